Source: an optimization exercise on an open RTL-to-GDS flow (aim: small area). Production flows keep margins and buffers that such runs may drop.
Where RTL was checked, it was by simulation tests only, not by an equivalence proof against the original.
Runs are listed by start time; runs that overlapped did not see each other's results, and the first one shown may already differ from the original design.
The series may have gaps, and a smaller design here may also do less where the tests do not look.
Only the layout flow was run in run 1; the RTL was not checked for function there.
No activity file was given, so power comes from the tool's default toggle rates.

**flow/run.sh**
```bash
#!/bin/bash
# synth_recipe.tcl (not shown) runs the flow's synth.tcl, then flattens the netlist and writes it again
# the make line also repeats each setting of config.mk as NAME=value (left out here)
make -C /OpenROAD-flow-scripts/flow DESIGN_CONFIG=/design/flow/config.mk WORK_HOME=/design/flow/orfs CLKGATE_MAP_FILE= SYNTH_SCRIPT=/design/flow/synth_recipe.tcl finish
```
**flow/config.mk**
```make
export PLATFORM = sky130hd
export DESIGN_NAME = combine
export DESIGN_NICKNAME = combine
export VERILOG_FILES = /design/flow/design.v
export SDC_FILE = /design/flow/constraint.sdc
export NUM_CORES = 4
export LEC_CHECK = 0
export CAP_MARGIN = 20
export CORE_MARGIN = 2
export CORE_UTILIZATION = 40
export SLEW_MARGIN = 20
```
**flow/constraint.sdc**
```tcl
create_clock -name core_clock -period 8.0 [get_ports {clk}]
set_input_delay 1.6000 -clock core_clock [delete_from_list [all_inputs] [get_ports {clk}]]
set_output_delay 1.6000 -clock core_clock [all_outputs]
set_load 0.01 [all_outputs]
```
**flow/design.v**
```verilog
`timescale 1ns / 1ps
    module display(led, led_in);
        output reg [6:0]led ;
        input [3:0]led_in;
        always @(led_in) begin
            case (led_in)
                4'd0: led = 7'b0000001;
                4'd1: led = 7'b1001111;
                4'd2: led = 7'b0010010;
                4'd3: led = 7'b0000110;
                4'd4: led = 7'b1001100;
                4'd5: led = 7'b0100100;
                4'd6: led = 7'b0100000;
                4'd7: led = 7'b0001111;
                4'd8: led = 7'b0000000;
                4'd9: led = 7'b0000100;
                default: led = 7'b0000000;
            endcase
        end
    endmodule
`timescale 1ns / 1ps
module edgeDetector(input sig, input clk, output p, input rst);
    reg [1:0] sig_ly;
    always @(posedge clk) begin
      if (rst) sig_ly <= 2'b00;
      else begin
        sig_ly[0] <= sig;
        sig_ly[1] <= sig_ly[0];
      end
    end
    assign p = sig_ly[0] & ~sig_ly[1];
endmodule
`timescale 1ns / 1ps
module get1hz(clk, enb, rst);
    input clk;
    input rst;
    output reg enb;
    parameter div = 20;
    reg [4:0] cnt;
    always @(posedge clk) begin
      if (rst) begin
        cnt <= 5'd0;
        enb <= 1'b0;
      end
      else begin
        if (cnt >= (div-1)) cnt <= 0;
        else cnt <= cnt+1;
        enb <= (cnt == 0) ? 1:0;
      end
    end
endmodule
`timescale 1ns / 1ps
module clock(clk, enb, btn, mode, hour, min, sec, h1, h2, m1, m2, s1, s2, rst);
    input clk;
    input rst;
    input enb;
    input [3:0] btn;
    input [3:0] mode;
    output reg [5:0] hour, min, sec;
    output [3:0] h1, h2, m1, m2, s1, s2;
    wire p0, p1, p2, p3;
    wire [3:0] p;
    edgeDetector e0(btn[0], clk, p0, rst);
    edgeDetector e1(btn[1], clk, p1, rst);
    edgeDetector e2(btn[2], clk, p2, rst);
    edgeDetector e3(btn[3], clk, p3, rst);
    assign p = {p3, p2, p1, p0};
    always @ (posedge clk) begin
        if (rst) begin
            hour <= 6'd0;
            min <= 6'd0;
            sec <= 6'd0;
        end
        else if(|p) begin
            if (mode == 0) begin
                case (p)
                    4'b1000:begin
                        if (hour >= 6'd23) hour <= 6'd0;
                        else hour <= hour + 6'd1;
                    end
                    4'b0100:begin
                        if (hour <= 6'd0) hour <= 6'd23;
                        else hour <= hour - 6'd1;
                    end                    
                    4'b0010: begin
                        if (min >= 6'd59) begin
                            min <= 0;
                            if (hour >= 6'd23) hour <= 6'd0;
                            else hour <= hour + 6'd1;
                        end
                        else min <= min + 6'd1;
                    end
                    4'b0001: begin
                        if (min <= 6'd0) begin
                            min <= 59;
                            if (hour <= 6'd0) hour <= 6'd23;
                            else hour <= hour - 6'd1;
                        end
                        else min <= min - 6'd1;
                    end
                endcase
            end
        end 
        else if(enb) begin
            if(sec >= 6'd59) begin   
                sec <= 0;
                if( min >= 6'd59) begin   
                    min <= 0;
                    if( hour >= 6'd23) hour <= 0;
                    else hour <= hour + 6'd1;
                end
                else min <= min + 6'd1;
            end
            else sec <= sec + 6'd1;
        end
    end
    assign h1 = hour / 6'd10;
    assign h2 = hour % 6'd10;
    assign m1 = min / 6'd10;
    assign m2 = min % 6'd10;
    assign s1 = sec / 6'd10;
    assign s2 = sec % 6'd10;
endmodule
`timescale 1ns / 1ps
module alarmClk(
    input clk,
    input [3:0] btn,
    input sw0,
    input [5:0] c_hour, c_min,
    input [3:0] mode,
    output reg [5:0] a_hr, a_min,
    output reg alarm,
    input rst
);
    wire p0, p1, p2, p3;
    wire [3:0] p;
    edgeDetector e0(btn[0], clk, p0, rst);
    edgeDetector e1(btn[1], clk, p1, rst);
    edgeDetector e2(btn[2], clk, p2, rst);
    edgeDetector e3(btn[3], clk, p3, rst);
    assign p = {p3, p2, p1, p0};
    always @ (posedge clk) begin
    if (rst) begin
        alarm <= 1'b0;
        a_hr <= 6'd0;
        a_min <= 6'd0;
    end
    else begin
    if (sw0 == 1'b1) begin
        if ({c_hour, c_min} == {a_hr, a_min}) alarm <= 1'b1;
        else alarm <= 1'b0;
    end
    else alarm <= 1'b0;
        if(mode == 2) begin
            if (|p) begin
                case (p)
                    4'b1000: begin
                        if(a_hr >= 6'd23) a_hr <= 6'd0; 
                        else a_hr <= a_hr + 6'd1;          
                    end
                    4'b0100: begin
                        if(a_hr <= 6'd0) a_hr <= 6'd23; 
                        else a_hr <= a_hr - 6'd1;          
                    end                                    
                    4'b0010: begin
                        if(a_min >= 6'd59) a_min <= 6'd0;
                        else a_min <= a_min + 6'd1;          
                    end
                    4'b0001: begin
                        if(a_min <= 6'd0) a_min <= 6'd59;
                        else a_min <= a_min - 6'd1;
                    end
                endcase
            end
        end
    end
    end
endmodule
`timescale 1ns / 1ps
module mmdd(
    input clk,
    input [3:0] mode,
    input [3:0] btn,
    input [5:0] hr, min, sec,
    output [3:0] mm1, mm2, dd1, dd2,
    input rst
);
    reg [5:0] mm, dd;
    wire p0, p1, p2, p3;
    wire [3:0] p;
    edgeDetector e0(btn[0], clk, p0, rst);
    edgeDetector e1(btn[1], clk, p1, rst);
    edgeDetector e2(btn[2], clk, p2, rst);
    edgeDetector e3(btn[3], clk, p3, rst);
    assign p = {p3, p2, p1, p0};
    always @ (posedge clk)
    begin
        if (rst) begin
            mm <= 6'd0;
            dd <= 6'd0;
        end
        else if(mode == 1) begin
            if (mm == 0) begin
                mm <= 1;
                dd <= 1;
            end
            if (|p) begin
                case (p)
                    4'b1000: begin
                        if (mm >= 6'd12) mm <= 1;
                        else mm <= mm + 6'd1;
                    end
                    4'b0100: begin
                        if (mm <= 6'd1) mm <= 12;
                        else mm <= mm - 6'd1;
                    end
                    4'b0010: begin
                        dd <= dd + 1; 
                        if (mm == 6'd1 || mm==6'd3 || mm==6'd5 || mm==6'd7 || mm == 6'd8 || mm == 6'd10) begin  
                            if (dd >= 6'd31) begin
                                dd <= 1;
                                mm <= mm + 1;
                            end
                        end
                        else if (mm == 6'd2) begin  
                            if (dd >= 6'd28) begin
                                dd <= 1;
                                mm <= mm + 1;
                            end
                        end
                        else if (mm == 6'd4 || mm == 6'd6 || mm == 6'd9 || mm == 6'd11) begin  
                            if (dd >= 6'd30) begin
                                dd <= 1;
                                mm <= mm + 1;
                            end
                        end
                        else if (mm == 6'd12) begin  
                            if (dd >= 6'd31) begin
                                dd <= 1;
                                mm <= 1;
                            end
                        end
                    end
                    4'b0001: begin
                        dd <= dd - 1; 
                        if (mm==6'd3 || mm==6'd5 || mm==6'd7 || mm == 6'd8 || mm == 6'd10 || mm == 6'd12 ) begin  
                            if (dd <= 6'd1) begin
                                dd <= 31;
                                mm <= mm - 1;
                            end
                        end
                        else if (mm == 6'd2) begin  
                            if (dd <= 6'd1) begin
                                dd <= 28;
                                mm <= mm - 1;
                            end
                        end
                        else if (mm == 6'd4 || mm == 6'd6 || mm == 6'd9 || mm == 6'd11) begin  
                            if (dd >= 6'd1) begin
                                dd <= 30;
                                mm <= mm - 1;
                            end
                        end
                        else if (mm == 6'd1) begin  
                            if (dd <= 6'd1) begin
                                dd <= 31;
                                mm <= 12;
                            end
                        end
                    end
                endcase
            end
            else if (hr == 23 && min == 59 && sec == 59) begin
                dd <= dd + 1;
                if (mm == 6'd1 || mm==6'd3 || mm==6'd5 || mm==6'd7 || mm == 6'd8 || mm == 6'd10) begin  
                    if (dd >= 6'd31) begin
                        dd <= 1;
                        mm <= mm + 1;
                    end
                end
                else if (mm == 6'd2) begin  
                    if (dd >= 6'd28) begin
                        dd <= 1;
                        mm <= mm + 1;
                    end
                end
                else if (mm == 6'd4 || mm == 6'd6 || mm == 6'd9 || mm == 6'd11) begin  
                    if (dd >= 6'd30) begin
                        dd <= 1;
                        mm <= mm + 1;
                    end
                end
                else if (mm == 6'd12) begin  
                    if (dd >= 6'd31) begin
                        dd <= 1;
                        mm <= 1;
                    end
                end
            end
        end
    end
    assign mm1 = mm / 6'd10;
    assign mm2 = mm % 6'd10;
    assign dd1 = dd / 6'd10;
    assign dd2 = dd % 6'd10;
endmodule
`timescale 1ns / 1ps
module countClock(
    input clk,
    input enb,
    input [3:0] mode,
    input [3:0] btn,
    output reg [5:0] counthr, countmin, countsec,
    output reg countflag,
    output reg timeout,
    input rst
    );
    wire p0, p1, p2, p3;
    wire [3:0] p;
    edgeDetector e0(btn[0], clk, p0, rst);
    edgeDetector e1(btn[1], clk, p1, rst);
    edgeDetector e2(btn[2], clk, p2, rst);
    edgeDetector e3(btn[3], clk, p3, rst);
    assign p = {p3, p2, p1, p0};
    always @ (posedge clk) begin
      if (rst) begin
        counthr <= 6'd0;
        countmin <= 6'd0;
        countsec <= 6'd0;
        countflag <= 1'b0;
        timeout <= 1'b0;
      end
      else begin
        if (mode == 3) begin
            if(|p) begin
                case (p)
                    4'b1000: begin
                        if (counthr >= 23) counthr <= 6'd0; 
                        else counthr <= counthr + 1;
                    end 
                    4'b0100: begin
                        if (countmin >= 59) countmin <= 6'd0;
                        else countmin <= countmin + 1;
                    end 
                    4'b0010: begin
                        if (countsec >= 59) countsec <= 6'd0;
                        else countsec <= countsec + 1;
                    end 
                    4'b0001: begin
                        countflag <= ~countflag;
                    end 
                endcase
            end
        end
        if (enb) begin
        if (countflag) begin
            if (counthr == 6'd0 && countmin == 6'd0 && countsec == 6'd0) begin
                timeout <= 1;  
            end
            else if (countsec == 6'd0) begin
                if (countmin == 6'd0) begin
                    if (counthr > 6'd0) begin
                        counthr <= counthr - 1;
                        countmin <= 59;
                        countsec <= 59;
                    end
                end
                else begin
                    countmin <= countmin - 1;
                    countsec <= 59;
                end
            end 
            else begin
                countsec <= countsec - 1;
            end
        end
        else timeout <= 0;
        end
      end
    end
endmodule
`timescale 1ns / 1ps
module policeSiren(enb_alarm, enb_count, clk_in, clk_out_red, clk_out_blue, rst);
    input enb_alarm, enb_count;
    input clk_in;
    input rst;
    output reg clk_out_red, clk_out_blue;
    reg [3:0] counter_red;
    reg [3:0] counter_blue;
    parameter Div = 12;
    always @ (posedge clk_in) begin
      if (rst) begin
        counter_red <= 4'd0;
        counter_blue <= 4'd0;
        clk_out_red <= 1'b0;
        clk_out_blue <= 1'b0;
      end
      else begin
        if (enb_alarm) begin
            counter_red <= counter_red + 4'd1;
            if (counter_red >= (Div-1)) counter_red <= 4'd0;
            clk_out_red <= (counter_red < Div/2)? 1'b1 : 1'b0;
        end
        if (enb_count) begin
            counter_blue <= counter_blue + 4'd1;
            if (counter_blue >= (Div-1)) counter_blue <= 4'd0;
            clk_out_blue <= (counter_blue < Div/2)? 1'b1 : 1'b0;
        end
      end
    end
endmodule
`timescale 1ns / 1ps
module combine(led1, led2, led3, led4, led5, led6, l_red, l_blue, sw0, sw1, btn, clk, rst);
    input sw0, sw1;
    input rst;
    input [3:0] btn;
    input clk;
    output [6:0] led1, led2;
    output [6:0] led3, led4;
    output [6:0] led5, led6;
    output l_red, l_blue;
    wire enb;
    wire al_on, count_flag, timeout_on;
    wire [3:0] h1, h2, m1, m2, s1, s2;
    wire [3:0] dd1, dd2, mm1, mm2;
    wire [3:0] a_hr1, a_hr2, a_min1, a_min2;
    wire [3:0] counth1, counth2, countm1, countm2, counts1, counts2;
    reg [3:0] led1_reg, led2_reg, led3_reg, led4_reg, led5_reg, led6_reg;
    wire [5:0] a_hr, a_min;
    wire [5:0] hr, min, sec;
    wire [5:0] dd, mm;
    wire [5:0] counthr, countmin, countsec;
    reg [3:0] mode_controller;
    reg [3:0] sw1_prev;
    get1hz get(clk, enb, rst);
    clock dc(clk, enb, btn, mode_controller, hr, min, sec, h1, h2, m1, m2, s1, s2, rst);
    alarmClk alarm(clk, btn, sw0, hr, min, mode_controller, a_hr, a_min, al_on, rst);
    mmdd monthDate(clk, mode_controller, btn, hr, min, sec, mm1, mm2, dd1, dd2, rst);
    countClock counting(clk, enb, mode_controller, btn, counthr, countmin, countsec, count_flag, timeout_on, rst);
    policeSiren alert(al_on, timeout_on, clk, l_red, l_blue, rst);
    assign a_hr1 = a_hr / 6'd10;
    assign a_hr2 = a_hr % 6'd10;
    assign a_min1 = a_min / 6'd10;
    assign a_min2 = a_min % 6'd10;
    assign counth1 = counthr / 6'd10;
    assign counth2 = counthr % 6'd10;
    assign countm1 = countmin / 6'd10;
    assign countm2 = countmin % 6'd10;
    assign counts1 = countsec / 6'd10;
    assign counts2 = countsec % 6'd10;
    display dis1(led1, led1_reg);
    display dis2(led2, led2_reg);
    display dis3(led3, led3_reg);
    display dis4(led4, led4_reg);
    display dis5(led5, led5_reg);
    display dis6(led6, led6_reg);
    always @(posedge clk) begin
      if (rst) begin
        mode_controller <= 4'd0;
        sw1_prev <= 4'd0;
        led1_reg <= 4'd0;
        led2_reg <= 4'd0;
        led3_reg <= 4'd0;
        led4_reg <= 4'd0;
        led5_reg <= 4'd0;
        led6_reg <= 4'd0;
      end
      else begin
        if(sw1 != sw1_prev)begin
            if(mode_controller >= 5) mode_controller <= 0;
            else mode_controller <= mode_controller + 1'b1;    
        end
        sw1_prev <= sw1;        
        if(mode_controller == 0) begin
            led1_reg <= h1;
            led2_reg <= h2;
            led3_reg <= m1;
            led4_reg <= m2;
            led5_reg <= s1;
            led6_reg <= s2;
        end
        else if(mode_controller == 1) begin
            led1_reg <= mm1;
            led2_reg <= mm2;
            led3_reg <= dd1;
            led4_reg <= dd2;
            led5_reg <= 2;
            led6_reg <= 4;            
        end
        else if(mode_controller == 2) begin
            led1_reg <= a_hr1;
            led2_reg <= a_hr2;
            led3_reg <= a_min1;
            led4_reg <= a_min2;
            led5_reg <= 2;
            led6_reg <= 2;
        end
        else if(mode_controller == 3) begin
            led1_reg <= counth1;
            led2_reg <= counth2;
            led3_reg <= countm1;
            led4_reg <= countm2;
            led5_reg <= counts1;
            led6_reg <= counts2;        
        end
        else if(mode_controller == 4) begin
            led1_reg <= 4;
            led2_reg <= 4;
            led3_reg <= 4;
            led4_reg <= 4;
            led5_reg <= 4;
            led6_reg <= 4;        
        end
        else if(mode_controller == 5) begin
            led1_reg <= 8;
            led2_reg <= 8;
            led3_reg <= 8;
            led4_reg <= 8;
            led5_reg <= 8;
            led6_reg <= 8;        
        end
      end
    end
endmodule
```
==> results of run 1 <==
[Yosys cell counts (8+ instances only)]
| cell | instances | area, µm² |
|---|---|---|
| nor2_1 | 167 | 627 |
| dfxtp_1 | 156 | 3120 |
| nand2_1 | 137 | 514 |
| a21oi_1 | 131 | 656 |
| o21ai_0 | 116 | 581 |
| ha_1 | 97 | 1210 |
| inv_1 | 79 | 297 |
| clkbuf_1 | 66 | 248 |
| nand3_1 | 62 | 310 |
| nor3_1 | 45 | 225 |
| nor2b_1 | 43 | 269 |
| nand2b_1 | 41 | 257 |
| xnor2_1 | 37 | 324 |
| buf_2 | 27 | 135 |
| a211oi_1 | 25 | 188 |
| a31oi_1 | 22 | 138 |
| mux2i_1 | 21 | 210 |
| a221oi_1 | 20 | 175 |
| and3_1 | 20 | 125 |
| xor2_1 | 17 | 149 |
| and2_1 | 16 | 100 |
| or3_1 | 15 | 93.8 |
| a22oi_1 | 14 | 105 |
| o211ai_1 | 13 | 97.6 |
| o22ai_1 | 13 | 81.3 |
| nor3b_1 | 12 | 90.1 |
| o21ai_1 | 12 | 60.1 |
| nor4_1 | 11 | 68.8 |
| nand3b_1 | 10 | 75.1 |
| or2_2 | 10 | 62.6 |
| a21o_1 | 9 | 67.6 |
| a311oi_1 | 9 | 78.8 |
| nand4_1 | 9 | 56.3 |
| a32oi_1 | 8 | 70.1 |
| o221ai_1 | 8 | 70.1 |
[path summary, 6_finish.rpt]
check / startpoint / end / cells past startpoint
setup / recovery: dc.min[3] / led3[3] / 14
hold / removal: led6_reg[0] / led6_reg[0] / 2
hold reg to reg: led6_reg[0] / led6_reg[0] / 2
setup reg to reg: dc.min[3] / led3[3] / 14
[cells by family (layout without fill, tap and decap cells)]
logic type / count (synthesis) / count (layout) / share of synthesized area, %
XOR/XNOR: 54 / 54 / 3.85
AO/OA/AOI/OAI: 483 / 483 / 25.9
buffers and inverters: 184 / 175 / 6.08
flip-flops: 156 / 156 / 25.4
adder cells (fa/ha/maj): 98 / 98 / 9.95
multiplexers: 25 / 25 / 2.08
AND/OR/NAND/NOR: 640 / 640 / 26.7
[area by class of cell]
cell class                 instances  area (µm²)
sequential                       156        3120
inverter                          80         300
clock inverter                    15         191
multi-input combinational       1300        8420
clock buffer                      17         425
fill                            3104       16900
timing repair buffer              63         598
tap                              396         495
[metal layers]
metal	routed length, µm	track usage [%]
met4	1030	8.97
met5	0	0
met2	16600	36.5
met1	16500	30.5
met3	1950	3.71
[per-stage QoR]
| step | setup slack (ns) | hold WS, ns | util, % | std cells | total power (W) |
|---|---|---|---|---|---|
| 6_report | 3.91 | 0.468 | 44.6 | 2027 | 0.00273 |
| 2_1_floorplan | 4.49 | 0.439 | - | 1640 | 0.00157 |
| 3_5_place_dp | 3.84 | 0.458 | 42.5 | 1995 | 0.00187 |
| 5_1_grt | 3.62 | 0.507 | 44.6 | 2027 | 0.00289 |
| 3_3_place_gp | 3.94 | 0.449 | 42.5 | 1995 | 0.00187 |
| 4_1_cts | 4.00 | 0.467 | 44.6 | 2027 | 0.00274 |
[where the power goes]
group,internal (W),total [W],switching (W)
logic,0.000375,0.000910,0.000535
registers,0.000872,0.000962,0.0000902
clock network,0.000451,0.000860,0.000409
[worst register-to-register path, delay by kind of cell (launching register included)]
family / cells / cell delay, ns
AND/OR/NAND/NOR: 3 / 0.75
AO/OA/AOI/OAI: 7 / 1.47
adder cells (fa/ha/maj): 2 / 0.72
flip-flops: 1 / 0.75
buffers and inverters: 2 / 0.32
==> results.json, run 1 <==
{
  "cp_slowest_cell": "dfxtp_1",
  "end_kind": "register",
  "yosys_warnings": 9,
  "finalHoldViolations": 0,
  "post_drt_wl_per_cell_um": 17.8,
  "grt_usage_pct": 22.7,
  "die_y_um": 179,
  "reg2reg_slack_ns": 3.91,
  "arrival_ns": 4.47,
  "p_per_area_nw_per_um2": 202,
  "design_area_um2": 13600,
  "rows": 64,
  "pin_count": 52,
  "critPathKind": "register to register",
  "synth_flop_cell": "dfxtp_1",
  "final.setup.tns_ns": 0,
  "root_buffer": "clkbuf_16",
  "insertion_delay_ns": 0.45,
  "antenna_left": 0,
  "cap_viol_max_count": 0,
  "cp_max_fo": 19,
  "wl_um": 36100,
  "diodes": 0,
  "fin_worst_skew_ns": 0.0111,
  "syn_nets": 1745,
  "synth_enable_flop_cells": 0,
  "syn_inst": 1640,
  "coreArea_um2": 30400,
  "final_cell_mix": "nor2_1, dfxtp_1, nand2_1",
  "grt_antenna_before_repair": 0,
  "relSlewSlack_pct": 31.0,
  "cp_num_buf_inv": 2,
  "peakVddDrop_uv": 174,
  "grt_pass1_vias": 11100,
  "worst_pin_slew_ns": 1.03,
  "async_reset_ff_share_pct": 0,
  "post_cts_resized": 0,
  "rsz0062_at_grt": "no",
  "cp_data_required_time_ns": 8.38,
  "avgSynthCellArea_um2": 7.50,
  "cpMostUsedCell": "a21oi_1",
  "synth.distinct_cells": 110,
  "port_buffers": 51,
  "p_leak_nw": 5.17,
  "synthesis.area_um2": 12300,
  "drt_iter0_markers": 822,
  "firstDrtPassIters": 6,
  "crit_path_start_kind": "register",
  "via_per_inst": 5.87,
  "htree_levels": 4,
  "cts_tree": "built",
  "cp_top_family": "compound AO/OA/AOI/OAI gates",
  "slowest_delay_ns": 0.75,
  "drc": 0,
  "clockBufferDepth": 2,
  "layout.nets": 1723,
  "cts_buffers": 17,
  "cts.sinks": 156,
  "hpwlAfterDp_um": 26300,
  "layout_commonest_cell": "nor2_1",
  "die_area_um2": 32200,
  "synth-seq-cells": 156,
  "setup_viol": 0,
  "grt_pass1_wl_um": 58200,
  "worst_hold_path_type": "register to register",
  "gp_congestion": 0.903,
  "holdBufCountCts": 0,
  "vias": 11900,
  "area_growth_pct": 10.3,
  "ys_seq_area_share_pct": 25.4,
  "grt-ovfl-total": 0,
  "die_w_um": 179,
  "post-route-period-util_pct": 51.1,
  "placed_area_um2": 12900,
  "post_cts_buffers": 0,
  "path_cells": "inv_1 > ha_1 > a21oi_1 > o21ai_0 > o221ai_1 > o21ai_0 > nor2b_1 > a211oi_1 > a21oi_1 > nor2_1 > inv_1 > ha_1 > or3_1 > a21oi_1",
  "final_layout_size_suffix_gt1_share_pct": 6.13,
  "clk_transition_reported_paths_ns": 0.07,
  "grt_max_degree": 56,
  "initial_core_util_pct": 40.4,
  "slew_violations": 0,
  "status": "no timing/DRC/antenna violations",
  "fin_crit_ns": 4.09,
  "timing.fmax_ghz": 0.245
}
==> run 2, diff against run 1 <==
==> flow/design.v (replaced) <==
module combine(led1, led2, led3, led4, led5, led6, l_red, l_blue, sw0, sw1, btn, clk, rst);
    input sw0, sw1;
    input rst;
    input [3:0] btn;
    input clk;
    output [6:0] led1, led2;
    output [6:0] led3, led4;
    output [6:0] led5, led6;
    output l_red, l_blue;
    reg [3:0] e0, e1;       
    reg [3:0] pq;           
    reg sw0_l, sw1_l;       
    reg [4:0] cnt;          
    reg [3:0] cr, cb;       
    reg [2:0] mode;
    reg sw1p;
    reg [4:0] hr;
    reg [5:0] mn, sc;
    reg [3:0] mm;
    reg [5:0] dd;
    reg [4:0] ahr;
    reg [5:0] amin;
    reg [4:0] ch;
    reg [5:0] cm, cs;
    reg cflag, tout;
    wire enb = (cnt == 5'd2);      
    wire any = |pq;
    wire b3 = (pq == 4'b1000);
    wire b2 = (pq == 4'b0100);
    wire b1 = (pq == 4'b0010);
    wire b0 = (pq == 4'b0001);
    wire al = sw0_l & (hr == ahr) & (mn == amin);
    reg [2:0] n_mode;
    reg [4:0] n_hr, n_ahr, n_ch;
    reg [5:0] n_mn, n_sc, n_dd, n_amin, n_cm, n_cs;
    reg [3:0] n_mm;
    reg n_cflag, n_tout;
    wire m31u = (mm == 4'd1) || (mm == 4'd3) || (mm == 4'd5) || (mm == 4'd7) || (mm == 4'd8) || (mm == 4'd10);
    wire m31d = (mm == 4'd3) || (mm == 4'd5) || (mm == 4'd7) || (mm == 4'd8) || (mm == 4'd10) || (mm == 4'd12);
    wire m30  = (mm == 4'd4) || (mm == 4'd6) || (mm == 4'd9) || (mm == 4'd11);
    always @* begin
        n_mode = mode;
        if (sw1_l != sw1p) n_mode = (mode >= 3'd5) ? 3'd0 : mode + 3'd1;
        n_hr = hr; n_mn = mn; n_sc = sc;
        if (any) begin
            if (mode == 3'd0) begin
                if (b3) n_hr = (hr >= 5'd23) ? 5'd0 : hr + 5'd1;
                if (b2) n_hr = (hr == 5'd0) ? 5'd23 : hr - 5'd1;
                if (b1) begin
                    if (mn >= 6'd59) begin
                        n_mn = 6'd0;
                        n_hr = (hr >= 5'd23) ? 5'd0 : hr + 5'd1;
                    end else n_mn = mn + 6'd1;
                end
                if (b0) begin
                    if (mn == 6'd0) begin
                        n_mn = 6'd59;
                        n_hr = (hr == 5'd0) ? 5'd23 : hr - 5'd1;
                    end else n_mn = mn - 6'd1;
                end
            end
        end else if (enb) begin
            if (sc >= 6'd59) begin
                n_sc = 6'd0;
                if (mn >= 6'd59) begin
                    n_mn = 6'd0;
                    n_hr = (hr >= 5'd23) ? 5'd0 : hr + 5'd1;
                end else n_mn = mn + 6'd1;
            end else n_sc = sc + 6'd1;
        end
        n_mm = mm; n_dd = dd;
        if (mode == 3'd1) begin
            if (mm == 4'd0) begin
                n_mm = 4'd1;
                n_dd = 6'd1;
            end
            if (any) begin
                if (b3) n_mm = (mm >= 4'd12) ? 4'd1 : mm + 4'd1;
                if (b2) n_mm = (mm <= 4'd1) ? 4'd12 : mm - 4'd1;
                if (b1) begin
                    n_dd = dd + 6'd1;
                    if (m31u) begin
                        if (dd >= 6'd31) begin n_dd = 6'd1; n_mm = mm + 4'd1; end
                    end else if (mm == 4'd2) begin
                        if (dd >= 6'd28) begin n_dd = 6'd1; n_mm = mm + 4'd1; end
                    end else if (m30) begin
                        if (dd >= 6'd30) begin n_dd = 6'd1; n_mm = mm + 4'd1; end
                    end else if (mm == 4'd12) begin
                        if (dd >= 6'd31) begin n_dd = 6'd1; n_mm = 4'd1; end
                    end
                end
                if (b0) begin
                    n_dd = dd - 6'd1;
                    if (m31d) begin
                        if (dd <= 6'd1) begin n_dd = 6'd31; n_mm = mm - 4'd1; end
                    end else if (mm == 4'd2) begin
                        if (dd <= 6'd1) begin n_dd = 6'd28; n_mm = mm - 4'd1; end
                    end else if (m30) begin
                        if (dd >= 6'd1) begin n_dd = 6'd30; n_mm = mm - 4'd1; end
                    end else if (mm == 4'd1) begin
                        if (dd <= 6'd1) begin n_dd = 6'd31; n_mm = 4'd12; end
                    end
                end
            end else if (hr == 5'd23 && mn == 6'd59 && sc == 6'd59) begin
                n_dd = dd + 6'd1;
                if (m31u) begin
                    if (dd >= 6'd31) begin n_dd = 6'd1; n_mm = mm + 4'd1; end
                end else if (mm == 4'd2) begin
                    if (dd >= 6'd28) begin n_dd = 6'd1; n_mm = mm + 4'd1; end
                end else if (m30) begin
                    if (dd >= 6'd30) begin n_dd = 6'd1; n_mm = mm + 4'd1; end
                end else if (mm == 4'd12) begin
                    if (dd >= 6'd31) begin n_dd = 6'd1; n_mm = 4'd1; end
                end
            end
        end
        n_ahr = ahr; n_amin = amin;
        if (mode == 3'd2) begin
            if (b3) n_ahr = (ahr >= 5'd23) ? 5'd0 : ahr + 5'd1;
            if (b2) n_ahr = (ahr == 5'd0) ? 5'd23 : ahr - 5'd1;
            if (b1) n_amin = (amin >= 6'd59) ? 6'd0 : amin + 6'd1;
            if (b0) n_amin = (amin == 6'd0) ? 6'd59 : amin - 6'd1;
        end
        n_ch = ch; n_cm = cm; n_cs = cs; n_cflag = cflag; n_tout = tout;
        if (mode == 3'd3) begin
            if (b3) n_ch = (ch >= 5'd23) ? 5'd0 : ch + 5'd1;
            if (b2) n_cm = (cm >= 6'd59) ? 6'd0 : cm + 6'd1;
            if (b1) n_cs = (cs >= 6'd59) ? 6'd0 : cs + 6'd1;
            if (b0) n_cflag = ~cflag;
        end
        if (enb) begin
            if (cflag) begin
                if (ch == 5'd0 && cm == 6'd0 && cs == 6'd0) n_tout = 1'b1;
                else if (cs == 6'd0) begin
                    if (cm == 6'd0) begin
                        n_ch = ch - 5'd1;
                        n_cm = 6'd59;
                        n_cs = 6'd59;
                    end else begin
                        n_cm = cm - 6'd1;
                        n_cs = 6'd59;
                    end
                end else n_cs = cs - 6'd1;
            end else n_tout = 1'b0;
        end
    end
    always @(posedge clk) begin
        if (rst) begin
            e0 <= 4'd0; e1 <= 4'd0; pq <= 4'd0;
            sw0_l <= 1'b0; sw1_l <= 1'b0;
            cnt <= 5'd0;
            cr <= 4'd0; cb <= 4'd0;
            mode <= 3'd0; sw1p <= 1'b0;
            hr <= 5'd0; mn <= 6'd0; sc <= 6'd0;
            mm <= 4'd0; dd <= 6'd0;
            ahr <= 5'd0; amin <= 6'd0;
            ch <= 5'd0; cm <= 6'd0; cs <= 6'd0; cflag <= 1'b0; tout <= 1'b0;
        end else begin
            e0 <= btn; e1 <= e0; pq <= e0 & ~e1;
            sw0_l <= sw0; sw1_l <= sw1;
            cnt <= (cnt >= 5'd19) ? 5'd0 : cnt + 5'd1;
            if (al) cr <= (cr >= 4'd11) ? 4'd0 : cr + 4'd1;
            if (n_tout) cb <= (cb >= 4'd11) ? 4'd0 : cb + 4'd1;
            mode <= n_mode; sw1p <= sw1_l;
            hr <= n_hr; mn <= n_mn; sc <= n_sc;
            mm <= n_mm; dd <= n_dd;
            ahr <= n_ahr; amin <= n_amin;
            ch <= n_ch; cm <= n_cm; cs <= n_cs; cflag <= n_cflag; tout <= n_tout;
        end
    end
    assign l_red  = (cr != 4'd0) && (cr <= 4'd6);
    assign l_blue = (cb != 4'd0) && (cb <= 4'd6);
    reg [5:0] v1, v2, v3;
    always @* begin
        case (mode)
            3'd0: begin v1 = {1'b0, hr}; v2 = mn; v3 = sc; end
            3'd1: begin v1 = {2'b0, mm}; v2 = dd; v3 = cs; end
            3'd2: begin v1 = {1'b0, ahr}; v2 = amin; v3 = cs; end
            default: begin v1 = {1'b0, ch}; v2 = cm; v3 = cs; end
        endcase
    end
    wire [3:0] t1 = v1 / 6'd10, u1 = v1 % 6'd10;
    wire [3:0] t2 = v2 / 6'd10, u2 = v2 % 6'd10;
    wire [3:0] t3 = v3 / 6'd10, u3 = v3 % 6'd10;
    reg [3:0] d1, d2, d3, d4, d5, d6;
    always @* begin
        d1 = t1; d2 = u1; d3 = t2; d4 = u2; d5 = t3; d6 = u3;
        case (mode)
            3'd1: begin d5 = 4'd2; d6 = 4'd4; end
            3'd2: begin d5 = 4'd2; d6 = 4'd2; end
            3'd4: begin d1 = 4'd4; d2 = 4'd4; d3 = 4'd4; d4 = 4'd4; d5 = 4'd4; d6 = 4'd4; end
            3'd5: begin d1 = 4'd8; d2 = 4'd8; d3 = 4'd8; d4 = 4'd8; d5 = 4'd8; d6 = 4'd8; end
            default: ;
        endcase
    end
    function [6:0] seg;
        input [3:0] d;
        case (d)
            4'd0: seg = 7'b0000001;
            4'd1: seg = 7'b1001111;
            4'd2: seg = 7'b0010010;
            4'd3: seg = 7'b0000110;
            4'd4: seg = 7'b1001100;
            4'd5: seg = 7'b0100100;
            4'd6: seg = 7'b0100000;
            4'd7: seg = 7'b0001111;
            4'd8: seg = 7'b0000000;
            4'd9: seg = 7'b0000100;
            default: seg = 7'b0000000;
        endcase
    endfunction
    assign led1 = seg(d1);
    assign led2 = seg(d2);
    assign led3 = seg(d3);
    assign led4 = seg(d4);
    assign led5 = seg(d5);
    assign led6 = seg(d6);
endmodule
==> results.json, run 2 <==
{
  "synth-seq-cells": 88,
  "synth_top_area_share_pct": 19.8,
  "clk_transition_reported_paths_ns": 0.07,
  "drt_iter0_markers": 736,
  "relSlewSlack_pct": 34.5,
  "initial_core_util_pct": 40.8,
  "via_per_inst": 5.90,
  "rows": 54,
  "pin_count": 52,
  "peakVddDrop_uv": 104,
  "critPathKind": "register to primary output",
  "end_kind": "primary output",
  "grt_pass1_vias": 8263,
  "layout_commonest_cell": "nor2_1",
  "synthTopCellsByArea": "dfxtp_1, ha_1, nor2_1",
  "r2r_end": "dd[2]",
  "post_drt_wl_per_cell_um": 16.4,
  "insertion_delay_ns": 0.35,
  "syn_nets": 1344,
  "cp_slowest_cell": "or3_1",
  "diodes": 0,
  "cts_tree": "built",
  "holdBufCountCts": 0,
  "grt_antenna_before_repair": 0,
  "hold_depth": 1,
  "cts_buffers": 9,
  "area_growth_pct": 9.82,
  "timing.fmax_ghz": 0.139,
  "root_buffer": "clkbuf_16",
  "p_leak_nw": 3.75,
  "cp_data_required_time_ns": 6.40,
  "fillers": 2284,
  "synth_enable_flop_cells": 0,
  "antenna_left": 0,
  "ys_seq_area_share_pct": 19.8,
  "synth.most_common_cell": "nor2_1",
  "avgSynthCellArea_um2": 7.08,
  "crit_start": "mode[0]",
  "final.setup.tns_ns": 0,
  "grt_usage_pct": 21.3,
  "reg2reg_slack_ns": 4.56,
  "synth_top_area_cell": "dfxtp_1",
  "final_cell_mix": "nor2_1, nand2_1, a21oi_1",
  "coreArea_um2": 21800,
  "vias": 9055,
  "setup_viol": 0,
  "synth_flop_cell": "dfxtp_1",
  "cts.sinks": 88,
  "fin_worst_skew_ns": 0.00739,
  "final_layout_size_suffix_gt1_share_pct": 4.86,
  "async_reset_ff_share_pct": 0,
  "crit_end": "led4[3]",
  "gp_congestion": 0.939,
  "path_cells": "inv_1 > ha_1 > buf_4 > or3_1 > and3_1 > nor4_1 > nor2_1 > ha_1 > o21a_1 > o21ai_1 > o21ai_1 > a221o_1 > inv_2 > a21oi_1 > nor2_1 > xnor2_1 > nand2_1 > ha_1 > or2_1 > a21oi_1 > clkdlybuf4s50_1",
  "slew_violations": 0,
  "worst_hold_path_type": "register to register",
  "wl_um": 25100,
  "synth.distinct_cells": 89,
  "worst_pin_slew_ns": 0.979,
  "htree_levels": 3,
  "hpwlAfterDp_um": 18600,
  "reg2reg_from": "mm[0]",
  "clockBufferDepth": 2,
  "die_area_um2": 23500,
  "holdCritStartpoint": "e1[3]",
  "post_cts_resized": 0,
  "firstDrtPassIters": 8,
  "port_buffers": 51,
  "cap_viol_max_count": 0,
  "grt_max_degree": 78,
  "rr_worst_depth": 11,
  "crit_path_start_kind": "register",
  "drc": 0,
  "p_per_area_nw_per_um2": 152,
  "slowest_delay_ns": 0.56,
  "status": "no timing/DRC/antenna violations",
  "post-route-period-util_pct": 90.1,
  "stdcell_count": 1534,
  "synthesis.area_um2": 8910,
  "die_w_um": 153,
  "grt_pass1_wl_um": 42100,
  "cp_max_fo": 21,
  "arrival_ns": 5.61,
  "yosys_warnings": 1,
  "die_y_um": 153,
  "post_cts_buffers": 0,
  "rsz0062_at_grt": "no",
  "cpMostUsedCell": "ha_1",
  "finalHoldViolations": 0,
  "fin_crit_ns": 7.21,
  "place_inst": 1518,
  "syn_inst": 1259,
  "layout.nets": 1334,
  "ys_top_cells_by_count": "nor2_1, nand2_1, a21oi_1, dfxtp_1, ha_1",
  "grt-ovfl-total": 0
}
==> run 2: cells by family after synthesis <==
logic type / after synthesis / share of synthesized area [%]
AND/OR/NAND/NOR: 493 / 26.6
AO/OA/AOI/OAI: 391 / 29.3
multiplexers: 24 / 2.84
flip-flops: 88 / 19.8
buffers and inverters: 145 / 6.64
adder cells (fa/ha/maj): 77 / 10.8
XOR/XNOR: 41 / 4.03
==> run 2: final cells by class <==
cell class | instances | area (µm²) | share of cell area (%)
tap | 280 | 350 | 3.58
inverter | 64 | 240 | 2.46
multi-input combinational | 1026 | 6570 | 67.1
timing repair buffer | 60 | 573 | 5.86
clock inverter | 5 | 57.6 | 0.588
clock buffer | 11 | 233 | 2.38
sequential | 88 | 1760 | 18.0
==> run 2: layer usage <==
layer	vias up	global-route usage (%)	routed length (µm)
li1	4548	-	-
met1	4207	29.3	11800
met2	261	34.9	11500
met3	39	2.32	1290
met4	0	6.53	551
met5	-	0	0
==> run 2: per-stage QoR <==
step	util, %	cell area, µm²	power, W	hold WS, ns	setup slack [ns]
5_1_grt	44.8	9780	0.00158	0.404	0.377
2_1_floorplan	-	8910	0.000882	0.367	2.49
3_5_place_dp	43.5	9490	0.00106	0.375	1.25
4_1_cts	44.8	9780	0.00149	0.387	0.837
3_3_place_gp	43.5	9490	0.00105	0.372	1.27
6_report	44.8	9780	0.00148	0.384	0.794
==> run 2: where the power goes <==
group	internal [W]	switching (W)	total, W
clock network	0.000243	0.000189	0.000432
registers	0.000455	0.0000354	0.000490
logic	0.000245	0.000316	0.000561
==> run 2: worst min-delay path by stage <==
stage	end
after global routing	pq[3]
final	pq[3]
after CTS	pq[1]
after global placement	pq[2]
after floorplan	pq[0]
after detailed placement	pq[3]
==> run 2: worst max-delay path, delay by kind of cell, from the launching register on <==
kind	cells	cell delay (ns)
AO/OA/AOI/OAI	6	0.92
XOR/XNOR	1	0.17
flip-flops	1	0.37
adder cells (fa/ha/maj)	3	0.75
AND/OR/NAND/NOR	7	2.10
buffers and inverters	4	0.96
==> run 3, diff against run 2 <==
==> flow/flow/run.sh (new file) <==
#!/bin/bash
# Own layout flow: the standard layout (standard.sh), except that synthesis
# maps the logic with an area-oriented ABC script (area.abc) and without the
# platform's half/full adder cells. Synthesis is otherwise the standard flow's own script
# (synth_recipe.tcl: synth -nofsm -noshare, flatten, renames), so the registers
# keep the standard synthesis's names and cells.
set -euo pipefail
W=$PWD
F=$W/flow
export AREA_ABC_SCRIPT=$F/area.abc
make -C "$FLOW_HOME" DESIGN_CONFIG="$W/config.mk" WORK_HOME="$W/orfs" CLKGATE_MAP_FILE= \
  SYNTH_SCRIPT="$F/synth.tcl" ADDER_MAP_FILE= synth > "$W/synth.log" 2>&1
bash "$W/standard.sh" ADDER_MAP_FILE= > "$W/layout.log" 2>&1
==> flow/flow/area.abc (new file) <==
strash
&get -n
&fraig -x
&put
dc2
strash
&get -n
&dch -f
&nf -R 1000
&put
topo
==> flow/flow/synth.tcl (new file) <==
# synth_recipe.tcl with the final ABC mapping run on the script in $AREA_ABC_SCRIPT
proc synth {args} { yosys synth -nofsm -noshare {*}$args }
proc abc {args} {
  set i [lsearch -exact $args -script]
  if { $i >= 0 && [info exists ::env(AREA_ABC_SCRIPT)] } {
    set f [open $::env(AREA_ABC_SCRIPT) r]
    set s [string trim [read $f]]
    close $f
    lset args [expr { $i + 1 }] "+[join [split $s "\n"] ";"]"
  }
  yosys abc {*}$args
}
source $::env(SCRIPTS_DIR)/synth.tcl
# left out here: clear keep_hierarchy, flatten, clean up, hide names made inside functions, write 1_2_yosys.v
==> flow/standard.sh (new file) <==
#!/bin/bash
# synth_recipe.tcl (not shown) runs the flow's synth.tcl, then flattens the netlist and writes it again
# the make line also repeats each setting of config.mk as NAME=value (left out here)
make -C /OpenROAD-flow-scripts/flow DESIGN_CONFIG=/design/flow/config.mk WORK_HOME=/design/flow/orfs CLKGATE_MAP_FILE= SYNTH_SCRIPT=/design/flow/synth_recipe.tcl "${@:-finish}"
removed: flow/run.sh
==> results.json, run 3 <==
{
  "fillers": 1636,
  "via_per_inst": 5.94,
  "synth-seq-cells": 88,
  "rows": 46,
  "rsz0062_at_grt": "no",
  "design_area_um2": 7560,
  "final_layout_size_suffix_gt1_share_pct": 2.57,
  "cp_slowest_cell": "and2_0",
  "post_cts_buffers": 0,
  "place_inst": 1210,
  "synthTopCellsByArea": "dfxtp_1, nor2_1, a21oi_1",
  "power_frac_seq_pct": 36.7,
  "setup_ws_ns": 1.56,
  "synth.distinct_cells": 57,
  "cts.sinks": 88,
  "cp_num_cells": 19,
  "layout_commonest_cell": "nor2_1",
  "cp_top_family": "simple AND/OR/NAND/NOR gates",
  "ys_top_cells_by_count": "nor2_1, nand2_1, a21oi_1, dfxtp_1, o21ai_0",
  "cap_viol_max_count": 0,
  "status": "no timing/DRC/antenna violations",
  "fin_worst_skew_ns": 0.00944,
  "diodes": 0,
  "grt_usage_pct": 23.2,
  "r2r_end": "mm[1]",
  "multi_input_area_um2": 4610,
  "slew_violations": 0,
  "ys_seq_area_share_pct": 27.4,
  "wl_um": 20000,
  "arrival_ns": 4.84,
  "firstDrtPassIters": 6,
  "cp_num_buf_inv": 1,
  "netSwitchingFraction_pct": 35.2,
  "synth_enable_flop_cells": 0,
  "pre_cts_ws_ns": 1.97,
  "path_cells": "nor2_1 > and2_0 > a221oi_1 > nand2_1 > o31ai_1 > nand3_1 > o21a_1 > nand2_1 > a31o_1 > xnor2_1 > o21ai_0 > nand2_1 > nand3_1 > nand2_1 > o311ai_0 > nand2_1 > a21oi_1 > nor2b_1 > clkdlybuf4s50_1",
  "antenna_left": 0,
  "reg2reg_slack_ns": 4.41,
  "synth_flop_cell": "dfxtp_1",
  "avgSynthCellArea_um2": 6.87,
  "hpwlAfterDp_um": 14600,
  "coreArea_um2": 15800,
  "insertion_delay_ns": 0.36,
  "cts_buffers": 9,
  "cts_tree": "built",
  "initial_core_util_pct": 40.7,
  "combPwrFrac_pct": 31.5,
  "critPathKind": "register to primary output",
  "die_area_um2": 17100,
  "power_w": 0.00137,
  "grt_max_degree": 72,
  "fin_crit_ns": 6.44,
  "die_y_um": 131,
  "worst_hold_path_type": "register to register",
  "placed_area_um2": 7270,
  "timing.fmax_ghz": 0.155,
  "grt_pass1_vias": 6207,
  "cpMostUsedCell": "nand2_1",
  "post_drt_wl_per_cell_um": 16.3,
  "post_cts_resized": 0,
  "synth.most_common_cell": "nor2_1",
  "reg2reg_from": "mm[2]",
  "gp_congestion": 0.945,
  "async_reset_ff_share_pct": 0,
  "synth_top_area_cell": "dfxtp_1",
  "p_int_w": 0.000886,
  "area_growth_pct": 17.4,
  "yosys_warnings": 1,
  "die_w_um": 131,
  "drt_iter0_markers": 536,
  "cp_data_required_time_ns": 6.40,
  "holdBufCountCts": 0,
  "relSlewSlack_pct": 36.3,
  "seq_area_um2": 1760,
  "post-route-period-util_pct": 80.5,
  "grt-ovfl-total": 0,
  "power_frac_clock_pct": 31.8,
  "slowest_delay_ns": 0.63,
  "peakVddDrop_uv": 118,
  "rr_worst_depth": 11,
  "grt_antenna_before_repair": 0,
  "clk_transition_reported_paths_ns": 0.07,
  "final.setup.tns_ns": 0,
  "htree_levels": 3,
  "syn_nets": 945,
  "pin_count": 52,
  "crit_start": "mode[2]",
  "crit_path_start_kind": "register",
  "port_buffers": 50,
  "vias": 7287,
  "synthesis.area_um2": 6440,
  "setup_viol": 0,
  "end_kind": "primary output",
  "p_per_area_nw_per_um2": 181,
  "syn_inst": 937,
  "clockBufferDepth": 2,
  "worst_pin_slew_ns": 0.947,
  "finalHoldViolations": 0,
  "p_switching_w": 0.000481,
  "p_leak_nw": 2.73,
  "grt_pass1_wl_um": 31300,
  "cp_max_fo": 13,
  "final_cell_mix": "nor2_1, nand2_1, a21oi_1",
  "synth_top_area_share_pct": 27.4,
  "crit_end": "led4[5]",
  "drc": 0,
  "layout.nets": 1013,
  "stdcell_count": 1226,
  "root_buffer": "clkbuf_16"
}
-- run 3: cell families (layout without fill, tap and decap cells) --
family | after synthesis | after routing | synth area share [%]
AND/OR/NAND/NOR | 468 | 468 | 33.8
AO/OA/AOI/OAI | 308 | 308 | 30.4
flip-flops | 88 | 88 | 27.4
XOR/XNOR | 45 | 45 | 6.12
buffers and inverters | 21 | 94 | 1.28
multiplexers | 6 | 6 | 0.952
other | 1 | 1 | 0.0582
-- run 3: layout make-up --
type,instances,share of cell area [%]
Clock buffer,10,3.03
Clock inverter,6,0.877
Inverter,20,0.993
Multi-Input combinational cell,828,60.9
Sequential cell,88,23.3
Tap cell,216,3.57
Timing Repair Buffer,58,7.34
-- run 3: how the worst min path moves through the flow --
stage,startpoint,end,slack [ns],cells after the start
2_1_floorplan,e1[0],pq[0],0.37,1
4_1_cts,e1[2],pq[2],0.38,1
3_3_place_gp,e1[2],pq[2],0.37,1
6_report,e1[2],pq[2],0.38,1
3_5_place_dp,e1[3],pq[3],0.37,1
5_1_grt,e1[1],pq[1],0.40,1
-- run 3: layer usage --
layer,vias up,GRT usage [%],wire (µm)
li1,3622,-,-
met1,3425,32.0,9120
met2,210,37.3,9330
met3,30,3.38,1150
met4,0,7.57,390
met5,-,0,0
-- run 3: stage by stage --
stage | util, % | hold slack [ns]
after floorplan | - | 0.367
after global placement | 45.9 | 0.371
after detailed placement | 45.9 | 0.373
after CTS | 47.8 | 0.385
after global routing | 47.8 | 0.405
final | 47.8 | 0.382
-- run 3: power by group through the flow --
| stage | logic (W) | clock network [W] | registers, W |
|---|---|---|---|
| after floorplan | 0.000272 | 0 | 0.000495 |
| after global placement | 0.000427 | 0 | 0.000511 |
| after detailed placement | 0.000426 | 0 | 0.000510 |
| after CTS | 0.000428 | 0.000446 | 0.000500 |
| after global routing | 0.000477 | 0.000459 | 0.000505 |
| final | 0.000431 | 0.000434 | 0.000501 |
==> run 4, diff against run 3 <==
==> flow/design.v (replaced) <==
module combine(led1, led2, led3, led4, led5, led6, l_red, l_blue, sw0, sw1, btn, clk, rst);
    input sw0, sw1;
    input rst;
    input [3:0] btn;
    input clk;
    output [6:0] led1, led2;
    output [6:0] led3, led4;
    output [6:0] led5, led6;
    output l_red, l_blue;
    reg [3:0] e0, e1;       
    reg [3:0] pq;           
    reg sw0_l, sw1_l;       
    reg [4:0] cnt;          
    reg [3:0] cr, cb;       
    reg [2:0] mode;
    reg sw1p;
    reg [4:0] hr;
    reg [5:0] mn, sc;
    reg [3:0] mm;
    reg [5:0] dd;
    reg [4:0] ahr;
    reg [5:0] amin;
    reg [4:0] ch;
    reg [5:0] cm, cs;
    reg cflag, tout;
    wire enb = (cnt == 5'd2);      
    wire any = |pq;
    wire b3 = (pq == 4'b1000);
    wire b2 = (pq == 4'b0100);
    wire b1 = (pq == 4'b0010);
    wire b0 = (pq == 4'b0001);
    wire md0 = (mode == 3'd0), md1 = (mode == 3'd1), md2 = (mode == 3'd2), md3 = (mode == 3'd3);
    wire al = sw0_l & (hr == ahr) & (mn == amin);
    function h23;  input [4:0] h; h23 = h[4] & h[2] & h[1] & h[0]; endfunction
    function m59;  input [5:0] m; m59 = m[5] & m[4] & m[3] & m[1] & m[0]; endfunction
    function [4:0] hinc; input [4:0] h; hinc = h23(h) ? 5'd0 : h + 5'd1; endfunction
    function [4:0] hdec; input [4:0] h; hdec = (h == 5'd0) ? 5'd23 : h - 5'd1; endfunction
    function [5:0] minc; input [5:0] m; minc = m59(m) ? 6'd0 : m + 6'd1; endfunction
    function [5:0] mdec; input [5:0] m; mdec = (m == 6'd0) ? 6'd59 : m - 6'd1; endfunction
    wire tick = enb & ~any;
    wire sc59 = m59(sc), mn59 = m59(mn), mn0 = (mn == 6'd0);
    wire mn_up = (md0 & b1) | (tick & sc59);
    wire mn_dn = md0 & b0;
    wire hr_up = (md0 & (b3 | (b1 & mn59))) | (tick & sc59 & mn59);
    wire hr_dn = md0 & (b2 | (b0 & mn0));
    wire [5:0] n_sc = tick ? minc(sc) : sc;
    wire [5:0] n_mn = mn_up ? minc(mn) : mn_dn ? mdec(mn) : mn;
    wire [4:0] n_hr = hr_up ? hinc(hr) : hr_dn ? hdec(hr) : hr;
    wire mm0    = (mm == 4'd0);
    wire mm2    = ~mm[3] & ~mm[2] & mm[1] & ~mm[0];
    wire mm12   = mm[3] & mm[2];
    wire mm_le1 = ~mm[3] & ~mm[2] & ~mm[1];
    wire is31   = mm[3] ^ mm[0];                           
    wire is30   = ~(mm[3] ^ mm[0]) & (mm[3] | mm[2]);      
    wire dd_le1 = (dd <= 6'd1);
    wire eom = (is31 & (dd >= 6'd31)) | (mm2 & (dd >= 6'd28)) | (is30 & (dd >= 6'd30));
    wire som = is30 | (dd_le1 & ~mm0);                     
    wire midnight = h23(hr) & mn59 & sc59;
    wire day_up = md1 & (b1 | (~any & midnight));
    wire day_dn = md1 & b0;
    wire mm_up = (md1 & b3) | (day_up & eom);
    wire mm_dn = (md1 & b2) | (day_dn & som);
    wire [3:0] mm_inc = mm12 ? 4'd1 : mm + 4'd1;
    wire [3:0] mm_dec = mm_le1 ? 4'd12 : mm - 4'd1;
    wire [3:0] n_mm = mm_up ? mm_inc : mm_dn ? mm_dec : (md1 & mm0) ? 4'd1 : mm;
    reg [5:0] n_dd;
    always @* begin
        n_dd = dd;
        if (day_up) n_dd = eom ? 6'd1 : dd + 6'd1;
        else if (day_dn) begin
            if (is30) n_dd = 6'd30;
            else if (dd_le1 & mm2) n_dd = 6'd28;
            else if (dd_le1 & ~mm0) n_dd = 6'd31;
            else n_dd = dd - 6'd1;
        end else if (md1 & mm0) n_dd = 6'd1;
    end
    wire [4:0] n_ahr = (md2 & b3) ? hinc(ahr) : (md2 & b2) ? hdec(ahr) : ahr;
    wire [5:0] n_amin = (md2 & b1) ? minc(amin) : (md2 & b0) ? mdec(amin) : amin;
    wire cz_s = (cs == 6'd0), cz_m = (cm == 6'd0), cz_h = (ch == 5'd0);
    wire dn = enb & cflag & ~(cz_s & cz_m & cz_h);
    wire [5:0] n_cs = dn ? (cz_s ? 6'd59 : cs - 6'd1) : (md3 & b1) ? minc(cs) : cs;
    wire [5:0] n_cm = (dn & cz_s) ? (cz_m ? 6'd59 : cm - 6'd1) : (md3 & b2) ? minc(cm) : cm;
    wire [4:0] n_ch = (dn & cz_s & cz_m) ? ch - 5'd1 : (md3 & b3) ? hinc(ch) : ch;
    wire n_cflag = cflag ^ (md3 & b0);
    wire n_tout = enb ? (cflag & (tout | (cz_s & cz_m & cz_h))) : tout;
    wire [2:0] n_mode = (sw1_l != sw1p) ? ((mode >= 3'd5) ? 3'd0 : mode + 3'd1) : mode;
    always @(posedge clk) begin
        if (rst) begin
            e0 <= 4'd0; e1 <= 4'd0; pq <= 4'd0;
            sw0_l <= 1'b0; sw1_l <= 1'b0;
            cnt <= 5'd0;
            cr <= 4'd0; cb <= 4'd0;
            mode <= 3'd0; sw1p <= 1'b0;
            hr <= 5'd0; mn <= 6'd0; sc <= 6'd0;
            mm <= 4'd0; dd <= 6'd0;
            ahr <= 5'd0; amin <= 6'd0;
            ch <= 5'd0; cm <= 6'd0; cs <= 6'd0; cflag <= 1'b0; tout <= 1'b0;
        end else begin
            e0 <= btn; e1 <= e0; pq <= e0 & ~e1;
            sw0_l <= sw0; sw1_l <= sw1;
            cnt <= (cnt >= 5'd19) ? 5'd0 : cnt + 5'd1;
            if (al) cr <= (cr >= 4'd11) ? 4'd0 : cr + 4'd1;
            if (n_tout) cb <= (cb >= 4'd11) ? 4'd0 : cb + 4'd1;
            mode <= n_mode; sw1p <= sw1_l;
            hr <= n_hr; mn <= n_mn; sc <= n_sc;
            mm <= n_mm; dd <= n_dd;
            ahr <= n_ahr; amin <= n_amin;
            ch <= n_ch; cm <= n_cm; cs <= n_cs; cflag <= n_cflag; tout <= n_tout;
        end
    end
    assign l_red  = (cr != 4'd0) && (cr <= 4'd6);
    assign l_blue = (cb != 4'd0) && (cb <= 4'd6);
    reg [5:0] v1, v2, v3;
    always @* begin
        case (mode)
            3'd0: begin v1 = {1'b0, hr}; v2 = mn; v3 = sc; end
            3'd1: begin v1 = {2'b0, mm}; v2 = dd; v3 = cs; end
            3'd2: begin v1 = {1'b0, ahr}; v2 = amin; v3 = cs; end
            default: begin v1 = {1'b0, ch}; v2 = cm; v3 = cs; end
        endcase
    end
    wire [3:0] t1 = v1 / 6'd10, u1 = v1 % 6'd10;
    wire [3:0] t2 = v2 / 6'd10, u2 = v2 % 6'd10;
    wire [3:0] t3 = v3 / 6'd10, u3 = v3 % 6'd10;
    reg [3:0] d1, d2, d3, d4, d5, d6;
    always @* begin
        d1 = t1; d2 = u1; d3 = t2; d4 = u2; d5 = t3; d6 = u3;
        case (mode)
            3'd1: begin d5 = 4'd2; d6 = 4'd4; end
            3'd2: begin d5 = 4'd2; d6 = 4'd2; end
            3'd4: begin d1 = 4'd4; d2 = 4'd4; d3 = 4'd4; d4 = 4'd4; d5 = 4'd4; d6 = 4'd4; end
            3'd5: begin d1 = 4'd8; d2 = 4'd8; d3 = 4'd8; d4 = 4'd8; d5 = 4'd8; d6 = 4'd8; end
            default: ;
        endcase
    end
    function [6:0] seg;
        input [3:0] d;
        case (d)
            4'd0: seg = 7'b0000001;
            4'd1: seg = 7'b1001111;
            4'd2: seg = 7'b0010010;
            4'd3: seg = 7'b0000110;
            4'd4: seg = 7'b1001100;
            4'd5: seg = 7'b0100100;
            4'd6: seg = 7'b0100000;
            4'd7: seg = 7'b0001111;
            4'd8: seg = 7'b0000000;
            4'd9: seg = 7'b0000100;
            default: seg = 7'b0000000;
        endcase
    endfunction
    assign led1 = seg(d1);
    assign led2 = seg(d2);
    assign led3 = seg(d3);
    assign led4 = seg(d4);
    assign led5 = seg(d5);
    assign led6 = seg(d6);
endmodule
==> results.json, run 4 <==
{
  "yosys_warnings": 1,
  "synth.most_common_cell": "nor2_1",
  "worst_hold_path_type": "register to register",
  "async_reset_ff_share_pct": 0,
  "pin_count": 52,
  "grt_max_degree": 78,
  "finalHoldViolations": 0,
  "status": "no timing/DRC/antenna violations",
  "syn_inst": 800,
  "synth_top_area_share_pct": 31.0,
  "vias": 6133,
  "grt_usage_pct": 21.8,
  "layout_commonest_cell": "nor2_1",
  "whs_ns": 0.382,
  "cp_slowest_cell": "nor2b_1",
  "synthAdderAreaFrac_pct": 0,
  "grt-ovfl-total": 0,
  "ys_top_cells_by_count": "nor2_1, nand2_1, a21oi_1, dfxtp_1, o21ai_0",
  "synth_enable_flop_cells": 0,
  "wl_um": 16300,
  "cap_viol_max_count": 0,
  "drt_iter0_markers": 687,
  "synth-xor-area-share_pct": 5.71,
  "layout.nets": 871,
  "slowest_delay_ns": 0.69,
  "htree_levels": 3,
  "firstDrtPassIters": 8,
  "rows": 43,
  "path_cells": "nor2b_1 > nor2b_1 > a222oi_1 > a21boi_0 > o21bai_1 > or2_0 > nand2_1 > nor2_1 > clkinv_1 > a31oi_1 > xor2_1 > and2_0 > o21ai_0 > a21oi_1 > o21ai_0 > a21oi_1 > or2_0 > a21oi_1 > clkdlybuf4s50_1",
  "die_y_um": 123,
  "antenna_left": 0,
  "fillers": 1368,
  "synth_compound_area_share_pct": 27.7,
  "cts.sinks": 88,
  "grt_pass1_wl_um": 26500,
  "grt_antenna_before_repair": 0,
  "clk_transition_reported_paths_ns": 0.07,
  "area_growth_pct": 18.4,
  "cts_buffers": 9,
  "post_cts_buffers": 0,
  "post_drt_wl_per_cell_um": 15.5,
  "slew_violations": 0,
  "final_cell_mix": "nor2_1, nand2_1, a21oi_1",
  "relSlewSlack_pct": 35.4,
  "synth-seq-cells": 88,
  "insertion_delay_ns": 0.35,
  "hpwlAfterDp_um": 12000,
  "setup_viol": 0,
  "critPathKind": "register to primary output",
  "arrival_ns": 5.82,
  "synth.distinct_cells": 49,
  "cp_top_family": "simple AND/OR/NAND/NOR gates",
  "clockBufferDepth": 2,
  "syn_nets": 808,
  "cp_num_buf_inv": 2,
  "cp_max_fo": 9,
  "die_area_um2": 15200,
  "root_buffer": "clkbuf_16",
  "port_buffers": 50,
  "via_per_inst": 5.85,
  "timing.fmax_ghz": 0.135,
  "die_w_um": 123,
  "coreArea_um2": 13900,
  "fin_crit_ns": 7.42,
  "holdBufCountCts": 0,
  "synth_flop_cell": "dfxtp_1",
  "synthesis.area_um2": 5680,
  "ys_seq_area_share_pct": 31.0,
  "p_per_area_nw_per_um2": 184,
  "cp_data_required_time_ns": 6.40,
  "rsz0062_at_grt": "no",
  "cts_tree": "built",
  "post_cts_resized": 0,
  "reg2reg_slack_ns": 4.79,
  "end_kind": "primary output",
  "diodes": 0,
  "worst_pin_slew_ns": 0.960,
  "grt_pass1_vias": 5433,
  "synth_top_area_cell": "dfxtp_1",
  "crit_path_start_kind": "register",
  "synthMuxAreaShare_pct": 1.59,
  "p_leak_nw": 2.47,
  "gp_congestion": 0.911,
  "drc": 0,
  "fin_worst_skew_ns": 0.00914,
  "final_layout_size_suffix_gt1_share_pct": 2.42,
  "initial_core_util_pct": 40.9,
  "cpMostUsedCell": "a21oi_1",
  "peakVddDrop_uv": 170,
  "synthTopCellsByArea": "dfxtp_1, nor2_1, a21oi_1",
  "synth-simple-area-share_pct": 32.6,
  "avgSynthCellArea_um2": 7.10,
  "final.setup.tns_ns": 0,
  "post-route-period-util_pct": 92.7,
  "synth_top_family_by_area": "simple AND/OR/NAND/NOR gates"
}
==> run 4: cell count changes after synthesis, moves of 6 or more <==
| cell | delta |
|---|---|
| nor2_1 | -45 |
| nor3_1 | -14 |
| a211oi_1 | -13 |
| o21ai_0 | -10 |
| nand2_1 | -9 |
| xnor2_1 | -9 |
| a2111oi_0 | -6 |
| a21o_1 | -6 |
| a21oi_1 | -6 |
| and3_1 | -6 |
| o31ai_1 | -6 |
==> run 4: metrics by stage <==
step	instance area, µm²	total power [W]	util, %	setup WS (ns)	instances
floorplan	5680	0.000681	-	2.18	800
global placement	6420	0.000811	46.2	1.40	1032
detailed placement	6420	0.000819	46.2	1.12	1032
CTS	6720	0.00125	48.4	0.679	1048
global route	6720	0.00130	48.4	0.0490	1048
finish	6720	0.00124	48.4	0.585	1048
==> run 4: cell type report <==
| type | count | area, µm² | share of cell area (%) |
|---|---|---|---|
| clock buffers | 9 | 225 | 3.35 |
| inverters | 17 | 63.8 | 0.950 |
| flip-flops and latches | 88 | 1760 | 26.2 |
| multi-input cells | 694 | 3850 | 57.3 |
| repair buffers | 53 | 518 | 7.71 |
| clock inverters | 7 | 75.1 | 1.12 |
| well taps | 180 | 225 | 3.35 |
==> run 4: per-layer routing <==
metal	vias up	GRT usage, %	routed length (µm)
met5	-	0	0
met4	0	6.39	332
met3	24	4.75	1080
met2	210	35.0	7100
met1	2815	29.5	7730
li1	3084	-	-
==> run 4: cell families after synthesis <==
family                 Yosys count
buffers and inverters           18
XOR/XNOR                        37
AND/OR/NAND/NOR                391
flip-flops                      88
multiplexers                     9
other                            1
AO/OA/AOI/OAI                  256
==> run 4: worst paths after layout <==
kind	to	from	cells after the start
worst max register to register	mm[0]	pq[1]	10
worst min-delay path	pq[2]	e1[2]	1
worst max-delay path	led4[0]	mode[0]	19
worst min register to register	pq[2]	e1[2]	1
==> run 4: where the power goes <==
group	switching [W]	internal, W	leakage, nW	total [W]
clock network	0.000203	0.000221	0.144	0.000424
registers	0.0000321	0.000456	0.716	0.000489
logic	0.000173	0.000150	1.61	0.000323
total	0.000408	0.000828	2.47	0.00124
==> run 5, diff against run 4 <==
==> flow/flow/run.sh (replaced) <==
#!/bin/bash
# Own layout flow: the standard layout (standard.sh), except that
# * synthesis maps the logic with an area-oriented ABC script (area.abc) and
#   without the platform's half/full adder cells. Synthesis is otherwise
#   the standard flow's own script (synth_recipe.tcl: synth -nofsm -noshare, flatten,
#   renames), so the registers keep the standard synthesis's names and cells;
# * every port still gets its buffer, but a small one (buf_1);
# * clock tree synthesis builds the tree from clkbuf_8 cells, without dummy loads.
set -euo pipefail
W=$PWD
F=$W/flow
export AREA_ABC_SCRIPT=$F/area.abc
make -C "$FLOW_HOME" DESIGN_CONFIG="$W/config.mk" WORK_HOME="$W/orfs" CLKGATE_MAP_FILE= \
  SYNTH_SCRIPT="$F/synth.tcl" ADDER_MAP_FILE= synth > "$W/synth.log" 2>&1
bash "$W/standard.sh" ADDER_MAP_FILE= \
  "BUFFER_PORTS_ARGS=-buffer_cell sky130_fd_sc_hd__buf_1" \
  "CTS_ARGS=-sink_clustering_enable -repair_clock_nets -dont_use_dummy_load -buf_list sky130_fd_sc_hd__clkbuf_8" \
  > "$W/layout.log" 2>&1
==> results.json, run 5 <==
{
  "peakVddDrop_uv": 94.2,
  "clk_transition_reported_paths_ns": 0.10,
  "hpwlAfterDp_um": 11200,
  "fin_worst_skew_ns": 0.0413,
  "pin_count": 52,
  "end_kind": "primary output",
  "cp_max_fo": 9,
  "htree_levels": 3,
  "cp_data_required_time_ns": 6.40,
  "initial_core_util_pct": 40.9,
  "post-route-period-util_pct": 86.6,
  "fillers": 1456,
  "post_cts_buffers": 0,
  "critPathKind": "register to primary output",
  "yosys_warnings": 1,
  "synthTopCellsByArea": "dfxtp_1, nor2_1, a21oi_1",
  "relSlewSlack_pct": 38.2,
  "syn_inst": 800,
  "die_area_um2": 15200,
  "grt_pass1_wl_um": 24900,
  "cap_viol_max_count": 0,
  "ys_top_cells_by_count": "nor2_1, nand2_1, a21oi_1, dfxtp_1, o21ai_0",
  "layout.nets": 872,
  "holdBufCountCts": 0,
  "cp_top_family": "simple AND/OR/NAND/NOR gates",
  "finalHoldViolations": 0,
  "via_per_inst": 5.70,
  "synth_top_area_cell": "dfxtp_1",
  "avgSynthCellArea_um2": 7.10,
  "cp_slowest_cell": "nor2b_1",
  "status": "no timing/DRC/antenna violations",
  "synth_enable_flop_cells": 0,
  "slew_violations": 0,
  "coreArea_um2": 13900,
  "gp_congestion": 0.904,
  "p_leak_nw": 2.27,
  "cpMostUsedCell": "a21oi_1",
  "firstDrtPassIters": 5,
  "clockBufferDepth": 2,
  "slowest_delay_ns": 0.63,
  "synthesis.area_um2": 5680,
  "rows": 43,
  "worst_hold_path_type": "register to register",
  "multi_input_area_um2": 3840,
  "p_per_area_nw_per_um2": 161,
  "synth-seq-cells": 88,
  "grt_antenna_before_repair": 0,
  "drc": 0,
  "cts.sinks": 88,
  "ys_seq_area_share_pct": 31.0,
  "crit_path_start_kind": "register",
  "worst_pin_slew_ns": 0.917,
  "synth.distinct_cells": 49,
  "root_buffer": "clkbuf_8",
  "grt-ovfl-total": 0,
  "layout_commonest_cell": "nor2_1",
  "stdcell_count": 1042,
  "post_drt_wl_per_cell_um": 14.8,
  "cts_tree": "built",
  "grt_pass1_vias": 5074,
  "die_w_um": 123,
  "synth_top_area_share_pct": 31.0,
  "insertion_delay_ns": 0.39,
  "async_reset_ff_share_pct": 0,
  "arrival_ns": 5.33,
  "path_cells": "nor2b_1 > nor2b_1 > nand2_1 > a21oi_1 > or2_0 > nand2_1 > nor2_1 > clkinv_1 > a31oi_1 > xor2_1 > and2_0 > o21ai_0 > a21oi_1 > o21ai_0 > a21oi_1 > or2_0 > a21oi_1 > buf_1",
  "cts_buffers": 9,
  "diodes": 0,
  "vias": 5936,
  "setup_viol": 0,
  "timing.fmax_ghz": 0.144,
  "cp_num_buf_inv": 2,
  "drt_iter0_markers": 526,
  "die_y_um": 123,
  "syn_nets": 808,
  "final_cell_mix": "nor2_1, nand2_1, a21oi_1",
  "seq_area_um2": 1760,
  "grt_usage_pct": 20.7,
  "post_cts_resized": 0,
  "grt_max_degree": 78,
  "rsz0062_at_grt": "no",
  "wl_um": 15500,
  "final_layout_size_suffix_gt1_share_pct": 1.62,
  "port_buffers": 50,
  "area_growth_pct": 9.87,
  "power_w": 0.00100,
  "antenna_left": 0,
  "final.setup.tns_ns": 0,
  "place_inst": 1033,
  "fin_crit_ns": 6.93,
  "synth.most_common_cell": "nor2_1",
  "synth_flop_cell": "dfxtp_1"
}
run 5: final cells by class:
type / count / area share (%)
clock buffers: 9 / 1.99
inverters: 17 / 1.02
multi-input cells: 694 / 61.6
flip-flops and latches: 88 / 28.2
well taps: 180 / 3.61
repair buffers: 54 / 3.51
run 5: final timing paths:
kind                               from       to  slack (ns)  cells past startpoint
worst max register to register    pq[1]    mm[0]        4.81                     10
worst min register to register    e1[0]    pq[0]        0.39                      1
worst min-delay path              e1[0]    pq[0]        0.39                      1
worst max-delay path            mode[0]  led4[0]        1.07                     18
run 5: kinds of logic (layout without fill, tap and decap cells):
group / count (synthesis) / count (layout) / share of synthesized area, %
mux: 9 / 9 / 1.59
xor+xnor: 37 / 37 / 5.71
flops: 88 / 88 / 31.0
other cells: 1 / 1 / 0.0661
buf+inv: 18 / 80 / 1.26
compound gates: 256 / 256 / 27.7
simple gates: 391 / 391 / 32.6
run 5: per-stage QoR:
step	util, %	hold slack, ns	area, µm²	setup WS (ns)
detailed placement	44.0	0.371	6110	1.54
global placement	44.0	0.370	6110	1.75
CTS	44.9	0.387	6240	1.13
finish	44.9	0.387	6240	1.07
floorplan	-	0.367	5680	2.18
global route	44.9	0.403	6240	0.361
run 5: report_power, final:
part | total, W | switching, W | internal [W] | leakage (nW)
registers | 0.000488 | 0.0000313 | 0.000457 | 0.716
logic | 0.000267 | 0.000168 | 0.0000987 | 1.49
clock network | 0.000248 | 0.000147 | 0.000101 | 0.0647
run 5: routing by layer:
layer  global-route usage [%]  up-vias  share of wire [%]
li1                         -     3055                  -
met1                     29.1     2697                 50
met2                     31.8      165                 43
met3                     3.09       19                5.5
met4                     8.03        0                1.9
met5                        0        -                  0
==> run 6, diff against run 5 <==
--- a/flow/design.v
+++ b/flow/design.v
@@ -44,8 +44,12 @@
     wire hr_up = (md0 & (b3 | (b1 & mn59))) | (tick & sc59 & mn59);
     wire hr_dn = md0 & (b2 | (b0 & mn0));
     wire [5:0] n_sc = tick ? minc(sc) : sc;
-    wire [5:0] n_mn = mn_up ? minc(mn) : mn_dn ? mdec(mn) : mn;
-    wire [4:0] n_hr = hr_up ? hinc(hr) : hr_dn ? hdec(hr) : hr;
+    wire [4:0] hx = (any & md2) ? ahr : (any & md3) ? ch : hr;
+    wire [5:0] mx = (any & md2) ? amin : (any & md3 & b2) ? cm : (any & md3) ? cs : mn;
+    wire [4:0] h_inc = hinc(hx), h_dec = hdec(hx);
+    wire [5:0] m_inc = minc(mx), m_dec = mdec(mx);
+    wire [5:0] n_mn = mn_up ? m_inc : mn_dn ? m_dec : mn;
+    wire [4:0] n_hr = hr_up ? h_inc : hr_dn ? h_dec : hr;
     wire mm0    = (mm == 4'd0);
     wire mm2    = ~mm[3] & ~mm[2] & mm[1] & ~mm[0];
     wire mm12   = mm[3] & mm[2];
@@ -74,13 +78,13 @@
             else n_dd = dd - 6'd1;
         end else if (md1 & mm0) n_dd = 6'd1;
     end
-    wire [4:0] n_ahr = (md2 & b3) ? hinc(ahr) : (md2 & b2) ? hdec(ahr) : ahr;
-    wire [5:0] n_amin = (md2 & b1) ? minc(amin) : (md2 & b0) ? mdec(amin) : amin;
+    wire [4:0] n_ahr = (md2 & b3) ? h_inc : (md2 & b2) ? h_dec : ahr;
+    wire [5:0] n_amin = (md2 & b1) ? m_inc : (md2 & b0) ? m_dec : amin;
     wire cz_s = (cs == 6'd0), cz_m = (cm == 6'd0), cz_h = (ch == 5'd0);
     wire dn = enb & cflag & ~(cz_s & cz_m & cz_h);
-    wire [5:0] n_cs = dn ? (cz_s ? 6'd59 : cs - 6'd1) : (md3 & b1) ? minc(cs) : cs;
-    wire [5:0] n_cm = (dn & cz_s) ? (cz_m ? 6'd59 : cm - 6'd1) : (md3 & b2) ? minc(cm) : cm;
-    wire [4:0] n_ch = (dn & cz_s & cz_m) ? ch - 5'd1 : (md3 & b3) ? hinc(ch) : ch;
+    wire [5:0] n_cs = dn ? (cz_s ? 6'd59 : cs - 6'd1) : (md3 & b1) ? m_inc : cs;
+    wire [5:0] n_cm = (dn & cz_s) ? (cz_m ? 6'd59 : cm - 6'd1) : (md3 & b2) ? m_inc : cm;
+    wire [4:0] n_ch = (dn & cz_s & cz_m) ? ch - 5'd1 : (md3 & b3) ? h_inc : ch;
     wire n_cflag = cflag ^ (md3 & b0);
     wire n_tout = enb ? (cflag & (tout | (cz_s & cz_m & cz_h))) : tout;
     wire [2:0] n_mode = (sw1_l != sw1p) ? ((mode >= 3'd5) ? 3'd0 : mode + 3'd1) : mode;
==> results.json, run 6 <==
{
  "rsz0062_at_grt": "no",
  "r2r_end": "mn[4]",
  "holdBufCountCts": 0,
  "arrival_ns": 4.64,
  "reg2reg_slack_ns": 3.62,
  "worst_hold_path_type": "register to register",
  "grt_pass1_wl_um": 26300,
  "wl_um": 16400,
  "synth-seq-cells": 88,
  "setup_viol": 0,
  "pin_count": 52,
  "rows": 43,
  "p_per_area_nw_per_um2": 166,
  "post-route-period-util_pct": 77.9,
  "ys_top_cells_by_count": "nor2_1, nand2_1, dfxtp_1, a21oi_1, o21ai_0",
  "port_buffers": 50,
  "gp_congestion": 0.950,
  "final.setup.tns_ns": 0,
  "crit_start": "mode[1]",
  "post_drt_wl_per_cell_um": 15.8,
  "stdcell_count": 1037,
  "grt_pass1_vias": 5060,
  "synth_top_area_share_pct": 31.5,
  "avgSynthCellArea_um2": 7.06,
  "layout.nets": 867,
  "grt-ovfl-total": 0,
  "syn_inst": 793,
  "whs_ns": 0.384,
  "cts.sinks": 88,
  "root_buffer": "clkbuf_8",
  "die_w_um": 122,
  "diodes": 0,
  "layout_commonest_cell": "nor2_1",
  "initial_core_util_pct": 40.6,
  "clockBufferDepth": 2,
  "cts_buffers": 9,
  "drt_iter0_markers": 571,
  "synth_enable_flop_cells": 0,
  "insertion_delay_ns": 0.37,
  "place_inst": 1028,
  "post_cts_buffers": 0,
  "critPathKind": "register to primary output",
  "async_reset_ff_share_pct": 0,
  "grt_antenna_before_repair": 0,
  "peakVddDrop_uv": 92.8,
  "synthTopCellsByArea": "dfxtp_1, nor2_1, nand2_1",
  "slew_violations": 0,
  "htree_levels": 3,
  "ys_seq_area_share_pct": 31.5,
  "syn_nets": 801,
  "antenna_left": 0,
  "fin_worst_skew_ns": 0.0281,
  "cp_data_required_time_ns": 6.40,
  "cts_tree": "built",
  "synth.most_common_cell": "nor2_1",
  "synth_flop_cell": "dfxtp_1",
  "hpwlAfterDp_um": 12100,
  "timing.fmax_ghz": 0.160,
  "rr_worst_depth": 13,
  "coreArea_um2": 13800,
  "synth_top_area_cell": "dfxtp_1",
  "cp_max_fo": 17,
  "firstDrtPassIters": 6,
  "crit_path_start_kind": "register",
  "relSlewSlack_pct": 40.8,
  "p_leak_nw": 2.23,
  "die_y_um": 122,
  "clk_transition_reported_paths_ns": 0.09,
  "reg2reg_from": "mode[0]",
  "synthesis.area_um2": 5600,
  "grt_max_degree": 78,
  "vias": 6013,
  "die_area_um2": 15000,
  "post_cts_resized": 0,
  "crit_end": "led4[0]",
  "grt_usage_pct": 22.2,
  "yosys_warnings": 1,
  "final_core_util_pct": 44.8,
  "final_cell_mix": "nor2_1, nand2_1, dfxtp_1",
  "area_growth_pct": 10.4,
  "worst_pin_slew_ns": 0.888,
  "status": "no timing/DRC/antenna violations",
  "cap_viol_max_count": 0,
  "end_kind": "primary output",
  "finalHoldViolations": 0,
  "via_per_inst": 5.80,
  "drc": 0,
  "final_layout_size_suffix_gt1_share_pct": 1.98,
  "fin_crit_ns": 6.24,
  "synth.distinct_cells": 52
}
-- run 6: changes by cell type after synthesis, sizes merged, moves of 5 or more --
| cell | delta |
|---|---|
| nor2b | -5 |
| a21oi | -14 |
| o31ai | -5 |
| nor2 | +12 |
| nand2 | +16 |
| o22ai | +6 |
| nand3 | +5 |
| and3 | -6 |
| a31oi | -10 |
| o21ai | -8 |
-- run 6: worst min-delay path by stage --
stage	start	end	cells past startpoint
2_1_floorplan	e1[0]	pq[0]	1
3_3_place_gp	e1[1]	pq[1]	1
3_5_place_dp	e1[1]	pq[1]	1
4_1_cts	e1[1]	pq[1]	1
5_1_grt	e1[1]	pq[1]	1
6_report	e1[1]	pq[1]	1
-- run 6: final cells by class --
| type | count | area (µm²) |
|---|---|---|
| inverter | 20 | 75.1 |
| clock buffer | 9 | 124 |
| multi-input combinational | 684 | 3760 |
| sequential | 88 | 1760 |
| fill | 1486 | 7600 |
| tap | 180 | 225 |
| timing repair buffer | 56 | 234 |
-- run 6: logic make-up after synthesis --
kind of cell           Yosys count  synth area share, %
XOR/XNOR                        32                 5.01
AND/OR/NAND/NOR                401                 32.6
multiplexers                     9                 1.63
other                            1               0.0670
buffers and inverters           21                 1.48
flip-flops                      88                 31.5
AO/OA/AOI/OAI                  241                 27.7
-- run 6: critical path: stages, from the launching register on --
cell      delay (ns)
dfxtp_1         0.60
nor3b_2         0.08
buf_4           0.21
nor2_1          0.49
nand2_1         0.12
nand2_1         0.11
clkinv_1        0.08
nand3_1         0.12
o21ai_0         0.12
o211ai_1        0.26
nand2_1         0.18
xor2_1          0.24
nor2_1          0.08
or2_0           0.28
a21oi_1         0.18
xor2_1          0.08
a21boi_0        0.50
a21o_1          0.17
nand2_1         0.07
a21oi_1         0.12
buf_1           0.16
-- run 6: power by group --
part	total (W)	switching, W	internal [W]
Clock	0.000246	0.000145	0.000101
Combinational	0.000297	0.000193	0.000105
Sequential	0.000484	0.0000277	0.000456
Total	0.00103	0.000366	0.000661
-- run 6: through the flow --
stage / setup slack (ns) / instance area, µm² / total power, W
2_1_floorplan: 2.22 / 5600 / 0.000694
3_3_place_gp: 2.41 / 6050 / 0.000787
3_5_place_dp: 2.30 / 6050 / 0.000786
4_1_cts: 1.86 / 6180 / 0.00103
5_1_grt: 1.30 / 6180 / 0.00109
6_report: 1.76 / 6180 / 0.00103
-- run 6: layer usage --
metal / up-vias / GRT usage, % / part of all wire (%)
met5: - / 0 / 0
met4: 0 / 8.48 / 1.9
met3: 26 / 3.62 / 7.5
met2: 235 / 33.9 / 44
met1: 2718 / 31.4 / 47
li1: 3034 / - / -
==> run 7, diff against run 6 <==
--- a/flow/design.v
+++ b/flow/design.v
@@ -44,12 +44,8 @@
     wire hr_up = (md0 & (b3 | (b1 & mn59))) | (tick & sc59 & mn59);
     wire hr_dn = md0 & (b2 | (b0 & mn0));
     wire [5:0] n_sc = tick ? minc(sc) : sc;
-    wire [4:0] hx = (any & md2) ? ahr : (any & md3) ? ch : hr;
-    wire [5:0] mx = (any & md2) ? amin : (any & md3 & b2) ? cm : (any & md3) ? cs : mn;
-    wire [4:0] h_inc = hinc(hx), h_dec = hdec(hx);
-    wire [5:0] m_inc = minc(mx), m_dec = mdec(mx);
-    wire [5:0] n_mn = mn_up ? m_inc : mn_dn ? m_dec : mn;
-    wire [4:0] n_hr = hr_up ? h_inc : hr_dn ? h_dec : hr;
+    wire [5:0] n_mn = mn_up ? minc(mn) : mn_dn ? mdec(mn) : mn;
+    wire [4:0] n_hr = hr_up ? hinc(hr) : hr_dn ? hdec(hr) : hr;
     wire mm0    = (mm == 4'd0);
     wire mm2    = ~mm[3] & ~mm[2] & mm[1] & ~mm[0];
     wire mm12   = mm[3] & mm[2];
@@ -78,13 +74,13 @@
             else n_dd = dd - 6'd1;
         end else if (md1 & mm0) n_dd = 6'd1;
     end
-    wire [4:0] n_ahr = (md2 & b3) ? h_inc : (md2 & b2) ? h_dec : ahr;
-    wire [5:0] n_amin = (md2 & b1) ? m_inc : (md2 & b0) ? m_dec : amin;
+    wire [4:0] n_ahr = (md2 & b3) ? hinc(ahr) : (md2 & b2) ? hdec(ahr) : ahr;
+    wire [5:0] n_amin = (md2 & b1) ? minc(amin) : (md2 & b0) ? mdec(amin) : amin;
     wire cz_s = (cs == 6'd0), cz_m = (cm == 6'd0), cz_h = (ch == 5'd0);
     wire dn = enb & cflag & ~(cz_s & cz_m & cz_h);
-    wire [5:0] n_cs = dn ? (cz_s ? 6'd59 : cs - 6'd1) : (md3 & b1) ? m_inc : cs;
-    wire [5:0] n_cm = (dn & cz_s) ? (cz_m ? 6'd59 : cm - 6'd1) : (md3 & b2) ? m_inc : cm;
-    wire [4:0] n_ch = (dn & cz_s & cz_m) ? ch - 5'd1 : (md3 & b3) ? h_inc : ch;
+    wire [5:0] n_cs = dn ? (cz_s ? 6'd59 : cs - 6'd1) : (md3 & b1) ? minc(cs) : cs;
+    wire [5:0] n_cm = (dn & cz_s) ? (cz_m ? 6'd59 : cm - 6'd1) : (md3 & b2) ? minc(cm) : cm;
+    wire [4:0] n_ch = (dn & cz_s & cz_m) ? ch - 5'd1 : (md3 & b3) ? hinc(ch) : ch;
     wire n_cflag = cflag ^ (md3 & b0);
     wire n_tout = enb ? (cflag & (tout | (cz_s & cz_m & cz_h))) : tout;
     wire [2:0] n_mode = (sw1_l != sw1p) ? ((mode >= 3'd5) ? 3'd0 : mode + 3'd1) : mode;
--- a/flow/flow/run.sh
+++ b/flow/flow/run.sh
@@ -5,7 +5,7 @@
 #   the standard flow's own script (synth_recipe.tcl: synth -nofsm -noshare, flatten,
 #   renames), so the registers keep the standard synthesis's names and cells;
 # * every port still gets its buffer, but a small one (buf_1);
-# * clock tree synthesis builds the tree from clkbuf_8 cells, without dummy loads.
+# * clock tree synthesis builds the tree from clkbuf_4 cells, without dummy loads.
 set -euo pipefail
 W=$PWD
 F=$W/flow
@@ -14,5 +14,5 @@
   SYNTH_SCRIPT="$F/synth.tcl" ADDER_MAP_FILE= synth > "$W/synth.log" 2>&1
 bash "$W/standard.sh" ADDER_MAP_FILE= \
   "BUFFER_PORTS_ARGS=-buffer_cell sky130_fd_sc_hd__buf_1" \
-  "CTS_ARGS=-sink_clustering_enable -repair_clock_nets -dont_use_dummy_load -buf_list sky130_fd_sc_hd__clkbuf_8" \
+  "CTS_ARGS=-sink_clustering_enable -repair_clock_nets -dont_use_dummy_load -buf_list {sky130_fd_sc_hd__clkbuf_4 sky130_fd_sc_hd__clkbuf_8}" \
   > "$W/layout.log" 2>&1
==> results.json, run 7 <==
{
  "status": "no timing/DRC/antenna violations",
  "clk_transition_reported_paths_ns": 0.10,
  "peakVddDrop_uv": 94.2,
  "synth_top_area_cell": "dfxtp_1",
  "synth_flop_cell": "dfxtp_1",
  "layout_commonest_cell": "nor2_1",
  "synthesis.area_um2": 5680,
  "avgSynthCellArea_um2": 7.10,
  "grt_pass1_vias": 5074,
  "r2r_end": "mm[0]",
  "vias": 5936,
  "rsz0062_at_grt": "no",
  "rr_worst_depth": 10,
  "async_reset_ff_share_pct": 0,
  "via_per_inst": 5.70,
  "drt_iter0_markers": 526,
  "power_w": 0.00100,
  "hpwlAfterDp_um": 11200,
  "synth.distinct_cells": 49,
  "root_buffer": "clkbuf_8",
  "ys_seq_area_share_pct": 31.0,
  "cts_buffers": 9,
  "critPathKind": "register to primary output",
  "fin_crit_ns": 6.93,
  "coreArea_um2": 13900,
  "post-route-period-util_pct": 86.6,
  "holdCritStartpoint": "e1[0]",
  "rows": 43,
  "cts_tree": "built",
  "grt-ovfl-total": 0,
  "crit_path_start_kind": "register",
  "die_area_um2": 15200,
  "gp_congestion": 0.904,
  "worst_pin_slew_ns": 0.917,
  "cts.sinks": 88,
  "end_kind": "primary output",
  "arrival_ns": 5.33,
  "grt_antenna_before_repair": 0,
  "final_cell_mix": "nor2_1, nand2_1, a21oi_1",
  "post_drt_wl_per_cell_um": 14.8,
  "cp_data_required_time_ns": 6.40,
  "yosys_warnings": 1,
  "synth_top_area_share_pct": 31.0,
  "fillers": 1456,
  "grt_max_degree": 78,
  "post_cts_buffers": 0,
  "grt_usage_pct": 20.7,
  "reg2reg_from": "pq[1]",
  "syn_nets": 808,
  "area_growth_pct": 9.87,
  "port_buffers": 50,
  "place_inst": 1033,
  "fin_worst_skew_ns": 0.0413,
  "grt_pass1_wl_um": 24900,
  "pin_count": 52,
  "finalHoldViolations": 0,
  "stdcell_count": 1042,
  "holdPathEnd": "pq[0]",
  "whs_ns": 0.387,
  "initial_core_util_pct": 40.9,
  "hold_depth": 1,
  "cp_max_fo": 9,
  "layout.nets": 872,
  "slew_violations": 0,
  "timing.fmax_ghz": 0.144,
  "placed_area_um2": 6110,
  "htree_levels": 3,
  "p_per_area_nw_per_um2": 161,
  "relSlewSlack_pct": 38.2,
  "cap_viol_max_count": 0,
  "setup_viol": 0,
  "reg2reg_slack_ns": 4.81,
  "design_area_um2": 6240,
  "die_w_um": 123,
  "synth.most_common_cell": "nor2_1",
  "antenna_left": 0,
  "insertion_delay_ns": 0.39,
  "ys_top_cells_by_count": "nor2_1, nand2_1, a21oi_1, dfxtp_1, o21ai_0",
  "worst_hold_path_type": "register to register",
  "synth_enable_flop_cells": 0,
  "synthTopCellsByArea": "dfxtp_1, nor2_1, a21oi_1",
  "clockBufferDepth": 2,
  "final.setup.tns_ns": 0,
  "synth-seq-cells": 88,
  "firstDrtPassIters": 5,
  "die_y_um": 123,
  "post_cts_resized": 0,
  "p_leak_nw": 2.27,
  "syn_inst": 800,
  "holdBufCountCts": 0,
  "final_layout_size_suffix_gt1_share_pct": 1.62,
  "wl_um": 15500,
  "drc": 0,
  "diodes": 0
}
==> run 7: cell count changes after synthesis, sizes merged, moves of 6 or more <==
cell   delta
o22ai     -6
a31oi    +10
a21oi    +14
nor2     -12
nand2    -16
o21ai     +8
and3      +6
==> run 7: final cells by class <==
class / instances / area [µm²] / area share (%)
clock buffers: 9 / 124 / 1.99
well taps: 180 / 225 / 3.61
inverters: 17 / 63.8 / 1.02
repair buffers: 54 / 219 / 3.51
multi-input cells: 694 / 3840 / 61.6
flip-flops and latches: 88 / 1760 / 28.2
==> run 7: critical path, stage by stage (launching register included) <==
cell	delay (ns)
dfxtp_1	0.43
nor2b_1	0.57
nor2b_1	0.63
nand2_1	0.11
a21oi_1	0.27
or2_0	0.20
nand2_1	0.09
nor2_1	0.18
clkinv_1	0.08
a31oi_1	0.40
xor2_1	0.17
and2_0	0.21
o21ai_0	0.37
a21oi_1	0.12
o21ai_0	0.49
a21oi_1	0.10
or2_0	0.27
a21oi_1	0.12
buf_1	0.16
==> run 7: stage by stage <==
| stage | setup slack [ns] | util [%] |
|---|---|---|
| finish | 1.07 | 44.9 |
| floorplan | 2.18 | - |
| detailed placement | 1.54 | 44.0 |
| global route | 0.361 | 44.9 |
| CTS | 1.13 | 44.9 |
| global placement | 1.75 | 44.0 |
==> run 7: where the power goes <==
| group | total (W) | internal, W | leakage, nW | switching (W) |
|---|---|---|---|---|
| clock | 0.000248 | 0.000101 | 0.0647 | 0.000147 |
| sequential | 0.000488 | 0.000457 | 0.716 | 0.0000313 |
| combinational | 0.000267 | 0.0000987 | 1.49 | 0.000168 |
| total | 0.00100 | 0.000656 | 2.27 | 0.000346 |
==> run 7: worst max-delay path by stage <==
stage,start,endpoint,slack [ns],cells after the start
final,mode[0],led4[0],1.07,18
after floorplan,mode[1],led4[0],2.18,16
after CTS,mode[0],led4[0],1.13,19
after global routing,mode[0],led4[0],0.36,18
after detailed placement,mode[0],led4[0],1.54,18
after global placement,mode[0],led4[0],1.75,19
==> run 7: metal layers <==
metal  track usage, %  up-vias  wire, µm
met5                0        -         0
met4             8.03        0       301
met3             3.09       19       847
met2             31.8      165      6620
met1             29.1     2697      7700
li1                 -     3055         -
==> run 7: cells by family after synthesis <==
logic type / count (synthesis) / share of synthesized area, %
AO/OA/AOI/OAI: 256 / 27.7
XOR/XNOR: 37 / 5.71
buffers and inverters: 18 / 1.26
flip-flops: 88 / 31.0
multiplexers: 9 / 1.59
other: 1 / 0.0661
AND/OR/NAND/NOR: 391 / 32.6
==> run 8, diff against run 7 <==
--- a/flow/design.v
+++ b/flow/design.v
@@ -44,8 +44,12 @@
     wire hr_up = (md0 & (b3 | (b1 & mn59))) | (tick & sc59 & mn59);
     wire hr_dn = md0 & (b2 | (b0 & mn0));
     wire [5:0] n_sc = tick ? minc(sc) : sc;
-    wire [5:0] n_mn = mn_up ? minc(mn) : mn_dn ? mdec(mn) : mn;
-    wire [4:0] n_hr = hr_up ? hinc(hr) : hr_dn ? hdec(hr) : hr;
+    wire [4:0] hx = (any & md2) ? ahr : (any & md3) ? ch : hr;
+    wire [5:0] mx = (any & md2) ? amin : (any & md3 & b2) ? cm : (any & md3) ? cs : mn;
+    wire [4:0] h_inc = hinc(hx), h_dec = hdec(hx);
+    wire [5:0] m_inc = minc(mx), m_dec = mdec(mx);
+    wire [5:0] n_mn = mn_up ? m_inc : mn_dn ? m_dec : mn;
+    wire [4:0] n_hr = hr_up ? h_inc : hr_dn ? h_dec : hr;
     wire mm0    = (mm == 4'd0);
     wire mm2    = ~mm[3] & ~mm[2] & mm[1] & ~mm[0];
     wire mm12   = mm[3] & mm[2];
@@ -74,13 +78,13 @@
             else n_dd = dd - 6'd1;
         end else if (md1 & mm0) n_dd = 6'd1;
     end
-    wire [4:0] n_ahr = (md2 & b3) ? hinc(ahr) : (md2 & b2) ? hdec(ahr) : ahr;
-    wire [5:0] n_amin = (md2 & b1) ? minc(amin) : (md2 & b0) ? mdec(amin) : amin;
+    wire [4:0] n_ahr = (md2 & b3) ? h_inc : (md2 & b2) ? h_dec : ahr;
+    wire [5:0] n_amin = (md2 & b1) ? m_inc : (md2 & b0) ? m_dec : amin;
     wire cz_s = (cs == 6'd0), cz_m = (cm == 6'd0), cz_h = (ch == 5'd0);
     wire dn = enb & cflag & ~(cz_s & cz_m & cz_h);
-    wire [5:0] n_cs = dn ? (cz_s ? 6'd59 : cs - 6'd1) : (md3 & b1) ? minc(cs) : cs;
-    wire [5:0] n_cm = (dn & cz_s) ? (cz_m ? 6'd59 : cm - 6'd1) : (md3 & b2) ? minc(cm) : cm;
-    wire [4:0] n_ch = (dn & cz_s & cz_m) ? ch - 5'd1 : (md3 & b3) ? hinc(ch) : ch;
+    wire [5:0] n_cs = dn ? (cz_s ? 6'd59 : cs - 6'd1) : (md3 & b1) ? m_inc : cs;
+    wire [5:0] n_cm = (dn & cz_s) ? (cz_m ? 6'd59 : cm - 6'd1) : (md3 & b2) ? m_inc : cm;
+    wire [4:0] n_ch = (dn & cz_s & cz_m) ? ch - 5'd1 : (md3 & b3) ? h_inc : ch;
     wire n_cflag = cflag ^ (md3 & b0);
     wire n_tout = enb ? (cflag & (tout | (cz_s & cz_m & cz_h))) : tout;
     wire [2:0] n_mode = (sw1_l != sw1p) ? ((mode >= 3'd5) ? 3'd0 : mode + 3'd1) : mode;
==> flow/flow/run.sh (replaced) <==
#!/bin/bash
# Own layout flow: the standard layout (standard.sh), except that
# * synthesis maps the logic with an area-oriented ABC script (area.abc: a
#   5-minute &deepsyn AIG optimisation, then &nf area mapping) and
#   without the platform's half/full adder cells. Synthesis is otherwise
#   the standard flow's own script (synth_recipe.tcl: synth -nofsm -noshare, flatten,
#   renames), so the registers keep the standard synthesis's names and cells;
# * every port still gets its buffer, but a small one (buf_1);
# * clock tree synthesis builds the tree from clkbuf_8 cells, without dummy loads.
set -euo pipefail
W=$PWD
F=$W/flow
export AREA_ABC_SCRIPT=$F/area.abc
make -C "$FLOW_HOME" DESIGN_CONFIG="$W/config.mk" WORK_HOME="$W/orfs" CLKGATE_MAP_FILE= \
  SYNTH_SCRIPT="$F/synth.tcl" ADDER_MAP_FILE= synth > "$W/synth.log" 2>&1
bash "$W/standard.sh" ADDER_MAP_FILE= \
  "BUFFER_PORTS_ARGS=-buffer_cell sky130_fd_sc_hd__buf_1" \
  "CTS_ARGS=-sink_clustering_enable -repair_clock_nets -dont_use_dummy_load -buf_list sky130_fd_sc_hd__clkbuf_8" \
  > "$W/layout.log" 2>&1
==> flow/flow/area.abc (replaced) <==
strash
&get -n
&fraig -x
&deepsyn -T 300
&put
strash
&get -n
&dch -f
&nf -R 1000
&put
topo
==> results.json, run 8 <==
{
  "relSlewSlack_pct": 34.7,
  "synth_top_area_share_pct": 33.5,
  "layout.nets": 780,
  "pre_cts_ws_ns": 1.96,
  "drt_iter0_markers": 378,
  "post_cts_resized": 0,
  "post-route-period-util_pct": 81.2,
  "post_cts_buffers": 0,
  "synth.most_common_cell": "nor2_1",
  "synthTopCellsByArea": "dfxtp_1, nor2_1, a21oi_1",
  "syn_inst": 707,
  "place_inst": 933,
  "worst_pin_slew_ns": 0.966,
  "ys_top_cells_by_count": "nor2_1, dfxtp_1, nand2_1, a21oi_1, o21ai_0",
  "grt_pass1_vias": 5159,
  "root_buffer": "clkbuf_8",
  "synth_top_area_cell": "dfxtp_1",
  "gp_congestion": 0.936,
  "grt_max_degree": 34,
  "htree_levels": 3,
  "fin_crit_ns": 6.50,
  "crit_path_start_kind": "register",
  "initial_core_util_pct": 41.3,
  "wl_um": 16000,
  "coreArea_um2": 12700,
  "cts_tree": "built",
  "final_cell_mix": "nor2_1, dfxtp_1, nand2_1",
  "finalHoldViolations": 0,
  "area_growth_pct": 10.6,
  "firstDrtPassIters": 5,
  "setup_ws_ns": 1.50,
  "die_area_um2": 14100,
  "cp_max_fo": 21,
  "syn_nets": 715,
  "synthesis.area_um2": 5260,
  "end_kind": "primary output",
  "async_reset_ff_share_pct": 0,
  "diodes": 0,
  "grt_pass1_wl_um": 26000,
  "clockBufferDepth": 2,
  "port_buffers": 50,
  "arrival_ns": 4.90,
  "hpwlAfterDp_um": 12200,
  "insertion_delay_ns": 0.38,
  "drc": 0,
  "cap_viol_max_count": 0,
  "final.setup.tns_ns": 0,
  "die_y_um": 119,
  "synth-seq-cells": 88,
  "p_leak_nw": 2.13,
  "grt_usage_pct": 23.1,
  "stdcell_count": 942,
  "peakVddDrop_uv": 121,
  "antenna_left": 0,
  "synth_enable_flop_cells": 0,
  "grt-ovfl-total": 0,
  "die_w_um": 119,
  "timing.fmax_ghz": 0.154,
  "critPathKind": "register to primary output",
  "yosys_warnings": 1,
  "slew_violations": 0,
  "worst_hold_path_type": "register to register",
  "vias": 5470,
  "cts_buffers": 9,
  "ys_seq_area_share_pct": 33.5,
  "p_per_area_nw_per_um2": 164,
  "post_drt_wl_per_cell_um": 17.0,
  "fin_worst_skew_ns": 0.0198,
  "grt_antenna_before_repair": 0,
  "rsz0062_at_grt": "no",
  "avgSynthCellArea_um2": 7.44,
  "cp_data_required_time_ns": 6.40,
  "clk_transition_reported_paths_ns": 0.09,
  "cts.sinks": 88,
  "reg2reg_slack_ns": 4.11,
  "rows": 41,
  "final_layout_size_suffix_gt1_share_pct": 1.95,
  "status": "no timing/DRC/antenna violations",
  "setup_viol": 0,
  "pin_count": 52,
  "holdBufCountCts": 0,
  "synth_flop_cell": "dfxtp_1",
  "synth.distinct_cells": 54,
  "via_per_inst": 5.81,
  "layout_commonest_cell": "nor2_1"
}
-- run 8: cell count changes after synthesis, sizes merged, moves of 5 or more --
| cell | delta |
|---|---|
| a21oi | -29 |
| a222oi | -6 |
| a22o | +6 |
| a311oi | -6 |
| a31oi | -8 |
| and3 | -9 |
| clkinv | +6 |
| nand2 | -25 |
| nor2 | -30 |
| nor3 | +7 |
| o21a | +5 |
| o21ai | -15 |
| o22ai | +16 |
| xor2 | -6 |
-- run 8: per-stage QoR --
step	hold WS, ns	instance area [µm²]	total power, W	util, %
after floorplan	0.367	5260	0.000640	-
after global placement	0.372	5690	0.000711	44.8
after detailed placement	0.372	5690	0.000717	44.8
after CTS	0.385	5820	0.000964	45.7
after global routing	0.399	5820	0.00101	45.7
final	0.384	5820	0.000955	45.7
-- run 8: area by class of cell --
type | instances | area (µm²)
Inverter | 23 | 86.3
Tap cell | 172 | 215
Fill cell | 1358 | 6900
Sequential cell | 88 | 1760
Clock buffer | 9 | 124
Multi-Input combinational cell | 595 | 3400
Timing Repair Buffer | 55 | 226
-- run 8: worst max-delay path: stages, from the launching register on --
cell and delay (ns):
dfxtp_1 0.83, clkinv_1 0.47, nor2_1 0.74, a22oi_1 0.14
nand2_1 0.17, a21oi_1 0.11, nor2_1 0.22, and2_0 0.34
nor3_1 0.10, a21oi_1 0.12, o21ai_0 0.16, nand2b_1 0.19
nand3_1 0.13, o21ai_0 0.16, and2_0 0.24, o31ai_1 0.22
buf_1 0.17
-- run 8: final timing paths --
path	from	cells after the start	end
min reg2reg	e1[1]	1	pq[1]
max reg2reg	cnt[2]	13	ch[1]
max	mode[1]	16	led4[1]
min	e1[1]	1	pq[1]
-- run 8: logic make-up (layout without fill, tap and decap cells) --
kind of cell           after synthesis  in the layout  synth area share, %
AO/OA/AOI/OAI                      216            216                 26.0
XOR/XNOR                            35             35                 5.83
buffers and inverters               24             87                 1.78
flip-flops                          88             88                 33.5
multiplexers                        12             12                 2.38
other                                1              1               0.0713
AND/OR/NAND/NOR                    331            331                 30.5
-- run 8: where the power goes --
group / switching [W] / internal [W]
clock: 0.000146 / 0.000101
sequential: 0.0000260 / 0.000453
combinational: 0.000146 / 0.0000844
-- run 8: metal layers --
metal | global-route usage [%] | vias up | part of all wire [%]
li1 | - | 2707 | -
met1 | 29.8 | 2539 | 44
met2 | 37.8 | 192 | 47
met3 | 4.83 | 32 | 6.7
met4 | 8.71 | 0 | 2.5
met5 | 0 | - | 0
==> run 9, diff against run 8 <==
--- a/flow/design.v
+++ b/flow/design.v
@@ -7,11 +7,16 @@
     output [6:0] led3, led4;
     output [6:0] led5, led6;
     output l_red, l_blue;
-    reg [3:0] e0, e1;       
-    reg [3:0] pq;           
+    reg [3:0] e0;
+    reg [2:0] pc, pq;
+    wire [3:0] pn = btn & ~e0;
+    wire pn_one = (pn == 4'b0001) | (pn == 4'b0010) | (pn == 4'b0100) | (pn == 4'b1000);
+    wire [1:0] pn_idx = {pn[3] | pn[2], pn[3] | pn[1]};
+    wire [2:0] pn_code = pn_one ? {1'b1, pn_idx} : {2'b00, |pn};
     reg sw0_l, sw1_l;       
     reg [4:0] cnt;          
-    reg [3:0] cr, cb;       
+    reg rph, bph;
+    reg [2:0] rj, bj;
     reg [2:0] mode;
     reg sw1p;
     reg [4:0] hr;
@@ -24,11 +29,11 @@
     reg [5:0] cm, cs;
     reg cflag, tout;
     wire enb = (cnt == 5'd2);      
-    wire any = |pq;
-    wire b3 = (pq == 4'b1000);
-    wire b2 = (pq == 4'b0100);
-    wire b1 = (pq == 4'b0010);
-    wire b0 = (pq == 4'b0001);
+    wire any = pq[2] | pq[0];
+    wire b3 = pq[2] & pq[1] & pq[0];
+    wire b2 = pq[2] & pq[1] & ~pq[0];
+    wire b1 = pq[2] & ~pq[1] & pq[0];
+    wire b0 = pq[2] & ~pq[1] & ~pq[0];
     wire md0 = (mode == 3'd0), md1 = (mode == 3'd1), md2 = (mode == 3'd2), md3 = (mode == 3'd3);
     wire al = sw0_l & (hr == ahr) & (mn == amin);
     function h23;  input [4:0] h; h23 = h[4] & h[2] & h[1] & h[0]; endfunction
@@ -90,21 +95,27 @@
     wire [2:0] n_mode = (sw1_l != sw1p) ? ((mode >= 3'd5) ? 3'd0 : mode + 3'd1) : mode;
     always @(posedge clk) begin
         if (rst) begin
-            e0 <= 4'd0; e1 <= 4'd0; pq <= 4'd0;
+            e0 <= 4'd0; pc <= 3'd0; pq <= 3'd0;
             sw0_l <= 1'b0; sw1_l <= 1'b0;
             cnt <= 5'd0;
-            cr <= 4'd0; cb <= 4'd0;
+            rph <= 1'b0; rj <= 3'd0; bph <= 1'b0; bj <= 3'd0;
             mode <= 3'd0; sw1p <= 1'b0;
             hr <= 5'd0; mn <= 6'd0; sc <= 6'd0;
             mm <= 4'd0; dd <= 6'd0;
             ahr <= 5'd0; amin <= 6'd0;
             ch <= 5'd0; cm <= 6'd0; cs <= 6'd0; cflag <= 1'b0; tout <= 1'b0;
         end else begin
-            e0 <= btn; e1 <= e0; pq <= e0 & ~e1;
+            e0 <= btn; pc <= pn_code; pq <= pc;
             sw0_l <= sw0; sw1_l <= sw1;
             cnt <= (cnt >= 5'd19) ? 5'd0 : cnt + 5'd1;
-            if (al) cr <= (cr >= 4'd11) ? 4'd0 : cr + 4'd1;
-            if (n_tout) cb <= (cb >= 4'd11) ? 4'd0 : cb + 4'd1;
+            if (al) begin
+                rj <= (rj == 3'd5) ? 3'd0 : rj + 3'd1;
+                rph <= rph ^ (rj == 3'd0);
+            end
+            if (n_tout) begin
+                bj <= (bj == 3'd5) ? 3'd0 : bj + 3'd1;
+                bph <= bph ^ (bj == 3'd0);
+            end
             mode <= n_mode; sw1p <= sw1_l;
             hr <= n_hr; mn <= n_mn; sc <= n_sc;
             mm <= n_mm; dd <= n_dd;
@@ -112,8 +123,8 @@
             ch <= n_ch; cm <= n_cm; cs <= n_cs; cflag <= n_cflag; tout <= n_tout;
         end
     end
-    assign l_red  = (cr != 4'd0) && (cr <= 4'd6);
-    assign l_blue = (cb != 4'd0) && (cb <= 4'd6);
+    assign l_red  = rph;
+    assign l_blue = bph;
     reg [5:0] v1, v2, v3;
     always @* begin
         case (mode)
--- a/flow/flow/run.sh
+++ b/flow/flow/run.sh
@@ -1,7 +1,8 @@
 #!/bin/bash
 # Own layout flow: the standard layout (standard.sh), except that
-# * synthesis maps the logic with an area-oriented ABC script (area.abc: a
-#   5-minute &deepsyn AIG optimisation, then &nf area mapping) and
+# * synthesis maps the logic with an area-oriented ABC script (area.abc:
+#   three rounds of a 200-second &deepsyn AIG optimisation, each followed
+#   by &nf area mapping) and
 #   without the platform's half/full adder cells. Synthesis is otherwise
 #   the standard flow's own script (synth_recipe.tcl: synth -nofsm -noshare, flatten,
 #   renames), so the registers keep the standard synthesis's names and cells;
==> flow/flow/area.abc (replaced) <==
strash
&get -n
&fraig -x
&deepsyn -T 200
&put
strash
&get -n
&dch -f
&nf -R 1000
&put
strash
&get -n
&deepsyn -T 200
&put
strash
&get -n
&dch -f
&nf -R 1000
&put
strash
&get -n
&deepsyn -T 200
&put
strash
&get -n
&dch -f
&nf -R 1000
&put
topo
==> results.json, run 9 <==
{
  "setup_viol": 0,
  "cp_max_fo": 12,
  "synth_enable_flop_cells": 0,
  "cap_viol_max_count": 0,
  "die_w_um": 118,
  "synth_top_area_cell": "dfxtp_1",
  "post_cts_buffers": 0,
  "yosys_warnings": 1,
  "drt_iter0_markers": 481,
  "grt_antenna_before_repair": 0,
  "fin_worst_skew_ns": 0.0294,
  "die_area_um2": 14000,
  "p_switching_w": 0.000416,
  "holdPathEnd": "pq[1]",
  "r2r_end": "amin[5]",
  "synth-xor-area-share_pct": 5.54,
  "worst_hold_path_type": "register to register",
  "slew_violations": 0,
  "post_cts_resized": 0,
  "holdCritStartpoint": "pc[1]",
  "layout.nets": 787,
  "rr_worst_depth": 12,
  "final_layout_size_suffix_gt1_share_pct": 1.67,
  "clk_transition_reported_paths_ns": 0.07,
  "p_per_area_nw_per_um2": 190,
  "firstDrtPassIters": 7,
  "crit_path_start_kind": "register",
  "grt_max_degree": 58,
  "synthMuxAreaShare_pct": 2.83,
  "post_drt_wl_per_cell_um": 17.5,
  "cts_buffers": 9,
  "cts.sinks": 86,
  "synthTopCellsByArea": "dfxtp_1, nor2_1, nand2_1",
  "area_growth_pct": 10.3,
  "final_core_util_pct": 45.4,
  "gp_congestion": 0.940,
  "cp_data_required_time_ns": 6.40,
  "cts_tree": "built",
  "htree_levels": 3,
  "critPathKind": "register to primary output",
  "async_reset_ff_share_pct": 0,
  "ys_seq_area_share_pct": 33.0,
  "synth_compound_area_share_pct": 25.9,
  "end_kind": "primary output",
  "synthesis.area_um2": 5210,
  "initial_core_util_pct": 41.1,
  "p_leak_nw": 2.13,
  "reg2reg_slack_ns": 3.97,
  "layout_commonest_cell": "nor2_1",
  "relSlewSlack_pct": 38.7,
  "status": "no timing/DRC/antenna violations",
  "synth-simple-area-share_pct": 31.1,
  "holdBufCountCts": 0,
  "place_inst": 940,
  "worst_pin_slew_ns": 0.907,
  "fillers": 1318,
  "vias": 5593,
  "antenna_left": 0,
  "reg2reg_from": "mode[0]",
  "synth_top_area_share_pct": 33.0,
  "post-route-period-util_pct": 75.8,
  "rows": 41,
  "insertion_delay_ns": 0.38,
  "power_frac_seq_pct": 44.2,
  "synth_top_family_by_area": "simple AND/OR/NAND/NOR gates",
  "clockBufferDepth": 2,
  "coreArea_um2": 12700,
  "slowest_delay_ns": 0.64,
  "syn_inst": 717,
  "synth_flop_cell": "dfxtp_1",
  "cp_slowest_cell": "nor2_1",
  "hpwlAfterDp_um": 12600,
  "port_buffers": 50,
  "synth.most_common_cell": "nor2_1",
  "cp_num_buf_inv": 1,
  "root_buffer": "clkbuf_8",
  "diodes": 0,
  "synth.distinct_cells": 53,
  "stdcell_count": 949,
  "pin_count": 52,
  "grt_pass1_wl_um": 26600,
  "hold_depth": 1,
  "grt-ovfl-total": 0,
  "path_cells": "nor2_1 > nor2b_1 > a22o_1 > a21oi_1 > a21boi_0 > nor2_1 > nand3b_1 > a21boi_0 > a21oi_1 > nor4_1 > buf_1",
  "combPwrFrac_pct": 33.3,
  "drc": 0,
  "rsz0062_at_grt": "no",
  "ys_top_cells_by_count": "nor2_1, nand2_1, dfxtp_1, a21oi_1, o21ai_0",
  "via_per_inst": 5.89,
  "p_int_w": 0.000676,
  "avgSynthCellArea_um2": 7.27,
  "die_y_um": 118,
  "finalHoldViolations": 0,
  "syn_nets": 725,
  "final_cell_mix": "nor2_1, nand2_1, dfxtp_1",
  "cp_top_family": "compound AO/OA/AOI/OAI gates",
  "grt_usage_pct": 23.9,
  "peakVddDrop_uv": 125,
  "arrival_ns": 4.46,
  "fin_crit_ns": 6.06,
  "synth-seq-cells": 86,
  "grt_pass1_vias": 5150,
  "synthAdderAreaFrac_pct": 0,
  "timing.fmax_ghz": 0.165,
  "whs_ns": 0.436,
  "final.setup.tns_ns": 0,
  "wl_um": 16600,
  "power_frac_clock_pct": 22.5,
  "netSwitchingFraction_pct": 38.0
}
run 9: cell count changes after synthesis, sizes merged, moves of 7 or more:
| cell | delta |
|---|---|
| and2 | -8 |
| nand2 | +21 |
| nor2 | +11 |
| o21ai | +10 |
| o22ai | -7 |
| xnor2 | -8 |
run 9: routing by layer:
metal / track usage, % / routed length, µm / vias to the layer above
met5: 0 / 0 / -
met4: 9.49 / 416 / 0
met3: 4.87 / 970 / 28
met2: 39.0 / 7800 / 213
met1: 31.0 / 7400 / 2634
li1: - / - / 2718
run 9: how the worst max path moves through the flow:
stage | startpoint | endpoint | slack, ns | cells past startpoint
5_1_grt | mode[1] | led3[5] | 1.52 | 14
6_report | mode[0] | led2[4] | 1.94 | 11
3_3_place_gp | mode[1] | led3[5] | 2.63 | 14
3_5_place_dp | mode[1] | led3[5] | 2.42 | 14
2_1_floorplan | mode[0] | led2[4] | 3.01 | 10
4_1_cts | mode[1] | led3[5] | 2.01 | 14
run 9: cell families (layout without fill, tap and decap cells):
group | after synthesis | count (layout)
other | 1 | 1
XOR/XNOR | 33 | 33
multiplexers | 13 | 13
AO/OA/AOI/OAI | 217 | 217
flip-flops | 86 | 86
buffers and inverters | 20 | 80
AND/OR/NAND/NOR | 347 | 347
run 9: metrics by stage:
stage	setup slack (ns)	total power, W	cell area (µm²)
floorplan	3.01	0.000734	5210
global placement	2.63	0.000840	5620
detailed placement	2.42	0.000851	5620
CTS	2.01	0.00110	5750
global route	1.52	0.00116	5750
finish	1.94	0.00109	5750
run 9: final cells by class:
type,instances,area [µm²],share of cell area [%]
timing repair buffer,52,204,3.55
clock buffer,9,124,2.15
multi-input combinational,611,3410,59.4
tap,172,215,3.74
inverter,19,71.3,1.24
sequential,86,1720,30.0
run 9: power by group through the flow:
stage	clock network, W	logic [W]	registers [W]
global placement	0	0.000349	0.000491
CTS	0.000254	0.000361	0.000481
floorplan	0	0.000254	0.000480
finish	0.000246	0.000364	0.000483
detailed placement	0	0.000360	0.000491
global route	0.000271	0.000406	0.000486
==> run 10, diff against run 9 <==
--- a/flow/flow/run.sh
+++ b/flow/flow/run.sh
@@ -16,5 +16,5 @@
   SYNTH_SCRIPT="$F/synth.tcl" ADDER_MAP_FILE= synth > "$W/synth.log" 2>&1
 bash "$W/standard.sh" ADDER_MAP_FILE= \
   "BUFFER_PORTS_ARGS=-buffer_cell sky130_fd_sc_hd__buf_1" \
-  "CTS_ARGS=-sink_clustering_enable -repair_clock_nets -dont_use_dummy_load -buf_list sky130_fd_sc_hd__clkbuf_8" \
+  "CTS_ARGS=-sink_clustering_enable -repair_clock_nets -dont_use_dummy_load -sink_clustering_size 25 -buf_list sky130_fd_sc_hd__clkbuf_8" \
   > "$W/layout.log" 2>&1
==> flow/flow/area.abc (replaced) <==
strash
&get -n
&fraig -x
&put
dc2
strash
&get -n
&dch -f
&nf -R 1000
&put
topo
==> results.json, run 10 <==
{
  "status": "no timing/DRC/antenna violations",
  "relSlewSlack_pct": 30.5,
  "path_cells": "nor2b_1 > nor2b_1 > a222oi_1 > o21ai_0 > o21ai_0 > o21ai_0 > nor2b_1 > o21bai_1 > xor2_1 > and2_0 > o21ai_0 > nand2_1 > xor2_1 > o21ai_0 > a21o_1 > nand2_1 > a21oi_1 > buf_1",
  "r2r_end": "amin[4]",
  "antenna_left": 0,
  "diodes": 0,
  "htree_levels": 3,
  "place_inst": 1048,
  "synth.distinct_cells": 52,
  "multi_input_area_um2": 3870,
  "hpwlAfterDp_um": 12600,
  "synth.most_common_cell": "nor2_1",
  "synthesis.area_um2": 5680,
  "reg2reg_slack_ns": 3.95,
  "vias": 6110,
  "finalHoldViolations": 0,
  "cts.sinks": 86,
  "coreArea_um2": 13900,
  "cp_slowest_cell": "dfxtp_1",
  "cpMostUsedCell": "o21ai_0",
  "cts_buffers": 9,
  "rows": 43,
  "via_per_inst": 5.78,
  "wl_um": 17200,
  "gp_congestion": 0.902,
  "grt_max_degree": 79,
  "cts_tree": "built",
  "fillers": 1462,
  "area_growth_pct": 10.1,
  "syn_nets": 822,
  "post_drt_wl_per_cell_um": 16.3,
  "grt-ovfl-total": 0,
  "root_buffer": "clkbuf_8",
  "arrival_ns": 5.39,
  "die_area_um2": 15200,
  "final_cell_mix": "nor2_1, a21oi_1, nand2_1",
  "grt_pass1_vias": 5139,
  "post_cts_resized": 0,
  "seq_area_um2": 1720,
  "die_y_um": 123,
  "cap_viol_max_count": 0,
  "drc": 0,
  "drt_iter0_markers": 689,
  "die_w_um": 123,
  "yosys_warnings": 1,
  "insertion_delay_ns": 0.38,
  "hold_depth": 1,
  "clk_transition_reported_paths_ns": 0.10,
  "synth_top_area_share_pct": 30.3,
  "cp_data_required_time_ns": 6.40,
  "p_per_area_nw_per_um2": 154,
  "holdBufCountCts": 0,
  "placed_area_um2": 6130,
  "firstDrtPassIters": 7,
  "ys_seq_area_share_pct": 30.3,
  "pin_count": 52,
  "end_kind": "primary output",
  "synth-seq-cells": 86,
  "synthTopCellsByArea": "dfxtp_1, nor2_1, a21oi_1",
  "post-route-period-util_pct": 87.4,
  "reg2reg_from": "mode[0]",
  "p_leak_nw": 2.26,
  "final_layout_size_suffix_gt1_share_pct": 1.82,
  "holdPathEnd": "pq[0]",
  "synth_top_area_cell": "dfxtp_1",
  "cp_max_fo": 16,
  "port_buffers": 50,
  "syn_inst": 814,
  "worst_pin_slew_ns": 1.03,
  "layout_commonest_cell": "nor2_1",
  "final.setup.tns_ns": 0,
  "slew_violations": 0,
  "grt_antenna_before_repair": 1,
  "layout.nets": 887,
  "synth_enable_flop_cells": 0,
  "stdcell_count": 1057,
  "final_core_util_pct": 45.0,
  "cp_num_buf_inv": 1,
  "synth_flop_cell": "dfxtp_1",
  "grt_pass1_wl_um": 27000,
  "rsz0062_at_grt": "no",
  "initial_core_util_pct": 40.9,
  "critPathKind": "register to primary output",
  "timing.fmax_ghz": 0.143,
  "worst_hold_path_type": "register to register",
  "ys_top_cells_by_count": "nor2_1, a21oi_1, nand2_1, dfxtp_1, o21ai_0",
  "setup_viol": 0,
  "design_area_um2": 6250,
  "async_reset_ff_share_pct": 0,
  "cp_top_family": "compound AO/OA/AOI/OAI gates",
  "slowest_delay_ns": 0.59,
  "fin_worst_skew_ns": 0.0258,
  "rr_worst_depth": 14,
  "peakVddDrop_uv": 62.1,
  "holdCritStartpoint": "pc[0]",
  "clockBufferDepth": 2,
  "fin_crit_ns": 6.99,
  "crit_path_start_kind": "register",
  "grt_usage_pct": 22.9,
  "post_cts_buffers": 0,
  "avgSynthCellArea_um2": 6.98
}
run 10: cell types whose count changed after synthesis, sizes merged, moves of 7 or more:
| cell | previous run | this run |
|---|---|---|
| nor2 | 102 | 144 |
| a21oi | 64 | 97 |
| o21a | 18 | 6 |
| a31oi | 4 | 13 |
| a222oi | 1 | 8 |
| a22o | 8 | 1 |
| nand2 | 98 | 91 |
| nor2b | 24 | 31 |
run 10: per-layer routing:
metal  track usage, %  up-vias  wire length [µm]
li1                 -     3107                 -
met1             31.9     2737              8110
met2             34.1      238              7440
met3             5.21       26              1290
met4             8.95        2               353
met5                0        -                12
run 10: through the flow:
| step | total power, W | setup WS [ns] | hold WS, ns |
|---|---|---|---|
| final | 0.000964 | 1.01 | 0.445 |
| after global routing | 0.00102 | 0.418 | 0.467 |
| after detailed placement | 0.000720 | 1.51 | 0.423 |
| after floorplan | 0.000644 | 2.09 | 0.414 |
| after global placement | 0.000719 | 1.77 | 0.417 |
| after CTS | 0.000968 | 1.09 | 0.451 |
run 10: worst reg2reg max path: stages (launching register included):
cell and delay (ns):
dfxtp_1 0.59, nand2_1 0.15, or2_0 0.35, nor3_1 0.84
a21oi_1 0.16, nor2_1 0.12, a21oi_1 0.16, nor2_1 0.33
clkinv_1 0.12, or3_1 0.40, nand2b_1 0.17, nand2_1 0.06
a21oi_1 0.10, a221oi_1 0.33, nor2_1 0.06
run 10: kinds of logic after synthesis:
family / Yosys count / synth area share, %
flops: 86 / 30.3
buf+inv: 24 / 1.65
other cells: 1 / 0.0660
xor+xnor: 40 / 6.17
compound gates: 257 / 27.9
mux: 8 / 1.41
simple gates: 398 / 32.5
run 10: cell type report:
type | count | share of cell area (%)
inverters | 23 | 1.38
well taps | 180 | 3.60
multi-input cells | 704 | 61.9
clock buffers | 9 | 1.98
repair buffers | 55 | 3.62
flip-flops and latches | 86 | 27.5
run 10: worst max-delay path by stage:
stage | startpoint | end | slack (ns) | cells after the start
2_1_floorplan | mode[1] | led4[3] | 2.09 | 16
3_3_place_gp | mode[0] | led4[0] | 1.77 | 18
3_5_place_dp | mode[0] | led4[0] | 1.51 | 18
4_1_cts | mode[0] | led4[0] | 1.09 | 18
5_1_grt | mode[0] | led4[0] | 0.42 | 18
6_report | mode[0] | led4[0] | 1.01 | 18
run 10: power breakdown:
group	switching (W)	total, W	internal [W]
Sequential	0.0000240	0.000468	0.000444
Combinational	0.000159	0.000245	0.0000857
Clock	0.000151	0.000252	0.000101
==> run 11, diff against run 10 <==
--- a/flow/design.v
+++ b/flow/design.v
@@ -14,7 +14,8 @@
     wire [1:0] pn_idx = {pn[3] | pn[2], pn[3] | pn[1]};
     wire [2:0] pn_code = pn_one ? {1'b1, pn_idx} : {2'b00, |pn};
     reg sw0_l, sw1_l;       
-    reg [4:0] cnt;          
+    reg [1:0] cq;
+    reg [2:0] c5;
     reg rph, bph;
     reg [2:0] rj, bj;
     reg [2:0] mode;
@@ -28,7 +29,7 @@
     reg [4:0] ch;
     reg [5:0] cm, cs;
     reg cflag, tout;
-    wire enb = (cnt == 5'd2);      
+    wire enb = cq[1] & cq[0] & c5[1] & ~c5[0];      
     wire any = pq[2] | pq[0];
     wire b3 = pq[2] & pq[1] & pq[0];
     wire b2 = pq[2] & pq[1] & ~pq[0];
@@ -97,7 +98,7 @@
         if (rst) begin
             e0 <= 4'd0; pc <= 3'd0; pq <= 3'd0;
             sw0_l <= 1'b0; sw1_l <= 1'b0;
-            cnt <= 5'd0;
+            cq <= 2'd0; c5 <= 3'd0;
             rph <= 1'b0; rj <= 3'd0; bph <= 1'b0; bj <= 3'd0;
             mode <= 3'd0; sw1p <= 1'b0;
             hr <= 5'd0; mn <= 6'd0; sc <= 6'd0;
@@ -107,14 +108,15 @@
         end else begin
             e0 <= btn; pc <= pn_code; pq <= pc;
             sw0_l <= sw0; sw1_l <= sw1;
-            cnt <= (cnt >= 5'd19) ? 5'd0 : cnt + 5'd1;
+            cq <= {cq[0], ~cq[1]};
+            c5 <= c5[2] ? 3'd0 : c5 + 3'd1;
             if (al) begin
-                rj <= (rj == 3'd5) ? 3'd0 : rj + 3'd1;
-                rph <= rph ^ (rj == 3'd0);
+                rj <= {rj[1], rj[0], ~rj[2]};
+                rph <= rph ^ (~rj[2] & ~rj[0]);
             end
             if (n_tout) begin
-                bj <= (bj == 3'd5) ? 3'd0 : bj + 3'd1;
-                bph <= bph ^ (bj == 3'd0);
+                bj <= {bj[1], bj[0], ~bj[2]};
+                bph <= bph ^ (~bj[2] & ~bj[0]);
             end
             mode <= n_mode; sw1p <= sw1_l;
             hr <= n_hr; mn <= n_mn; sc <= n_sc;
--- a/flow/flow/run.sh
+++ b/flow/flow/run.sh
@@ -16,5 +16,5 @@
   SYNTH_SCRIPT="$F/synth.tcl" ADDER_MAP_FILE= synth > "$W/synth.log" 2>&1
 bash "$W/standard.sh" ADDER_MAP_FILE= \
   "BUFFER_PORTS_ARGS=-buffer_cell sky130_fd_sc_hd__buf_1" \
-  "CTS_ARGS=-sink_clustering_enable -repair_clock_nets -dont_use_dummy_load -sink_clustering_size 25 -buf_list sky130_fd_sc_hd__clkbuf_8" \
+  "CTS_ARGS=-sink_clustering_enable -repair_clock_nets -dont_use_dummy_load -buf_list sky130_fd_sc_hd__clkbuf_8" \
   > "$W/layout.log" 2>&1
==> flow/flow/area.abc (replaced) <==
strash
&get -n
&fraig -x
&deepsyn -T 200
&put
strash
&get -n
&dch -f
&nf -R 1000
&put
strash
&get -n
&deepsyn -T 200
&put
strash
&get -n
&dch -f
&nf -R 1000
&put
strash
&get -n
&deepsyn -T 200
&put
strash
&get -n
&dch -f
&nf -R 1000
&put
topo
==> results.json, run 11 <==
{
  "status": "no timing/DRC/antenna violations",
  "grt-ovfl-total": 0,
  "cts_tree": "built",
  "p_int_w": 0.000703,
  "vias": 5491,
  "design_area_um2": 5750,
  "crit_path_start_kind": "register",
  "power_frac_clock_pct": 21.5,
  "via_per_inst": 5.84,
  "post_drt_wl_per_cell_um": 17.2,
  "insertion_delay_ns": 0.39,
  "clockBufferDepth": 2,
  "end_kind": "primary output",
  "reg2reg_from": "mode[1]",
  "p_leak_nw": 2.13,
  "slew_violations": 0,
  "coreArea_um2": 12700,
  "arrival_ns": 4.70,
  "worst_hold_path_type": "register to register",
  "cp_data_required_time_ns": 6.40,
  "initial_core_util_pct": 41.1,
  "setup_viol": 0,
  "p_per_area_nw_per_um2": 200,
  "hpwlAfterDp_um": 12200,
  "yosys_warnings": 1,
  "synthTopCellsByArea": "dfxtp_1, nor2_1, a21oi_1",
  "cts_buffers": 9,
  "critPathKind": "register to primary output",
  "peakVddDrop_uv": 115,
  "synth-seq-cells": 86,
  "synth_top_area_share_pct": 33.1,
  "grt_pass1_vias": 5029,
  "netSwitchingFraction_pct": 38.9,
  "ys_seq_area_share_pct": 33.1,
  "die_y_um": 118,
  "syn_nets": 716,
  "path_cells": "nor2b_1 > a221oi_1 > nor2_1 > and2_0 > nor2_1 > a221oi_1 > nand2_1 > nand3_1 > a21boi_0 > nor2_1 > nor3_1 > buf_1",
  "cts.sinks": 86,
  "drc": 0,
  "area_growth_pct": 10.3,
  "fin_worst_skew_ns": 0.0255,
  "cp_max_fo": 25,
  "ys_top_cells_by_count": "nor2_1, dfxtp_1, nand2_1, a21oi_1, o21ai_0",
  "r2r_end": "mn[4]",
  "wl_um": 16100,
  "hold_depth": 1,
  "holdBufCountCts": 0,
  "worst_pin_slew_ns": 1.05,
  "holdPathEnd": "cq[0]",
  "relSlewSlack_pct": 29.1,
  "layout_commonest_cell": "nor2_1",
  "post-route-period-util_pct": 78.8,
  "synth_flop_cell": "dfxtp_1",
  "p_switching_w": 0.000447,
  "cpMostUsedCell": "nor2_1",
  "firstDrtPassIters": 5,
  "cp_num_buf_inv": 1,
  "synth_top_area_cell": "dfxtp_1",
  "grt_usage_pct": 22.9,
  "cp_top_family": "simple AND/OR/NAND/NOR gates",
  "antenna_left": 0,
  "post_cts_buffers": 0,
  "power_frac_seq_pct": 44.8,
  "gp_congestion": 0.919,
  "fin_crit_ns": 6.30,
  "holdCritStartpoint": "cq[1]",
  "power_w": 0.00115,
  "finalHoldViolations": 0,
  "cap_viol_max_count": 0,
  "synth.distinct_cells": 50,
  "layout.nets": 778,
  "synthesis.area_um2": 5210,
  "grt_pass1_wl_um": 25600,
  "final_cell_mix": "nor2_1, dfxtp_1, nand2_1",
  "post_cts_resized": 0,
  "slowest_delay_ns": 0.91,
  "port_buffers": 50,
  "diodes": 0,
  "grt_max_degree": 39,
  "place_inst": 931,
  "avgSynthCellArea_um2": 7.36,
  "rsz0062_at_grt": "no",
  "placed_area_um2": 5620,
  "synth.most_common_cell": "nor2_1",
  "syn_inst": 708,
  "root_buffer": "clkbuf_8",
  "reg2reg_slack_ns": 3.96,
  "rows": 41,
  "rr_worst_depth": 12,
  "grt_antenna_before_repair": 0,
  "final.setup.tns_ns": 0,
  "pin_count": 52,
  "die_area_um2": 14000,
  "async_reset_ff_share_pct": 0,
  "timing.fmax_ghz": 0.159,
  "cp_slowest_cell": "dfxtp_1",
  "stdcell_count": 940,
  "combPwrFrac_pct": 33.8,
  "drt_iter0_markers": 387,
  "die_w_um": 118,
  "htree_levels": 3,
  "clk_transition_reported_paths_ns": 0.08,
  "final_layout_size_suffix_gt1_share_pct": 1.82,
  "synth_enable_flop_cells": 0
}
-- run 11: layout make-up --
| class | instances | area [µm²] |
|---|---|---|
| clock buffer | 9 | 124 |
| fill | 1351 | 6920 |
| inverter | 25 | 93.8 |
| multi-input combinational | 596 | 3390 |
| sequential | 86 | 1720 |
| tap | 172 | 215 |
| timing repair buffer | 52 | 204 |
-- run 11: worst max-delay path by stage --
stage	startpoint	endpoint	slack (ns)	cells past startpoint
after floorplan	mode[1]	led4[0]	2.59	11
after global placement	mode[1]	led4[0]	2.38	12
after detailed placement	mode[1]	led4[0]	2.17	15
after CTS	mode[1]	led4[0]	1.74	15
after global routing	mode[1]	led4[0]	1.22	12
final	mode[1]	led4[0]	1.70	12
-- run 11: per-stage QoR --
stage | setup slack [ns] | hold slack, ns | utilization [%]
global placement | 2.38 | 0.405 | 44.4
CTS | 1.74 | 0.416 | 45.3
finish | 1.70 | 0.415 | 45.4
global route | 1.22 | 0.449 | 45.4
floorplan | 2.59 | 0.389 | -
detailed placement | 2.17 | 0.404 | 44.4
-- run 11: cells by family after synthesis --
logic type | after synthesis | share of synthesized area [%]
AOI/OAI and AO/OA | 228 | 27.7
xor gates and xnor gates | 25 | 4.20
buffers and inverters | 26 | 1.95
DFF | 86 | 33.1
muxes | 13 | 2.91
other | 1 | 0.0720
and+or+nand+nor | 329 | 30.1
-- run 11: routing by layer --
| layer | wire [µm] | vias to the layer above | global-route usage (%) |
|---|---|---|---|
| li1 | - | 2726 | - |
| met1 | 7440 | 2544 | 29.5 |
| met4 | 249 | 0 | 6.48 |
| met5 | 0 | - | 0 |
| met2 | 7430 | 206 | 38.3 |
| met3 | 1010 | 15 | 4.84 |
-- run 11: power by group through the flow --
stage                     Sequential (W)  Combinational [W]  Clock [W]
after global routing            0.000519           0.000433   0.000270
after detailed placement        0.000523           0.000383          0
after floorplan                 0.000501           0.000274          0
after global placement          0.000523           0.000376          0
final                           0.000515           0.000388   0.000247
after CTS                       0.000513           0.000385   0.000254
==> run 12, diff against run 11 <==
--- a/flow/flow/run.sh
+++ b/flow/flow/run.sh
@@ -16,5 +16,5 @@
   SYNTH_SCRIPT="$F/synth.tcl" ADDER_MAP_FILE= synth > "$W/synth.log" 2>&1
 bash "$W/standard.sh" ADDER_MAP_FILE= \
   "BUFFER_PORTS_ARGS=-buffer_cell sky130_fd_sc_hd__buf_1" \
-  "CTS_ARGS=-sink_clustering_enable -repair_clock_nets -dont_use_dummy_load -buf_list sky130_fd_sc_hd__clkbuf_8" \
+  "CTS_ARGS=-repair_clock_nets -dont_use_dummy_load -buf_list sky130_fd_sc_hd__clkbuf_16" \
   > "$W/layout.log" 2>&1
==> flow/flow/area.abc (replaced) <==
strash
&get -n
&fraig -x
&put
dc2
strash
&get -n
&dch -f
&nf -R 1000
&put
topo
==> results.json, run 12 <==
{
  "status": "no timing/DRC/antenna violations",
  "synthTopCellsByArea": "dfxtp_1, nor2_1, a21oi_1",
  "rows": 43,
  "fin_worst_skew_ns": 0.0260,
  "pin_count": 52,
  "synth_top_area_cell": "dfxtp_1",
  "crit_path_start_kind": "register",
  "power_frac_clock_pct": 33.0,
  "diodes": 0,
  "netSwitchingFraction_pct": 32.3,
  "hold_depth": 1,
  "ys_seq_area_share_pct": 31.0,
  "synthesis.area_um2": 5560,
  "die_y_um": 122,
  "syn_inst": 796,
  "fin_crit_ns": 6.67,
  "layout.nets": 869,
  "setup_viol": 0,
  "worst_pin_slew_ns": 0.923,
  "post_cts_resized": 0,
  "cp_data_required_time_ns": 6.40,
  "finalHoldViolations": 0,
  "synth_flop_cell": "dfxtp_1",
  "timing.fmax_ghz": 0.150,
  "grt_usage_pct": 22.8,
  "hpwlAfterDp_um": 12100,
  "p_switching_w": 0.000349,
  "grt-ovfl-total": 0,
  "drt_iter0_markers": 550,
  "area_growth_pct": 12.1,
  "syn_nets": 804,
  "insertion_delay_ns": 0.36,
  "post_drt_wl_per_cell_um": 15.9,
  "cap_viol_max_count": 0,
  "grt_antenna_before_repair": 0,
  "holdBufCountCts": 0,
  "initial_core_util_pct": 40.5,
  "rsz0062_at_grt": "no",
  "worst_hold_path_type": "register to register",
  "setup_ws_ns": 1.33,
  "avgSynthCellArea_um2": 6.98,
  "ys_top_cells_by_count": "nor2_1, nand2_1, a21oi_1, dfxtp_1, o21ai_0",
  "synth.distinct_cells": 47,
  "arrival_ns": 5.07,
  "cts.sinks": 86,
  "combPwrFrac_pct": 23.5,
  "peakVddDrop_uv": 103,
  "critPathKind": "register to primary output",
  "post-route-period-util_pct": 83.3,
  "whs_ns": 0.434,
  "grt_pass1_wl_um": 26900,
  "vias": 5957,
  "die_area_um2": 14800,
  "cts_buffers": 9,
  "end_kind": "primary output",
  "power_frac_seq_pct": 43.4,
  "layout_commonest_cell": "nor2_1",
  "p_per_area_nw_per_um2": 174,
  "clk_transition_reported_paths_ns": 0.06,
  "grt_max_degree": 84,
  "port_buffers": 50,
  "final.setup.tns_ns": 0,
  "final_layout_size_suffix_gt1_share_pct": 1.86,
  "p_int_w": 0.000732,
  "die_w_um": 122,
  "gp_congestion": 0.938,
  "synth.most_common_cell": "nor2_1",
  "via_per_inst": 5.73,
  "wl_um": 16500,
  "synth_top_area_share_pct": 31.0,
  "drc": 0,
  "root_buffer": "clkbuf_16",
  "relSlewSlack_pct": 38.2,
  "p_leak_nw": 2.31,
  "post_cts_buffers": 0,
  "slew_violations": 0,
  "synth_enable_flop_cells": 0,
  "yosys_warnings": 1,
  "final_cell_mix": "nor2_1, nand2_1, a21oi_1",
  "clockBufferDepth": 2,
  "synth-seq-cells": 86,
  "cp_max_fo": 13,
  "coreArea_um2": 13700,
  "htree_levels": 3,
  "antenna_left": 0,
  "grt_pass1_vias": 5164,
  "pre_cts_ws_ns": 1.80,
  "firstDrtPassIters": 5,
  "async_reset_ff_share_pct": 0,
  "rr_worst_depth": 11,
  "cts_tree": "built"
}
## run 12: cell types whose count changed in the layout (fill, tap and decap cells not counted), sizes merged, moves of 11 or more
| cell | before | now |
|---|---|---|
| and3 | 6 | 17 |
| nand2 | 70 | 110 |
| nor2 | 105 | 140 |
| a21oi | 56 | 89 |
| a222oi | 0 | 11 |
| xnor2 | 8 | 22 |
## run 12: final timing paths
path            from       to  slack [ns]
min reg2reg    pc[1]    pq[1]        0.43
max reg2reg  mode[0]    cs[5]        4.09
max          mode[0]  led4[0]        1.33
min            pc[1]    pq[1]        0.43
## run 12: final cells by class
| cell class | instances | area, µm² |
|---|---|---|
| fillers | 1421 | 7490 |
| multi-input cells | 683 | 3730 |
| flip-flops and latches | 86 | 1720 |
| repair buffers | 55 | 226 |
| clock buffers | 9 | 225 |
| well taps | 180 | 225 |
| inverters | 26 | 97.6 |
## run 12: metrics by stage
step,area (µm²),utilization (%),total power (W),std cells
floorplan,5560,-,0.000653,796
global placement,6000,43.8,0.000729,1030
detailed placement,6000,43.8,0.000730,1030
CTS,6230,45.4,0.00109,1039
global route,6230,45.4,0.00114,1039
finish,6230,45.4,0.00108,1039
## run 12: metal layers
metal	global-route usage, %	wire length [µm]	vias up
met2	34.8	7130	215
li1	-	-	3005
met5	0	0	-
met4	5.96	289	0
met3	5.01	1120	22
met1	32.4	7990	2715
## run 12: power groups by stage
stage	sequential, W	clock, W	combinational, W
global route	0.000472	0.000382	0.000289
global placement	0.000478	0	0.000251
finish	0.000470	0.000357	0.000254
floorplan	0.000470	0	0.000183
detailed placement	0.000478	0	0.000252
CTS	0.000469	0.000367	0.000253
## run 12: critical path, stage by stage (launching register included)
cell and delay (ns):
dfxtp_1 0.54, nor2b_1 0.39, nor2b_1 0.73, a221oi_1 0.17, nand2_1 0.14, o21ai_0 0.11
nand3_1 0.12, o21ai_0 0.10, nand2b_1 0.19, a31oi_1 0.43, xnor2_1 0.17, nor2b_1 0.18
o21ai_0 0.25, nor2b_1 0.23, xnor2_1 0.08, a21oi_1 0.38, a21o_1 0.15, nand2b_1 0.08
a21oi_1 0.11, buf_1 0.16
## run 12: kinds of logic (layout without fill, tap and decap cells)
logic type / after synthesis / after routing / share of synthesized area [%]
multiplexers: 11 / 11 / 1.98
flip-flops: 86 / 86 / 31.0
other: 1 / 1 / 0.0675
AND/OR/NAND/NOR: 398 / 398 / 32.6
AO/OA/AOI/OAI: 235 / 235 / 26.4
XOR/XNOR: 38 / 38 / 5.99
buffers and inverters: 27 / 90 / 1.89
==> run 13, diff against run 12 <==
--- a/flow/flow/run.sh
+++ b/flow/flow/run.sh
@@ -16,5 +16,5 @@
   SYNTH_SCRIPT="$F/synth.tcl" ADDER_MAP_FILE= synth > "$W/synth.log" 2>&1
 bash "$W/standard.sh" ADDER_MAP_FILE= \
   "BUFFER_PORTS_ARGS=-buffer_cell sky130_fd_sc_hd__buf_1" \
-  "CTS_ARGS=-repair_clock_nets -dont_use_dummy_load -buf_list sky130_fd_sc_hd__clkbuf_16" \
+  "CTS_ARGS=-sink_clustering_enable -sink_clustering_size 40 -sink_clustering_max_diameter 300 -repair_clock_nets -dont_use_dummy_load -buf_list sky130_fd_sc_hd__clkbuf_16" \
   > "$W/layout.log" 2>&1
==> results.json, run 13 <==
{
  "cap_viol_max_count": 0,
  "finalHoldViolations": 0,
  "r2r_end": "cs[5]",
  "synthTopCellsByArea": "dfxtp_1, nor2_1, a21oi_1",
  "drt_iter0_markers": 550,
  "synthesis.area_um2": 5560,
  "via_per_inst": 5.73,
  "grt-ovfl-total": 0,
  "cts_buffers": 9,
  "grt_usage_pct": 22.8,
  "setup_viol": 0,
  "synth-xor-area-share_pct": 5.99,
  "grt_max_degree": 84,
  "clockBufferDepth": 2,
  "wl_um": 16500,
  "cpMostUsedCell": "nor2b_1",
  "slowest_delay_ns": 0.73,
  "combPwrFrac_pct": 23.5,
  "hpwlAfterDp_um": 12100,
  "slew_violations": 0,
  "fin_crit_ns": 6.67,
  "synth_top_area_share_pct": 31.0,
  "ys_seq_area_share_pct": 31.0,
  "cp_slowest_cell": "nor2b_1",
  "syn_nets": 804,
  "whs_ns": 0.434,
  "die_w_um": 122,
  "avgSynthCellArea_um2": 6.98,
  "reg2reg_from": "mode[0]",
  "async_reset_ff_share_pct": 0,
  "end_kind": "primary output",
  "rsz0062_at_grt": "no",
  "post_cts_buffers": 0,
  "firstDrtPassIters": 5,
  "pin_count": 52,
  "critPathKind": "register to primary output",
  "coreArea_um2": 13700,
  "syn_inst": 796,
  "die_y_um": 122,
  "path_cells": "nor2b_1 > nor2b_1 > a221oi_1 > nand2_1 > o21ai_0 > nand3_1 > o21ai_0 > nand2b_1 > a31oi_1 > xnor2_1 > nor2b_1 > o21ai_0 > nor2b_1 > xnor2_1 > a21oi_1 > a21o_1 > nand2b_1 > a21oi_1 > buf_1",
  "worst_hold_path_type": "register to register",
  "post_cts_resized": 0,
  "synthMuxAreaShare_pct": 1.98,
  "die_area_um2": 14800,
  "gp_congestion": 0.938,
  "cts_tree": "built",
  "final_cell_mix": "nor2_1, nand2_1, a21oi_1",
  "antenna_left": 0,
  "power_frac_seq_pct": 43.4,
  "crit_start": "mode[0]",
  "status": "no timing/DRC/antenna violations",
  "final_layout_size_suffix_gt1_share_pct": 1.86,
  "area_growth_pct": 12.1,
  "grt_antenna_before_repair": 0,
  "p_switching_w": 0.000349,
  "port_buffers": 50,
  "rr_worst_depth": 11,
  "yosys_warnings": 1,
  "p_leak_nw": 2.31,
  "synth.most_common_cell": "nor2_1",
  "synth_compound_area_share_pct": 26.4,
  "p_per_area_nw_per_um2": 174,
  "fin_worst_skew_ns": 0.0260,
  "synth-seq-cells": 86,
  "rows": 43,
  "cp_max_fo": 13,
  "synth_enable_flop_cells": 0,
  "ys_top_cells_by_count": "nor2_1, nand2_1, a21oi_1, dfxtp_1, o21ai_0",
  "vias": 5957,
  "cts.sinks": 86,
  "cp_num_buf_inv": 1,
  "post_drt_wl_per_cell_um": 15.9,
  "initial_core_util_pct": 40.5,
  "grt_pass1_vias": 5164,
  "synth_top_area_cell": "dfxtp_1",
  "timing.fmax_ghz": 0.150,
  "layout.nets": 869,
  "insertion_delay_ns": 0.36,
  "synth_flop_cell": "dfxtp_1",
  "power_frac_clock_pct": 33.0,
  "netSwitchingFraction_pct": 32.3,
  "clk_transition_reported_paths_ns": 0.06,
  "synth-simple-area-share_pct": 32.6,
  "cp_data_required_time_ns": 6.40,
  "final.setup.tns_ns": 0,
  "grt_pass1_wl_um": 26900,
  "cp_top_family": "simple AND/OR/NAND/NOR gates",
  "reg2reg_slack_ns": 4.09,
  "drc": 0,
  "layout_commonest_cell": "nor2_1",
  "synth.distinct_cells": 47,
  "peakVddDrop_uv": 103,
  "post-route-period-util_pct": 83.3,
  "p_int_w": 0.000732,
  "diodes": 0,
  "arrival_ns": 5.07,
  "holdBufCountCts": 0,
  "synth_top_family_by_area": "simple AND/OR/NAND/NOR gates",
  "root_buffer": "clkbuf_16",
  "synthAdderAreaFrac_pct": 0,
  "relSlewSlack_pct": 38.2,
  "crit_path_start_kind": "register",
  "cp_num_cells": 19,
  "htree_levels": 3,
  "worst_pin_slew_ns": 0.923,
  "crit_end": "led4[0]"
}
## run 13: power groups by stage
stage                     Sequential, W  Combinational (W)  Clock [W]
after detailed placement       0.000478           0.000252          0
after global routing           0.000472           0.000289   0.000382
after global placement         0.000478           0.000251          0
final                          0.000470           0.000254   0.000357
after floorplan                0.000470           0.000183          0
after CTS                      0.000469           0.000253   0.000367
## run 13: metrics by stage
stage          worst slack (ns)  power [W]  utilization [%]  area (µm²)  std cells
2_1_floorplan              2.43   0.000653                -        5560        796
3_3_place_gp               2.07   0.000729             43.8        6000       1030
4_1_cts                    1.44    0.00109             45.4        6230       1039
3_5_place_dp               1.80   0.000730             43.8        6000       1030
6_report                   1.33    0.00108             45.4        6230       1039
5_1_grt                   0.817    0.00114             45.4        6230       1039
## run 13: layer usage
metal  wire [µm]  GRT usage, %  vias to the layer above
met2        7130          34.8                      215
met1        7990          32.4                     2715
li1            -             -                     3005
met3        1120          5.01                       22
met4         289          5.96                        0
met5           0             0                        -
## run 13: final cells by class
class / count / area, µm²
Sequential cell: 86 / 1720
Inverter: 26 / 97.6
Multi-Input combinational cell: 683 / 3730
Fill cell: 1421 / 7490
Timing Repair Buffer: 55 / 226
Tap cell: 180 / 225
Clock buffer: 9 / 225
## run 13: worst min-delay path by stage
stage	start	end	slack, ns	cells after the start
after detailed placement	pc[2]	pq[2]	0.42	1
after global placement	pc[1]	pq[1]	0.42	1
after global routing	pc[2]	pq[2]	0.46	1
final	pc[1]	pq[1]	0.43	1
after floorplan	cq[1]	cq[0]	0.40	1
after CTS	pc[2]	pq[2]	0.44	1
## run 13: cell families after synthesis
family                    count (synthesis)
DFF                                      86
AOI/OAI and AO/OA                       235
xor gates and xnor gates                 38
muxes                                    11
other                                     1
buffers and inverters                    27
and+or+nand+nor                         398
==> run 14, diff against run 13 <==
==> flow/flow/run.sh (replaced) <==
#!/bin/bash
# Own layout flow: the standard layout (standard.sh), except that
# * synthesis maps the logic with an area-oriented ABC script (area.abc:
#   three rounds of a 200-second &deepsyn AIG optimisation, each followed by
#   &nf area mapping) and without the platform's half/full adder cells.
#   &deepsyn is randomised, so synthesis runs four times in parallel with
#   different &deepsyn seeds and the layout continues from the run with the
#   smallest cell area. Synthesis is otherwise the standard flow's own script
#   (synth_recipe.tcl: synth -nofsm -noshare, flatten, renames), so the
#   registers keep the standard synthesis's names and cells;
# * every port still gets its buffer, but a small one (buf_1);
# * clock tree synthesis builds the tree from clkbuf_8 cells, without dummy loads.
# Each tool's output goes to a log here: synth_sN.log for synthesis run N,
# synth_pick.log for the choice, layout.log for the rest of the layout.
set -uo pipefail
W=$PWD
F=$W/flow
P=${FLOW_PLATFORM:-sky130hd}
SEEDS="0 7 23 61"
for s in $SEEDS; do
  sed "s/&deepsyn -T \([0-9]*\)/\&deepsyn -T \1 -S $s/" "$F/area.abc" > "$W/area_s$s.abc"
  AREA_ABC_SCRIPT="$W/area_s$s.abc" make -C "$FLOW_HOME" DESIGN_CONFIG="$W/config.mk" \
    WORK_HOME="$W/orfs_s$s" CLKGATE_MAP_FILE= SYNTH_SCRIPT="$F/synth.tcl" ADDER_MAP_FILE= \
    synth > "$W/synth_s$s.log" 2>&1 &
done
wait
best=""
bestarea=""
for s in $SEEDS; do
  stat="$W/orfs_s$s/reports/$P/combine/base/synth_stat.txt"
  [[ -f "$stat" && -f "$W/orfs_s$s/results/$P/combine/base/1_synth.odb" ]] || continue
  area=$(sed -n "s/.*Chip area for module .*: *//p" "$stat" | head -1)
  echo "seed $s: area $area" >> "$W/synth_pick.log"
  if [[ -z "$best" ]] || awk -v a="$area" -v b="$bestarea" 'BEGIN { exit !(a < b) }'; then
    best=$s
    bestarea=$area
  fi
done
if [[ -z "$best" ]]; then
  echo "no synthesis run finished" >> "$W/synth_pick.log"
  exit 1
fi
echo "picked seed $best (area $bestarea)" >> "$W/synth_pick.log"
mv "$W/orfs_s$best" "$W/orfs"
set -e
bash "$W/standard.sh" ADDER_MAP_FILE= \
  "BUFFER_PORTS_ARGS=-buffer_cell sky130_fd_sc_hd__buf_1" \
  "CTS_ARGS=-sink_clustering_enable -repair_clock_nets -dont_use_dummy_load -buf_list sky130_fd_sc_hd__clkbuf_8" \
  > "$W/layout.log" 2>&1
==> flow/flow/area.abc (replaced) <==
strash
&get -n
&fraig -x
&deepsyn -T 5
&put
strash
&get -n
&dch -f
&nf -R 1000
&put
strash
&get -n
&deepsyn -T 5
&put
strash
&get -n
&dch -f
&nf -R 1000
&put
strash
&get -n
&deepsyn -T 5
&put
strash
&get -n
&dch -f
&nf -R 1000
&put
topo
==> results.json, run 14 <==
{
  "cp_num_cells": 14,
  "place_inst": 958,
  "rows": 41,
  "synth-simple-area-share_pct": 32.3,
  "grt-ovfl-total": 0,
  "final_layout_size_suffix_gt1_share_pct": 1.51,
  "crit_start": "mode[0]",
  "post_cts_buffers": 0,
  "cp_num_buf_inv": 1,
  "async_reset_ff_share_pct": 0,
  "reg2reg_slack_ns": 3.89,
  "syn_inst": 735,
  "power_frac_clock_pct": 24.9,
  "avgSynthCellArea_um2": 7.16,
  "synth_compound_area_share_pct": 27.2,
  "root_buffer": "clkbuf_8",
  "layout.nets": 805,
  "die_w_um": 119,
  "synth_top_area_share_pct": 32.7,
  "synth_top_area_cell": "dfxtp_1",
  "ys_top_cells_by_count": "nor2_1, nand2_1, dfxtp_1, a21oi_1, o21ai_0",
  "synthMuxAreaShare_pct": 2.33,
  "initial_core_util_pct": 41.4,
  "yosys_warnings": 1,
  "pre_cts_ws_ns": 2.23,
  "post_drt_wl_per_cell_um": 17.2,
  "pin_count": 52,
  "p_switching_w": 0.000348,
  "grt_max_degree": 78,
  "reg2reg_from": "pq[2]",
  "htree_levels": 3,
  "p_int_w": 0.000638,
  "setup_ws_ns": 1.76,
  "whs_ns": 0.418,
  "cts.sinks": 86,
  "cap_viol_max_count": 0,
  "synth_top_family_by_area": "simple AND/OR/NAND/NOR gates",
  "diodes": 0,
  "cp_slowest_cell": "nor2_1",
  "crit_end": "led4[2]",
  "worst_pin_slew_ns": 1.02,
  "status": "no timing/DRC/antenna violations",
  "grt_use_met3_pct": 4.54,
  "busiest_layer": "met2",
  "slowest_delay_ns": 0.64,
  "grtUsageMet1_pct": 32.4,
  "clk_transition_reported_paths_ns": 0.09,
  "p_per_area_nw_per_um2": 170,
  "combPwrFrac_pct": 27.6,
  "power_w": 0.000986,
  "cp_data_required_time_ns": 6.40,
  "arrival_ns": 4.64,
  "die_y_um": 119,
  "relSlewSlack_pct": 31.2,
  "drc": 0,
  "via_per_inst": 5.97,
  "finalHoldViolations": 0,
  "area_growth_pct": 10.2,
  "synthesis.area_um2": 5260,
  "insertion_delay_ns": 0.37,
  "holdBufCountCts": 0,
  "fin_crit_ns": 6.24,
  "synth-seq-cells": 86,
  "final_cell_mix": "nor2_1, nand2_1, dfxtp_1",
  "p_leak_nw": 2.09,
  "clockBufferDepth": 2,
  "crit_path_start_kind": "register",
  "rsz0062_at_grt": "no",
  "path_cells": "or2_0 > nor2_1 > a221oi_1 > or2_0 > xnor2_1 > nand2_1 > mux2i_1 > mux2_1 > or3_1 > nand4_1 > nor2_1 > o32ai_1 > nand3_1 > buf_1",
  "vias": 5770,
  "critPathKind": "register to primary output",
  "synthTopCellsByArea": "dfxtp_1, nor2_1, nand2_1",
  "grt_pass1_wl_um": 27300,
  "synth.distinct_cells": 46,
  "post-route-period-util_pct": 78.0,
  "peakVddDrop_uv": 95.2,
  "cts_buffers": 9,
  "synth-xor-area-share_pct": 3.16,
  "synth_flop_cell": "dfxtp_1",
  "synthAdderAreaFrac_pct": 0,
  "cp_top_family": "simple AND/OR/NAND/NOR gates",
  "coreArea_um2": 12700,
  "layout_commonest_cell": "nor2_1",
  "fin_worst_skew_ns": 0.0147,
  "syn_nets": 743,
  "grt_util_met2_pct": 37.6,
  "slew_violations": 0,
  "grt_usage_pct": 23.8,
  "hpwlAfterDp_um": 12700,
  "synth.most_common_cell": "nor2_1",
  "die_area_um2": 14100,
  "ys_seq_area_share_pct": 32.7,
  "antenna_left": 0,
  "post_cts_resized": 0,
  "grt_pass1_vias": 5369,
  "end_kind": "primary output",
  "worst_hold_path_type": "register to register",
  "firstDrtPassIters": 5,
  "rr_worst_depth": 11,
  "cp_max_fo": 12,
  "synth_enable_flop_cells": 0,
  "final.setup.tns_ns": 0,
  "drt_iter0_markers": 636,
  "setup_viol": 0,
  "timing.fmax_ghz": 0.160,
  "port_buffers": 50,
  "netSwitchingFraction_pct": 35.3,
  "stdcell_count": 967,
  "grt_antenna_before_repair": 0,
  "r2r_end": "mn[4]",
  "power_frac_seq_pct": 47.4,
  "gp_congestion": 0.990,
  "wl_um": 16600,
  "cts_tree": "built"
}
==> run 14: per-stage QoR <==
stage / cell area (µm²) / utilization (%)
after floorplan: 5260 / -
after global routing: 5800 / 45.6
after global placement: 5670 / 44.6
after CTS: 5800 / 45.6
after detailed placement: 5670 / 44.6
final: 5800 / 45.6
==> run 14: final cells by class <==
class	instances	area (µm²)
Fill cell	1378	6930
Inverter	29	109
Clock buffer	9	124
Tap cell	172	215
Sequential cell	86	1720
Multi-Input combinational cell	619	3420
Timing Repair Buffer	52	204
==> run 14: layer usage <==
| layer | wire (µm) | share of wire (%) |
|---|---|---|
| met1 | 7620 | 46 |
| met2 | 7570 | 45 |
| met3 | 1090 | 6.6 |
| met4 | 367 | 2.2 |
| met5 | 0 | 0 |
==> run 14: cell families (layout without fill, tap and decap cells) <==
kind of cell,after synthesis,count (layout)
buffers and inverters,30,90
xor gates and xnor gates,19,19
DFF,86,86
AOI/OAI and AO/OA,224,224
other,1,1
muxes,12,12
and+or+nand+nor,363,363
==> run 14: worst min path at each step <==
stage	start	end	slack, ns	cells after the start
2_1_floorplan	cq[1]	cq[0]	0.39	1
3_3_place_gp	cq[1]	cq[0]	0.41	1
3_5_place_dp	cq[1]	cq[0]	0.41	1
4_1_cts	cq[1]	cq[0]	0.42	1
5_1_grt	cq[1]	cq[0]	0.44	1
6_report	cq[1]	cq[0]	0.42	1
==> run 14: power groups by stage <==
stage | clock network [W] | registers (W) | logic [W]
5_1_grt | 0.000273 | 0.000470 | 0.000303
2_1_floorplan | 0 | 0.000468 | 0.000188
3_5_place_dp | 0 | 0.000477 | 0.000268
4_1_cts | 0.000255 | 0.000467 | 0.000270
6_report | 0.000246 | 0.000468 | 0.000272
3_3_place_gp | 0 | 0.000476 | 0.000261
==> run 15, diff against run 14 <==
==> flow/flow/area.abc (replaced) <==
strash
&get -n
&fraig -x
&deepsyn -T 200
&put
strash
&get -n
&dch -f
&nf -R 1000
&put
strash
&get -n
&deepsyn -T 200
&put
strash
&get -n
&dch -f
&nf -R 1000
&put
strash
&get -n
&deepsyn -T 200
&put
strash
&get -n
&dch -f
&nf -R 1000
&put
topo
==> results.json, run 15 <==
{
  "p_leak_nw": 2.10,
  "coreArea_um2": 12600,
  "reg2reg_slack_ns": 4.41,
  "layout.nets": 757,
  "fin_crit_ns": 6.76,
  "slew_violations": 0,
  "place_inst": 910,
  "root_buffer": "clkbuf_8",
  "area_growth_pct": 10.3,
  "syn_nets": 696,
  "port_buffers": 50,
  "setup_viol": 0,
  "path_cells": "and2_0 > a22oi_1 > nand2_1 > a21oi_1 > nor3_1 > o31a_1 > o21ai_0 > or3_1 > o21ai_0 > nor2_1 > xor2_1 > a21boi_0 > nor2_1 > a211oi_1 > buf_1",
  "hpwlAfterDp_um": 11600,
  "die_w_um": 117,
  "netSwitchingFraction_pct": 34.7,
  "wl_um": 15300,
  "power_frac_clock_pct": 25.8,
  "die_area_um2": 13700,
  "post_cts_resized": 0,
  "cp_slowest_cell": "dfxtp_1",
  "worst_pin_slew_ns": 0.870,
  "holdBufCountCts": 0,
  "grt_pass1_vias": 4782,
  "end_kind": "primary output",
  "synth_flop_cell": "dfxtp_1",
  "clk_transition_reported_paths_ns": 0.08,
  "initial_core_util_pct": 40.7,
  "p_switching_w": 0.000339,
  "diodes": 0,
  "die_y_um": 117,
  "grt-ovfl-total": 0,
  "synth_top_area_cell": "dfxtp_1",
  "fin_worst_skew_ns": 0.0123,
  "synth_enable_flop_cells": 0,
  "power_frac_seq_pct": 48.2,
  "ys_top_cells_by_count": "nor2_1, dfxtp_1, nand2_1, a21oi_1, nor3_1",
  "gp_congestion": 0.958,
  "ys_seq_area_share_pct": 33.7,
  "vias": 5274,
  "synth.distinct_cells": 54,
  "slowest_delay_ns": 0.89,
  "p_per_area_nw_per_um2": 173,
  "rsz0062_at_grt": "no",
  "drc": 0,
  "combPwrFrac_pct": 26.0,
  "cp_max_fo": 27,
  "status": "no timing/DRC/antenna violations",
  "timing.fmax_ghz": 0.148,
  "rows": 41,
  "cts_buffers": 9,
  "grt_pass1_wl_um": 24100,
  "cts.sinks": 86,
  "p_int_w": 0.000637,
  "insertion_delay_ns": 0.38,
  "final_cell_mix": "nor2_1, dfxtp_1, nand2_1",
  "cts_tree": "built",
  "stdcell_count": 919,
  "grt_antenna_before_repair": 0,
  "async_reset_ff_share_pct": 0,
  "whs_ns": 0.429,
  "cap_viol_max_count": 0,
  "critPathKind": "register to primary output",
  "avgSynthCellArea_um2": 7.43,
  "htree_levels": 3,
  "clockBufferDepth": 2,
  "post_cts_buffers": 0,
  "post_drt_wl_per_cell_um": 16.6,
  "arrival_ns": 5.16,
  "peakVddDrop_uv": 111,
  "synth_top_area_share_pct": 33.7,
  "drt_iter0_markers": 340,
  "relSlewSlack_pct": 41.9,
  "synth.most_common_cell": "nor2_1",
  "layout_commonest_cell": "nor2_1",
  "post-route-period-util_pct": 84.5,
  "crit_path_start_kind": "register",
  "final_layout_size_suffix_gt1_share_pct": 1.47,
  "yosys_warnings": 1,
  "syn_inst": 688,
  "cp_data_required_time_ns": 6.40,
  "pin_count": 52,
  "worst_hold_path_type": "register to register",
  "grt_usage_pct": 22.9,
  "synth-seq-cells": 86,
  "firstDrtPassIters": 5,
  "grt_max_degree": 47,
  "synthesis.area_um2": 5110,
  "synthTopCellsByArea": "dfxtp_1, nor2_1, a21oi_1",
  "final.setup.tns_ns": 0,
  "via_per_inst": 5.74,
  "antenna_left": 0,
  "finalHoldViolations": 0
}
run 15: worst paths after layout:
| kind | startpoint | to | depth (start not counted) |
|---|---|---|---|
| setup / recovery | mode[1] | led4[1] | 15 |
| hold / removal | cq[1] | cq[0] | 1 |
| setup reg to reg | pq[2] | amin[5] | 10 |
| hold reg to reg | cq[1] | cq[0] | 1 |
run 15: cell type report:
cell class	count	area (µm²)
Timing Repair Buffer	51	196
Inverter	19	71.3
Multi-Input combinational cell	582	3310
Sequential cell	86	1720
Fill cell	1302	6930
Clock buffer	9	124
Tap cell	172	215
run 15: worst max-delay path, delay by kind of cell, from the launching register on:
family	cells	cell delay, ns
xor+xnor	1	0.19
simple gates	6	1.86
compound gates	7	1.66
buf+inv	1	0.17
flops	1	0.89
run 15: logic make-up after synthesis:
logic type | count (synthesis) | synth area share, %
flops | 86 | 33.7
buf+inv | 20 | 1.54
simple gates | 328 | 30.3
other cells | 1 | 0.0734
xor+xnor | 35 | 6.00
mux | 8 | 1.64
compound gates | 210 | 26.8
run 15: stage by stage:
step / instance area (µm²) / util, % / total power, W / setup slack [ns]
floorplan: 5110 / - / 0.000650 / 2.16
global placement: 5520 / 43.9 / 0.000725 / 2.04
detailed placement: 5520 / 43.9 / 0.000731 / 1.66
CTS: 5640 / 44.9 / 0.000982 / 1.23
global route: 5640 / 44.9 / 0.00103 / 0.839
finish: 5640 / 44.9 / 0.000976 / 1.24
run 15: power groups by stage:
stage                     clock network [W]  registers, W  logic, W
after global routing               0.000278      0.000473  0.000284
after detailed placement                  0      0.000480  0.000252
after CTS                          0.000260      0.000470  0.000253
after floorplan                           0      0.000471  0.000179
after global placement                    0      0.000480  0.000246
final                              0.000252      0.000470  0.000253
run 15: metal layers:
metal	wire length [µm]	global-route usage [%]
met5	0	0
met4	472	10.5
met3	921	3.86
met2	6940	36.5
met1	6960	30.5
==> run 16, diff against run 15 <==
--- a/flow/design.v
+++ b/flow/design.v
@@ -21,13 +21,15 @@
     reg [2:0] mode;
     reg sw1p;
     reg [4:0] hr;
-    reg [5:0] mn, sc;
+    reg [5:0] mn;
+    reg [6:0] sc;           
     reg [3:0] mm;
     reg [5:0] dd;
     reg [4:0] ahr;
     reg [5:0] amin;
     reg [4:0] ch;
-    reg [5:0] cm, cs;
+    reg [5:0] cm;
+    reg [6:0] cs;           
     reg cflag, tout;
     wire enb = cq[1] & cq[0] & c5[1] & ~c5[0];      
     wire any = pq[2] | pq[0];
@@ -42,16 +44,27 @@
     function [4:0] hinc; input [4:0] h; hinc = h23(h) ? 5'd0 : h + 5'd1; endfunction
     function [4:0] hdec; input [4:0] h; hdec = (h == 5'd0) ? 5'd23 : h - 5'd1; endfunction
     function [5:0] minc; input [5:0] m; minc = m59(m) ? 6'd0 : m + 6'd1; endfunction
+    function b59; input [6:0] m; b59 = m[6] & m[4] & m[3] & m[0]; endfunction
+    function [6:0] binc;
+        input [6:0] m;
+        if (m[3] & m[0]) binc = (m[6] & m[4]) ? 7'd0 : {m[6:4] + 3'd1, 4'd0};
+        else binc = {m[6:4], m[3:0] + 4'd1};
+    endfunction
+    function [6:0] bdec;
+        input [6:0] m;
+        if (m[3:0] == 4'd0) bdec = (m[6:4] == 3'd0) ? {3'd5, 4'd9} : {m[6:4] - 3'd1, 4'd9};
+        else bdec = {m[6:4], m[3:0] - 4'd1};
+    endfunction
     function [5:0] mdec; input [5:0] m; mdec = (m == 6'd0) ? 6'd59 : m - 6'd1; endfunction
     wire tick = enb & ~any;
-    wire sc59 = m59(sc), mn59 = m59(mn), mn0 = (mn == 6'd0);
+    wire sc59 = b59(sc), mn59 = m59(mn), mn0 = (mn == 6'd0);
     wire mn_up = (md0 & b1) | (tick & sc59);
     wire mn_dn = md0 & b0;
     wire hr_up = (md0 & (b3 | (b1 & mn59))) | (tick & sc59 & mn59);
     wire hr_dn = md0 & (b2 | (b0 & mn0));
-    wire [5:0] n_sc = tick ? minc(sc) : sc;
+    wire [6:0] n_sc = tick ? binc(sc) : sc;
     wire [4:0] hx = (any & md2) ? ahr : (any & md3) ? ch : hr;
-    wire [5:0] mx = (any & md2) ? amin : (any & md3 & b2) ? cm : (any & md3) ? cs : mn;
+    wire [5:0] mx = (any & md2) ? amin : (any & md3) ? cm : mn;
     wire [4:0] h_inc = hinc(hx), h_dec = hdec(hx);
     wire [5:0] m_inc = minc(mx), m_dec = mdec(mx);
     wire [5:0] n_mn = mn_up ? m_inc : mn_dn ? m_dec : mn;
@@ -86,9 +99,9 @@
     end
     wire [4:0] n_ahr = (md2 & b3) ? h_inc : (md2 & b2) ? h_dec : ahr;
     wire [5:0] n_amin = (md2 & b1) ? m_inc : (md2 & b0) ? m_dec : amin;
-    wire cz_s = (cs == 6'd0), cz_m = (cm == 6'd0), cz_h = (ch == 5'd0);
+    wire cz_s = (cs == 7'd0), cz_m = (cm == 6'd0), cz_h = (ch == 5'd0);
     wire dn = enb & cflag & ~(cz_s & cz_m & cz_h);
-    wire [5:0] n_cs = dn ? (cz_s ? 6'd59 : cs - 6'd1) : (md3 & b1) ? m_inc : cs;
+    wire [6:0] n_cs = dn ? bdec(cs) : (md3 & b1) ? binc(cs) : cs;
     wire [5:0] n_cm = (dn & cz_s) ? (cz_m ? 6'd59 : cm - 6'd1) : (md3 & b2) ? m_inc : cm;
     wire [4:0] n_ch = (dn & cz_s & cz_m) ? ch - 5'd1 : (md3 & b3) ? h_inc : ch;
     wire n_cflag = cflag ^ (md3 & b0);
@@ -101,10 +114,10 @@
             cq <= 2'd0; c5 <= 3'd0;
             rph <= 1'b0; rj <= 3'd0; bph <= 1'b0; bj <= 3'd0;
             mode <= 3'd0; sw1p <= 1'b0;
-            hr <= 5'd0; mn <= 6'd0; sc <= 6'd0;
+            hr <= 5'd0; mn <= 6'd0; sc <= 7'd0;
             mm <= 4'd0; dd <= 6'd0;
             ahr <= 5'd0; amin <= 6'd0;
-            ch <= 5'd0; cm <= 6'd0; cs <= 6'd0; cflag <= 1'b0; tout <= 1'b0;
+            ch <= 5'd0; cm <= 6'd0; cs <= 7'd0; cflag <= 1'b0; tout <= 1'b0;
         end else begin
             e0 <= btn; pc <= pn_code; pq <= pc;
             sw0_l <= sw0; sw1_l <= sw1;
@@ -127,7 +140,8 @@
     end
     assign l_red  = rph;
     assign l_blue = bph;
-    reg [5:0] v1, v2, v3;
+    reg [5:0] v1, v2;
+    reg [6:0] v3;
     always @* begin
         case (mode)
             3'd0: begin v1 = {1'b0, hr}; v2 = mn; v3 = sc; end
@@ -138,7 +152,7 @@
     end
     wire [3:0] t1 = v1 / 6'd10, u1 = v1 % 6'd10;
     wire [3:0] t2 = v2 / 6'd10, u2 = v2 % 6'd10;
-    wire [3:0] t3 = v3 / 6'd10, u3 = v3 % 6'd10;
+    wire [3:0] t3 = {1'b0, v3[6:4]}, u3 = v3[3:0];
     reg [3:0] d1, d2, d3, d4, d5, d6;
     always @* begin
         d1 = t1; d2 = u1; d3 = t2; d4 = u2; d5 = t3; d6 = u3;
==> results.json, run 16 <==
{
  "status": "no timing/DRC/antenna violations",
  "highest_layer": "met4",
  "rows": 41,
  "wl_met1_um": 7130,
  "fin_crit_ns": 7.08,
  "die_w_um": 117,
  "async_reset_ff_share_pct": 0,
  "cpMostUsedCell": "a21oi_1",
  "grt_usage_pct": 24.1,
  "grt_pass1_wl_um": 25200,
  "synthMuxAreaShare_pct": 0.889,
  "worst_pin_slew_ns": 0.805,
  "p_per_area_nw_per_um2": 173,
  "finalHoldViolations": 0,
  "p_leak_nw": 1.97,
  "fillers": 1315,
  "synth_top_area_cell": "dfxtp_1",
  "synth.distinct_cells": 51,
  "firstDrtPassIters": 5,
  "syn_inst": 683,
  "insertion_delay_ns": 0.38,
  "worst_hold_path_type": "register to register",
  "die_y_um": 117,
  "area_growth_pct": 10.4,
  "ys_seq_area_share_pct": 34.8,
  "die_area_um2": 13600,
  "post_cts_buffers": 0,
  "via_per_inst": 5.85,
  "antenna_left": 0,
  "final_cell_mix": "dfxtp_1, nor2_1, nand2_1",
  "rsz0062_at_grt": "no",
  "slowest_delay_ns": 0.76,
  "relSlewSlack_pct": 45.9,
  "post_drt_wl_per_cell_um": 17.4,
  "reg_top3": "cs: 7 flops, sc: 7 flops",
  "syn_nets": 691,
  "post-route-period-util_pct": 88.4,
  "post_cts_resized": 0,
  "drc": 0,
  "crit_path_start_kind": "register",
  "final.setup.tns_ns": 0,
  "layout_commonest_cell": "dfxtp_1",
  "port_buffers": 50,
  "clockBufferDepth": 2,
  "end_kind": "primary output",
  "synth-xor-area-share_pct": 4.50,
  "synth_compound_area_share_pct": 28.2,
  "cts_buffers": 9,
  "pin_count": 52,
  "path_cells": "clkinv_1 > nor2_1 > a22oi_1 > nand2_1 > a21oi_1 > o21ai_0 > nor2b_1 > o31ai_1 > a21oi_1 > and3_1 > nor3_1 > o22ai_1 > o21a_1 > or2_0 > a21boi_0 > and2_0 > buf_1",
  "grt_max_degree": 74,
  "ys_top_cells_by_count": "dfxtp_1, nor2_1, nand2_1, a21oi_1, o21ai_0",
  "peakVddDrop_uv": 115,
  "avgSynthCellArea_um2": 7.42,
  "vias": 5350,
  "grt_antenna_before_repair": 0,
  "synth-seq-cells": 88,
  "placed_area_um2": 5470,
  "synth_top_area_share_pct": 34.8,
  "dr_wl_met2_um": 7180,
  "slew_violations": 0,
  "design_area_um2": 5590,
  "synth_flop_cell": "dfxtp_1",
  "holdBufCountCts": 0,
  "synthAdderAreaFrac_pct": 0,
  "grt_pass1_vias": 4814,
  "root_buffer": "clkbuf_8",
  "stdcell_count": 914,
  "setup_viol": 0,
  "coreArea_um2": 12500,
  "place_inst": 905,
  "cp_max_fo": 20,
  "setup_ws_ns": 0.925,
  "cts_tree": "built",
  "clk_transition_reported_paths_ns": 0.08,
  "diodes": 0,
  "synthTopCellsByArea": "dfxtp_1, nor2_1, a21oi_1",
  "final_layout_size_suffix_gt1_share_pct": 1.48,
  "wl_met3_um": 975,
  "synth_top_family_by_area": "simple AND/OR/NAND/NOR gates",
  "synthesis.area_um2": 5060,
  "timing.fmax_ghz": 0.141,
  "layout.nets": 752,
  "yosys_warnings": 1,
  "cap_viol_max_count": 0,
  "initial_core_util_pct": 40.6,
  "wl_um": 15900,
  "grt-ovfl-total": 0,
  "synth.most_common_cell": "dfxtp_1",
  "pre_cts_ws_ns": 1.56,
  "hpwlAfterDp_um": 11900,
  "cp_slowest_cell": "dfxtp_1",
  "cp_data_required_time_ns": 6.40,
  "gp_congestion": 0.897,
  "htree_levels": 3,
  "synth-simple-area-share_pct": 29.4,
  "arrival_ns": 5.48,
  "drt_iter0_markers": 619,
  "critPathKind": "register to primary output",
  "synth_enable_flop_cells": 0,
  "fin_worst_skew_ns": 0.0156,
  "cts.sinks": 88
}
==> run 16: cell types whose count changed after synthesis, sizes merged, moves of 4 or more <==
cell,delta
clkinv,+9
nand3,-4
nor3,-4
nor4,+5
o22ai,+7
or3,-5
o21ai,+13
a22o,-7
mux2i,-5
nor2,-8
xor2,-10
nand2,-4
and3,+5
==> run 16: critical path, delay by kind of cell (launching register included) <==
kind	cells	cell delay, ns
simple gates	7	1.95
flops	1	0.76
compound gates	8	1.82
buf+inv	2	0.59
==> run 16: report_power, final <==
| part | total (W) | switching, W | internal [W] | leakage (nW) |
|---|---|---|---|---|
| Combinational | 0.000231 | 0.000147 | 0.0000834 | 1.19 |
| Clock | 0.000255 | 0.000154 | 0.000101 | 0.0647 |
| Sequential | 0.000482 | 0.0000278 | 0.000454 | 0.715 |
| Total | 0.000968 | 0.000329 | 0.000639 | 1.97 |
==> run 16: metrics by stage <==
stage	total power (W)	hold WS, ns	util (%)
2_1_floorplan	0.000645	0.411	-
3_3_place_gp	0.000714	0.423	43.9
3_5_place_dp	0.000719	0.423	43.9
4_1_cts	0.000969	0.437	44.9
5_1_grt	0.00102	0.455	44.9
6_report	0.000968	0.438	44.9
==> run 16: final cells by class <==
cell class | count | area [µm²] | share of cell area (%)
well taps | 172 | 215 | 3.85
flip-flops and latches | 88 | 1760 | 31.5
clock buffers | 9 | 124 | 2.21
inverters | 28 | 105 | 1.88
multi-input cells | 566 | 3190 | 57.0
repair buffers | 51 | 196 | 3.51
==> run 16: cell families after synthesis <==
family,Yosys count
simple gates,312
compound gates,223
flops,88
buf+inv,29
xor+xnor,26
mux,4
other cells,1
==> run 16: final timing paths <==
kind	start	end	slack [ns]	depth (start not counted)
max	mode[1]	led4[6]	0.92	17
min	pc[2]	pq[2]	0.44	1
max reg2reg	cm[0]	ch[4]	4.15	11
min reg2reg	pc[2]	pq[2]	0.44	1
==> run 16: per-layer routing <==
layer | vias up | global-route usage [%]
met5 | - | 0
met4 | 0 | 12.4
met3 | 37 | 3.48
met2 | 223 | 37.8
met1 | 2481 | 32.3
li1 | 2609 | -

-- static timing again, ports no longer ideal --
The results above use ideal ports. As a check the final layouts listed here were re-extracted and re-timed, cells and wires unchanged.
Step 1, drivers: a clkbuf_16 drives clk and a buf_2 each remaining input, both assumed.
Step 2, shift: input delay + t, output delay - t, t = (earliest + latest rising clock arrival at the registers) / 2. This alone moves slack from input paths to output paths.
Three values: ideal, step 1, step 2; two values: the first two.
run	shift t [ns]	slack for setup (ns)	worst data-port slew with drivers (ns)
run 1	0.498	3.911 / 3.911 / 3.768	0.04
run 2	0.393	0.794 / 0.750 / 1.143	0.03
run 3	0.398	1.564 / 1.520 / 1.918	0.03
run 4	0.388	0.585 / 0.546 / 0.934	0.03
run 5	0.403	1.068 / 1.032 / 1.435	0.03
run 6	0.394	1.764 / 1.729 / 2.123	0.03
run 7	0.403	1.068 / 1.032 / 1.435	0.03
run 8	0.407	1.503 / 1.469 / 1.876	0.03
run 9	0.404	1.939 / 1.903 / 2.307	0.03
run 10	0.407	1.007 / 0.971 / 1.378	0.03
run 11	0.407	1.697 / 1.663 / 2.070	0.05
run 12	0.384	1.334 / 1.294 / 1.678	0.03
run 13	0.384	1.334 / 1.294 / 1.678	0.03
run 14	0.399	1.761 / 1.729 / 2.129	0.04
run 15	0.405	1.236 / 1.202 / 1.607	0.03
run 16	0.407	0.925 / 0.889 / 1.297	0.03
After both steps setup and hold are still met in every run listed. The setup slack of run 1, which loses most, moves by 0.000 ns with the drivers and by -0.143 ns with both steps.
